This is an optimization exercise on Yosys and OpenROAD, whose aim is small area, a short achievable clock period and few clock cycles per item, not a production implementation. Where RTL was checked, it was by simulation tests only, not by an equivalence proof against the original. The runs stand in the order in which they began. Some may have run side by side, so a run need not build on the results above it, and the first need not be the original design. Some runs may be left out. An edit can pass the tests and still lose a function that they never use. No functional check of the RTL was part of runs 2 and 4. Power figures rest on the tool's default switching activity, not on a simulated workload.

==> flow/design.v <==
module RC6dynamicRotFun(
    input   wire    [4:0]   inRotValue,
    input   wire    [31:0]  inData,
    output  reg     [31:0]  outData
    );
    always @(*) begin
        case (inRotValue)
            5'd0:  outData = inData;
            5'd1:  outData = {inData[30:0], inData[31]};
            5'd2:  outData = {inData[29:0], inData[31:30]};
            5'd3:  outData = {inData[28:0], inData[31:29]};
            5'd4:  outData = {inData[27:0], inData[31:28]};
            5'd5:  outData = {inData[26:0], inData[31:27]};
            5'd6:  outData = {inData[25:0], inData[31:26]};
            5'd7:  outData = {inData[24:0], inData[31:25]};
            5'd8:  outData = {inData[23:0], inData[31:24]};
            5'd9:  outData = {inData[22:0], inData[31:23]};
            5'd10: outData = {inData[21:0], inData[31:22]};
            5'd11: outData = {inData[20:0], inData[31:21]};
            5'd12: outData = {inData[19:0], inData[31:20]};
            5'd13: outData = {inData[18:0], inData[31:19]};
            5'd14: outData = {inData[17:0], inData[31:18]};
            5'd15: outData = {inData[16:0], inData[31:17]};
            5'd16: outData = {inData[15:0], inData[31:16]};
            5'd17: outData = {inData[14:0], inData[31:15]};
            5'd18: outData = {inData[13:0], inData[31:14]};
            5'd19: outData = {inData[12:0], inData[31:13]};
            5'd20: outData = {inData[11:0], inData[31:12]};
            5'd21: outData = {inData[10:0], inData[31:11]};
            5'd22: outData = {inData[9:0],  inData[31:10]};
            5'd23: outData = {inData[8:0],  inData[31:9]};
            5'd24: outData = {inData[7:0],  inData[31:8]};
            5'd25: outData = {inData[6:0],  inData[31:7]};
            5'd26: outData = {inData[5:0],  inData[31:6]};
            5'd27: outData = {inData[4:0],  inData[31:5]};
            5'd28: outData = {inData[3:0],  inData[31:4]};
            5'd29: outData = {inData[2:0],  inData[31:3]};
            5'd30: outData = {inData[1:0],  inData[31:2]};
            5'd31: outData = {inData[0],    inData[31:1]};
        endcase
    end
endmodule
module RC6keyExpansion(
    input   wire    [31:0]  inLregValue,
    input   wire    [31:0]  inSregValue,
    input   wire    [31:0]  inAdata,
    input   wire    [31:0]  inBdata,
    output  wire    [31:0]  outAdata,
    output  wire    [31:0]  outBdata
    );
wire    [4:0]   RotationValue;
wire    [31:0]  temp1;
wire    [31:0]  temp2;
assign temp1 = inSregValue + inAdata + inBdata;
assign outAdata = {temp1[28:0], temp1[31:29]};
assign RotationValue = outAdata + inBdata;
assign temp2 = inLregValue + outAdata + inBdata;
RC6dynamicRotFun _RC6dynamicRotFun1(.inRotValue(RotationValue), .inData(temp2), .outData(outBdata));
endmodule
module RC6keyReg(
	input		wire			 	inClk,
	input		wire			 	inReset,
	input 	wire			 	inExtWr,
	input 	wire			 	inIntWr,
	input		wire				inKeyRd,
	input		wire				inStart,	 
	input 	wire 	[255:0] 	inExtKey,
	input		wire	[31:0]	inSvalue,
	input		wire	[31:0]	inLvalue,
	output	wire	[31:0]	outKey0,
	output	wire	[31:0]	outKey1,
	output	wire	[31:0]	outKey2,
	output	wire	[31:0]	outKey3,
	output	wire	[63:0]	outSubKeys,
	output 	wire 	[31:0] 	outLregValue,
	output	wire	[31:0]	outSregValue,
	output	wire	[31:0]	outAdata,
	output	wire	[31:0]	outBdata
	);
reg 	[255:0] 	regLarray;	 
reg	[1407:0]	regSarray;	 
reg	[31:0]	regAdata;	 
reg	[31:0]	regBdata;	 
always @(posedge(inClk)) begin	 
	if(inReset == 1'b1 || inStart == 1'b1) begin
		regSarray <= 1408'h4B32C376ACFB49BD0EC3D004708C564BD254DC92341D62D995E5E920F7AE6F675976F5AEBB3F7BF51D08023C7ED08883E0990ECA42619511A42A1B5805F2A19F67BB27E6C983AE2D2B4C34748D14BABBEEDD410250A5C749B26E4D901436D3D775FF5A1ED7C7E065399066AC9B58ECF3FD21733A5EE9F981C0B27FC8227B060F84438C56E60C129D47D498E4A99D1F2B0B65A5726D2E2BB9CEF6B20030BF38479287BE8EF45044D55618CB1CB7E15163;
		regLarray <= 256'b0;
		regAdata <= 32'b0;
		regBdata <= 32'b0;	
	end
	if(inExtWr == 1'b1) begin  
				regLarray[7:0]     <= inExtKey[255:248];
            regLarray[15:8]    <= inExtKey[247:240];
            regLarray[23:16]   <= inExtKey[239:232];
            regLarray[31:24]   <= inExtKey[231:224];
            regLarray[39:32]   <= inExtKey[223:216];
            regLarray[47:40]   <= inExtKey[215:208];
            regLarray[55:48]   <= inExtKey[207:200];
            regLarray[63:56]   <= inExtKey[199:192];
            regLarray[71:64]   <= inExtKey[191:184];
            regLarray[79:72]   <= inExtKey[183:176];
            regLarray[87:80]   <= inExtKey[175:168];
            regLarray[95:88]   <= inExtKey[167:160];
            regLarray[103:96]  <= inExtKey[159:152];
            regLarray[111:104] <= inExtKey[151:144];
            regLarray[119:112] <= inExtKey[143:136];
            regLarray[127:120] <= inExtKey[135:128];
            regLarray[135:128] <= inExtKey[127:120];
            regLarray[143:136] <= inExtKey[119:112];
            regLarray[151:144] <= inExtKey[111:104];
            regLarray[159:152] <= inExtKey[103:96];
            regLarray[167:160] <= inExtKey[95:88];
            regLarray[175:168] <= inExtKey[87:80];
            regLarray[183:176] <= inExtKey[79:72];
            regLarray[191:184] <= inExtKey[71:64];
            regLarray[199:192] <= inExtKey[63:56];
            regLarray[207:200] <= inExtKey[55:48];
            regLarray[215:208] <= inExtKey[47:40];
            regLarray[223:216] <= inExtKey[39:32];
            regLarray[231:224] <= inExtKey[31:24];
            regLarray[239:232] <= inExtKey[23:16];
            regLarray[247:240] <= inExtKey[15:8];
            regLarray[255:248] <= inExtKey[7:0];
	end
	if(inIntWr == 1'b1) begin
		regSarray <= {inSvalue, regSarray[1407:32]};	 
		regLarray <= {inLvalue,regLarray[255:32]};  
		regAdata <= inSvalue;
		regBdata <= inLvalue;
	end
	if(inKeyRd == 1'b1) begin  
		regSarray <= {64'b0, regSarray[1407:64]};
	end
end
assign outKey0 = regSarray[31:0];		
assign outKey1 = regSarray[63:32];
assign outKey2 = regSarray[159:128];
assign outKey3 = regSarray[191:160];
assign outSubKeys = regSarray[127:64];
assign outLregValue = regLarray[31:0];
assign outSregValue = regSarray[31:0];
assign outAdata = regAdata;
assign outBdata = regBdata;
endmodule
module RC6control(
	input 	wire 			inClk,
	input 	wire 			inReset,
	input 	wire 			inKeyWr,
	input		wire 			inDataWr,
	output	wire			outKeyExtWr,
	output	wire			outKeyIntWr,
	output	wire			outDataExtWr,
	output	wire			outDataIntWr,
	output	wire			outMode1,
	output	wire			outMode2,
	output	wire			outBusy,
	output	wire			outStart
	);
reg	[8:0]	regCounter;
always @(posedge(inClk)) begin
	if (inReset == 1'b1 || regCounter == 8'd152) begin
		regCounter <= 9'b0;
	end else
	if ((inKeyWr == 1'b1 && inDataWr == 1'b1) || regCounter != 9'b0) begin
		regCounter <= regCounter + 9'd1;
	end
end
assign outKeyExtWr 		= (regCounter == 9'b0) ? inKeyWr : 1'b0;
assign outKeyIntWr 		= (regCounter == 9'b0 || regCounter > 9'd132) ? 1'b0 : 1'b1;
assign outDataIntWr 		= (regCounter > 9'd132) ? 1'b1 : 1'b0;
assign outDataExtWr 		= (regCounter == 9'b0) ? inDataWr : 1'b0;
assign outMode1	 		= (regCounter == 9'd133) ? 1'b1 : 1'b0;
assign outMode2	 		= (regCounter == 9'd152) ? 1'b1 : 1'b0;
assign outBusy  			= (regCounter == 9'b0) ? 1'b0 : 1'b1;
assign outStart			= (regCounter == 9'b0 && inKeyWr == 1'b1 && inDataWr == 1'b1 && inReset == 1'b0) ? 1'b1 : 1'b0;
endmodule
module RC6dataReg(
	input		wire				inClk,
	input		wire				inReset,
	input		wire				inExtWr,
	input		wire				inIntWr,
	input		wire	[127:0]	inExtData,
	input		wire	[127:0]	inIntData,
	output	wire	[127:0]	outData
	);
reg	[127:0]	regData;
always @(posedge(inClk)) begin
	if(inReset == 1'b1) begin
		regData <= 128'b0;
	end
	if(inExtWr == 1'b1) begin
		regData <= inExtData;
	end
	if(inIntWr == 1'b1) begin
		regData <= inIntData;
	end
end
assign outData = regData;
endmodule
module RC6round(
    input  wire           inMode1,	 
    input  wire           inMode2,	 
    input  wire  [31:0]   inKey0,	 
    input  wire  [31:0]   inKey1,	 
    input  wire  [31:0]   inKey2,	 
    input  wire  [31:0]   inKey3,	 
    input  wire  [127:0]  inData,	 
    input  wire  [63:0]   inSubKeys, 
    output wire  [127:0]  outData	 
    );
wire [31:0] Adata;	 
wire [31:0] Bdata;
wire [31:0] Cdata;
wire [31:0] Ddata;
wire [31:0] B_final;
wire [31:0] D_final;
wire [31:0] tVariable;
wire [31:0] uVariable;
wire [4:0] t_shift;
wire [4:0] u_shift;
wire [63:0] temp0_full;
wire [63:0] temp1_full;
wire [31:0] temp0;
wire [31:0] temp1;
wire [31:0] temp3;
wire [31:0] temp4;
wire [31:0] temp5;
wire [31:0] temp6;
assign Bdata = (inMode1) ? (inData[95:64] + inKey0) : inData[95:64];
assign Ddata = (inMode1) ? (inData[31:0] + inKey1)  : inData[31:0];
assign temp0_full = Bdata * ({Bdata[30:0], 1'b0} + 1);  
assign temp0 = temp0_full[31:0];  
assign tVariable = {temp0[26:0],temp0[31:27]};
assign temp1_full = Ddata * ({Ddata[30:0], 1'b0} + 1);  
assign temp1 = temp1_full[31:0];  
assign uVariable = {temp1[26:0],temp1[31:27]};
assign t_shift = tVariable[4:0];
assign u_shift = uVariable[4:0];
assign temp3 = inData[127:96] ^ tVariable;
RC6dynamicRotFun _RC6dynamicRotFun2(.inRotValue(u_shift), .inData(temp3), .outData(temp4));
assign temp5 = inData[63:32] ^ uVariable;
RC6dynamicRotFun _RC6dynamicRotFun3(.inRotValue(t_shift), .inData(temp5), .outData(temp6));
assign Adata = (temp4 + inSubKeys[31:0]);
assign Cdata = (temp6 + inSubKeys[63:32]);
assign B_final = (Bdata + inKey2);
assign D_final = (Ddata + inKey3);
assign outData = (inMode2 == 1'b1) ? {B_final, Cdata, D_final, Adata} : {Bdata, Cdata, Ddata, Adata};
endmodule
module RC6dataOutReg(
	input		wire				inClk,
	input		wire				inRd,
	input		wire				inReset,
	input		wire	[127:0]	inData,
	output	wire	[127:0]	outData
	);
reg	[127:0]	regData;
always @(posedge(inClk)) begin	 
	if(inReset == 1'b1) begin
		regData <= 128'b0;
	end
	if(inRd == 1'b1) begin			 
		regData[127:120] <= inData[103:96]; 	 
		regData[119:112] <= inData[111:104]; 	 
		regData[111:104] <= inData[119:112]; 	 
		regData[103:96]  <= inData[127:120]; 	 
		regData[95:88]   <= inData[71:64]; 		 
		regData[87:80]   <= inData[79:72]; 		 
		regData[79:72]   <= inData[87:80]; 		 
		regData[71:64]   <= inData[95:88]; 		 
		regData[63:56]   <= inData[39:32]; 		 
		regData[55:48]   <= inData[47:40]; 		 
		regData[47:40]   <= inData[55:48]; 		 
		regData[39:32]   <= inData[63:56]; 		 
		regData[31:24]   <= inData[7:0]; 		 
		regData[23:16]   <= inData[15:8]; 		 
		regData[15:8]    <= inData[23:16]; 		 
		regData[7:0]     <= inData[31:24]; 		 
	end
end
assign outData = regData;			 
endmodule
module RC6encryption(
	input		wire			  	inClk,
	input		wire				inReset,
	input		wire				inKeyWr,
	input		wire				inDataWr,
	input 	wire 	[127:0] 	inData,
	input		wire	[255:0] 	inKey,
	output 	wire 	[127:0] 	outData,
	output	wire				outBusy
	);
wire	wireOutControl_outKeyExtWr;
wire	wireOutControl_outKeyIntWr;
wire	wireOutControl_outDataExtWr;
wire	wireOutControl_outDataIntWr;
wire	wireOutControl_outMode1;
wire	wireOutControl_outMode2;
wire	wireOutControl_outStart;
wire	[63:0]	wireOutKeyReg_outSubKeys;
wire	[31:0]	wireOutKeyReg_outKey0;
wire	[31:0]	wireOutKeyReg_outKey1;
wire	[31:0]	wireOutKeyReg_outKey2;
wire	[31:0]	wireOutKeyReg_outKey3;
wire	[31:0]	wireOutKeyReg_outLvalue;
wire	[31:0]	wireOutKeyReg_outSvalue;
wire	[31:0]	wireOutKeyReg_outAdata;
wire	[31:0]	wireOutKeyReg_outBdata;
wire	[31:0]	wireOutKeyExpansion_outSvalue;
wire	[31:0]	wireOutKeyExpansion_outLvalue;
wire	[127:0]	wireOutRC6round_outData;
wire	[127:0]	wireOutDataReg_outData;
RC6keyReg _RC6keyReg(
	.inClk(inClk),
	.inReset(inReset),
	.inExtWr(wireOutControl_outKeyExtWr),
	.inIntWr(wireOutControl_outKeyIntWr),
	.inKeyRd(wireOutControl_outDataIntWr),
	.inStart(wireOutControl_outStart),
	.inExtKey(inKey),
	.inSvalue(wireOutKeyExpansion_outSvalue),
	.inLvalue(wireOutKeyExpansion_outLvalue),
	.outKey0(wireOutKeyReg_outKey0),
	.outKey1(wireOutKeyReg_outKey1),
	.outKey2(wireOutKeyReg_outKey2),
	.outKey3(wireOutKeyReg_outKey3),
	.outSubKeys(wireOutKeyReg_outSubKeys),
	.outLregValue(wireOutKeyReg_outLvalue),
	.outSregValue(wireOutKeyReg_outSvalue),
	.outAdata(wireOutKeyReg_outAdata),
	.outBdata(wireOutKeyReg_outBdata)
	);
RC6keyExpansion _RC6keyExpansion(
	.inLregValue(wireOutKeyReg_outLvalue),
	.inSregValue(wireOutKeyReg_outSvalue),
	.inAdata(wireOutKeyReg_outAdata),
	.inBdata(wireOutKeyReg_outBdata),
	.outAdata(wireOutKeyExpansion_outSvalue),
	.outBdata(wireOutKeyExpansion_outLvalue)
	);
RC6control _RC6control(
	.inClk(inClk),
	.inReset(inReset),
	.inKeyWr(inKeyWr),
	.inDataWr(inDataWr),
	.outKeyExtWr(wireOutControl_outKeyExtWr),
	.outKeyIntWr(wireOutControl_outKeyIntWr),
	.outDataExtWr(wireOutControl_outDataExtWr),
	.outDataIntWr(wireOutControl_outDataIntWr),
	.outMode1(wireOutControl_outMode1),
	.outMode2(wireOutControl_outMode2),
	.outBusy(outBusy),
	.outStart(wireOutControl_outStart)
	);
RC6dataReg _RC6dataReg(
	.inClk(inClk),
	.inReset(inReset),
	.inExtWr(wireOutControl_outDataExtWr),
	.inIntWr(wireOutControl_outDataIntWr),
	.inExtData(inData),
	.inIntData(wireOutRC6round_outData),
	.outData(wireOutDataReg_outData)
	);
RC6round _RC6round(	
	.inMode1(wireOutControl_outMode1),
	.inMode2(wireOutControl_outMode2),
	.inKey0(wireOutKeyReg_outKey0),
	.inKey1(wireOutKeyReg_outKey1),
	.inKey2(wireOutKeyReg_outKey2),
	.inKey3(wireOutKeyReg_outKey3),
	.inData(wireOutDataReg_outData),
	.inSubKeys(wireOutKeyReg_outSubKeys),
	.outData(wireOutRC6round_outData)
	);
RC6dataOutReg _RC6dataOutReg(
	.inClk(inClk),
	.inRd(wireOutControl_outMode2),
	.inReset(inReset),
	.inData(wireOutRC6round_outData),
	.outData(outData)
	);
endmodule
==> flow/run.sh <==
#!/bin/bash
# synth_recipe.tcl (not shown) runs the flow's synth.tcl, then flattens the netlist and writes it again
# the make line also repeats each setting of config.mk as NAME=value (left out here)
make -C /OpenROAD-flow-scripts/flow DESIGN_CONFIG=/design/flow/config.mk WORK_HOME=/design/flow/orfs CLKGATE_MAP_FILE= SYNTH_SCRIPT=/design/flow/synth_recipe.tcl finish
==> flow/config.mk <==
export PLATFORM = sky130hd
export DESIGN_NAME = RC6encryption
export DESIGN_NICKNAME = RC6encryption
export VERILOG_FILES = /design/flow/design.v
export SDC_FILE = /design/flow/constraint.sdc
export NUM_CORES = 4
export LEC_CHECK = 0
export CAP_MARGIN = 20
export CORE_MARGIN = 2
export CORE_UTILIZATION = 40
export SLEW_MARGIN = 20
==> flow/constraint.sdc <==
create_clock -name core_clock -period 20.0 [get_ports {inClk}]
set_input_delay 4.0000 -clock core_clock [delete_from_list [all_inputs] [get_ports {inClk}]]
set_output_delay 4.0000 -clock core_clock [all_outputs]
set_load 0.01 [all_outputs]
==> results of run 1 <==
sequential cells by signal (all words and copies together) (netlist names):
| register | count |
|---|---|
| _RC6keyReg.regBdata | 32 |
| _RC6dataReg.regData | 128 |
| _RC6dataOutReg.regData | 128 |
| _RC6keyReg.regSarray | 1408 |
| _RC6control.regCounter | 9 |
| _RC6keyReg.regAdata | 32 |
| _RC6keyReg.regLarray | 256 |
synth_stat cells (43+ instances only):
library cell	count
inv_1	981
nor3_1	163
o22ai_1	685
nand4_1	64
a221oi_1	151
a21o_1	143
nor2_1	794
a22oi_1	136
a221o_1	44
clkbuf_1	1053
a2111oi_0	46
nand3_1	803
xor2_1	159
dfxtp_1	73
ha_1	515
mux2i_1	62
o2111ai_1	47
edfxtp_1	1920
nand2b_1	49
and3_1	44
a211oi_1	64
o21ai_0	1063
a22o_1	251
o211ai_1	56
fa_1	809
o21bai_1	56
xnor2_1	303
o221ai_1	126
a21oi_1	415
and2_1	43
nand2_1	3378
o21a_1	46
nor4_1	118
layout by cell type, fill, tap and decap left out, drive strengths merged, types with 33 or more instances in the layout:
cell | netlist | final
clkinv | 14 | 110
o211ai | 56 | 56
or4 | 40 | 40
edfxtp | 1920 | 1920
nor4 | 118 | 118
a31oi | 40 | 40
nand3 | 806 | 806
a221o | 44 | 44
buf | 94 | 532
a221oi | 151 | 151
o22ai | 685 | 685
a211oi | 64 | 64
fa | 809 | 809
xnor2 | 303 | 303
clkdlybuf4s50 | 0 | 516
nand4 | 64 | 64
nor3 | 165 | 165
dfxtp | 73 | 73
o21ai | 1077 | 1077
ha | 515 | 515
o221ai | 126 | 126
nand2b | 49 | 49
o21bai | 56 | 56
a21o | 143 | 143
a22o | 251 | 251
o2111ai | 47 | 47
and2 | 45 | 45
nor2 | 794 | 794
nand2 | 3384 | 3384
a21oi | 415 | 415
or3 | 33 | 33
a2111oi | 46 | 46
clkbuf | 1053 | 289
o21a | 46 | 46
and3 | 44 | 44
a22oi | 136 | 136
inv | 983 | 991
xor2 | 159 | 159
mux2i | 62 | 62
path summary, 6_finish.rpt:
path | depth (start not counted) | startpoint | end | slack (ns)
worst max-delay path | 56 | _RC6keyReg.regSarray[0] | _RC6dataReg.regData[30] | 1.58
worst min-delay path | 2 | _RC6keyReg.regSarray[991] | _RC6keyReg.regSarray[927] | 0.45
worst max register to register | 56 | _RC6keyReg.regSarray[0] | _RC6dataReg.regData[30] | 1.58
worst min register to register | 2 | _RC6keyReg.regSarray[991] | _RC6keyReg.regSarray[927] | 0.45
layer usage:
metal	up-vias	routed length (um)
met2	7306	259000
met1	61500	240000
met3	2044	61600
li1	54600	-
met5	-	357
met4	30	47300
layout make-up:
class                           count  area, sq um  area share [%]
Antenna cell                       25         62.6          0.0387
Clock buffer                      289         5940            3.68
Clock inverter                    125         1180           0.731
Inverter                          997         3750            2.32
Multi-Input combinational cell  11100        76300            47.2
Sequential cell                  1993        59100            36.6
Tap cell                         4751         5940            3.68
Timing Repair Buffer             1048         9270            5.74
stage by stage:
| stage | area (sq um) | setup TNS [ns] | std cells | setup WS [ns] |
|---|---|---|---|---|
| 2_1_floorplan | 142000 | -7582.58 | 15300 | -5.64 |
| 3_3_place_gp | 154000 | 0 | 19900 | 2.27 |
| 3_5_place_dp | 154000 | 0 | 19900 | 1.99 |
| 4_1_cts | 161000 | 0 | 20300 | 1.83 |
| 5_1_grt | 162000 | 0 | 20300 | 0.553 |
| 6_report | 162000 | 0 | 20300 | 1.58 |
worst reg2reg max path, delay by kind of cell (launching register included):
family                   cells  cell delay, ns
AO/OA/AOI/OAI               29            7.83
adder cells (fa/ha/maj)     12            5.19
AND/OR/NAND/NOR              6            2.14
buffers and inverters        6            1.51
XOR/XNOR                     3            1.01
flip-flops                   1            0.42
logic make-up (layout without fill, tap and decap cells):
kind of cell,after synthesis,in the layout
buf+inv,2144,2459
other cells,0,25
flops,1993,1993
compound gates,3629,3629
xor+xnor,466,466
simple gates,5626,5626
fa+ha+maj,1324,1324
mux,73,73
==> reports/metrics.csv, run 1 <==
stage,metric,value,unit
outcome,status,timing/DRC/antenna clean,
worst_setup_path,most frequent cell on the critical path,fa_1,
synthesis,Synth Register Bits,1993,
synthesis,synthesized area per cell,9.33,sq um
worst_setup_path,Critical Path Start Type,register,
clocking,Clock Sinks,1993,
routing,Final ANT Viol Nets,0,
worst_setup_path,CP max stage cell,a21oi_1,
grt,initial antenna violation count,55,
synthesis,Post-synth EDFFs,1920,
clocking,CTS tree,yes,
timing,Rel. slew slack,10.9,%
clocking,Root Driver,clkbuf_16,
synthesis,Synth Flop Type,edfxtp_1,
clocking,post-CTS setup buffers,0,
timing,RSZ-0062 raised after global routing,no,
grt,GR met3 Demand/Resource,8.11,%
place,I/O Buffers,516,
grt,Most Crowded Layer GR,met2,
timing,final worst-path cycle share,92.1,%
timing,Min Hold Slack,0.451,ns
worst_setup_path,CP max FO,39,
place,dpl hpwl,425,mm
place,GP Congestion,1.03,
die,Die Wd,601,um
die,Die Height,601,um
clocking,worst skew pair latency,0.98,ns
worst_setup_path,Worst Path Required,20.60,ns
grt,gr ovfl total,0,
routing,DRT iter0 DRCs,17600,
clocking,clock-pin slew on the worst setup and hold paths,0.06,ns
timing,Worst Tran Pin Value,1.32,ns
synthesis,Synth cell types,93,
die,Site Rows,219,
die,Initial Utilization,40.1,%
grt,first-pass GRT wire length,876,mm
timing,Fin. Hold Viols,0,
routing,routed wire length,608,mm
clocking,CTS Buffer Depth,4,
synthesis,dominant cells by area after synthesis,"edfxtp_1 40%, fa_1 11%, nand2_1 8.9%",
timing,fin crit period,18.42,ns
die,Core ar.,355000,sq um
routing,TritonRoute pass-1 iters,13,
grt,met1 Usage GRT,43.1,%
synthesis,"Seq/Total Area, Yosys",41.5,%
synthesis,Post-Synth XOR/XNOR Area,2.90,%
clocking,post-cts hold buffer count,0,
layout,Layout area overhead,13.4,%
layout,post-layout util,45.5,%
grt,met2 Use GR,48.3,%
synthesis,synth warn,5,
min_path,Worst Hold Class,register to register,
synthesis,Mapped Area,142000,sq um
synthesis,post-synthesis mux area share,0.523,%
worst_setup_path,crit-path max cell delay,0.74,ns
worst_setup_path,Top Family by Delay on Critical Path,compound AO/OA/AOI/OAI gates,
timing,FMAX,54.3,MHz
layout,fillers,34300,
clocking,Num CTS Buffers,224,
synthesis,Synth Area in Adders,15.9,%
flow_run,max-cap violations,0,
synthesis,combinational family with the most area after synthesis,compound AO/OA/AOI/OAI gates,
layout,fraction of layout cells with a size suffix above 1,6.94,%
die,num ports,517,
synthesis,Synth top area share,40.5,%
clocking,CTS resizes,0,
layout,fin nets,17100,
clocking,H-tree Lvls,4,
timing,Layout Skew,0.130,ns
worst_setup_path,Critical Path AT,19.03,ns
timing,Setup Viol. Count Final,0,
die,die area,361000,sq um
worst_setup_path,crit end category,register,
routing,via count,125000,
worst_setup_path,CP Class,register to register,
worst_setup_path,WP buf/inv,6,
grt,largest net degree at the start of global routing,216,
synthesis,simple logic cell fraction of the synthesized area,16.7,%
grt,Overall Global Routing Usage,32.8,%
synthesis,compound-cell area share of the yosys netlist,16.8,%
timing,max-slew violations,0,
synthesis,Gate Count Post-Synth,15300,
routing,# DRC,0,
synthesis,"FFs w/ async S/R, synth",0,%
routing,via/cell ratio,6.16,
synthesis,top cell type by total area after synthesis,edfxtp_1,
grt,number of global-route vias before repair,122000,
routing,DR WL/cell,29.9,um
Testbench counts, summed over its fixed seeds: cycles 48,960, items 320.
Power of run 1 is not shown: default switching activity piles up to over one toggle a cycle in this logic, so the estimate is an artifact.
==> run 2: changes to the inputs <==
==> flow/design.v (replaced) <==
module RC6round(
    input  wire [31:0] inData,
    output wire [31:0] outData
    );
wire [31:0] rows [0:15];
wire [31:0] diag;
genvar i, k;
generate
    for (k = 0; k < 32; k = k + 1) begin : g_diag
        if (k % 2 == 1) begin : g_odd
            assign diag[k] = inData[(k - 1) / 2];
        end else begin : g_even
            assign diag[k] = 1'b0;
        end
    end
    for (i = 0; i < 15; i = i + 1) begin : g_rows
        for (k = 0; k < 32; k = k + 1) begin : g_bits
            if (k >= 2 * i + 3) begin : g_pp
                assign rows[i][k] = inData[i] & inData[k - i - 2];
            end else begin : g_zero
                assign rows[i][k] = 1'b0;
            end
        end
    end
endgenerate
assign rows[15] = 32'd0;
wire [31:0] sum = inData + diag + rows[0] + rows[1] + rows[2] + rows[3] + rows[4] + rows[5] + rows[6]
                + rows[7] + rows[8] + rows[9] + rows[10] + rows[11] + rows[12] + rows[13] + rows[14];
assign outData = {sum[26:0], sum[31:27]};
endmodule
module RC6encryption(
	input		wire			  	inClk,
	input		wire				inReset,
	input		wire				inKeyWr,
	input		wire				inDataWr,
	input 	wire 	[127:0] 	inData,
	input		wire	[255:0] 	inKey,
	output 	wire 	[127:0] 	outData,
	output	wire				outBusy
	);
localparam [31:0] P32 = 32'hB7E15163;
localparam [31:0] Q32 = 32'h9E3779B9;
function [31:0] bswap(input [31:0] x);
	bswap = {x[7:0], x[15:8], x[23:16], x[31:24]};
endfunction
function [31:0] rotl(input [31:0] x, input [4:0] n);
	reg [31:0] y;
	begin
		y = n[0] ? {x[30:0], x[31]}    : x;
		y = n[1] ? {y[29:0], y[31:30]} : y;
		y = n[2] ? {y[27:0], y[31:28]} : y;
		y = n[3] ? {y[23:0], y[31:24]} : y;
		y = n[4] ? {y[15:0], y[31:16]} : y;
		rotl = y;
	end
endfunction
reg			busy;
reg	[7:0]	cnt;
always @(posedge inClk) begin
	if (inReset)
		busy <= 1'b0;
	else if (!busy)
		busy <= inKeyWr & inDataWr;
	else if (cnt == 8'd132)
		busy <= 1'b0;
	cnt <= (busy && !inReset) ? cnt + 8'd1 : 8'd0;
end
wire	start	= inKeyWr & inDataWr & ~busy & ~inReset;
wire	first	= (cnt == 8'd0);
wire	pass1	= (cnt < 8'd44);
wire	stepX	= (cnt >= 8'd91) && (cnt <= 8'd129) && cnt[0];
wire	stepY	= (cnt >= 8'd90) && !cnt[0];
wire	pre		= (cnt == 8'd90);
assign outBusy = busy;
reg	[31:0]	sr [0:43];	 
reg	[31:0]	lr [0:7];	 
reg	[31:0]	pc;			 
wire	[31:0]	Ap = sr[43];
wire	[31:0]	Bp = first ? 32'd0 : lr[7];
wire	[31:0]	Sin = pass1 ? pc : sr[0];
wire	[31:0]	s1 = Sin + Ap + Bp;
wire	[31:0]	An = {s1[28:0], s1[31:29]};
wire	[31:0]	s2 = lr[0] + An + Bp;
wire	[4:0]		rk = An[4:0] + Bp[4:0];
wire	[31:0]	Bn = rotl(s2, rk);
integer n;
always @(posedge inClk) begin
	for (n = 0; n < 43; n = n + 1)
		sr[n] <= sr[n + 1];
	sr[43] <= busy ? An : 32'd0;
	for (n = 0; n < 7; n = n + 1)
		lr[n] <= busy ? lr[n + 1] : bswap(inKey[255 - 32 * n -: 32]);
	lr[7] <= busy ? Bn : bswap(inKey[31:0]);
	pc <= busy ? pc + Q32 : P32;
end
reg	[31:0]	d0, d1, d2, d3;	 
reg	[31:0]	T, U;
wire	[31:0]	ft, fu;
RC6round _fB(.inData(d1), .outData(ft));
RC6round _fD(.inData(d3), .outData(fu));
wire	[31:0]	K0 = pre ? sr[43] : sr[42];
wire	[31:0]	K2 = pre ? sr[42] : sr[43];
wire	[31:0]	a0 = rotl(d0 ^ T, U[4:0]) + K0;
wire	[31:0]	a2 = rotl(d2 ^ U, T[4:0]) + K2;
always @(posedge inClk) begin
	T <= stepX ? ft : 32'd0;
	U <= stepX ? fu : 32'd0;
	if (start) begin
		d0 <= inData[31:0];
		d1 <= inData[127:96];
		d2 <= inData[95:64];
		d3 <= inData[63:32];
	end else if (stepY) begin
		d0 <= d1;
		d1 <= a2;
		d2 <= d3;
		d3 <= a0;
	end
end
assign outData = {bswap(d3), bswap(d0), bswap(d1), bswap(d2)};
endmodule
==> reports/metrics.csv, run 2 <==
stage,metric,value,unit,change
clocking,CTS resizes,0,,unchanged
synthesis,synthesized area per cell,11.4,sq um,+22%
min_path,hold_sp,sr[16][31],,
routing,DRT iter0 DRCs,3278,,-81%
routing,TritonRoute pass-1 iters,7,,-6
grt,gr ovfl total,0,,unchanged
clocking,Root Driver,clkbuf_16,,
min_path,Worst Hold Class,register to register,,
place,I/O Buffers,516,,unchanged
routing,# DRC,0,,unchanged
synthesis,Post-synth top cells,"1,769 x dfxtp_1, 690 x nand2_1, 640 x inv_1",,
die,Core ar.,190000,sq um,-46%
worst_setup_path,CP max FO,36,,-7.7%
routing,via/cell ratio,4.90,,-21%
synthesis,combinational family with the most area after synthesis,adder cells,,
grt,GR met3 Demand/Resource,3.24,%,-4.9 points
layout,most frequent cells in the layout,"1,768 x dfxtp_1, 689 x nand2_1, 639 x inv_1",,
grt,number of global-route vias before repair,49200,,-60%
outcome,status,timing/DRC/antenna clean,,
min_path,Hold EP,sr[15][31],,
layout,fillers,17200,,-50%
die,Die Wd,442,um,-26%
layout,"most common cell after layout, fill and taps aside",dfxtp_1,,
synthesis,"FFs w/ async S/R, synth",0,%,unchanged
clocking,post-cts hold buffer count,0,,unchanged
worst_setup_path,crit end category,register,,
die,Die Height,442,um,-26%
synthesis,simple logic cell fraction of the synthesized area,8.94,%,-7.7 points
timing,max-slew violations,0,,unchanged
synthesis,Synth Register Bits,1897,,-4.8%
routing,routed wire length,204,mm,-66%
grt,met2 Use GR,34.2,%,-14 points
place,GP Congestion,0.928,,-10%
worst_setup_path,CP Class,register to register,,
layout,area of the multi-input gates,34100,sq um,-55%
synthesis,synth warn,4,,-1
pwr,maximum vdd drop,0.112,mV,
layout,post-layout util,47.9,%,+2.4 points
grt,Overall Global Routing Usage,20.7,%,-12 points
clocking,clock-pin slew on the worst setup and hold paths,0.06,ns,about the same
layout,max reg flops,1408,,unchanged
worst_setup_path,crit-path max cell delay,0.55,ns,-0.19 ns
timing,Setup Viol. Count Final,0,,unchanged
die,die area,195000,sq um,-46%
place,pre-CTS WS,9.70,ns,+7.71 ns
die,num ports,517,,unchanged
clocking,CTS tree,yes,,
synthesis,Synth Flop Type,dfxtp_1,,
layout,Register Area,39300,sq um,-34%
synthesis,Post-Synth XOR/XNOR Area,3.48,%,+0.58 points
layout,fraction of layout cells with a size suffix above 1,10.2,%,+3.3 points
clocking,Clock Sinks,1897,,-4.8%
synthesis,top cell type by total area after synthesis,dfxtp_1,,
grt,initial antenna violation count,11,,-80%
routing,Final ANT Viol Nets,0,,unchanged
grt,Most Crowded Layer GR,met2,,
synthesis,dominant cells by area after synthesis,"dfxtp_1 46%, fa_1 12%, ha_1 5.6%",,
place,dpl hpwl,153,mm,-64%
min_path,Hold Path Depth,0,,-2
timing,RSZ-0062 raised after global routing,no,,
worst_setup_path,Reg2Reg Depth,36,,-36%
flow_run,max-cap violations,0,,unchanged
worst_setup_path,Critical Path Start Type,register,,
routing,DR WL/cell,20.5,um,-31%
timing,FMAX,95.3,MHz,+76%
layout,Finished Layout Cells,9922,,-51%
clocking,post-CTS setup buffers,0,,unchanged
timing,final worst-path cycle share,52.5,%,-40 points
worst_setup_path,Worst Path Required,20.68,ns,+0.08 ns
synthesis,Synth cell types,85,,-8.6%
worst_setup_path,Worst R2R Start,cnt[2],,
synthesis,"Seq/Total Area, Yosys",51.2,%,+9.7 points
layout,Layout area overhead,18.8,%,
pwr,Leak,39.4,nW,
worst_setup_path,CP max stage cell,o41ai_1,,
synthesis,Post-synth EDFFs,128,,-93%
timing,Min Hold Slack,0.281,ns,-0.171 ns
grt,first-pass GRT wire length,306,mm,-65%
synthesis,Mapped Area,76700,sq um,-46%
worst_setup_path,reg-to-reg endpoint,lr[7][28],,
timing,Layout Skew,0.0612,ns,-0.0687 ns
clocking,CTS Buffer Depth,3,,-1
worst_setup_path,Critical Path AT,11.18,ns,-7.85 ns
grt,met1 Usage GRT,27.3,%,-16 points
clocking,Num CTS Buffers,181,,-19%
timing,Fin. Hold Viols,0,,unchanged
routing,via count,48600,,-61%
clocking,worst skew pair latency,0.83,ns,-0.15 ns
timing,fin crit period,10.50,ns,-7.93 ns
synthesis,compound-cell area share of the yosys netlist,6.85,%,-9.9 points
layout,largest reg by FF count,sr,,
place,placed cells,9576,,-52%
layout,fin nets,8426,,-51%
synthesis,Gate Count Post-Synth,6729,,-56%
grt,largest net degree at the start of global routing,93,,-57%
timing,Setup WS post-layout,9.50,ns,+7.93 ns
layout,top flop regs,"sr x1408, lr x256",,
clocking,H-tree Lvls,4,,unchanged
pwr,PD cells,153,nW/um^2,
worst_setup_path,Reg2Reg Setup Slack,9.50,ns,+7.93 ns
timing,Setup TNS Final,0,ns,unchanged
synthesis,post-synthesis mux area share,7.91,%,+7.4 points
timing,Worst Tran Pin Value,1.08,ns,-0.243 ns
die,Site Rows,160,,-27%
die,Initial Utilization,40.3,%,+0.17 points
timing,Rel. slew slack,28.0,%,+17 points
synthesis,Synth Area in Adders,17.2,%,+1.3 points
synthesis,"count leader, synth",dfxtp_1,,
synthesis,Synth top area share,46.2,%,+5.7 points
run 2: cell types whose count changed in the layout (fill, tap and decap cells not counted), sizes merged, moves of 455 or more:
cell,delta
o22ai,-676
nor2,-455
o21ai,-885
buf,-456
nand3,-757
dfxtp,+1696
edfxtp,-1792
nand2,-2694
run 2: worst max-delay path by stage:
| stage | from | endpoint | slack (ns) | cells after the start |
|---|---|---|---|---|
| 2_1_floorplan | cnt[6] | d0[0] | 9.33 | 4 |
| 3_3_place_gp | cnt[2] | lr[7][28] | 9.83 | 36 |
| 3_5_place_dp | cnt[2] | lr[7][28] | 9.70 | 36 |
| 4_1_cts | cnt[2] | lr[7][28] | 9.67 | 36 |
| 5_1_grt | cnt[2] | lr[7][28] | 8.80 | 36 |
| 6_report | cnt[2] | lr[7][28] | 9.50 | 36 |
run 2: kinds of logic (layout without fill, tap and decap cells):
kind of cell,count (synthesis),count (layout)
mux,491,491
simple gates,1521,1521
other cells,0,6
buf+inv,901,1577
flops,1897,1897
compound gates,826,826
xor+xnor,305,305
fa+ha+maj,788,788
run 2: report_power, final:
part           switching (W)  leakage (nW)  total [W]  internal [W]
logic                0.00339          20.6    0.00574       0.00235
clock network        0.00149          3.10    0.00354       0.00205
registers           0.000248          15.7    0.00462       0.00437
run 2: area by class of cell:
cell class / count / area share, %
Sequential cell: 1897 / 43.1
Antenna cell: 6 / 0.0165
Multi-Input combinational cell: 3931 / 37.4
Clock buffer: 248 / 5.58
Timing Repair Buffer: 592 / 6.34
Tap cell: 2511 / 3.45
Inverter: 647 / 2.67
Clock inverter: 90 / 1.46
run 2: routing by layer:
layer | part of all wire, % | vias to the layer above | wire length (um)
met2 | 47 | 1299 | 96300
li1 | - | 23100 | -
met5 | 0 | - | 0
met4 | 3.8 | 0 | 7740
met1 | 44 | 23900 | 89800
met3 | 5.0 | 321 | 10100
run 2: per-stage QoR:
step | instance area [sq um] | total power [W]
after floorplan | 76700 | 0.00871
after global placement | 84600 | 0.0103
after detailed placement | 84600 | 0.0104
after CTS | 91000 | 0.0140
after global routing | 91100 | 0.0149
final | 91100 | 0.0139
run 2: worst max-delay path: cells and delay by family, from the launching register on:
| kind | cells | cell delay (ns) |
|---|---|---|
| flip-flops | 1 | 0.50 |
| adder cells (fa/ha/maj) | 6 | 1.89 |
| AO/OA/AOI/OAI | 16 | 4.68 |
| AND/OR/NAND/NOR | 7 | 1.12 |
| buffers and inverters | 4 | 1.04 |
| multiplexers | 1 | 0.41 |
| XOR/XNOR | 2 | 0.64 |
==> run 3: changes to the inputs <==
==> flow/design.v (replaced) <==
module RC6dynamicRotFun(
    input   wire    [4:0]   inRotValue,
    input   wire    [31:0]  inData,
    output  wire    [31:0]  outData
    );
wire [31:0] r0 = inRotValue[0] ? {inData[30:0], inData[31]} : inData;
wire [31:0] r1 = inRotValue[1] ? {r0[29:0], r0[31:30]} : r0;
wire [31:0] r2 = inRotValue[2] ? {r1[27:0], r1[31:28]} : r1;
wire [31:0] r3 = inRotValue[3] ? {r2[23:0], r2[31:24]} : r2;
assign outData = inRotValue[4] ? {r3[15:0], r3[31:16]} : r3;
endmodule
module RC6keyExpansion #(parameter W = 32) (
    input   wire    [W-1:0]  inA,
    input   wire    [W-1:0]  inB,
    output  wire    [W-1:0]  outSum0,
    output  wire    [W-1:0]  outSum1
    );
wire [W-1:0] p = inA ^ inB;
wire [W-1:0] g0 = inA & inB;
wire [W-1:0] p0 = p;
wire [W-1:0] g1, p1, g2, p2, g3, p3, g4, p4, g5, p5;
genvar i;
generate
    for (i = 0; i < W; i = i + 1) begin : g_ks
        if (i >= 1) begin : g_l1
            assign g1[i] = g0[i] | (p0[i] & g0[i-1]);
            assign p1[i] = p0[i] & p0[i-1];
        end else begin : g_l1n
            assign g1[i] = g0[i];
            assign p1[i] = p0[i];
        end
        if (i >= 2) begin : g_l2
            assign g2[i] = g1[i] | (p1[i] & g1[i-2]);
            assign p2[i] = p1[i] & p1[i-2];
        end else begin : g_l2n
            assign g2[i] = g1[i];
            assign p2[i] = p1[i];
        end
        if (i >= 4) begin : g_l3
            assign g3[i] = g2[i] | (p2[i] & g2[i-4]);
            assign p3[i] = p2[i] & p2[i-4];
        end else begin : g_l3n
            assign g3[i] = g2[i];
            assign p3[i] = p2[i];
        end
        if (i >= 8) begin : g_l4
            assign g4[i] = g3[i] | (p3[i] & g3[i-8]);
            assign p4[i] = p3[i] & p3[i-8];
        end else begin : g_l4n
            assign g4[i] = g3[i];
            assign p4[i] = p3[i];
        end
        if (i >= 16) begin : g_l5
            assign g5[i] = g4[i] | (p4[i] & g4[i-16]);
            assign p5[i] = p4[i] & p4[i-16];
        end else begin : g_l5n
            assign g5[i] = g4[i];
            assign p5[i] = p4[i];
        end
    end
endgenerate
assign outSum0 = p ^ {g5[W-2:0], 1'b0};
assign outSum1 = p ^ {g5[W-2:0] | p5[W-2:0], 1'b1};
endmodule
module RC6keyReg #(parameter W = 29) (
    input   wire    [W-1:0]  inA,
    input   wire    [W-1:0]  inB,
    output  wire             outCarry
    );
wire [W-1:0] g0 = inA & inB;
wire [W-1:0] p0 = inA ^ inB;
wire [W-1:0] g1, p1, g2, p2, g3, p3, g4, p4, g5;
genvar i;
generate
    for (i = 0; i < W; i = i + 1) begin : g_ks
        if (i >= 1) begin : g_l1
            assign g1[i] = g0[i] | (p0[i] & g0[i-1]);
            assign p1[i] = p0[i] & p0[i-1];
        end else begin : g_l1n
            assign g1[i] = g0[i];
            assign p1[i] = p0[i];
        end
        if (i >= 2) begin : g_l2
            assign g2[i] = g1[i] | (p1[i] & g1[i-2]);
            assign p2[i] = p1[i] & p1[i-2];
        end else begin : g_l2n
            assign g2[i] = g1[i];
            assign p2[i] = p1[i];
        end
        if (i >= 4) begin : g_l3
            assign g3[i] = g2[i] | (p2[i] & g2[i-4]);
            assign p3[i] = p2[i] & p2[i-4];
        end else begin : g_l3n
            assign g3[i] = g2[i];
            assign p3[i] = p2[i];
        end
        if (i >= 8) begin : g_l4
            assign g4[i] = g3[i] | (p3[i] & g3[i-8]);
            assign p4[i] = p3[i] & p3[i-8];
        end else begin : g_l4n
            assign g4[i] = g3[i];
            assign p4[i] = p3[i];
        end
        if (i >= 16) begin : g_l5
            assign g5[i] = g4[i] | (p4[i] & g4[i-16]);
        end else begin : g_l5n
            assign g5[i] = g4[i];
        end
    end
endgenerate
assign outCarry = g5[W-1];
endmodule
module RC6control #(parameter W = 1) (
    input   wire            inSel,
    input   wire    [W-1:0] inData0,
    input   wire    [W-1:0] inData1,
    output  wire    [W-1:0] outData
    );
assign outData = inSel ? inData1 : inData0;
endmodule
module RC6round(
    input  wire [31:0] inData,
    output wire [31:0] outData
    );
wire [31:0] rows [0:15];
wire [31:0] diag;
genvar i, k;
generate
    for (k = 0; k < 32; k = k + 1) begin : g_diag
        if (k % 2 == 1) begin : g_odd
            assign diag[k] = inData[(k - 1) / 2];
        end else begin : g_even
            assign diag[k] = 1'b0;
        end
    end
    for (i = 0; i < 15; i = i + 1) begin : g_rows
        for (k = 0; k < 32; k = k + 1) begin : g_bits
            if (k >= 2 * i + 3) begin : g_pp
                assign rows[i][k] = inData[i] & inData[k - i - 2];
            end else begin : g_zero
                assign rows[i][k] = 1'b0;
            end
        end
    end
endgenerate
assign rows[15] = 32'd0;
wire [31:0] sum = inData + diag + rows[0] + rows[1] + rows[2] + rows[3] + rows[4] + rows[5] + rows[6]
                + rows[7] + rows[8] + rows[9] + rows[10] + rows[11] + rows[12] + rows[13] + rows[14];
assign outData = {sum[26:0], sum[31:27]};
endmodule
module RC6encryption(
	input		wire			  	inClk,
	input		wire				inReset,
	input		wire				inKeyWr,
	input		wire				inDataWr,
	input 	wire 	[127:0] 	inData,
	input		wire	[255:0] 	inKey,
	output 	wire 	[127:0] 	outData,
	output	wire				outBusy
	);
localparam [31:0] P32 = 32'hB7E15163;
localparam [31:0] Q32 = 32'h9E3779B9;
function [31:0] bswap(input [31:0] x);
	bswap = {x[7:0], x[15:8], x[23:16], x[31:24]};
endfunction
function [31:0] rotl3(input [31:0] x);
	rotl3 = {x[28:0], x[31:29]};
endfunction
reg			busy;
reg	[7:0]	cnt;
reg			pass1n;		 
reg			loadD;		 
reg			stepY;		 
reg			pre;		 
reg			post;		 
reg			noTU;		 
wire		last = (cnt == 8'd131);
wire	[7:0]	cntn = cnt + 8'd1;
wire		run = busy && !inReset && !last;	 
always @(posedge inClk) begin
	if (inReset)
		busy <= 1'b0;
	else if (!busy)
		busy <= inKeyWr & inDataWr;
	else if (last)
		busy <= 1'b0;
	cnt		<= run ? cntn : 8'd0;
	pass1n	<= run ? (cntn < 8'd43) : 1'b1;
	loadD	<= run && (cntn == 8'd1);
	stepY	<= run && (((cntn >= 8'd90) && !cntn[0]) || (cntn == 8'd131));
	pre		<= run && (cntn == 8'd90);
	post	<= run && (cntn == 8'd131);
	noTU	<= run && ((cntn == 8'd90) || (cntn == 8'd131));
end
assign outBusy = busy;
reg	[31:0]	sr [0:42];	 
reg	[31:0]	lr [0:7];	 
reg	[31:0]	pc;			 
reg	[31:0]	SA;			 
reg	[31:0]	Br;			 
wire	[31:0]	x = SA;
wire	[31:0]	y = Br;
wire	[31:0]	L = lr[0];
wire	[28:0]	lo = x[28:0] + y[28:0];
wire			c29;
RC6keyReg #(.W(29)) _c29(.inA(x[28:0]), .inB(y[28:0]), .outCarry(c29));
wire	[2:0]		hi0 = x[31:29] + y[31:29];
wire	[2:0]		hi1 = hi0 + 3'd1;
wire	[3:0]		w = {1'b0, L[2:0]} + {1'b0, y[2:0]};
wire	[3:0]		wl0 = {1'b0, w[2:0]} + {1'b0, hi0};
wire	[3:0]		wl1 = {1'b0, w[2:0]} + {1'b0, hi1};
wire	[3:0]		wl;
RC6control #(.W(4)) _mwl(.inSel(c29), .inData0(wl0), .inData1(wl1), .outData(wl));
wire	[28:0]	b1 = L[31:3], b2 = y[31:3], b3 = x[28:0], b4 = y[28:0];
wire	[28:0]	bh = b1 ^ b2 ^ b3;
wire	[28:0]	bk = {((b1[27:0] & b2[27:0]) | (b1[27:0] & b3[27:0]) | (b2[27:0] & b3[27:0])), w[3]};
wire	[28:0]	bu = bh ^ bk ^ b4;
wire	[28:0]	bv = {((bh[27:0] & bk[27:0]) | (bh[27:0] & b4[27:0]) | (bk[27:0] & b4[27:0])), 1'b0};
wire	[28:0]	bs0, bs1;
RC6keyExpansion #(.W(29)) _addB(.inA(bu), .inB(bv), .outSum0(bs0), .outSum1(bs1));
wire	[28:0]	bs;
RC6control #(.W(29)) _mbs(.inSel(wl[3]), .inData0(bs0), .inData1(bs1), .outData(bs));
wire	[31:0]	s2 = {bs, wl[2:0]};
wire	[4:0]		rk0 = {lo[1:0], hi0} + y[4:0];
wire	[4:0]		rk1 = {lo[1:0], hi1} + y[4:0];
wire	[4:0]		rk;
RC6control #(.W(5)) _mrk(.inSel(c29), .inData0(rk0), .inData1(rk1), .outData(rk));
wire	[31:0]	Bn;
RC6dynamicRotFun _rotB(.inRotValue(rk), .inData(s2), .outData(Bn));
wire	[31:0]	Snext = pass1n ? pc : sr[0];
wire	[3:0]		ql0 = {1'b0, Snext[2:0]} + {1'b0, hi0};
wire	[3:0]		ql1 = {1'b0, Snext[2:0]} + {1'b0, hi1};
wire	[3:0]		ql;
RC6control #(.W(4)) _mql(.inSel(c29), .inData0(ql0), .inData1(ql1), .outData(ql));
wire	[28:0]	q1 = Snext[31:3], q2 = x[28:0], q3 = y[28:0];
wire	[28:0]	qh = q1 ^ q2 ^ q3;
wire	[28:0]	qk = {((q1[27:0] & q2[27:0]) | (q1[27:0] & q3[27:0]) | (q2[27:0] & q3[27:0])), 1'b0};
wire	[28:0]	qs0, qs1;
RC6keyExpansion #(.W(29)) _addA(.inA(qh), .inB(qk), .outSum0(qs0), .outSum1(qs1));
wire	[28:0]	qs;
RC6control #(.W(29)) _mqs(.inSel(ql[3]), .inData0(qs0), .inData1(qs1), .outData(qs));
wire	[31:0]	SAn = {qs, ql[2:0]};
wire	[31:0]	An = {lo[28:0], c29 ? hi1 : hi0};
integer n;
always @(posedge inClk) begin
	for (n = 0; n < 42; n = n + 1)
		sr[n] <= sr[n + 1];
	sr[42] <= busy ? An : inData[127:96];
	if (!busy) begin
		sr[41] <= inData[95:64];
		sr[40] <= inData[63:32];
		sr[39] <= inData[31:0];
	end
	for (n = 0; n < 7; n = n + 1)
		lr[n] <= busy ? lr[n + 1] : bswap(inKey[255 - 32 * n -: 32]);
	lr[7] <= busy ? Bn : bswap(inKey[31:0]);
	pc <= busy ? pc + Q32 : P32 + Q32;
	SA <= busy ? SAn : P32;
	Br <= busy ? Bn : 32'd0;
end
reg	[31:0]	d0, d1, d2, d3;	 
reg	[31:0]	d1s, d3s;			 
reg	[31:0]	T, U;
wire	[31:0]	ft, fu;
RC6round _fB(.inData(d1s), .outData(ft));
RC6round _fD(.inData(d3s), .outData(fu));
wire	[31:0]	Te = noTU ? 32'd0 : T;
wire	[31:0]	Ue = noTU ? 32'd0 : U;
wire	[31:0]	K0 = noTU ? sr[42] : sr[41];
wire	[31:0]	K2 = pre ? sr[41] : (post ? An : sr[42]);
wire	[31:0]	r0, r2;
RC6dynamicRotFun _rot0(.inRotValue(Ue[4:0]), .inData(d0 ^ Te), .outData(r0));
RC6dynamicRotFun _rot2(.inRotValue(Te[4:0]), .inData(d2 ^ Ue), .outData(r2));
wire	[31:0]	a0 = r0 + K0;
wire	[31:0]	a2 = r2 + K2;
always @(posedge inClk) begin
	T <= ft;
	U <= fu;
	d1s <= a2;
	d3s <= a0;
	if (loadD) begin
		d0 <= sr[38];
		d1 <= sr[41];
		d2 <= sr[40];
		d3 <= sr[39];
	end else if (stepY) begin
		d0 <= d1;
		d1 <= a2;
		d2 <= d3;
		d3 <= a0;
	end
end
assign outData = {bswap(d3), bswap(d0), bswap(d1), bswap(d2)};
endmodule
==> flow/flow/run.sh (new file) <==
#!/bin/bash
set -euo pipefail
bash standard.sh SETUP_SLACK_MARGIN=14 finish > standard.log 2>&1
==> flow/standard.sh (new file) <==
#!/bin/bash
# synth_recipe.tcl (not shown) runs the flow's synth.tcl, then flattens the netlist and writes it again
# the make line also repeats each setting of config.mk as NAME=value (left out here)
make -C /OpenROAD-flow-scripts/flow DESIGN_CONFIG=/design/flow/config.mk WORK_HOME=/design/flow/orfs CLKGATE_MAP_FILE= SYNTH_SCRIPT=/design/flow/synth_recipe.tcl "${@:-finish}"
--- a/flow/config.mk
+++ b/flow/config.mk
@@ -5,7 +5,8 @@
 export SDC_FILE = /design/flow/constraint.sdc
 export NUM_CORES = 4
 export LEC_CHECK = 0
-export CAP_MARGIN = 20
+export CAP_MARGIN = 30
 export CORE_MARGIN = 2
 export CORE_UTILIZATION = 40
-export SLEW_MARGIN = 20
+export SLEW_MARGIN = 30
+export SYNTH_HIERARCHICAL = 1
removed: flow/run.sh
==> reports/metrics.csv, run 3 <==
stage,metric,value,unit,change
layout,largest reg by FF count,sr,,
min_path,Worst Hold Class,register to register,,
clocking,Clock Sinks,1999,,+5.4%
worst_setup_path,Worst Path Required,16.00,ns,-4.68 ns
routing,DRT iter0 DRCs,4030,,+23%
layout,"most common cell after layout, fill and taps aside",dfxtp_1,,
synthesis,synthesized area per cell,12.4,sq um,+9.0%
place,dpl hpwl,203,mm,+33%
synthesis,Post-synth EDFFs,128,,unchanged
clocking,CTS Buffer Depth,3,,unchanged
layout,fin nets,8811,,+4.6%
synthesis,top cell type by total area after synthesis,dfxtp_1,,
timing,max-slew violations,0,,unchanged
timing,Rel. slew slack,24.4,%,-3.5 points
place,GP Congestion,0.943,,+1.6%
grt,gr ovfl total,0,,unchanged
worst_setup_path,Critical Path AT,1.95,ns,-9.23 ns
synthesis,Mapped Area,86300,sq um,+13%
worst_setup_path,crit-path max cell delay,0.59,ns,+0.04 ns
grt,largest net degree at the start of global routing,90,,-3.2%
flow_run,max-cap violations,0,,unchanged
timing,fin crit period,5.95,ns,-4.55 ns
layout,fraction of layout cells with a size suffix above 1,19.7,%,+9.5 points
routing,# DRC,0,,unchanged
die,Site Rows,170,,+6.3%
layout,post-layout util,47.7,%,-0.19 points
synthesis,Synth Flop Type,dfxtp_1,,
die,Core ar.,215000,sq um,+13%
worst_setup_path,CP Class,register to output pin,,
place,I/O Buffers,516,,unchanged
timing,final worst-path cycle share,29.8,%,-23 points
routing,routed wire length,261,mm,+28%
layout,most frequent cells in the layout,"1,829 x dfxtp_1, 682 x mux2_2, 551 x nand2_1",,
routing,Final ANT Viol Nets,0,,unchanged
clocking,Num CTS Buffers,197,,+8.8%
die,Die Wd,469,um,+6.1%
worst_setup_path,crit-path cells,clkdlybuf4s50_1,,
timing,Setup TNS Final,0,ns,unchanged
timing,Setup Viol. Count Final,0,,unchanged
synthesis,Post-synth top cells,"1,871 x dfxtp_1, 686 x mux2_2, 551 x nand2_1",,
clocking,worst skew pair latency,0.90,ns,+0.07 ns
synthesis,Synth cell types,95,,+12%
routing,via count,53900,,+11%
synthesis,"Seq/Total Area, Yosys",47.8,%,-3.4 points
die,Initial Utilization,40.2,%,-0.050 points
grt,Overall Global Routing Usage,23.5,%,+2.8 points
synthesis,dominant cells by area after synthesis,"dfxtp_1 43%, fa_1 11%, mux2_2 8.9%",,
clocking,CTS tree,yes,,
timing,Fin. Hold Viols,0,,unchanged
worst_setup_path,Top Family by Delay on Critical Path,buffers and inverters,,
synthesis,Synth Register Bits,1999,,+5.4%
worst_setup_path,WP buf/inv,1,,-3
clocking,clock-pin slew on the worst setup and hold paths,0.06,ns,about the same
timing,RSZ-0062 raised after global routing,no,,
grt,number of global-route vias before repair,54900,,+11%
routing,via/cell ratio,5.11,,+4.4%
synthesis,Synth top area share,43.4,%,-2.8 points
worst_setup_path,Critical Path Start Type,register,,
synthesis,Gate Count Post-Synth,6951,,+3.3%
clocking,Root Driver,clkbuf_16,,
timing,Worst Tran Pin Value,1.13,ns,+0.0450 ns
layout,Finished Layout Cells,10500,,+6.3%
timing,Layout Skew,0.0848,ns,+0.0236 ns
die,Die Height,469,um,+6.1%
synthesis,"count leader, synth",dfxtp_1,,
timing,Min Hold Slack,0.276,ns,-0.00406 ns
grt,first-pass GRT wire length,375,mm,+22%
routing,TritonRoute pass-1 iters,6,,-1
clocking,H-tree Lvls,4,,unchanged
die,num ports,517,,unchanged
timing,FMAX,168,MHz,+76%
grt,initial antenna violation count,33,,+22
layout,fillers,19000,,+11%
synthesis,synth warn,10,,+6
layout,top flop regs,"sr x1376, lr x256",,
die,die area,220000,sq um,+12%
layout,Layout area overhead,18.5,%,
clocking,post-cts hold buffer count,0,,unchanged
place,placed cells,10100,,+5.3%
worst_setup_path,CP max FO,2,,-94%
worst_setup_path,CP max stage cell,clkdlybuf4s50_1,,
routing,DR WL/cell,24.7,um,+20%
worst_setup_path,crit end category,output pin,,
outcome,status,timing/DRC/antenna clean,,
synthesis,"FFs w/ async S/R, synth",0,%,unchanged
layout,max reg flops,1376,,-2.3%
-- run 3: changes by cell type after synthesis, sizes merged, moves of 116 or more --
cell	delta
mux2	+423
nor2	-190
inv	-151
nand2	-137
mux4	+130
mux2i	-116
-- run 3: layer usage --
| metal | vias up | global-route usage, % | wire, um |
|---|---|---|---|
| met4 | 8 | 10.6 | 13300 |
| li1 | 24600 | - | - |
| met5 | - | 0.0649 | 45 |
| met2 | 2010 | 39.0 | 123000 |
| met1 | 26800 | 29.7 | 107000 |
| met3 | 462 | 4.41 | 17200 |
-- run 3: worst paths after layout --
kind	startpoint	endpoint	slack (ns)	cells after the start
min reg2reg	sr[27][1]	sr[26][1]	0.28	0
max reg2reg	d3s[19]	U[4]	14.16	19
max	d1[15]	outData[55]	14.05	1
min	sr[27][1]	sr[26][1]	0.28	0
-- run 3: Yosys stat by module (local to each module, per instance), excerpt --
module | copies in the design | cells inside | cell area [sq um]
RC6round | 2 | 906 | 8070
RC6encryption | 1 | 3976 | 58100
RC6dynamicRotFun | 3 | 116 | 1950
-- run 3: kinds of logic after synthesis --
kind of cell / count (synthesis) / share of synthesized area, %
adder cells (fa/ha/maj): 895 / 17.1
XOR/XNOR: 392 / 3.98
other: 1 / 0.00434
AO/OA/AOI/OAI: 731 / 5.77
flip-flops: 1999 / 47.8
multiplexers: 928 / 14.7
AND/OR/NAND/NOR: 1228 / 6.85
buffers and inverters: 777 / 3.77
-- run 3: final cells by class --
type,count,area [sq um],area share [%]
well taps,2838,3550,3.47
multi-input cells,4181,42000,41.1
inverters,495,1860,1.82
diodes,8,20.0,0.0196
clock inverters,102,1430,1.40
flip-flops and latches,1999,41400,40.4
repair buffers,654,6420,6.28
clock buffers,269,5630,5.51
-- run 3: timing repair --
| item | CTS | global route |
|---|---|---|
| endpoints found under the setup margin | 92 | 30 |
| setup buffers | 71 | 12 |
| cloned | 3 | 1 |
| pin swaps | 2 | 0 |
| endpoints found under the hold margin | 0 | 0 |
| gates resized for setup | 37 | 60 |
-- run 3: per-stage QoR --
| stage | setup slack [ns] | cell area [sq um] |
|---|---|---|
| after detailed placement | 13.60 | 94200 |
| final | 14.05 | 102000 |
| after floorplan | 14.51 | 86300 |
| after global placement | 13.60 | 94100 |
| after global routing | 13.98 | 102000 |
| after CTS | 13.93 | 102000 |
Testbench counts for the RTL of run 3, summed over its fixed seeds: cycles 42,560, items 320.
Power of run 3 is left out: the tool's default activity adds up to more than one toggle a clock period on the data nets, which glitch-free logic cannot reach.
==> run 4: changes to the inputs <==
--- a/flow/design.v
+++ b/flow/design.v
@@ -174,6 +174,7 @@
 reg			pre;		 
 reg			post;		 
 reg			noTU;		 
+reg			zS;			 
 wire		last = (cnt == 8'd131);
 wire	[7:0]	cntn = cnt + 8'd1;
 wire		run = busy && !inReset && !last;	 
@@ -191,6 +192,7 @@
 	pre		<= run && (cntn == 8'd90);
 	post	<= run && (cntn == 8'd131);
 	noTU	<= run && ((cntn == 8'd90) || (cntn == 8'd131));
+	zS		<= run && ((cntn == 8'd88) || (cntn == 8'd129));
 end
 assign outBusy = busy;
 reg	[31:0]	sr [0:42];	 
@@ -264,20 +266,18 @@
 wire	[31:0]	ft, fu;
 RC6round _fB(.inData(d1s), .outData(ft));
 RC6round _fD(.inData(d3s), .outData(fu));
-wire	[31:0]	Te = noTU ? 32'd0 : T;
-wire	[31:0]	Ue = noTU ? 32'd0 : U;
 wire	[31:0]	K0 = noTU ? sr[42] : sr[41];
 wire	[31:0]	K2 = pre ? sr[41] : (post ? An : sr[42]);
 wire	[31:0]	r0, r2;
-RC6dynamicRotFun _rot0(.inRotValue(Ue[4:0]), .inData(d0 ^ Te), .outData(r0));
-RC6dynamicRotFun _rot2(.inRotValue(Te[4:0]), .inData(d2 ^ Ue), .outData(r2));
+RC6dynamicRotFun _rot0(.inRotValue(U[4:0]), .inData(d0 ^ T), .outData(r0));
+RC6dynamicRotFun _rot2(.inRotValue(T[4:0]), .inData(d2 ^ U), .outData(r2));
 wire	[31:0]	a0 = r0 + K0;
 wire	[31:0]	a2 = r2 + K2;
 always @(posedge inClk) begin
 	T <= ft;
 	U <= fu;
-	d1s <= a2;
-	d3s <= a0;
+	d1s <= zS ? 32'd0 : a2;
+	d3s <= zS ? 32'd0 : a0;
 	if (loadD) begin
 		d0 <= sr[38];
 		d1 <= sr[41];
==> flow/flow/run.sh (replaced) <==
#!/bin/bash
set -euo pipefail
bash standard.sh SETUP_SLACK_MARGIN=15 finish > standard.log 2>&1
==> reports/metrics.csv, run 4 <==
stage,metric,value,unit,change
routing,DR WL/cell,24.7,um,about the same
layout,"most common cell after layout, fill and taps aside",dfxtp_1,,
synthesis,"FFs w/ async S/R, synth",0,%,unchanged
die,Initial Utilization,40.2,%,about the same
grt,gr ovfl total,0,,unchanged
synthesis,"Seq/Total Area, Yosys",47.9,%,+0.050 points
die,num ports,517,,unchanged
synthesis,dominant cells by area after synthesis,"dfxtp_1 43%, fa_1 11%, mux2_2 8.6%",,
outcome,status,timing/DRC/antenna clean,,
worst_setup_path,crit end category,output pin,,
die,Die Wd,468,um,about the same
layout,max reg flops,1376,,unchanged
clocking,Clock Sinks,2000,,+0.050%
clocking,worst skew pair latency,0.86,ns,-0.04 ns
clocking,CTS tree,yes,,
worst_setup_path,Reg2Reg Depth,20,,+1
timing,final worst-path cycle share,28.0,%,-1.7 points
routing,via/cell ratio,5.16,,+1.0%
min_path,Worst Hold Class,register to register,,
synthesis,Gate Count Post-Synth,7005,,+0.78%
routing,routed wire length,270,mm,+3.5%
timing,RSZ-0062 raised after global routing,yes,,
layout,most frequent cells in the layout,"1,748 x dfxtp_1, 590 x mux2_2, 524 x nand2_1",,
worst_setup_path,CP max stage cell,edfxtp_1,,
place,GP Congestion,0.953,,+0.99%
die,Core ar.,214000,sq um,about the same
synthesis,Post-synth top cells,"1,872 x dfxtp_1, 661 x mux2_2, 543 x nand2_1",,
synthesis,synth warn,10,,unchanged
layout,fin nets,9173,,+4.1%
routing,# DRC,0,,unchanged
flow_run,max-cap violations,0,,unchanged
timing,Setup Viol. Count Final,0,,unchanged
grt,Overall Global Routing Usage,23.9,%,+0.46 points
worst_setup_path,crit-path max cell delay,0.55,ns,-0.04 ns
routing,via count,56300,,+4.5%
min_path,Hold EP,sr[14][8],,
grt,initial antenna violation count,24,,-27%
timing,max-slew violations,0,,unchanged
grt,number of global-route vias before repair,56800,,+3.5%
synthesis,Post-synth EDFFs,128,,unchanged
place,dpl hpwl,201,mm,-0.79%
synthesis,"count leader, synth",dfxtp_1,,
synthesis,Mapped Area,86300,sq um,about the same
min_path,Hold Path Depth,0,,unchanged
worst_setup_path,WP buf/inv,1,,unchanged
clocking,Num CTS Buffers,198,,+0.51%
clocking,Root Driver,clkbuf_16,,
synthesis,Synth cell types,101,,+6.3%
routing,DRT iter0 DRCs,4347,,+7.9%
worst_setup_path,Critical Path AT,1.60,ns,-0.35 ns
worst_setup_path,Worst Path Required,16.00,ns,about the same
worst_setup_path,Worst R2R Start,d1s[3],,
worst_setup_path,Reg2Reg Setup Slack,14.55,ns,+0.39 ns
routing,TritonRoute pass-1 iters,5,,-1
synthesis,Synth Register Bits,2000,,+0.050%
timing,FMAX,178,MHz,+6.2%
clocking,H-tree Lvls,4,,unchanged
synthesis,Synth Flop Type,dfxtp_1,,
worst_setup_path,Critical Path Start Type,register,,
layout,largest reg by FF count,sr,,
worst_setup_path,reg-to-reg endpoint,T[0],,
grt,largest net degree at the start of global routing,151,,+68%
layout,fraction of layout cells with a size suffix above 1,30.2,%,+10 points
min_path,hold_sp,sr[15][8],,
timing,fin crit period,5.60,ns,-0.348 ns
synthesis,synthesized area per cell,12.3,sq um,-0.83%
worst_setup_path,CP max FO,2,,unchanged
timing,Layout Skew,0.0619,ns,-0.0229 ns
timing,Rel. slew slack,29.1,%,+4.7 points
die,die area,219000,sq um,about the same
timing,Worst Tran Pin Value,1.06,ns,-0.0620 ns
clocking,post-cts hold buffer count,0,,unchanged
layout,top flop regs,"sr x1376, lr x256",,
synthesis,top cell type by total area after synthesis,dfxtp_1,,
timing,Setup TNS Final,0,ns,unchanged
worst_setup_path,CP Class,register to output pin,,
routing,Final ANT Viol Nets,0,,unchanged
layout,Layout area overhead,25.5,%,
grt,first-pass GRT wire length,382,mm,+1.8%
clocking,CTS Buffer Depth,3,,unchanged
place,I/O Buffers,516,,unchanged
timing,Fin. Hold Viols,0,,unchanged
die,Die Height,468,um,about the same
worst_setup_path,crit-path cells,buf_2,,
clocking,clock-pin slew on the worst setup and hold paths,0.07,ns,about the same
worst_setup_path,Top Family by Delay on Critical Path,flip-flops,,
synthesis,Synth top area share,43.4,%,+0.048 points
die,Site Rows,170,,unchanged
==> run 4: worst max path at each step <==
stage | from | end | cells past startpoint
after floorplan | d3s[3] | U[0] | 20
after global placement | Br[1] | d1[20] | 22
after detailed placement | Br[1] | d1[20] | 22
after CTS | d2[23] | outData[15] | 1
after global routing | d1[12] | outData[52] | 1
final | d1[12] | outData[52] | 1
==> run 4: area by class of cell <==
type                       count  area, sq um
multi-input combinational   4219        45200
tap                         2838         3550
inverter                     501         1900
timing repair buffer         971         8980
fill                       18700       106000
clock inverter                88         1240
clock buffer                 280         5680
antenna                       14         35.0
sequential                  2000        41700
==> run 4: logic make-up after synthesis <==
family / synth area share (%)
simple gates: 6.84
fa+ha+maj: 17.1
xor+xnor: 3.94
flops: 47.9
mux: 14.4
other cells: 0.00435
compound gates: 6.08
buf+inv: 3.81
==> run 4: what timing repair did <==
item                       in CTS  in global routing
setup endpoints to repair     321                282
pin swaps                     140                196
setup buffers                 286                141
resized for setup            1088                406
gates cloned                    5                  0
==> run 4: per-stage QoR <==
| stage | hold slack [ns] | worst slack, ns | std cells | cell area (sq um) | utilization, % |
|---|---|---|---|---|---|
| 2_1_floorplan | 0.310 | 14.92 | 7008 | 87000 | - |
| 3_3_place_gp | 0.310 | 13.76 | 10100 | 94200 | 43.9 |
| 3_5_place_dp | 0.312 | 13.77 | 10100 | 94200 | 44.0 |
| 4_1_cts | 0.282 | 14.33 | 10800 | 105000 | 49.1 |
| 5_1_grt | 0.283 | 14.35 | 10900 | 108000 | 50.5 |
| 6_report | 0.286 | 14.40 | 10900 | 108000 | 50.5 |
==> run 4: Yosys stat by module (local to each module, per instance), excerpt <==
| module | flip-flops and latches | times used | cells inside | area [sq um] |
|---|---|---|---|---|
| RC6encryption | 2000 | 1 | 4046 | 58200 |
| RC6dynamicRotFun | 0 | 3 | 116 | 1950 |
| RC6round | 0 | 2 | 898 | 7990 |
==> run 4: metal layers <==
layer  part of all wire (%)  wire length (um)  global-route usage (%)  up-vias
met2                     47            128000                    39.6     2138
met3                    7.7             20900                    5.77      529
li1                       -                 -                       -    25500
met5                  0.023                61                       0        -
met4                    5.3             14400                    11.5       10
met1                     39            106000                    29.4    28100
Power of run 4 is left out for the same reason.
==> run 5: changes to the inputs <==
--- a/flow/design.v
+++ b/flow/design.v
@@ -122,30 +122,415 @@
     input  wire [31:0] inData,
     output wire [31:0] outData
     );
-wire [31:0] rows [0:15];
-wire [31:0] diag;
-genvar i, k;
-generate
-    for (k = 0; k < 32; k = k + 1) begin : g_diag
-        if (k % 2 == 1) begin : g_odd
-            assign diag[k] = inData[(k - 1) / 2];
-        end else begin : g_even
-            assign diag[k] = 1'b0;
-        end
-    end
-    for (i = 0; i < 15; i = i + 1) begin : g_rows
-        for (k = 0; k < 32; k = k + 1) begin : g_bits
-            if (k >= 2 * i + 3) begin : g_pp
-                assign rows[i][k] = inData[i] & inData[k - i - 2];
-            end else begin : g_zero
-                assign rows[i][k] = 1'b0;
-            end
-        end
-    end
-endgenerate
-assign rows[15] = 32'd0;
-wire [31:0] sum = inData + diag + rows[0] + rows[1] + rows[2] + rows[3] + rows[4] + rows[5] + rows[6]
-                + rows[7] + rows[8] + rows[9] + rows[10] + rows[11] + rows[12] + rows[13] + rows[14];
+wire w1 = (inData[11] & inData[12]) ^ (inData[0] & inData[24]);
+wire w2 = (inData[11] & inData[12]) & (inData[0] & inData[24]);
+wire w3 = (inData[13] & ~inData[12]) ^ (inData[0] & inData[25]) ^ (inData[1] & inData[24]);
+wire w4 = ((inData[13] & ~inData[12]) & (inData[0] & inData[25])) | ((inData[13] & ~inData[12]) & (inData[1] & inData[24])) | ((inData[0] & inData[25]) & (inData[1] & inData[24]));
+wire w5 = (inData[12] & inData[13]) ^ (inData[0] & inData[26]) ^ (inData[1] & inData[25]);
+wire w6 = ((inData[12] & inData[13]) & (inData[0] & inData[26])) | ((inData[12] & inData[13]) & (inData[1] & inData[25])) | ((inData[0] & inData[26]) & (inData[1] & inData[25]));
+wire w7 = (inData[2] & inData[24]) ^ (inData[3] & inData[23]);
+wire w8 = (inData[2] & inData[24]) & (inData[3] & inData[23]);
+wire w9 = (inData[14] & ~inData[13]) ^ (inData[0] & inData[27]) ^ (inData[1] & inData[26]);
+wire w10 = ((inData[14] & ~inData[13]) & (inData[0] & inData[27])) | ((inData[14] & ~inData[13]) & (inData[1] & inData[26])) | ((inData[0] & inData[27]) & (inData[1] & inData[26]));
+wire w11 = (inData[2] & inData[25]) ^ (inData[3] & inData[24]) ^ (inData[4] & inData[23]);
+wire w12 = ((inData[2] & inData[25]) & (inData[3] & inData[24])) | ((inData[2] & inData[25]) & (inData[4] & inData[23])) | ((inData[3] & inData[24]) & (inData[4] & inData[23]));
+wire w13 = (inData[13] & inData[14]) ^ (inData[0] & inData[28]) ^ (inData[1] & inData[27]);
+wire w14 = ((inData[13] & inData[14]) & (inData[0] & inData[28])) | ((inData[13] & inData[14]) & (inData[1] & inData[27])) | ((inData[0] & inData[28]) & (inData[1] & inData[27]));
+wire w15 = (inData[2] & inData[26]) ^ (inData[3] & inData[25]) ^ (inData[4] & inData[24]);
+wire w16 = ((inData[2] & inData[26]) & (inData[3] & inData[25])) | ((inData[2] & inData[26]) & (inData[4] & inData[24])) | ((inData[3] & inData[25]) & (inData[4] & inData[24]));
+wire w17 = (inData[5] & inData[23]) ^ (inData[6] & inData[22]);
+wire w18 = (inData[5] & inData[23]) & (inData[6] & inData[22]);
+wire w19 = (inData[15] & ~inData[14]) ^ (inData[0] & inData[29]) ^ (inData[1] & inData[28]);
+wire w21 = (inData[2] & inData[27]) ^ (inData[3] & inData[26]) ^ (inData[4] & inData[25]);
+wire w23 = (inData[5] & inData[24]) ^ (inData[6] & inData[23]) ^ (inData[7] & inData[22]);
+wire w25 = (inData[7] & inData[8]) ^ (inData[0] & inData[16]);
+wire w26 = (inData[7] & inData[8]) & (inData[0] & inData[16]);
+wire w27 = (inData[9] & ~inData[8]) ^ (inData[0] & inData[17]) ^ (inData[1] & inData[16]);
+wire w28 = ((inData[9] & ~inData[8]) & (inData[0] & inData[17])) | ((inData[9] & ~inData[8]) & (inData[1] & inData[16])) | ((inData[0] & inData[17]) & (inData[1] & inData[16]));
+wire w29 = (inData[8] & inData[9]) ^ (inData[0] & inData[18]) ^ (inData[1] & inData[17]);
+wire w30 = ((inData[8] & inData[9]) & (inData[0] & inData[18])) | ((inData[8] & inData[9]) & (inData[1] & inData[17])) | ((inData[0] & inData[18]) & (inData[1] & inData[17]));
+wire w31 = (inData[2] & inData[16]) ^ (inData[3] & inData[15]);
+wire w32 = (inData[2] & inData[16]) & (inData[3] & inData[15]);
+wire w33 = (inData[10] & ~inData[9]) ^ (inData[0] & inData[19]) ^ (inData[1] & inData[18]);
+wire w34 = ((inData[10] & ~inData[9]) & (inData[0] & inData[19])) | ((inData[10] & ~inData[9]) & (inData[1] & inData[18])) | ((inData[0] & inData[19]) & (inData[1] & inData[18]));
+wire w35 = (inData[2] & inData[17]) ^ (inData[3] & inData[16]) ^ (inData[4] & inData[15]);
+wire w36 = ((inData[2] & inData[17]) & (inData[3] & inData[16])) | ((inData[2] & inData[17]) & (inData[4] & inData[15])) | ((inData[3] & inData[16]) & (inData[4] & inData[15]));
+wire w37 = (inData[9] & inData[10]) ^ (inData[0] & inData[20]) ^ (inData[1] & inData[19]);
+wire w38 = ((inData[9] & inData[10]) & (inData[0] & inData[20])) | ((inData[9] & inData[10]) & (inData[1] & inData[19])) | ((inData[0] & inData[20]) & (inData[1] & inData[19]));
+wire w39 = (inData[2] & inData[18]) ^ (inData[3] & inData[17]) ^ (inData[4] & inData[16]);
+wire w40 = ((inData[2] & inData[18]) & (inData[3] & inData[17])) | ((inData[2] & inData[18]) & (inData[4] & inData[16])) | ((inData[3] & inData[17]) & (inData[4] & inData[16]));
+wire w41 = (inData[5] & inData[15]) ^ (inData[6] & inData[14]);
+wire w42 = (inData[5] & inData[15]) & (inData[6] & inData[14]);
+wire w43 = (inData[11] & ~inData[10]) ^ (inData[0] & inData[21]) ^ (inData[1] & inData[20]);
+wire w44 = ((inData[11] & ~inData[10]) & (inData[0] & inData[21])) | ((inData[11] & ~inData[10]) & (inData[1] & inData[20])) | ((inData[0] & inData[21]) & (inData[1] & inData[20]));
+wire w45 = (inData[2] & inData[19]) ^ (inData[3] & inData[18]) ^ (inData[4] & inData[17]);
+wire w46 = ((inData[2] & inData[19]) & (inData[3] & inData[18])) | ((inData[2] & inData[19]) & (inData[4] & inData[17])) | ((inData[3] & inData[18]) & (inData[4] & inData[17]));
+wire w47 = (inData[5] & inData[16]) ^ (inData[6] & inData[15]) ^ (inData[7] & inData[14]);
+wire w48 = ((inData[5] & inData[16]) & (inData[6] & inData[15])) | ((inData[5] & inData[16]) & (inData[7] & inData[14])) | ((inData[6] & inData[15]) & (inData[7] & inData[14]));
+wire w49 = (inData[10] & inData[11]) ^ (inData[0] & inData[22]) ^ (inData[1] & inData[21]);
+wire w50 = ((inData[10] & inData[11]) & (inData[0] & inData[22])) | ((inData[10] & inData[11]) & (inData[1] & inData[21])) | ((inData[0] & inData[22]) & (inData[1] & inData[21]));
+wire w51 = (inData[2] & inData[20]) ^ (inData[3] & inData[19]) ^ (inData[4] & inData[18]);
+wire w52 = ((inData[2] & inData[20]) & (inData[3] & inData[19])) | ((inData[2] & inData[20]) & (inData[4] & inData[18])) | ((inData[3] & inData[19]) & (inData[4] & inData[18]));
+wire w53 = (inData[5] & inData[17]) ^ (inData[6] & inData[16]) ^ (inData[7] & inData[15]);
+wire w54 = ((inData[5] & inData[17]) & (inData[6] & inData[16])) | ((inData[5] & inData[17]) & (inData[7] & inData[15])) | ((inData[6] & inData[16]) & (inData[7] & inData[15]));
+wire w55 = (inData[8] & inData[14]) ^ (inData[9] & inData[13]);
+wire w56 = (inData[8] & inData[14]) & (inData[9] & inData[13]);
+wire w57 = (inData[12] & ~inData[11]) ^ (inData[0] & inData[23]) ^ (inData[1] & inData[22]);
+wire w58 = ((inData[12] & ~inData[11]) & (inData[0] & inData[23])) | ((inData[12] & ~inData[11]) & (inData[1] & inData[22])) | ((inData[0] & inData[23]) & (inData[1] & inData[22]));
+wire w59 = (inData[2] & inData[21]) ^ (inData[3] & inData[20]) ^ (inData[4] & inData[19]);
+wire w60 = ((inData[2] & inData[21]) & (inData[3] & inData[20])) | ((inData[2] & inData[21]) & (inData[4] & inData[19])) | ((inData[3] & inData[20]) & (inData[4] & inData[19]));
+wire w61 = (inData[5] & inData[18]) ^ (inData[6] & inData[17]) ^ (inData[7] & inData[16]);
+wire w62 = ((inData[5] & inData[18]) & (inData[6] & inData[17])) | ((inData[5] & inData[18]) & (inData[7] & inData[16])) | ((inData[6] & inData[17]) & (inData[7] & inData[16]));
+wire w63 = (inData[8] & inData[15]) ^ (inData[9] & inData[14]) ^ (inData[10] & inData[13]);
+wire w64 = ((inData[8] & inData[15]) & (inData[9] & inData[14])) | ((inData[8] & inData[15]) & (inData[10] & inData[13])) | ((inData[9] & inData[14]) & (inData[10] & inData[13]));
+wire w65 = (inData[1] & inData[23]) ^ (inData[2] & inData[22]) ^ (inData[3] & inData[21]);
+wire w66 = ((inData[1] & inData[23]) & (inData[2] & inData[22])) | ((inData[1] & inData[23]) & (inData[3] & inData[21])) | ((inData[2] & inData[22]) & (inData[3] & inData[21]));
+wire w67 = (inData[4] & inData[20]) ^ (inData[5] & inData[19]) ^ (inData[6] & inData[18]);
+wire w68 = ((inData[4] & inData[20]) & (inData[5] & inData[19])) | ((inData[4] & inData[20]) & (inData[6] & inData[18])) | ((inData[5] & inData[19]) & (inData[6] & inData[18]));
+wire w69 = (inData[7] & inData[17]) ^ (inData[8] & inData[16]) ^ (inData[9] & inData[15]);
+wire w70 = ((inData[7] & inData[17]) & (inData[8] & inData[16])) | ((inData[7] & inData[17]) & (inData[9] & inData[15])) | ((inData[8] & inData[16]) & (inData[9] & inData[15]));
+wire w71 = (inData[10] & inData[14]) ^ (inData[11] & inData[13]) ^ inData[26];
+wire w72 = ((inData[10] & inData[14]) & (inData[11] & inData[13])) | ((inData[10] & inData[14]) & inData[26]) | ((inData[11] & inData[13]) & inData[26]);
+wire w73 = (inData[2] & inData[23]) ^ (inData[3] & inData[22]) ^ (inData[4] & inData[21]);
+wire w74 = ((inData[2] & inData[23]) & (inData[3] & inData[22])) | ((inData[2] & inData[23]) & (inData[4] & inData[21])) | ((inData[3] & inData[22]) & (inData[4] & inData[21]));
+wire w75 = (inData[5] & inData[20]) ^ (inData[6] & inData[19]) ^ (inData[7] & inData[18]);
+wire w76 = ((inData[5] & inData[20]) & (inData[6] & inData[19])) | ((inData[5] & inData[20]) & (inData[7] & inData[18])) | ((inData[6] & inData[19]) & (inData[7] & inData[18]));
+wire w77 = (inData[8] & inData[17]) ^ (inData[9] & inData[16]) ^ (inData[10] & inData[15]);
+wire w78 = ((inData[8] & inData[17]) & (inData[9] & inData[16])) | ((inData[8] & inData[17]) & (inData[10] & inData[15])) | ((inData[9] & inData[16]) & (inData[10] & inData[15]));
+wire w79 = (inData[11] & inData[14]) ^ inData[27] ^ w3;
+wire w80 = ((inData[11] & inData[14]) & inData[27]) | ((inData[11] & inData[14]) & w3) | (inData[27] & w3);
+wire w81 = (inData[4] & inData[22]) ^ (inData[5] & inData[21]) ^ (inData[6] & inData[20]);
+wire w82 = ((inData[4] & inData[22]) & (inData[5] & inData[21])) | ((inData[4] & inData[22]) & (inData[6] & inData[20])) | ((inData[5] & inData[21]) & (inData[6] & inData[20]));
+wire w83 = (inData[7] & inData[19]) ^ (inData[8] & inData[18]) ^ (inData[9] & inData[17]);
+wire w84 = ((inData[7] & inData[19]) & (inData[8] & inData[18])) | ((inData[7] & inData[19]) & (inData[9] & inData[17])) | ((inData[8] & inData[18]) & (inData[9] & inData[17]));
+wire w85 = (inData[10] & inData[16]) ^ (inData[11] & inData[15]) ^ (inData[12] & inData[14]);
+wire w86 = ((inData[10] & inData[16]) & (inData[11] & inData[15])) | ((inData[10] & inData[16]) & (inData[12] & inData[14])) | ((inData[11] & inData[15]) & (inData[12] & inData[14]));
+wire w87 = inData[28] ^ w5 ^ w7;
+wire w88 = (inData[28] & w5) | (inData[28] & w7) | (w5 & w7);
+wire w89 = (inData[5] & inData[22]) ^ (inData[6] & inData[21]) ^ (inData[7] & inData[20]);
+wire w90 = ((inData[5] & inData[22]) & (inData[6] & inData[21])) | ((inData[5] & inData[22]) & (inData[7] & inData[20])) | ((inData[6] & inData[21]) & (inData[7] & inData[20]));
+wire w91 = (inData[8] & inData[19]) ^ (inData[9] & inData[18]) ^ (inData[10] & inData[17]);
+wire w92 = ((inData[8] & inData[19]) & (inData[9] & inData[18])) | ((inData[8] & inData[19]) & (inData[10] & inData[17])) | ((inData[9] & inData[18]) & (inData[10] & inData[17]));
+wire w93 = (inData[11] & inData[16]) ^ (inData[12] & inData[15]) ^ inData[29];
+wire w94 = ((inData[11] & inData[16]) & (inData[12] & inData[15])) | ((inData[11] & inData[16]) & inData[29]) | ((inData[12] & inData[15]) & inData[29]);
+wire w95 = w9 ^ w11 ^ w6;
+wire w96 = (w9 & w11) | (w9 & w6) | (w11 & w6);
+wire w97 = (inData[7] & inData[21]) ^ (inData[8] & inData[20]) ^ (inData[9] & inData[19]);
+wire w98 = ((inData[7] & inData[21]) & (inData[8] & inData[20])) | ((inData[7] & inData[21]) & (inData[9] & inData[19])) | ((inData[8] & inData[20]) & (inData[9] & inData[19]));
+wire w99 = (inData[10] & inData[18]) ^ (inData[11] & inData[17]) ^ (inData[12] & inData[16]);
+wire w100 = ((inData[10] & inData[18]) & (inData[11] & inData[17])) | ((inData[10] & inData[18]) & (inData[12] & inData[16])) | ((inData[11] & inData[17]) & (inData[12] & inData[16]));
+wire w101 = (inData[13] & inData[15]) ^ inData[30] ^ w13;
+wire w102 = ((inData[13] & inData[15]) & inData[30]) | ((inData[13] & inData[15]) & w13) | (inData[30] & w13);
+wire w103 = w15 ^ w17 ^ w10;
+wire w104 = (w15 & w17) | (w15 & w10) | (w17 & w10);
+wire w105 = (inData[8] & inData[21]) ^ (inData[9] & inData[20]) ^ (inData[10] & inData[19]);
+wire w107 = (inData[11] & inData[18]) ^ (inData[12] & inData[17]) ^ (inData[13] & inData[16]);
+wire w109 = inData[31] ^ w19 ^ w21;
+wire w111 = w23 ^ w14 ^ w16;
+wire w113 = (inData[4] & inData[5]) ^ (inData[0] & inData[10]);
+wire w114 = (inData[4] & inData[5]) & (inData[0] & inData[10]);
+wire w115 = (inData[6] & ~inData[5]) ^ (inData[0] & inData[11]) ^ (inData[1] & inData[10]);
+wire w116 = ((inData[6] & ~inData[5]) & (inData[0] & inData[11])) | ((inData[6] & ~inData[5]) & (inData[1] & inData[10])) | ((inData[0] & inData[11]) & (inData[1] & inData[10]));
+wire w117 = (inData[5] & inData[6]) ^ (inData[0] & inData[12]) ^ (inData[1] & inData[11]);
+wire w118 = ((inData[5] & inData[6]) & (inData[0] & inData[12])) | ((inData[5] & inData[6]) & (inData[1] & inData[11])) | ((inData[0] & inData[12]) & (inData[1] & inData[11]));
+wire w119 = (inData[2] & inData[10]) ^ (inData[3] & inData[9]);
+wire w120 = (inData[2] & inData[10]) & (inData[3] & inData[9]);
+wire w121 = (inData[7] & ~inData[6]) ^ (inData[0] & inData[13]) ^ (inData[1] & inData[12]);
+wire w122 = ((inData[7] & ~inData[6]) & (inData[0] & inData[13])) | ((inData[7] & ~inData[6]) & (inData[1] & inData[12])) | ((inData[0] & inData[13]) & (inData[1] & inData[12]));
+wire w123 = (inData[2] & inData[11]) ^ (inData[3] & inData[10]) ^ (inData[4] & inData[9]);
+wire w124 = ((inData[2] & inData[11]) & (inData[3] & inData[10])) | ((inData[2] & inData[11]) & (inData[4] & inData[9])) | ((inData[3] & inData[10]) & (inData[4] & inData[9]));
+wire w125 = (inData[6] & inData[7]) ^ (inData[0] & inData[14]) ^ (inData[1] & inData[13]);
+wire w126 = ((inData[6] & inData[7]) & (inData[0] & inData[14])) | ((inData[6] & inData[7]) & (inData[1] & inData[13])) | ((inData[0] & inData[14]) & (inData[1] & inData[13]));
+wire w127 = (inData[2] & inData[12]) ^ (inData[3] & inData[11]) ^ (inData[4] & inData[10]);
+wire w128 = ((inData[2] & inData[12]) & (inData[3] & inData[11])) | ((inData[2] & inData[12]) & (inData[4] & inData[10])) | ((inData[3] & inData[11]) & (inData[4] & inData[10]));
+wire w129 = (inData[5] & inData[9]) ^ (inData[6] & inData[8]);
+wire w130 = (inData[5] & inData[9]) & (inData[6] & inData[8]);
+wire w131 = (inData[8] & ~inData[7]) ^ (inData[0] & inData[15]) ^ (inData[1] & inData[14]);
+wire w132 = ((inData[8] & ~inData[7]) & (inData[0] & inData[15])) | ((inData[8] & ~inData[7]) & (inData[1] & inData[14])) | ((inData[0] & inData[15]) & (inData[1] & inData[14]));
+wire w133 = (inData[2] & inData[13]) ^ (inData[3] & inData[12]) ^ (inData[4] & inData[11]);
+wire w134 = ((inData[2] & inData[13]) & (inData[3] & inData[12])) | ((inData[2] & inData[13]) & (inData[4] & inData[11])) | ((inData[3] & inData[12]) & (inData[4] & inData[11]));
+wire w135 = (inData[5] & inData[10]) ^ (inData[6] & inData[9]) ^ inData[17];
+wire w136 = ((inData[5] & inData[10]) & (inData[6] & inData[9])) | ((inData[5] & inData[10]) & inData[17]) | ((inData[6] & inData[9]) & inData[17]);
+wire w137 = (inData[1] & inData[15]) ^ (inData[2] & inData[14]) ^ (inData[3] & inData[13]);
+wire w138 = ((inData[1] & inData[15]) & (inData[2] & inData[14])) | ((inData[1] & inData[15]) & (inData[3] & inData[13])) | ((inData[2] & inData[14]) & (inData[3] & inData[13]));
+wire w139 = (inData[4] & inData[12]) ^ (inData[5] & inData[11]) ^ (inData[6] & inData[10]);
+wire w140 = ((inData[4] & inData[12]) & (inData[5] & inData[11])) | ((inData[4] & inData[12]) & (inData[6] & inData[10])) | ((inData[5] & inData[11]) & (inData[6] & inData[10]));
+wire w141 = (inData[7] & inData[9]) ^ inData[18] ^ w25;
+wire w142 = ((inData[7] & inData[9]) & inData[18]) | ((inData[7] & inData[9]) & w25) | (inData[18] & w25);
+wire w143 = (inData[2] & inData[15]) ^ (inData[3] & inData[14]) ^ (inData[4] & inData[13]);
+wire w144 = ((inData[2] & inData[15]) & (inData[3] & inData[14])) | ((inData[2] & inData[15]) & (inData[4] & inData[13])) | ((inData[3] & inData[14]) & (inData[4] & inData[13]));
+wire w145 = (inData[5] & inData[12]) ^ (inData[6] & inData[11]) ^ (inData[7] & inData[10]);
+wire w146 = ((inData[5] & inData[12]) & (inData[6] & inData[11])) | ((inData[5] & inData[12]) & (inData[7] & inData[10])) | ((inData[6] & inData[11]) & (inData[7] & inData[10]));
+wire w147 = inData[19] ^ w27 ^ w26;
+wire w148 = (inData[19] & w27) | (inData[19] & w26) | (w27 & w26);
+wire w149 = (inData[4] & inData[14]) ^ (inData[5] & inData[13]) ^ (inData[6] & inData[12]);
+wire w150 = ((inData[4] & inData[14]) & (inData[5] & inData[13])) | ((inData[4] & inData[14]) & (inData[6] & inData[12])) | ((inData[5] & inData[13]) & (inData[6] & inData[12]));
+wire w151 = (inData[7] & inData[11]) ^ (inData[8] & inData[10]) ^ inData[20];
+wire w152 = ((inData[7] & inData[11]) & (inData[8] & inData[10])) | ((inData[7] & inData[11]) & inData[20]) | ((inData[8] & inData[10]) & inData[20]);
+wire w153 = w29 ^ w31 ^ w28;
+wire w154 = (w29 & w31) | (w29 & w28) | (w31 & w28);
+wire w155 = (inData[5] & inData[14]) ^ (inData[6] & inData[13]) ^ (inData[7] & inData[12]);
+wire w156 = ((inData[5] & inData[14]) & (inData[6] & inData[13])) | ((inData[5] & inData[14]) & (inData[7] & inData[12])) | ((inData[6] & inData[13]) & (inData[7] & inData[12]));
+wire w157 = (inData[8] & inData[11]) ^ inData[21] ^ w33;
+wire w158 = ((inData[8] & inData[11]) & inData[21]) | ((inData[8] & inData[11]) & w33) | (inData[21] & w33);
+wire w159 = w35 ^ w30 ^ w32;
+wire w160 = (w35 & w30) | (w35 & w32) | (w30 & w32);
+wire w161 = (inData[7] & inData[13]) ^ (inData[8] & inData[12]) ^ (inData[9] & inData[11]);
+wire w162 = ((inData[7] & inData[13]) & (inData[8] & inData[12])) | ((inData[7] & inData[13]) & (inData[9] & inData[11])) | ((inData[8] & inData[12]) & (inData[9] & inData[11]));
+wire w163 = inData[22] ^ w37 ^ w39;
+wire w164 = (inData[22] & w37) | (inData[22] & w39) | (w37 & w39);
+wire w165 = w41 ^ w34 ^ w36;
+wire w166 = (w41 & w34) | (w41 & w36) | (w34 & w36);
+wire w167 = (inData[8] & inData[13]) ^ (inData[9] & inData[12]) ^ inData[23];
+wire w168 = ((inData[8] & inData[13]) & (inData[9] & inData[12])) | ((inData[8] & inData[13]) & inData[23]) | ((inData[9] & inData[12]) & inData[23]);
+wire w169 = w43 ^ w45 ^ w47;
+wire w170 = (w43 & w45) | (w43 & w47) | (w45 & w47);
+wire w171 = w38 ^ w40 ^ w42;
+wire w172 = (w38 & w40) | (w38 & w42) | (w40 & w42);
+wire w173 = (inData[10] & inData[12]) ^ inData[24] ^ w49;
+wire w174 = ((inData[10] & inData[12]) & inData[24]) | ((inData[10] & inData[12]) & w49) | (inData[24] & w49);
+wire w175 = w51 ^ w53 ^ w55;
+wire w176 = (w51 & w53) | (w51 & w55) | (w53 & w55);
+wire w177 = w44 ^ w46 ^ w48;
+wire w178 = (w44 & w46) | (w44 & w48) | (w46 & w48);
+wire w179 = inData[25] ^ w57 ^ w59;
+wire w180 = (inData[25] & w57) | (inData[25] & w59) | (w57 & w59);
+wire w181 = w61 ^ w63 ^ w50;
+wire w182 = (w61 & w63) | (w61 & w50) | (w63 & w50);
+wire w183 = w52 ^ w54 ^ w56;
+wire w184 = (w52 & w54) | (w52 & w56) | (w54 & w56);
+wire w185 = w1 ^ w65 ^ w67;
+wire w186 = (w1 & w65) | (w1 & w67) | (w65 & w67);
+wire w187 = w69 ^ w71 ^ w58;
+wire w188 = (w69 & w71) | (w69 & w58) | (w71 & w58);
+wire w189 = w60 ^ w62 ^ w64;
+wire w190 = (w60 & w62) | (w60 & w64) | (w62 & w64);
+wire w191 = w2 ^ w73 ^ w75;
+wire w192 = (w2 & w73) | (w2 & w75) | (w73 & w75);
+wire w193 = w77 ^ w79 ^ w66;
+wire w194 = (w77 & w79) | (w77 & w66) | (w79 & w66);
+wire w195 = w68 ^ w70 ^ w72;
+wire w196 = (w68 & w70) | (w68 & w72) | (w70 & w72);
+wire w197 = w4 ^ w81 ^ w83;
+wire w198 = (w4 & w81) | (w4 & w83) | (w81 & w83);
+wire w199 = w85 ^ w87 ^ w74;
+wire w200 = (w85 & w87) | (w85 & w74) | (w87 & w74);
+wire w201 = w76 ^ w78 ^ w80;
+wire w202 = (w76 & w78) | (w76 & w80) | (w78 & w80);
+wire w203 = w8 ^ w89 ^ w91;
+wire w204 = (w8 & w89) | (w8 & w91) | (w89 & w91);
+wire w205 = w93 ^ w95 ^ w82;
+wire w206 = (w93 & w95) | (w93 & w82) | (w95 & w82);
+wire w207 = w84 ^ w86 ^ w88;
+wire w208 = (w84 & w86) | (w84 & w88) | (w86 & w88);
+wire w209 = w12 ^ w97 ^ w99;
+wire w210 = (w12 & w97) | (w12 & w99) | (w97 & w99);
+wire w211 = w101 ^ w103 ^ w90;
+wire w212 = (w101 & w103) | (w101 & w90) | (w103 & w90);
+wire w213 = w92 ^ w94 ^ w96;
+wire w214 = (w92 & w94) | (w92 & w96) | (w94 & w96);
+wire w215 = w18 ^ w105 ^ w107;
+wire w217 = w109 ^ w111 ^ w98;
+wire w219 = w100 ^ w102 ^ w104;
+wire w221 = (inData[2] & inData[3]) ^ (inData[0] & inData[6]);
+wire w222 = (inData[2] & inData[3]) & (inData[0] & inData[6]);
+wire w223 = (inData[4] & ~inData[3]) ^ (inData[0] & inData[7]) ^ (inData[1] & inData[6]);
+wire w224 = ((inData[4] & ~inData[3]) & (inData[0] & inData[7])) | ((inData[4] & ~inData[3]) & (inData[1] & inData[6])) | ((inData[0] & inData[7]) & (inData[1] & inData[6]));
+wire w225 = (inData[3] & inData[4]) ^ (inData[0] & inData[8]) ^ (inData[1] & inData[7]);
+wire w226 = ((inData[3] & inData[4]) & (inData[0] & inData[8])) | ((inData[3] & inData[4]) & (inData[1] & inData[7])) | ((inData[0] & inData[8]) & (inData[1] & inData[7]));
+wire w227 = (inData[2] & inData[6]) ^ (inData[3] & inData[5]);
+wire w228 = (inData[2] & inData[6]) & (inData[3] & inData[5]);
+wire w229 = (inData[5] & ~inData[4]) ^ (inData[0] & inData[9]) ^ (inData[1] & inData[8]);
+wire w230 = ((inData[5] & ~inData[4]) & (inData[0] & inData[9])) | ((inData[5] & ~inData[4]) & (inData[1] & inData[8])) | ((inData[0] & inData[9]) & (inData[1] & inData[8]));
+wire w231 = (inData[2] & inData[7]) ^ (inData[3] & inData[6]) ^ inData[11];
+wire w232 = ((inData[2] & inData[7]) & (inData[3] & inData[6])) | ((inData[2] & inData[7]) & inData[11]) | ((inData[3] & inData[6]) & inData[11]);
+wire w233 = (inData[1] & inData[9]) ^ (inData[2] & inData[8]) ^ (inData[3] & inData[7]);
+wire w234 = ((inData[1] & inData[9]) & (inData[2] & inData[8])) | ((inData[1] & inData[9]) & (inData[3] & inData[7])) | ((inData[2] & inData[8]) & (inData[3] & inData[7]));
+wire w235 = (inData[4] & inData[6]) ^ inData[12] ^ w113;
+wire w236 = ((inData[4] & inData[6]) & inData[12]) | ((inData[4] & inData[6]) & w113) | (inData[12] & w113);
+wire w237 = (inData[2] & inData[9]) ^ (inData[3] & inData[8]) ^ (inData[4] & inData[7]);
+wire w238 = ((inData[2] & inData[9]) & (inData[3] & inData[8])) | ((inData[2] & inData[9]) & (inData[4] & inData[7])) | ((inData[3] & inData[8]) & (inData[4] & inData[7]));
+wire w239 = inData[13] ^ w115 ^ w114;
+wire w240 = (inData[13] & w115) | (inData[13] & w114) | (w115 & w114);
+wire w241 = (inData[4] & inData[8]) ^ (inData[5] & inData[7]) ^ inData[14];
+wire w242 = ((inData[4] & inData[8]) & (inData[5] & inData[7])) | ((inData[4] & inData[8]) & inData[14]) | ((inData[5] & inData[7]) & inData[14]);
+wire w243 = w117 ^ w119 ^ w116;
+wire w244 = (w117 & w119) | (w117 & w116) | (w119 & w116);
+wire w245 = (inData[5] & inData[8]) ^ inData[15] ^ w121;
+wire w246 = ((inData[5] & inData[8]) & inData[15]) | ((inData[5] & inData[8]) & w121) | (inData[15] & w121);
+wire w247 = w123 ^ w118 ^ w120;
+wire w248 = (w123 & w118) | (w123 & w120) | (w118 & w120);
+wire w249 = inData[16] ^ w125 ^ w127;
+wire w250 = (inData[16] & w125) | (inData[16] & w127) | (w125 & w127);
+wire w251 = w129 ^ w122 ^ w124;
+wire w252 = (w129 & w122) | (w129 & w124) | (w122 & w124);
+wire w253 = w131 ^ w133 ^ w135;
+wire w254 = (w131 & w133) | (w131 & w135) | (w133 & w135);
+wire w255 = w126 ^ w128 ^ w130;
+wire w256 = (w126 & w128) | (w126 & w130) | (w128 & w130);
+wire w257 = w137 ^ w139 ^ w141;
+wire w258 = (w137 & w139) | (w137 & w141) | (w139 & w141);
+wire w259 = w132 ^ w134 ^ w136;
+wire w260 = (w132 & w134) | (w132 & w136) | (w134 & w136);
+wire w261 = w143 ^ w145 ^ w147;
+wire w262 = (w143 & w145) | (w143 & w147) | (w145 & w147);
+wire w263 = w138 ^ w140 ^ w142;
+wire w264 = (w138 & w140) | (w138 & w142) | (w140 & w142);
+wire w265 = w149 ^ w151 ^ w153;
+wire w266 = (w149 & w151) | (w149 & w153) | (w151 & w153);
+wire w267 = w144 ^ w146 ^ w148;
+wire w268 = (w144 & w146) | (w144 & w148) | (w146 & w148);
+wire w269 = w155 ^ w157 ^ w159;
+wire w270 = (w155 & w157) | (w155 & w159) | (w157 & w159);
+wire w271 = w150 ^ w152 ^ w154;
+wire w272 = (w150 & w152) | (w150 & w154) | (w152 & w154);
+wire w273 = w161 ^ w163 ^ w165;
+wire w274 = (w161 & w163) | (w161 & w165) | (w163 & w165);
+wire w275 = w156 ^ w158 ^ w160;
+wire w276 = (w156 & w158) | (w156 & w160) | (w158 & w160);
+wire w277 = w167 ^ w169 ^ w171;
+wire w278 = (w167 & w169) | (w167 & w171) | (w169 & w171);
+wire w279 = w162 ^ w164 ^ w166;
+wire w280 = (w162 & w164) | (w162 & w166) | (w164 & w166);
+wire w281 = w173 ^ w175 ^ w177;
+wire w282 = (w173 & w175) | (w173 & w177) | (w175 & w177);
+wire w283 = w168 ^ w170 ^ w172;
+wire w284 = (w168 & w170) | (w168 & w172) | (w170 & w172);
+wire w285 = w179 ^ w181 ^ w183;
+wire w286 = (w179 & w181) | (w179 & w183) | (w181 & w183);
+wire w287 = w174 ^ w176 ^ w178;
+wire w288 = (w174 & w176) | (w174 & w178) | (w176 & w178);
+wire w289 = w185 ^ w187 ^ w189;
+wire w290 = (w185 & w187) | (w185 & w189) | (w187 & w189);
+wire w291 = w180 ^ w182 ^ w184;
+wire w292 = (w180 & w182) | (w180 & w184) | (w182 & w184);
+wire w293 = w191 ^ w193 ^ w195;
+wire w294 = (w191 & w193) | (w191 & w195) | (w193 & w195);
+wire w295 = w186 ^ w188 ^ w190;
+wire w296 = (w186 & w188) | (w186 & w190) | (w188 & w190);
+wire w297 = w197 ^ w199 ^ w201;
+wire w298 = (w197 & w199) | (w197 & w201) | (w199 & w201);
+wire w299 = w192 ^ w194 ^ w196;
+wire w300 = (w192 & w194) | (w192 & w196) | (w194 & w196);
+wire w301 = w203 ^ w205 ^ w207;
+wire w302 = (w203 & w205) | (w203 & w207) | (w205 & w207);
+wire w303 = w198 ^ w200 ^ w202;
+wire w304 = (w198 & w200) | (w198 & w202) | (w200 & w202);
+wire w305 = w209 ^ w211 ^ w213;
+wire w306 = (w209 & w211) | (w209 & w213) | (w211 & w213);
+wire w307 = w204 ^ w206 ^ w208;
+wire w308 = (w204 & w206) | (w204 & w208) | (w206 & w208);
+wire w309 = w215 ^ w217 ^ w219;
+wire w311 = w210 ^ w212 ^ w214;
+wire w313 = (inData[1] & inData[2]) ^ (inData[0] & inData[4]);
+wire w314 = (inData[1] & inData[2]) & (inData[0] & inData[4]);
+wire w315 = (inData[3] & ~inData[2]) ^ (inData[0] & inData[5]) ^ (inData[1] & inData[4]);
+wire w316 = ((inData[3] & ~inData[2]) & (inData[0] & inData[5])) | ((inData[3] & ~inData[2]) & (inData[1] & inData[4])) | ((inData[0] & inData[5]) & (inData[1] & inData[4]));
+wire w317 = (inData[1] & inData[5]) ^ (inData[2] & inData[4]) ^ inData[8];
+wire w318 = ((inData[1] & inData[5]) & (inData[2] & inData[4])) | ((inData[1] & inData[5]) & inData[8]) | ((inData[2] & inData[4]) & inData[8]);
+wire w319 = (inData[2] & inData[5]) ^ inData[9] ^ w223;
+wire w320 = ((inData[2] & inData[5]) & inData[9]) | ((inData[2] & inData[5]) & w223) | (inData[9] & w223);
+wire w321 = inData[10] ^ w225 ^ w227;
+wire w322 = (inData[10] & w225) | (inData[10] & w227) | (w225 & w227);
+wire w323 = w229 ^ w231 ^ w226;
+wire w324 = (w229 & w231) | (w229 & w226) | (w231 & w226);
+wire w325 = w233 ^ w235 ^ w230;
+wire w326 = (w233 & w235) | (w233 & w230) | (w235 & w230);
+wire w327 = w237 ^ w239 ^ w234;
+wire w328 = (w237 & w239) | (w237 & w234) | (w239 & w234);
+wire w329 = w241 ^ w243 ^ w238;
+wire w330 = (w241 & w243) | (w241 & w238) | (w243 & w238);
+wire w331 = w245 ^ w247 ^ w242;
+wire w332 = (w245 & w247) | (w245 & w242) | (w247 & w242);
+wire w333 = w249 ^ w251 ^ w246;
+wire w334 = (w249 & w251) | (w249 & w246) | (w251 & w246);
+wire w335 = w253 ^ w255 ^ w250;
+wire w336 = (w253 & w255) | (w253 & w250) | (w255 & w250);
+wire w337 = w257 ^ w259 ^ w254;
+wire w338 = (w257 & w259) | (w257 & w254) | (w259 & w254);
+wire w339 = w261 ^ w263 ^ w258;
+wire w340 = (w261 & w263) | (w261 & w258) | (w263 & w258);
+wire w341 = w265 ^ w267 ^ w262;
+wire w342 = (w265 & w267) | (w265 & w262) | (w267 & w262);
+wire w343 = w269 ^ w271 ^ w266;
+wire w344 = (w269 & w271) | (w269 & w266) | (w271 & w266);
+wire w345 = w273 ^ w275 ^ w270;
+wire w346 = (w273 & w275) | (w273 & w270) | (w275 & w270);
+wire w347 = w277 ^ w279 ^ w274;
+wire w348 = (w277 & w279) | (w277 & w274) | (w279 & w274);
+wire w349 = w281 ^ w283 ^ w278;
+wire w350 = (w281 & w283) | (w281 & w278) | (w283 & w278);
+wire w351 = w285 ^ w287 ^ w282;
+wire w352 = (w285 & w287) | (w285 & w282) | (w287 & w282);
+wire w353 = w289 ^ w291 ^ w286;
+wire w354 = (w289 & w291) | (w289 & w286) | (w291 & w286);
+wire w355 = w293 ^ w295 ^ w290;
+wire w356 = (w293 & w295) | (w293 & w290) | (w295 & w290);
+wire w357 = w297 ^ w299 ^ w294;
+wire w358 = (w297 & w299) | (w297 & w294) | (w299 & w294);
+wire w359 = w301 ^ w303 ^ w298;
+wire w360 = (w301 & w303) | (w301 & w298) | (w303 & w298);
+wire w361 = w305 ^ w307 ^ w302;
+wire w362 = (w305 & w307) | (w305 & w302) | (w307 & w302);
+wire w363 = w309 ^ w311 ^ w306;
+wire w365 = (inData[0] & inData[1]) ^ (inData[0] & inData[2]);
+wire w366 = (inData[0] & inData[1]) & (inData[0] & inData[2]);
+wire w367 = (inData[2] & ~inData[1]) ^ (inData[0] & inData[3]) ^ inData[5];
+wire w368 = ((inData[2] & ~inData[1]) & (inData[0] & inData[3])) | ((inData[2] & ~inData[1]) & inData[5]) | ((inData[0] & inData[3]) & inData[5]);
+wire w369 = (inData[1] & inData[3]) ^ inData[6] ^ w313;
+wire w370 = ((inData[1] & inData[3]) & inData[6]) | ((inData[1] & inData[3]) & w313) | (inData[6] & w313);
+wire w371 = inData[7] ^ w315 ^ w314;
+wire w372 = (inData[7] & w315) | (inData[7] & w314) | (w315 & w314);
+wire w373 = w221 ^ w317 ^ w316;
+wire w374 = (w221 & w317) | (w221 & w316) | (w317 & w316);
+wire w375 = w222 ^ w319 ^ w318;
+wire w376 = (w222 & w319) | (w222 & w318) | (w319 & w318);
+wire w377 = w224 ^ w321 ^ w320;
+wire w378 = (w224 & w321) | (w224 & w320) | (w321 & w320);
+wire w379 = w228 ^ w323 ^ w322;
+wire w380 = (w228 & w323) | (w228 & w322) | (w323 & w322);
+wire w381 = w232 ^ w325 ^ w324;
+wire w382 = (w232 & w325) | (w232 & w324) | (w325 & w324);
+wire w383 = w236 ^ w327 ^ w326;
+wire w384 = (w236 & w327) | (w236 & w326) | (w327 & w326);
+wire w385 = w240 ^ w329 ^ w328;
+wire w386 = (w240 & w329) | (w240 & w328) | (w329 & w328);
+wire w387 = w244 ^ w331 ^ w330;
+wire w388 = (w244 & w331) | (w244 & w330) | (w331 & w330);
+wire w389 = w248 ^ w333 ^ w332;
+wire w390 = (w248 & w333) | (w248 & w332) | (w333 & w332);
+wire w391 = w252 ^ w335 ^ w334;
+wire w392 = (w252 & w335) | (w252 & w334) | (w335 & w334);
+wire w393 = w256 ^ w337 ^ w336;
+wire w394 = (w256 & w337) | (w256 & w336) | (w337 & w336);
+wire w395 = w260 ^ w339 ^ w338;
+wire w396 = (w260 & w339) | (w260 & w338) | (w339 & w338);
+wire w397 = w264 ^ w341 ^ w340;
+wire w398 = (w264 & w341) | (w264 & w340) | (w341 & w340);
+wire w399 = w268 ^ w343 ^ w342;
+wire w400 = (w268 & w343) | (w268 & w342) | (w343 & w342);
+wire w401 = w272 ^ w345 ^ w344;
+wire w402 = (w272 & w345) | (w272 & w344) | (w345 & w344);
+wire w403 = w276 ^ w347 ^ w346;
+wire w404 = (w276 & w347) | (w276 & w346) | (w347 & w346);
+wire w405 = w280 ^ w349 ^ w348;
+wire w406 = (w280 & w349) | (w280 & w348) | (w349 & w348);
+wire w407 = w284 ^ w351 ^ w350;
+wire w408 = (w284 & w351) | (w284 & w350) | (w351 & w350);
+wire w409 = w288 ^ w353 ^ w352;
+wire w410 = (w288 & w353) | (w288 & w352) | (w353 & w352);
+wire w411 = w292 ^ w355 ^ w354;
+wire w412 = (w292 & w355) | (w292 & w354) | (w355 & w354);
+wire w413 = w296 ^ w357 ^ w356;
+wire w414 = (w296 & w357) | (w296 & w356) | (w357 & w356);
+wire w415 = w300 ^ w359 ^ w358;
+wire w416 = (w300 & w359) | (w300 & w358) | (w359 & w358);
+wire w417 = w304 ^ w361 ^ w360;
+wire w418 = (w304 & w361) | (w304 & w360) | (w361 & w360);
+wire w419 = w308 ^ w363 ^ w362;
+wire [31:0] ra = {w419 , w417 , w415 , w413 , w411 , w409 , w407 , w405 , w403 , w401 , w399 , w397 , w395 , w393 , w391 , w389 , w387 , w385 , w383 , w381 , w379 , w377 , w375 , w373 , w371 , w369 , w367 , inData[4] , (inData[1] & ~inData[0]) , inData[2] , inData[0] , inData[0]};
+wire [31:0] rb = {w418 , w416 , w414 , w412 , w410 , w408 , w406 , w404 , w402 , w400 , w398 , w396 , w394 , w392 , w390 , w388 , w386 , w384 , w382 , w380 , w378 , w376 , w374 , w372 , w370 , w368 , w366 , w365 , inData[3] , 1'b0 , inData[1] , 1'b0};
+wire [31:0] sum = ra + rb;
 assign outData = {sum[26:0], sum[31:27]};
 endmodule
 module RC6encryption(
@@ -195,6 +580,7 @@
 	zS		<= run && ((cntn == 8'd88) || (cntn == 8'd129));
 end
 assign outBusy = busy;
+reg	[31:0]	d0, d1, d2, d3;	 
 reg	[31:0]	sr [0:42];	 
 reg	[31:0]	lr [0:7];	 
 reg	[31:0]	pc;			 
@@ -229,7 +615,7 @@
 RC6control #(.W(5)) _mrk(.inSel(c29), .inData0(rk0), .inData1(rk1), .outData(rk));
 wire	[31:0]	Bn;
 RC6dynamicRotFun _rotB(.inRotValue(rk), .inData(s2), .outData(Bn));
-wire	[31:0]	Snext = pass1n ? pc : sr[0];
+wire	[31:0]	Snext = pass1n ? pc : (post ? d2 : sr[0]);
 wire	[3:0]		ql0 = {1'b0, Snext[2:0]} + {1'b0, hi0};
 wire	[3:0]		ql1 = {1'b0, Snext[2:0]} + {1'b0, hi1};
 wire	[3:0]		ql;
@@ -260,14 +646,13 @@
 	SA <= busy ? SAn : P32;
 	Br <= busy ? Bn : 32'd0;
 end
-reg	[31:0]	d0, d1, d2, d3;	 
 reg	[31:0]	d1s, d3s;			 
 reg	[31:0]	T, U;
 wire	[31:0]	ft, fu;
 RC6round _fB(.inData(d1s), .outData(ft));
 RC6round _fD(.inData(d3s), .outData(fu));
 wire	[31:0]	K0 = noTU ? sr[42] : sr[41];
-wire	[31:0]	K2 = pre ? sr[41] : (post ? An : sr[42]);
+wire	[31:0]	K2 = pre ? sr[41] : sr[42];
 wire	[31:0]	r0, r2;
 RC6dynamicRotFun _rot0(.inRotValue(U[4:0]), .inData(d0 ^ T), .outData(r0));
 RC6dynamicRotFun _rot2(.inRotValue(T[4:0]), .inData(d2 ^ U), .outData(r2));
@@ -285,7 +670,7 @@
 		d3 <= sr[39];
 	end else if (stepY) begin
 		d0 <= d1;
-		d1 <= a2;
+		d1 <= post ? SAn : a2;
 		d2 <= d3;
 		d3 <= a0;
 	end
==> flow/flow/run.sh (replaced) <==
#!/bin/bash
# The standard ORFS layout (standard.sh: unchanged synthesis and steps)
# with two knobs the settings list does not offer:
#  - the port buffers that every input and output gets are buf_2 cells.
set -euo pipefail
bash standard.sh SETUP_SLACK_MARGIN=15 "BUFFER_PORTS_ARGS=-buffer_cell sky130_fd_sc_hd__buf_2" finish > standard.log 2>&1
--- a/flow/config.mk
+++ b/flow/config.mk
@@ -8,5 +8,7 @@
 export CAP_MARGIN = 30
 export CORE_MARGIN = 2
 export CORE_UTILIZATION = 40
+export CTS_CLUSTER_DIAMETER = 60
+export CTS_CLUSTER_SIZE = 25
 export SLEW_MARGIN = 30
 export SYNTH_HIERARCHICAL = 1
==> reports/metrics.csv, run 5 <==
stage,metric,value,unit,change
outcome,status,timing/DRC/antenna clean,,
synthesis,Synth Flop Type,dfxtp_1,,
die,Die Height,468,um,about the same
layout,top flop regs,"sr x1376, lr x256",,
layout,area of the multi-input gates,44000,sq um,-2.6%
synthesis,Post-synth EDFFs,128,,unchanged
grt,largest net degree at the start of global routing,166,,+9.9%
synthesis,Synth Register Bits,2000,,unchanged
die,die area,219000,sq um,-0.10%
timing,Setup Viol. Count Final,0,,unchanged
layout,fillers,19300,,+3.1%
timing,final worst-path cycle share,28.2,%,+0.16 points
routing,Final ANT Viol Nets,0,,unchanged
layout,"Design Area, Final",103000,sq um,-4.6%
worst_setup_path,crit end category,output pin,,
timing,Layout Skew,0.0809,ns,+0.0190 ns
routing,routed wire length,307,mm,+14%
clocking,CTS Buffer Depth,3,,unchanged
worst_setup_path,CP max stage cell,edfxtp_1,,
routing,DRT iter0 DRCs,5297,,+22%
synthesis,"count leader, synth",dfxtp_1,,
synthesis,synthesized area per cell,12.1,sq um,-2.1%
layout,fraction of layout cells with a size suffix above 1,32.1,%,+2.0 points
timing,Rel. slew slack,14.8,%,-14 points
synthesis,"FFs w/ async S/R, synth",0,%,unchanged
layout,Register Area,41600,sq um,-0.13%
timing,Worst Tran Pin Value,1.28,ns,+0.215 ns
routing,DR WL/cell,28.3,um,+15%
routing,via/cell ratio,5.37,,+4.0%
timing,RSZ-0062 raised after global routing,yes,,
routing,TritonRoute pass-1 iters,5,,unchanged
worst_setup_path,Critical Path AT,1.64,ns,+0.04 ns
clocking,worst skew pair latency,0.87,ns,about the same
die,Initial Utilization,40.2,%,-0.041 points
timing,Setup TNS Final,0,ns,unchanged
min_path,Worst Hold Class,register to register,,
synthesis,synth warn,9,,-1
worst_setup_path,Worst Path Required,16.00,ns,about the same
clocking,Root Driver,clkbuf_16,,
routing,via count,58200,,+3.3%
synthesis,Post-synth top cells,"1,872 x dfxtp_1, 620 x mux2_2, 513 x nand2_1",,
place,I/O Buffers,516,,unchanged
die,Die Wd,468,um,about the same
timing,fin crit period,5.64,ns,+0.0328 ns
synthesis,Synth cell types,104,,+3.0%
worst_setup_path,CP max FO,2,,unchanged
layout,Layout area overhead,19.8,%,
grt,initial antenna violation count,47,,+96%
layout,max reg flops,1376,,unchanged
synthesis,Mapped Area,86200,sq um,-0.10%
die,num ports,517,,unchanged
synthesis,Gate Count Post-Synth,7147,,+2.0%
timing,FMAX,177,MHz,-0.58%
synthesis,dominant cells by area after synthesis,"dfxtp_1 43%, fa_1 11%, mux2_2 8.1%",,
worst_setup_path,crit-path max cell delay,0.56,ns,about the same
grt,gr ovfl total,0,,unchanged
clocking,Clock Sinks,2000,,unchanged
worst_setup_path,crit-path cells,buf_2,,
die,Core ar.,214000,sq um,unchanged
worst_setup_path,WP buf/inv,1,,unchanged
grt,first-pass GRT wire length,427,mm,+12%
flow_run,max-cap violations,0,,unchanged
layout,"most common cell after layout, fill and taps aside",dfxtp_1,,
die,Site Rows,170,,unchanged
clocking,clock-pin slew on the worst setup and hold paths,0.09,ns,+0.02 ns
clocking,Num CTS Buffers,149,,-25%
clocking,CTS tree,yes,,
synthesis,Synth top area share,43.5,%,+0.045 points
grt,Overall Global Routing Usage,27.4,%,+3.5 points
synthesis,"Seq/Total Area, Yosys",47.9,%,+0.049 points
worst_setup_path,CP Class,register to output pin,,
worst_setup_path,Top Family by Delay on Critical Path,flip-flops,,
worst_setup_path,Critical Path Start Type,register,,
grt,number of global-route vias before repair,57100,,+0.56%
place,DP Area,91300,sq um,-3.2%
routing,# DRC,0,,unchanged
place,GP Congestion,0.998,,+4.7%
place,dpl hpwl,233,mm,+16%
clocking,H-tree Lvls,4,,unchanged
synthesis,top cell type by total area after synthesis,dfxtp_1,,
timing,max-slew violations,0,,unchanged
layout,most frequent cells in the layout,"1,750 x dfxtp_1, 578 x mux2_2, 499 x nand2_1",,
timing,Fin. Hold Viols,0,,unchanged
layout,fin nets,9021,,-1.7%
layout,largest reg by FF count,sr,,
## run 5: cell types whose count changed after synthesis, sizes merged, moves of 42 or more
cell / delta
a21o: +44
ha: -125
mux2: -42
a21oi: +43
inv: -44
and2: +68
## run 5: logic make-up after synthesis
family,count (synthesis),share of synthesized area (%)
fa+ha+maj,757,15.0
mux,884,14.1
other cells,1,0.00435
simple gates,1360,7.67
compound gates,955,7.32
xor+xnor,397,4.03
buf+inv,793,3.91
flops,2000,47.9
## run 5: modules after synthesis (local to each module, per instance), excerpt
| module | flops+latches | cells inside | area (sq um) |
|---|---|---|---|
| RC6round | 0 | 909 | 7670 |
| RC6dynamicRotFun | 0 | 116 | 1950 |
| RC6encryption | 2000 | 4166 | 58800 |
## run 5: final cells by class
| type | instances | area share [%] |
|---|---|---|
| inverter | 458 | 1.72 |
| clock inverter | 103 | 1.56 |
| sequential | 2000 | 40.3 |
| clock buffer | 157 | 3.69 |
| timing repair buffer | 910 | 6.64 |
| antenna | 7 | 0.0170 |
| tap | 2838 | 3.44 |
| multi-input combinational | 4357 | 42.6 |
## run 5: worst paths after layout
check	slack, ns	depth (start not counted)	startpoint	end
max	14.36	1	d0[2]	outData[90]
min	0.31	0	sr[3][21]	sr[2][21]
max reg2reg	14.81	17	Br[1]	lr[7][26]
min reg2reg	0.31	0	sr[3][21]	sr[2][21]
## run 5: repair_timing
item,4_1_cts,5_1_grt
endpoints found under the setup margin,288,260
resized for setup,696,229
pin swaps,146,122
cloned,8,3
hold buffers,0,0
setup buffers,235,85
## run 5: routing by layer
metal,vias up,GRT usage [%],share of wire (%)
met2,2413,40.7,43
met4,14,12.1,5.0
li1,25700,-,-
met1,29500,38.7,44
met3,511,5.41,7.9
met5,-,0,0.028
## run 5: through the flow
step | setup slack (ns) | cells | hold WS (ns) | util, %
finish | 14.36 | 10800 | 0.305 | 48.2
global route | 14.31 | 10800 | 0.305 | 48.2
CTS | 14.31 | 10700 | 0.300 | 47.3
detailed placement | 14.04 | 10200 | 0.312 | 42.6
global placement | 14.08 | 10200 | 0.309 | 42.6
floorplan | 15.00 | 7150 | 0.310 | -
Testbench counts for the RTL of run 5, summed over its fixed seeds: cycles 42,560, items 320.
Power of run 5 is left out for the same reason.
==> run 6: changes to the inputs <==
--- a/flow/config.mk
+++ b/flow/config.mk
@@ -8,7 +8,5 @@
 export CAP_MARGIN = 30
 export CORE_MARGIN = 2
 export CORE_UTILIZATION = 40
-export CTS_CLUSTER_DIAMETER = 60
-export CTS_CLUSTER_SIZE = 25
 export SLEW_MARGIN = 30
 export SYNTH_HIERARCHICAL = 1
==> reports/metrics.csv, run 6 <==
stage,metric,value,unit,change
outcome,status,timing/DRC/antenna clean,,
clocking,CTS tree,yes,,
grt,gr ovfl total,0,,unchanged
place,I/O Buffers,516,,unchanged
layout,post-layout util,49.2,%,+1.1 points
timing,Setup WS post-layout,14.34,ns,-0.0276 ns
synthesis,Synth Flop Type,dfxtp_1,,
grt,number of global-route vias before repair,57700,,+0.94%
timing,fin crit period,5.66,ns,+0.0276 ns
synthesis,top cell type by total area after synthesis,dfxtp_1,,
synthesis,Gate Count Post-Synth,7147,,unchanged
die,num ports,517,,unchanged
synthesis,Post-Synth XOR/XNOR Area,4.03,%,unchanged
worst_setup_path,Top Family by Delay on Critical Path,flip-flops,,
clocking,worst skew pair latency,0.91,ns,+0.04 ns
routing,# DRC,0,,unchanged
layout,most frequent cells in the layout,"1,754 x dfxtp_1, 573 x mux2_2, 495 x nand2_1",,
worst_setup_path,worst setup path start,d1[12],,
grt,first-pass GRT wire length,431,mm,+0.98%
min_path,hold_sp,sr[6][13],,
timing,Layout Skew,0.0987,ns,+0.0178 ns
synthesis,dominant cells by area after synthesis,"dfxtp_1 43%, fa_1 11%, mux2_2 8.1%",,
synthesis,Synth cell types,104,,unchanged
routing,DR WL/cell,28.3,um,-0.24%
place,pre-CTS WS,14.04,ns,unchanged
layout,fin nets,9078,,+0.63%
routing,met3 WL,23.6,mm,-2.1%
timing,final worst-path cycle share,28.3,%,+0.14 points
synthesis,Synth top area share,43.5,%,unchanged
layout,max reg flops,1376,,unchanged
worst_setup_path,crit end category,output pin,,
synthesis,post-synthesis mux area share,14.1,%,unchanged
layout,fraction of layout cells with a size suffix above 1,33.1,%,+0.95 points
layout,top flop regs,"sr x1376, lr x256",,
worst_setup_path,CP Class,register to output pin,,
clocking,Root Driver,clkbuf_16,,
layout,Layout area overhead,22.5,%,
synthesis,simple logic cell fraction of the synthesized area,7.67,%,unchanged
routing,via/cell ratio,5.35,,-0.29%
timing,RSZ-0062 raised after global routing,yes,,
worst_setup_path,Reg2Reg Setup Slack,14.72,ns,-0.09 ns
grt,Overall Global Routing Usage,27.7,%,+0.27 points
synthesis,"FFs w/ async S/R, synth",0,%,unchanged
synthesis,"count leader, synth",dfxtp_1,,
synthesis,Post-synth EDFFs,128,,unchanged
place,dpl hpwl,233,mm,unchanged
timing,Fin. Hold Viols,0,,unchanged
layout,fillers,19000,,-1.3%
worst_setup_path,Critical Path Start Type,register,,
clocking,CTS Buffer Depth,3,,unchanged
timing,FMAX,177,MHz,-0.49%
clocking,Num CTS Buffers,200,,+34%
worst_setup_path,CP max stage cell,edfxtp_1,,
clocking,H-tree Lvls,4,,unchanged
synthesis,synthesized area per cell,12.1,sq um,unchanged
clocking,post-cts hold buffer count,0,,unchanged
flow_run,max-cap violations,0,,unchanged
worst_setup_path,CP max FO,2,,unchanged
timing,Rel. slew slack,19.4,%,+4.6 points
worst_setup_path,crit-path max cell delay,0.56,ns,about the same
timing,Setup TNS Final,0,ns,unchanged
routing,met1 WL,137,mm,+1.9%
synthesis,Mapped Area,86200,sq um,unchanged
routing,TritonRoute pass-1 iters,6,,+1
worst_setup_path,WP buf/inv,1,,unchanged
synthesis,"Seq/Total Area, Yosys",47.9,%,unchanged
clocking,clock-pin slew on the worst setup and hold paths,0.07,ns,-0.02 ns
min_path,Worst Hold Class,register to register,,
synthesis,Post-synth top cells,"1,872 x dfxtp_1, 620 x mux2_2, 513 x nand2_1",,
layout,"most common cell after layout, fill and taps aside",dfxtp_1,,
routing,Final ANT Viol Nets,0,,unchanged
synthesis,combinational family with the most area after synthesis,adder cells,,
worst_setup_path,crit-path cells,buf_2,,
die,Die Wd,468,um,unchanged
timing,max-slew violations,0,,unchanged
routing,DR WL met2,134,mm,+1.3%
worst_setup_path,Critical Path AT,1.66,ns,+0.02 ns
routing,via count,58700,,+0.91%
routing,routed wire length,310,mm,+0.96%
timing,Min Hold Slack,0.236,ns,-0.0693 ns
worst_setup_path,Worst R2R Start,d3s[1],,
timing,Setup Viol. Count Final,0,,unchanged
timing,Worst Tran Pin Value,1.21,ns,-0.0687 ns
clocking,Clock Sinks,2000,,unchanged
synthesis,Synth Area in Adders,15.0,%,unchanged
die,Initial Utilization,40.2,%,unchanged
routing,max layer used,met5,,
synthesis,synth warn,9,,unchanged
grt,initial antenna violation count,46,,-2.1%
synthesis,Synth Register Bits,2000,,unchanged
die,Core ar.,214000,sq um,unchanged
synthesis,compound-cell area share of the yosys netlist,7.32,%,unchanged
die,die area,219000,sq um,unchanged
grt,largest net degree at the start of global routing,166,,unchanged
routing,DRT iter0 DRCs,5492,,+3.7%
place,GP Congestion,0.998,,unchanged
die,Die Height,468,um,unchanged
die,Site Rows,170,,unchanged
worst_setup_path,Worst Path Required,16.00,ns,about the same
layout,largest reg by FF count,sr,,
run 6: metal layers:
layer	global-route usage, %	vias up
met5	0	-
met4	11.6	10
met3	5.47	496
met2	41.1	2508
met1	39.3	29800
li1	-	25900
run 6: layout make-up:
cell class / instances / area, sq um / area share (%)
antenna: 16 / 40.0 / 0.0379
clock buffer: 266 / 5700 / 5.40
clock inverter: 109 / 1460 / 1.38
inverter: 458 / 1770 / 1.68
multi-input combinational: 4360 / 44300 / 42.0
sequential: 2000 / 41600 / 39.5
tap: 2838 / 3550 / 3.36
timing repair buffer: 913 / 7050 / 6.68
run 6: worst paths after layout:
| check | endpoint | depth (start not counted) |
|---|---|---|
| max reg2reg | U[4] | 19 |
| max | outData[52] | 1 |
| min | sr[5][13] | 0 |
| min reg2reg | sr[5][13] | 0 |
run 6: metrics by stage:
stage	area [sq um]	cells
after detailed placement	91300	10200
after floorplan	86300	7150
final	106000	11000
after CTS	103000	10800
after global routing	106000	10900
after global placement	91200	10200
run 6: kinds of logic (layout without fill, tap and decap cells):
kind of cell	count (synthesis)	in the layout
flops	2000	2000
simple gates	1360	1360
compound gates	955	955
mux	884	887
buf+inv	793	1746
fa+ha+maj	757	757
xor+xnor	397	397
other cells	1	20
run 6: per-module statistics from Yosys, one instance, submodules excluded, a selection:
module            cells  flip-flops and latches  cell area, sq um  times used
RC6dynamicRotFun    116                       0              1950           3
RC6encryption      4166                    2000             58800           1
RC6round            909                       0              7670           2
run 6: timing repair:
action,CTS,global route
setup buffers,211,110
pin swaps,146,145
cloned,13,3
gates resized for setup,708,278
setup endpoints to repair,290,260
Power of run 6 is left out for the same reason.
==> run 7: changes to the inputs <==
--- a/flow/config.mk
+++ b/flow/config.mk
@@ -7,6 +7,8 @@
 export LEC_CHECK = 0
 export CAP_MARGIN = 30
 export CORE_MARGIN = 2
-export CORE_UTILIZATION = 40
+export CORE_UTILIZATION = 55
+export CTS_CLUSTER_DIAMETER = 60
+export CTS_CLUSTER_SIZE = 25
 export SLEW_MARGIN = 30
 export SYNTH_HIERARCHICAL = 1
==> reports/metrics.csv, run 7 <==
stage,metric,value,unit,change
outcome,status,timing/DRC/antenna clean,,
synthesis,top cell type by total area after synthesis,dfxtp_1,,
die,Site Rows,145,,-15%
layout,Register Area,41600,sq um,about the same
layout,top flop regs,"sr x1376, lr x256",,
synthesis,"Seq/Total Area, Yosys",47.9,%,unchanged
layout,Layout area overhead,17.8,%,
worst_setup_path,WP buf/inv,1,,unchanged
die,Initial Utilization,55.3,%,+15 points
clocking,Root Driver,clkbuf_16,,
clocking,H-tree Lvls,4,,unchanged
place,GP Congestion,1.01,,+1.0%
synthesis,Synth top area share,43.5,%,unchanged
routing,# DRC,0,,unchanged
layout,"most common cell after layout, fill and taps aside",dfxtp_1,,
routing,via count,58000,,-1.2%
layout,fillers,11900,,-37%
layout,max reg flops,1376,,unchanged
timing,final worst-path cycle share,28.0,%,-0.36 points
synthesis,Synth Flop Type,dfxtp_1,,
clocking,clock-pin slew on the worst setup and hold paths,0.09,ns,+0.02 ns
routing,Final ANT Viol Nets,0,,unchanged
layout,largest reg by FF count,sr,,
timing,Rel. slew slack,24.1,%,+4.7 points
timing,FMAX,179,MHz,+1.3%
synthesis,synthesized area per cell,12.1,sq um,unchanged
worst_setup_path,CP Class,register to output pin,,
layout,fraction of layout cells with a size suffix above 1,31.6,%,-1.5 points
synthesis,Gate Count Post-Synth,7147,,unchanged
worst_setup_path,Top Family by Delay on Critical Path,flip-flops,,
timing,Setup TNS Final,0,ns,unchanged
min_path,Worst Hold Class,register to register,,
worst_setup_path,Critical Path AT,1.59,ns,-0.07 ns
synthesis,Synth cell types,104,,unchanged
worst_setup_path,crit-path max cell delay,0.56,ns,about the same
timing,fin crit period,5.59,ns,-0.0722 ns
synthesis,Post-synth EDFFs,128,,unchanged
worst_setup_path,crit end category,output pin,,
synthesis,"count leader, synth",dfxtp_1,,
grt,first-pass GRT wire length,398,mm,-7.6%
grt,largest net degree at the start of global routing,162,,-2.4%
grt,Overall Global Routing Usage,35.0,%,+7.2 points
layout,area of the multi-input gates,44000,sq um,-0.78%
worst_setup_path,CP max stage cell,edfxtp_1,,
worst_setup_path,Worst Path Required,16.00,ns,about the same
grt,number of global-route vias before repair,56100,,-2.8%
die,Die Height,400,um,-15%
timing,Worst Tran Pin Value,1.14,ns,-0.0705 ns
timing,RSZ-0062 raised after global routing,yes,,
clocking,CTS tree,yes,,
routing,via/cell ratio,5.79,,+8.2%
layout,most frequent cells in the layout,"1,747 x dfxtp_1, 582 x mux2_2, 496 x nand2_1",,
routing,DR WL/cell,28.5,um,+0.95%
synthesis,synth warn,9,,unchanged
clocking,worst skew pair latency,0.84,ns,-0.07 ns
layout,fin nets,8997,,-0.89%
die,num ports,517,,unchanged
clocking,CTS Buffer Depth,3,,unchanged
routing,DRT iter0 DRCs,5593,,+1.8%
die,die area,160000,sq um,-27%
synthesis,dominant cells by area after synthesis,"dfxtp_1 43%, fa_1 11%, mux2_2 8.1%",,
clocking,Num CTS Buffers,132,,-34%
place,dpl hpwl,214,mm,-8.5%
timing,max-slew violations,0,,unchanged
clocking,Clock Sinks,2000,,unchanged
routing,routed wire length,286,mm,-7.8%
synthesis,Post-synth top cells,"1,872 x dfxtp_1, 620 x mux2_2, 513 x nand2_1",,
routing,TritonRoute pass-1 iters,6,,unchanged
die,Die Wd,400,um,-15%
flow_run,max-cap violations,0,,unchanged
worst_setup_path,CP max FO,2,,unchanged
worst_setup_path,crit-path cells,buf_2,,
timing,Fin. Hold Viols,0,,unchanged
worst_setup_path,Critical Path Start Type,register,,
synthesis,"FFs w/ async S/R, synth",0,%,unchanged
synthesis,Mapped Area,86200,sq um,unchanged
synthesis,Synth Register Bits,2000,,unchanged
grt,gr ovfl total,0,,unchanged
timing,Layout Skew,0.0961,ns,-0.00256 ns
grt,initial antenna violation count,34,,-26%
timing,Setup Viol. Count Final,0,,unchanged
place,I/O Buffers,516,,unchanged
die,Core ar.,156000,sq um,-27%
run 7: final cells by class:
type	count	area share, %
Antenna cell	24	0.0591
Timing Repair Buffer	903	6.78
Clock inverter	65	1.15
Multi-Input combinational cell	4357	43.3
Sequential cell	2000	41.0
Tap cell	2058	2.54
Clock buffer	145	3.40
Inverter	458	1.73
run 7: repair_timing:
action | in CTS | in global routing
resized for setup | 558 | 329
pin swaps | 92 | 152
gates cloned | 10 | 3
hold buffers | 0 | 0
endpoints found under the setup margin | 279 | 254
endpoints found under the hold margin | 0 | 0
buffers inserted | 188 | 134
run 7: final timing paths:
check	startpoint	end	slack (ns)	cells past startpoint
worst min-delay path	sr[1][1]	sr[0][1]	0.31	0
worst max register to register	d3s[10]	U[1]	14.86	16
worst min register to register	sr[1][1]	sr[0][1]	0.31	0
worst max-delay path	d2[8]	outData[16]	14.41	1
run 7: per-module statistics from Yosys (local to each module, per instance), excerpt:
module | copies in the design | flip-flops and latches | cells inside | cell area, sq um
RC6encryption | 1 | 2000 | 4166 | 58800
RC6round | 2 | 0 | 909 | 7670
RC6dynamicRotFun | 3 | 0 | 116 | 1950
run 7: per-stage QoR:
step	instances	utilization [%]	setup slack, ns	area [sq um]	hold slack, ns
global route	9989	65.1	14.38	101000	0.296
detailed placement	9440	57.9	14.14	90200	0.312
CTS	9848	63.4	14.38	98800	0.297
global placement	9440	57.9	14.10	90200	0.310
floorplan	7150	-	15.00	86300	0.310
finish	10000	65.2	14.41	102000	0.306
run 7: logic make-up after synthesis:
logic type	count (synthesis)	synth area share (%)
buffers and inverters	793	3.91
and+or+nand+nor	1360	7.67
adders and majority gates	757	15.0
AOI/OAI and AO/OA	955	7.32
xor gates and xnor gates	397	4.03
DFF	2000	47.9
muxes	884	14.1
other	1	0.00435
run 7: routing by layer:
metal	routed length [um]	up-vias	track usage, %
met2	120000	2841	50.0
li1	-	25600	-
met1	124000	29000	49.8
met3	31300	506	11.5
met4	10700	20	11.7
met5	128	-	0
Power of run 7 is left out for the same reason.
==> run 8: changes to the inputs <==
==> flow/flow/run.sh (replaced) <==
#!/bin/bash
# The standard ORFS layout (standard.sh: unchanged synthesis and steps)
# with two knobs the settings list does not offer:
#  - the port buffers that every input and output gets are buf_2 cells.
set -euo pipefail
bash standard.sh SETUP_SLACK_MARGIN=14.2 "BUFFER_PORTS_ARGS=-buffer_cell sky130_fd_sc_hd__buf_2" finish > standard.log 2>&1
==> reports/metrics.csv, run 8 <==
stage,metric,value,unit,change
place,dpl hpwl,213,mm,-0.20%
clocking,post-cts hold buffer count,0,,unchanged
synthesis,simple logic cell fraction of the synthesized area,7.67,%,unchanged
outcome,status,timing/DRC/antenna clean,,
clocking,worst skew pair latency,0.83,ns,about the same
layout,Finished Layout Cells,9676,,-3.3%
grt,gr ovfl total,0,,unchanged
routing,routed wire length,271,mm,-5.1%
synthesis,dominant cells by area after synthesis,"dfxtp_1 43%, fa_1 11%, mux2_2 8.1%",,
worst_setup_path,Top Family by Delay on Critical Path,multiplexers,,
routing,# DRC,0,,unchanged
clocking,Clock Sinks,2000,,unchanged
synthesis,top cell type by total area after synthesis,dfxtp_1,,
worst_setup_path,Worst R2R Start,Br[1],,
synthesis,Synth Flop Type,dfxtp_1,,
min_path,Worst Hold Class,register to register,,
timing,Fin. Hold Viols,0,,unchanged
worst_setup_path,Worst Path Required,20.70,ns,+4.70 ns
worst_setup_path,Reg2Reg Depth,18,,+2
clocking,Root Driver,clkbuf_16,,
synthesis,"count leader, synth",dfxtp_1,,
clocking,H-tree Lvls,4,,unchanged
routing,Final ANT Viol Nets,0,,unchanged
synthesis,Synth top area share,43.5,%,unchanged
timing,Setup TNS Final,0,ns,unchanged
timing,FMAX,174,MHz,-2.7%
clocking,clock-pin slew on the worst setup and hold paths,0.09,ns,about the same
routing,DR WL/cell,28.0,um,-1.8%
grt,number of global-route vias before repair,54600,,-2.5%
place,placed cells,9444,,+0.042%
worst_setup_path,most frequent cell on the critical path,a21o_1,,
worst_setup_path,reg-to-reg endpoint,lr[7][27],,
worst_setup_path,WP buf/inv,1,,unchanged
synthesis,Post-Synth XOR/XNOR Area,4.03,%,unchanged
place,GP Congestion,1.00,,-0.69%
worst_setup_path,crit-path cells,ha_1 > a21o_1 > a21o_1 > fa_1 > inv_1 > ha_1 > nand4_1 > o211a_1 > o21ai_1 > a21oi_2 > o21ai_0 > xor2_1 > mux2_4 > mux4_2 > mux4_2 > mux2_2 > and2_1 > a21o_1,,
die,num ports,517,,unchanged
clocking,CTS Buffer Depth,3,,unchanged
synthesis,Synth Register Bits,2000,,unchanged
flow_run,max-cap violations,0,,unchanged
synthesis,Synth cell types,104,,unchanged
timing,Layout Skew,0.0523,ns,-0.0438 ns
timing,Rel. slew slack,19.6,%,-4.5 points
die,die area,160000,sq um,unchanged
grt,largest net degree at the start of global routing,172,,+6.2%
synthesis,combinational family with the most area after synthesis,adder cells,,
layout,most frequent cells in the layout,"1,833 x dfxtp_1, 616 x mux2_2, 516 x buf_2",,
timing,max-slew violations,0,,unchanged
worst_setup_path,crit-path max cell delay,0.57,ns,about the same
synthesis,post-synthesis mux area share,14.1,%,unchanged
layout,top flop regs,"sr x1376, lr x256",,
min_path,hold_sp,sr[7][6],,
layout,"most common cell after layout, fill and taps aside",dfxtp_1,,
timing,RSZ-0062 raised after global routing,yes,,
die,Initial Utilization,55.3,%,unchanged
worst_setup_path,Critical Path Start Type,register,,
worst_setup_path,Reg2Reg Setup Slack,14.25,ns,-0.61 ns
layout,Layout area overhead,10.2,%,
die,Die Height,400,um,unchanged
synthesis,"Seq/Total Area, Yosys",47.9,%,unchanged
worst_setup_path,Critical Path AT,6.45,ns,+4.86 ns
synthesis,"FFs w/ async S/R, synth",0,%,unchanged
die,Core ar.,156000,sq um,unchanged
synthesis,synth warn,9,,unchanged
synthesis,Post-synth EDFFs,128,,unchanged
layout,area of the multi-input gates,41600,sq um,-5.5%
grt,first-pass GRT wire length,387,mm,-3.0%
grt,Overall Global Routing Usage,33.8,%,-1.2 points
timing,Setup Viol. Count Final,0,,unchanged
synthesis,compound-cell area share of the yosys netlist,7.32,%,unchanged
min_path,Hold EP,sr[6][6],,
routing,DRT iter0 DRCs,5723,,+2.3%
worst_setup_path,crit end category,register,,
timing,Worst Tran Pin Value,1.19,ns,+0.0544 ns
synthesis,Synth Area in Adders,15.0,%,unchanged
die,Die Wd,400,um,unchanged
layout,max reg flops,1376,,unchanged
synthesis,synthesized area per cell,12.1,sq um,unchanged
layout,fraction of layout cells with a size suffix above 1,22.9,%,-8.7 points
layout,largest reg by FF count,sr,,
clocking,CTS tree,yes,,
synthesis,Gate Count Post-Synth,7147,,unchanged
timing,final worst-path cycle share,28.7,%,+0.79 points
place,I/O Buffers,516,,unchanged
timing,fin crit period,5.75,ns,+0.158 ns
routing,via/cell ratio,5.79,,about the same
clocking,Num CTS Buffers,132,,unchanged
worst_setup_path,CP max stage cell,fa_1,,
grt,initial antenna violation count,41,,+21%
layout,fin nets,8669,,-3.6%
routing,TritonRoute pass-1 iters,8,,+2
routing,via count,56000,,-3.4%
layout,fillers,12500,,+4.6%
worst_setup_path,CP max FO,10,,+8
min_path,Hold Path Depth,0,,unchanged
die,Site Rows,145,,unchanged
layout,Register Area,41400,sq um,-0.63%
synthesis,Mapped Area,86200,sq um,unchanged
worst_setup_path,CP Class,register to register,,
synthesis,Post-synth top cells,"1,872 x dfxtp_1, 620 x mux2_2, 513 x nand2_1",,
==> run 8: cell counts after synthesis <==
Identical to the previous run, type by type.
==> run 8: worst reg2reg max path: stages (launching register included) <==
cell,delay [ns]
dfxtp_2,0.53
ha_1,0.30
a21o_1,0.18
a21o_1,0.22
fa_1,0.57
inv_1,0.07
ha_1,0.37
nand4_1,0.22
o211a_1,0.18
o21ai_1,0.33
a21oi_2,0.22
o21ai_0,0.26
xor2_1,0.16
mux2_4,0.32
mux4_2,0.53
mux4_2,0.50
mux2_2,0.27
and2_1,0.25
a21o_1,0.18
==> run 8: layout make-up <==
class | instances | area share, %
Antenna cell | 13 | 0.0343
Clock buffer | 141 | 3.55
Clock inverter | 74 | 1.26
Inverter | 458 | 1.82
Multi-Input combinational cell | 4357 | 43.8
Sequential cell | 2000 | 43.6
Tap cell | 2058 | 2.71
Timing Repair Buffer | 575 | 3.26
==> run 8: cell families (layout without fill, tap and decap cells) <==
family                   Yosys count  after routing
XOR/XNOR                         397            397
other                              1             17
buffers and inverters            793           1248
AO/OA/AOI/OAI                    955            955
AND/OR/NAND/NOR                 1360           1360
adder cells (fa/ha/maj)          757            757
multiplexers                     884            884
flip-flops                      2000           2000
==> run 8: metrics by stage <==
step                      hold WS (ns)  cell area (sq um)  util [%]  setup WS, ns
after floorplan                  0.310              86200         -         14.76
after global placement           0.310              90200      57.8         14.10
after detailed placement         0.312              90200      57.9         13.98
after CTS                        0.313              94800      60.8         14.22
after global routing             0.311              94900      60.9         14.18
final                            0.312              94900      60.9         14.25
==> run 8: worst max-delay path by stage <==
| stage | startpoint | to | slack (ns) | cells after the start |
|---|---|---|---|---|
| CTS | d2[21] | outData[13] | 14.22 | 1 |
| finish | Br[1] | lr[7][27] | 14.25 | 18 |
| global placement | Br[1] | lr[7][4] | 14.10 | 13 |
| global route | d3s[15] | U[1] | 14.18 | 15 |
| floorplan | d1s[1] | T[0] | 14.76 | 17 |
| detailed placement | Br[1] | lr[7][27] | 13.98 | 13 |
==> run 8: per-module statistics from Yosys, one instance, submodules excluded, a selection <==
| module | copies in the design | flip-flops and latches | cells |
|---|---|---|---|
| RC6round | 2 | 0 | 909 |
| RC6encryption | 1 | 2000 | 4166 |
| RC6dynamicRotFun | 3 | 0 | 116 |
==> run 8: what timing repair did <==
action                     in CTS  in global routing
setup endpoints to repair      61                 53
buffers inserted                3                  1
resized for setup              10                 35
pin swaps                       0                  1
==> run 8: metal layers <==
layer | global-route usage [%] | share of wire [%] | wire (um) | up-vias
li1 | - | - | - | 25000
met3 | 9.37 | 10 | 28000 | 423
met4 | 10.5 | 3.4 | 9350 | 14
met5 | 0 | 0.030 | 82 | -
met1 | 50.0 | 45 | 121000 | 28000
met2 | 47.7 | 41 | 112000 | 2600
Power of run 8 is left out for the same reason.
==> run 9: changes to the inputs <==
==> flow/flow/run.sh (replaced) <==
#!/bin/bash
# The standard ORFS layout (standard.sh: unchanged synthesis and steps)
# with two knobs the settings list does not offer:
#  - the port buffers that every input and output gets are buf_2 cells.
set -euo pipefail
bash standard.sh SETUP_SLACK_MARGIN=14.45 "BUFFER_PORTS_ARGS=-buffer_cell sky130_fd_sc_hd__buf_2" finish > standard.log 2>&1
==> reports/metrics.csv, run 9 <==
stage,metric,value,unit,change
clocking,CTS tree,yes,,
timing,final worst-path cycle share,28.1,%,-0.64 points
grt,first-pass GRT wire length,390,mm,+0.85%
timing,FMAX,178,MHz,+2.3%
routing,DR WL/cell,28.1,um,+0.48%
synthesis,synth warn,9,,unchanged
synthesis,top cell type by total area after synthesis,dfxtp_1,,
worst_setup_path,CP Class,register to output pin,,
routing,via count,56600,,+1.0%
outcome,status,timing/DRC/antenna clean,,
timing,RSZ-0062 raised after global routing,yes,,
synthesis,Post-synth EDFFs,128,,unchanged
worst_setup_path,crit-path cells,buf_2,,
layout,fraction of layout cells with a size suffix above 1,24.5,%,+1.6 points
worst_setup_path,Worst Path Required,16.00,ns,-4.70 ns
worst_setup_path,crit end category,output pin,,
worst_setup_path,Reg2Reg Setup Slack,14.45,ns,+0.20 ns
worst_setup_path,crit-path max cell delay,0.60,ns,+0.03 ns
grt,initial antenna violation count,34,,-17%
routing,# DRC,0,,unchanged
place,GP Congestion,1.00,,unchanged
layout,most frequent cells in the layout,"1,799 x dfxtp_1, 616 x mux2_2, 513 x nand2_1",,
die,Core ar.,156000,sq um,unchanged
synthesis,synthesized area per cell,12.1,sq um,unchanged
synthesis,Gate Count Post-Synth,7147,,unchanged
synthesis,"count leader, synth",dfxtp_1,,
clocking,worst skew pair latency,0.82,ns,about the same
timing,fin crit period,5.62,ns,-0.128 ns
routing,DR WL met2,114,mm,+1.0%
worst_setup_path,WP buf/inv,1,,unchanged
die,num ports,517,,unchanged
synthesis,dominant cells by area after synthesis,"dfxtp_1 43%, fa_1 11%, mux2_2 8.1%",,
min_path,hold_sp,sr[7][6],,
min_path,Hold Path Depth,0,,unchanged
worst_setup_path,Critical Path Start Type,register,,
clocking,H-tree Lvls,4,,unchanged
synthesis,Synth Register Bits,2000,,unchanged
clocking,Clock Sinks,2000,,unchanged
worst_setup_path,Top Family by Delay on Critical Path,flip-flops,,
worst_setup_path,reg-to-reg endpoint,d1[20],,
clocking,CTS Buffer Depth,3,,unchanged
worst_setup_path,Reg2Reg Depth,14,,-4
worst_setup_path,CP max FO,2,,-8
timing,Layout Skew,0.0537,ns,+0.00142 ns
layout,"Design Area, Final",95900,sq um,+1.0%
layout,Layout area overhead,11.3,%,
synthesis,Post-synth top cells,"1,872 x dfxtp_1, 620 x mux2_2, 513 x nand2_1",,
routing,Final ANT Viol Nets,0,,unchanged
worst_setup_path,CP max stage cell,edfxtp_1,,
synthesis,Synth cell types,104,,unchanged
grt,number of global-route vias before repair,54900,,+0.49%
clocking,Root Driver,clkbuf_16,,
routing,via/cell ratio,5.81,,+0.28%
layout,post-layout util,61.6,%,+0.63 points
routing,routed wire length,274,mm,+1.2%
synthesis,Synth top area share,43.5,%,unchanged
grt,gr ovfl total,0,,unchanged
worst_setup_path,Critical Path AT,1.62,ns,-4.83 ns
timing,Setup Viol. Count Final,0,,unchanged
layout,top flop regs,"sr x1376, lr x256",,
synthesis,Synth Flop Type,dfxtp_1,,
die,Die Wd,400,um,unchanged
layout,"most common cell after layout, fill and taps aside",dfxtp_1,,
die,die area,160000,sq um,unchanged
worst_setup_path,Worst R2R Start,d2[14],,
timing,Worst Tran Pin Value,1.08,ns,-0.113 ns
clocking,Num CTS Buffers,132,,unchanged
synthesis,Mapped Area,86200,sq um,unchanged
min_path,Hold EP,sr[6][6],,
die,Site Rows,145,,unchanged
place,I/O Buffers,516,,unchanged
min_path,Worst Hold Class,register to register,,
layout,fin nets,8733,,+0.74%
routing,TritonRoute pass-1 iters,6,,-2
grt,Overall Global Routing Usage,34.1,%,+0.33 points
die,Initial Utilization,55.3,%,unchanged
synthesis,"Seq/Total Area, Yosys",47.9,%,unchanged
die,Die Height,400,um,unchanged
layout,max reg flops,1376,,unchanged
flow_run,max-cap violations,0,,unchanged
timing,max-slew violations,0,,unchanged
timing,Setup TNS Final,0,ns,unchanged
timing,Rel. slew slack,27.5,%,+7.9 points
layout,largest reg by FF count,sr,,
routing,max layer used,met5,,
routing,DRT iter0 DRCs,5753,,+0.52%
clocking,clock-pin slew on the worst setup and hold paths,0.09,ns,about the same
timing,Fin. Hold Viols,0,,unchanged
place,DP Area,90200,sq um,unchanged
routing,met3 WL,29.3,mm,+4.6%
place,dpl hpwl,213,mm,unchanged
synthesis,"FFs w/ async S/R, synth",0,%,unchanged
grt,largest net degree at the start of global routing,172,,unchanged
routing,met1 WL,121,mm,-0.18%
## run 9: cell counts after synthesis
Identical to the previous run, type by type.
## run 9: worst max path at each step
| stage | start | endpoint | slack [ns] | depth (start not counted) |
|---|---|---|---|---|
| floorplan | d1s[1] | T[0] | 14.76 | 17 |
| global placement | Br[1] | lr[7][4] | 14.10 | 13 |
| detailed placement | Br[1] | lr[7][27] | 13.98 | 13 |
| CTS | d1[17] | outData[41] | 14.39 | 1 |
| global route | d3s[4] | U[4] | 14.39 | 18 |
| finish | d1[17] | outData[41] | 14.38 | 1 |
## run 9: logic make-up after synthesis
logic type	count (synthesis)	synth area share (%)
and+or+nand+nor	1360	7.67
AOI/OAI and AO/OA	955	7.32
xor gates and xnor gates	397	4.03
buffers and inverters	793	3.91
DFF	2000	47.9
other	1	0.00435
muxes	884	14.1
adders and majority gates	757	15.0
## run 9: stage by stage
step | setup slack [ns] | cells | hold slack, ns
floorplan | 14.76 | 7150 | 0.310
global placement | 14.10 | 9444 | 0.310
detailed placement | 13.98 | 9444 | 0.312
CTS | 14.39 | 9720 | 0.313
global route | 14.39 | 9732 | 0.311
finish | 14.38 | 9746 | 0.310
## run 9: Yosys stat by module (local to each module, per instance), excerpt
module / copies in the design / area (sq um) / cells
RC6round: 2 / 7670 / 909
RC6dynamicRotFun: 3 / 1950 / 116
RC6encryption: 1 / 58800 / 4166
## run 9: area by class of cell
type	instances	area (sq um)
repair buffers	639	3770
diodes	19	47.5
flip-flops and latches	2000	41500
clock inverters	74	1200
fillers	12400	59900
clock buffers	141	3370
inverters	458	1730
well taps	2058	2570
multi-input cells	4357	41800
## run 9: routing by layer
| metal | vias up | global-route usage [%] |
|---|---|---|
| li1 | 25100 | - |
| met1 | 28400 | 50.0 |
| met2 | 2663 | 48.0 |
| met3 | 428 | 9.89 |
| met4 | 16 | 11.4 |
| met5 | - | 0 |
## run 9: repair_timing
| action | 4_1_cts | 5_1_grt |
|---|---|---|
| gates cloned | 0 | 0 |
| hold buffers | 0 | 0 |
| endpoints found under the setup margin | 127 | 114 |
| gates resized for setup | 81 | 111 |
| buffers inserted | 61 | 7 |
| pin swaps | 1 | 5 |
Power of run 9 is left out for the same reason.
==> run 10: changes to the inputs <==
--- a/flow/design.v
+++ b/flow/design.v
@@ -554,7 +554,6 @@
 reg			busy;
 reg	[7:0]	cnt;
 reg			pass1n;		 
-reg			loadD;		 
 reg			stepY;		 
 reg			pre;		 
 reg			post;		 
@@ -563,6 +562,7 @@
 wire		last = (cnt == 8'd131);
 wire	[7:0]	cntn = cnt + 8'd1;
 wire		run = busy && !inReset && !last;	 
+wire		start = !busy && inKeyWr && inDataWr && !inReset;
 always @(posedge inClk) begin
 	if (inReset)
 		busy <= 1'b0;
@@ -572,7 +572,6 @@
 		busy <= 1'b0;
 	cnt		<= run ? cntn : 8'd0;
 	pass1n	<= run ? (cntn < 8'd43) : 1'b1;
-	loadD	<= run && (cntn == 8'd1);
 	stepY	<= run && (((cntn >= 8'd90) && !cntn[0]) || (cntn == 8'd131));
 	pre		<= run && (cntn == 8'd90);
 	post	<= run && (cntn == 8'd131);
@@ -633,12 +632,7 @@
 always @(posedge inClk) begin
 	for (n = 0; n < 42; n = n + 1)
 		sr[n] <= sr[n + 1];
-	sr[42] <= busy ? An : inData[127:96];
-	if (!busy) begin
-		sr[41] <= inData[95:64];
-		sr[40] <= inData[63:32];
-		sr[39] <= inData[31:0];
-	end
+	sr[42] <= An;
 	for (n = 0; n < 7; n = n + 1)
 		lr[n] <= busy ? lr[n + 1] : bswap(inKey[255 - 32 * n -: 32]);
 	lr[7] <= busy ? Bn : bswap(inKey[31:0]);
@@ -663,11 +657,11 @@
 	U <= fu;
 	d1s <= zS ? 32'd0 : a2;
 	d3s <= zS ? 32'd0 : a0;
-	if (loadD) begin
-		d0 <= sr[38];
-		d1 <= sr[41];
-		d2 <= sr[40];
-		d3 <= sr[39];
+	if (start) begin
+		d0 <= inData[31:0];
+		d1 <= inData[127:96];
+		d2 <= inData[95:64];
+		d3 <= inData[63:32];
 	end else if (stepY) begin
 		d0 <= d1;
 		d1 <= post ? SAn : a2;
==> reports/metrics.csv, run 10 <==
stage,metric,value,unit,change
outcome,status,timing/DRC/antenna clean,,
synthesis,Mapped Area,84200,sq um,-2.3%
die,Core ar.,152000,sq um,-2.5%
timing,final worst-path cycle share,27.8,%,-0.28 points
worst_setup_path,Reg2Reg Depth,16,,+2
worst_setup_path,crit-path max cell delay,0.55,ns,-0.05 ns
layout,max reg flops,1376,,unchanged
timing,Layout Skew,0.114,ns,+0.0602 ns
layout,Layout area overhead,11.2,%,about the same
grt,Overall Global Routing Usage,28.6,%,-5.5 points
die,Initial Utilization,55.4,%,+0.12 points
synthesis,top cell type by total area after synthesis,dfxtp_1,,
worst_setup_path,CP max stage cell,edfxtp_1,,
routing,DRT iter0 DRCs,4069,,-29%
timing,RSZ-0062 raised after global routing,yes,,
clocking,clock-pin slew on the worst setup and hold paths,0.09,ns,about the same
timing,Fin. Hold Viols,0,,unchanged
synthesis,"count leader, synth",dfxtp_1,,
routing,TritonRoute pass-1 iters,5,,-1
timing,Setup TNS Final,0,ns,unchanged
grt,number of global-route vias before repair,52800,,-3.9%
worst_setup_path,CP max FO,2,,unchanged
worst_setup_path,Top Family by Delay on Critical Path,flip-flops,,
grt,initial antenna violation count,17,,-50%
place,GP Congestion,0.956,,-4.5%
timing,max-slew violations,0,,unchanged
grt,gr ovfl total,0,,unchanged
routing,# DRC,0,,unchanged
layout,"most common cell after layout, fill and taps aside",dfxtp_1,,
die,Site Rows,143,,-1.4%
worst_setup_path,Critical Path AT,1.56,ns,-0.06 ns
layout,largest reg by FF count,sr,,
clocking,CTS tree,yes,,
routing,routed wire length,225,mm,-18%
synthesis,synthesized area per cell,12.0,sq um,-0.62%
clocking,post-cts hold buffer count,0,,unchanged
clocking,H-tree Lvls,3,,-1
die,Die Height,395,um,-1.2%
synthesis,Post-synth EDFFs,128,,unchanged
synthesis,synth warn,9,,unchanged
die,num ports,517,,unchanged
worst_setup_path,WP depth,1,,unchanged
clocking,Clock Sinks,1999,,-0.050%
worst_setup_path,Reg2Reg Setup Slack,14.54,ns,+0.09 ns
clocking,CTS Buffer Depth,3,,unchanged
min_path,Worst Hold Class,register to register,,
synthesis,Post-synth top cells,"1,871 x dfxtp_1, 659 x nand2_1, 469 x mux2_2",,
worst_setup_path,Critical Path Start Type,register,,
routing,via/cell ratio,5.53,,-4.7%
grt,first-pass GRT wire length,335,mm,-14%
layout,fillers,12300,,-0.18%
layout,fraction of layout cells with a size suffix above 1,22.4,%,-2.1 points
synthesis,Synth cell types,104,,unchanged
layout,fin nets,8628,,-1.2%
timing,Setup Viol. Count Final,0,,unchanged
worst_setup_path,crit end category,output pin,,
synthesis,Synth Flop Type,dfxtp_1,,
clocking,Root Driver,clkbuf_16,,
place,dpl hpwl,171,mm,-20%
clocking,worst skew pair latency,0.82,ns,about the same
die,die area,156000,sq um,-2.3%
synthesis,Synth Register Bits,1999,,-0.050%
worst_setup_path,reg-to-reg endpoint,d1[24],,
die,Die Wd,395,um,-1.2%
routing,via count,53000,,-6.3%
timing,Rel. slew slack,35.0,%,+7.5 points
worst_setup_path,Critical Path End,outData[94],,
worst_setup_path,Worst R2R Start,d2[2],,
worst_setup_path,crit-path cells,buf_2,,
synthesis,"FFs w/ async S/R, synth",0,%,unchanged
synthesis,Gate Count Post-Synth,7025,,-1.7%
worst_setup_path,CP Class,register to output pin,,
worst_setup_path,Worst Path Required,16.00,ns,about the same
synthesis,"Seq/Total Area, Yosys",49.1,%,+1.1 points
synthesis,dominant cells by area after synthesis,"dfxtp_1 44%, fa_1 11%, mux2_2 6.3%",,
timing,FMAX,180,MHz,+1.0%
routing,DR WL/cell,23.5,um,-17%
routing,Final ANT Viol Nets,0,,unchanged
layout,most frequent cells in the layout,"1,815 x dfxtp_1, 659 x nand2_1, 515 x buf_2",,
grt,largest net degree at the start of global routing,100,,-42%
synthesis,Synth top area share,44.5,%,+1.0 points
place,I/O Buffers,516,,unchanged
flow_run,max-cap violations,0,,unchanged
worst_setup_path,worst setup path start,d0[6],,
timing,fin crit period,5.56,ns,-0.0560 ns
clocking,Num CTS Buffers,120,,-9.1%
worst_setup_path,WP buf/inv,1,,unchanged
timing,Worst Tran Pin Value,0.976,ns,-0.105 ns
layout,top flop regs,"sr x1376, lr x256",,
[run 10: metal layers]
layer  global-route usage [%]  vias to the layer above  wire [um]
met5                        0                        -         69
met4                     9.60                       10       9070
met3                     4.87                      384      16100
met2                     45.9                     2001     103000
met1                     39.3                    26200      96500
li1                         -                    24400          -
[run 10: timing repair]
item	4_1_cts	5_1_grt
resized for setup	45	113
setup buffers	57	19
gates cloned	1	3
pin swaps	1	5
setup endpoints to repair	207	107
[run 10: cells by family after synthesis]
| group | Yosys count | synth area share [%] |
|---|---|---|
| and+or+nand+nor | 1494 | 8.40 |
| AOI/OAI and AO/OA | 883 | 6.85 |
| muxes | 723 | 12.3 |
| other | 1 | 0.00445 |
| adders and majority gates | 757 | 15.4 |
| DFF | 1999 | 49.1 |
| buffers and inverters | 757 | 3.75 |
| xor gates and xnor gates | 411 | 4.28 |
[run 10: metrics by stage]
step                      util [%]  setup slack (ns)  area (sq um)  instances  hold slack, ns
after floorplan                  -             14.33         84200       7028           0.310
after global placement        58.1             13.43         88300       9311           0.310
after detailed placement      58.1             13.42         88300       9311           0.312
after CTS                     61.2             14.39         93000       9558           0.228
after global routing          61.6             14.33         93600       9581           0.243
final                         61.6             14.44         93600       9583           0.243
[run 10: area by class of cell]
cell class	count	area, sq um	share of cell area [%]
clock inverters	61	1040	1.11
clock buffers	128	3080	3.29
flip-flops and latches	1999	41400	44.2
well taps	2030	2540	2.71
multi-input cells	4273	40000	42.7
inverters	446	1690	1.81
diodes	3	7.51	0.00802
repair buffers	643	3830	4.09
[run 10: how the worst min path moves through the flow]
stage | start | to | slack (ns) | depth (start not counted)
after floorplan | sr[1][0] | sr[0][0] | 0.31 | 0
after global placement | sr[1][9] | sr[0][9] | 0.31 | 0
after detailed placement | sr[1][2] | sr[0][2] | 0.31 | 0
after CTS | sr[37][15] | sr[36][15] | 0.23 | 0
after global routing | sr[37][15] | sr[36][15] | 0.24 | 0
final | sr[40][19] | sr[39][19] | 0.24 | 0
[run 10: modules after synthesis (local to each module, per instance), a selection]
module / area, sq um / cells inside
RC6dynamicRotFun: 1950 / 116
RC6encryption: 57100 / 4114
RC6round: 7500 / 874
Testbench counts for the RTL of run 10, summed over its fixed seeds: cycles 42,560, items 320.
Power of run 10 is left out for the same reason.
==> run 11: changes to the inputs <==
==> flow/config.mk (replaced) <==
export PLATFORM = sky130hd
export DESIGN_NAME = RC6encryption
export DESIGN_NICKNAME = RC6encryption
export VERILOG_FILES = /design/flow/design.v
export SDC_FILE = /design/flow/constraint.sdc
export NUM_CORES = 4
export LEC_CHECK = 0
export CAP_MARGIN = 25
export CORE_MARGIN = 2
export CORE_UTILIZATION = 55
export CTS_CLUSTER_DIAMETER = 65
export CTS_CLUSTER_SIZE = 30
export SLEW_MARGIN = 25
export SYNTH_HIERARCHICAL = 1
==> reports/metrics.csv, run 11 <==
stage,metric,value,unit,change
grt,Overall Global Routing Usage,28.6,%,about the same
worst_setup_path,crit end category,output pin,,
layout,fin nets,8616,,-0.14%
routing,Final ANT Viol Nets,0,,unchanged
layout,Layout area overhead,11.0,%,
routing,via/cell ratio,5.52,,-0.15%
grt,number of global-route vias before repair,52600,,-0.37%
grt,first-pass GRT wire length,335,mm,+0.16%
worst_setup_path,CP Class,register to output pin,,
worst_setup_path,Top Family by Delay on Critical Path,flip-flops,,
place,dpl hpwl,171,mm,about the same
timing,final worst-path cycle share,27.7,%,-0.16 points
synthesis,Synth top area share,44.5,%,unchanged
die,Site Rows,143,,unchanged
timing,Setup TNS Final,0,ns,unchanged
worst_setup_path,WP buf/inv,1,,unchanged
grt,initial antenna violation count,16,,-1
timing,Setup Viol. Count Final,0,,unchanged
synthesis,top cell type by total area after synthesis,dfxtp_1,,
clocking,worst skew pair latency,0.80,ns,-0.02 ns
worst_setup_path,Critical Path AT,1.53,ns,-0.03 ns
die,Die Height,395,um,unchanged
layout,fraction of layout cells with a size suffix above 1,22.3,%,-0.094 points
min_path,Worst Hold Class,register to register,,
die,Initial Utilization,55.4,%,unchanged
place,I/O Buffers,516,,unchanged
synthesis,Synth Flop Type,dfxtp_1,,
timing,Layout Skew,0.109,ns,-0.00506 ns
synthesis,"count leader, synth",dfxtp_1,,
timing,Rel. slew slack,33.0,%,-2.0 points
synthesis,combinational family with the most area after synthesis,adder cells,,
clocking,Clock Sinks,1999,,unchanged
timing,FMAX,181,MHz,+0.58%
synthesis,Synth Register Bits,1999,,unchanged
synthesis,Mapped Area,84200,sq um,unchanged
die,Core ar.,152000,sq um,unchanged
clocking,post-cts hold buffer count,0,,unchanged
timing,max-slew violations,0,,unchanged
worst_setup_path,CP max FO,2,,unchanged
timing,fin crit period,5.53,ns,-0.0322 ns
layout,fillers,12300,,-0.0081%
synthesis,simple logic cell fraction of the synthesized area,8.40,%,unchanged
synthesis,"Seq/Total Area, Yosys",49.1,%,unchanged
clocking,clock-pin slew on the worst setup and hold paths,0.10,ns,about the same
clocking,H-tree Lvls,3,,unchanged
layout,"most common cell after layout, fill and taps aside",dfxtp_1,,
timing,Fin. Hold Viols,0,,unchanged
worst_setup_path,Worst Path Required,16.00,ns,about the same
synthesis,synthesized area per cell,12.0,sq um,unchanged
routing,TritonRoute pass-1 iters,5,,unchanged
synthesis,Synth cell types,104,,unchanged
layout,area of the multi-input gates,40000,sq um,about the same
synthesis,Post-synth EDFFs,128,,unchanged
routing,DRT iter0 DRCs,4382,,+7.7%
synthesis,post-synthesis mux area share,12.3,%,unchanged
layout,most frequent cells in the layout,"1,813 x dfxtp_1, 659 x nand2_1, 513 x buf_2",,
synthesis,compound-cell area share of the yosys netlist,6.85,%,unchanged
layout,post-layout util,61.5,%,-0.10 points
clocking,CTS Buffer Depth,3,,unchanged
synthesis,Post-Synth XOR/XNOR Area,4.28,%,unchanged
layout,top flop regs,"sr x1376, lr x256",,
synthesis,Synth Area in Adders,15.4,%,unchanged
clocking,CTS tree,yes,,
flow_run,max-cap violations,0,,unchanged
synthesis,"FFs w/ async S/R, synth",0,%,unchanged
layout,max reg flops,1376,,unchanged
worst_setup_path,crit-path max cell delay,0.56,ns,about the same
clocking,Root Driver,clkbuf_16,,
grt,largest net degree at the start of global routing,100,,unchanged
synthesis,Gate Count Post-Synth,7025,,unchanged
timing,Worst Tran Pin Value,1.01,ns,+0.0300 ns
grt,gr ovfl total,0,,unchanged
worst_setup_path,crit-path cells,buf_6,,
layout,Register Area,41400,sq um,about the same
routing,routed wire length,226,mm,+0.34%
routing,# DRC,0,,unchanged
routing,DR WL/cell,23.6,um,+0.50%
layout,largest reg by FF count,sr,,
clocking,Num CTS Buffers,108,,-10%
place,GP Congestion,0.956,,unchanged
synthesis,synth warn,9,,unchanged
routing,via count,52800,,-0.30%
synthesis,Post-synth top cells,"1,871 x dfxtp_1, 659 x nand2_1, 469 x mux2_2",,
die,Die Wd,395,um,unchanged
timing,Min Hold Slack,0.305,ns,+0.0613 ns
die,die area,156000,sq um,unchanged
worst_setup_path,Critical Path Start Type,register,,
worst_setup_path,CP max stage cell,edfxtp_1,,
die,num ports,517,,unchanged
timing,RSZ-0062 raised after global routing,yes,,
synthesis,dominant cells by area after synthesis,"dfxtp_1 44%, fa_1 11%, mux2_2 6.3%",,
outcome,status,timing/DRC/antenna clean,,
## run 11: cell count changes in the layout (fill, tap and decap cells not counted), moves of 4 or more
cell	previous run	this run
inv_8	3	7
clkbuf_16	124	111
dfxtp_4	13	17
ha_1	286	282
clkinv_16	10	17
inv_6	9	3
## run 11: kinds of logic (layout without fill, tap and decap cells)
logic type / Yosys count / after routing
adder cells (fa/ha/maj): 757 / 757
AO/OA/AOI/OAI: 883 / 883
multiplexers: 723 / 723
flip-flops: 1999 / 1999
other: 1 / 5
XOR/XNOR: 411 / 411
buffers and inverters: 757 / 1265
AND/OR/NAND/NOR: 1494 / 1495
## run 11: worst paths after layout
kind         startpoint          end  slack, ns  cells past startpoint
min reg2reg   sr[9][12]    sr[8][12]       0.30                      0
max reg2reg      d2[16]       d1[24]      14.53                     16
max               d0[6]  outData[94]      14.47                      1
min           sr[9][12]    sr[8][12]       0.30                      0
## run 11: what timing repair did
action / CTS / global route
setup buffers: 62 / 14
gates cloned: 1 / 3
setup endpoints to repair: 213 / 160
pin swaps: 1 / 9
resized for setup: 52 / 117
## run 11: cell type report
type                       count  share of cell area (%)
tap                         2030                    2.72
clock buffer                 112                    2.94
multi-input combinational   4273                    42.8
clock inverter                64                    1.31
inverter                     446                    1.81
sequential                  1999                    44.3
timing repair buffer         643                    4.11
antenna                        1                 0.00268
## run 11: per-module statistics from Yosys (local to each module, per instance), a selection
| module | copies in the design | cell area, sq um | cells | flops+latches |
|---|---|---|---|---|
| RC6dynamicRotFun | 3 | 1950 | 116 | 0 |
| RC6encryption | 1 | 57100 | 4114 | 1999 |
| RC6round | 2 | 7500 | 874 | 0 |
## run 11: per-layer routing
metal  GRT usage (%)  wire (um)  up-vias
met5               0         44        -
met4            9.87       8610       10
met3            4.44      16200      350
met2            45.7     103000     2052
met1            39.7      97300    26100
li1                -          -    24400
## run 11: through the flow
step / cell area [sq um] / instances / setup WS, ns
5_1_grt: 93500 / 9567 / 14.39
6_report: 93500 / 9568 / 14.47
4_1_cts: 92900 / 9550 / 14.35
3_5_place_dp: 88300 / 9311 / 13.41
3_3_place_gp: 88300 / 9311 / 13.43
2_1_floorplan: 84200 / 7028 / 14.33
Power of run 11 is left out for the same reason.
==> run 12: changes to the inputs <==
==> flow/config.mk (replaced) <==
export PLATFORM = sky130hd
export DESIGN_NAME = RC6encryption
export DESIGN_NICKNAME = RC6encryption
export VERILOG_FILES = /design/flow/design.v
export SDC_FILE = /design/flow/constraint.sdc
export NUM_CORES = 4
export LEC_CHECK = 0
export CAP_MARGIN = 30
export CORE_MARGIN = 2
export CORE_UTILIZATION = 55
export CTS_CLUSTER_DIAMETER = 60
export CTS_CLUSTER_SIZE = 25
export SLEW_MARGIN = 30
export SYNTH_HIERARCHICAL = 1
export TNS_END_PERCENT = 30
==> reports/metrics.csv, run 12 <==
stage,metric,value,unit,change
grt,first-pass GRT wire length,334,mm,-0.30%
clocking,worst skew pair latency,0.82,ns,+0.02 ns
grt,Overall Global Routing Usage,28.5,%,-0.056 points
synthesis,dominant cells by area after synthesis,"dfxtp_1 44%, fa_1 11%, mux2_2 6.3%",,
worst_setup_path,crit-path max cell delay,0.64,ns,+0.08 ns
die,Core ar.,152000,sq um,unchanged
routing,# DRC,0,,unchanged
routing,Final ANT Viol Nets,0,,unchanged
worst_setup_path,CP max FO,3,,+1
die,Die Height,395,um,unchanged
die,Site Rows,143,,unchanged
worst_setup_path,Critical Path AT,1.69,ns,+0.16 ns
flow_run,max-cap violations,0,,unchanged
synthesis,Synth Flop Type,dfxtp_1,,
layout,most frequent cells in the layout,"1,816 x dfxtp_1, 659 x nand2_1, 516 x buf_2",,
grt,largest net degree at the start of global routing,100,,unchanged
timing,RSZ-0062 raised after global routing,yes,,
grt,number of global-route vias before repair,52500,,-0.051%
place,pre-CTS WS,13.42,ns,+0.00860 ns
layout,fin nets,8588,,-0.32%
routing,DR WL/cell,23.5,um,-0.14%
clocking,H-tree Lvls,3,,unchanged
die,Initial Utilization,55.4,%,unchanged
synthesis,"FFs w/ async S/R, synth",0,%,unchanged
timing,Setup TNS Final,0,ns,unchanged
layout,"most common cell after layout, fill and taps aside",dfxtp_1,,
synthesis,"count leader, synth",dfxtp_1,,
place,GP Congestion,0.956,,unchanged
clocking,clock-pin slew on the worst setup and hold paths,0.09,ns,about the same
place,I/O Buffers,516,,unchanged
timing,Setup Viol. Count Final,0,,unchanged
place,DP Area,88300,sq um,about the same
worst_setup_path,Top Family by Delay on Critical Path,flip-flops,,
timing,Rel. slew slack,34.7,%,+1.8 points
synthesis,Synth Register Bits,1999,,unchanged
worst_setup_path,crit end category,output pin,,
timing,max-slew violations,0,,unchanged
routing,routed wire length,225,mm,-0.39%
grt,initial antenna violation count,18,,+2
clocking,CTS Buffer Depth,3,,unchanged
worst_setup_path,Worst Path Required,16.00,ns,about the same
worst_setup_path,crit-path cells,buf_2,,
synthesis,synthesized area per cell,12.0,sq um,unchanged
layout,"Design Area, Final",93300,sq um,-0.19%
synthesis,Synth cell types,104,,unchanged
routing,via/cell ratio,5.54,,+0.24%
die,Die Wd,395,um,unchanged
layout,max reg flops,1376,,unchanged
place,dpl hpwl,171,mm,about the same
layout,Layout area overhead,10.8,%,
synthesis,Post-synth top cells,"1,871 x dfxtp_1, 659 x nand2_1, 469 x mux2_2",,
synthesis,Synth top area share,44.5,%,unchanged
timing,Setup WS post-layout,14.31,ns,-0.154 ns
clocking,Root Driver,clkbuf_16,,
timing,Fin. Hold Viols,0,,unchanged
synthesis,Post-synth EDFFs,128,,unchanged
routing,DRT iter0 DRCs,4058,,-7.4%
routing,TritonRoute pass-1 iters,6,,+1
worst_setup_path,Critical Path Start Type,register,,
timing,fin crit period,5.69,ns,+0.154 ns
timing,FMAX,176,MHz,-2.7%
die,die area,156000,sq um,unchanged
clocking,Clock Sinks,1999,,unchanged
timing,Layout Skew,0.115,ns,+0.00655 ns
clocking,post-cts hold buffer count,0,,unchanged
layout,fraction of layout cells with a size suffix above 1,21.9,%,-0.43 points
outcome,status,timing/DRC/antenna clean,,
grt,gr ovfl total,0,,unchanged
layout,largest reg by FF count,sr,,
clocking,CTS tree,yes,,
min_path,Worst Hold Class,register to register,,
routing,via count,52800,,-0.0095%
layout,top flop regs,"sr x1376, lr x256",,
synthesis,top cell type by total area after synthesis,dfxtp_1,,
worst_setup_path,CP Class,register to output pin,,
worst_setup_path,CP max stage cell,edfxtp_1,,
synthesis,synth warn,9,,unchanged
timing,Worst Tran Pin Value,0.979,ns,-0.0266 ns
clocking,Num CTS Buffers,120,,+11%
die,num ports,517,,unchanged
synthesis,Mapped Area,84200,sq um,unchanged
timing,final worst-path cycle share,28.4,%,+0.77 points
worst_setup_path,WP buf/inv,1,,unchanged
synthesis,"Seq/Total Area, Yosys",49.1,%,unchanged
synthesis,Gate Count Post-Synth,7025,,unchanged
[run 12: cell counts after synthesis]
No cell type changed its count.
[run 12: worst paths after layout]
check / from / endpoint / slack [ns] / cells past startpoint
worst max register to register: d3s[0] / U[29] / 14.52 / 16
worst min register to register: sr[40][19] / sr[39][19] / 0.24 / 0
worst min-delay path: sr[40][19] / sr[39][19] / 0.24 / 0
worst max-delay path: d2[7] / outData[31] / 14.31 / 1
[run 12: cell families (layout without fill, tap and decap cells)]
kind of cell    count (synthesis)  count (layout)  synth area share (%)
buf+inv                       757            1238                  3.75
fa+ha+maj                     757             757                  15.4
xor+xnor                      411             411                  4.28
flops                        1999            1999                  49.1
mux                           723             723                  12.3
other cells                     1               8               0.00445
simple gates                 1494            1495                  8.40
compound gates                883             883                  6.85
[run 12: cell type report]
type	count	area [sq um]
inverters	446	1690
clock buffers	128	3080
fillers	12400	58600
well taps	2030	2540
clock inverters	61	1040
repair buffers	603	3530
multi-input cells	4273	40000
diodes	4	10.0
flip-flops and latches	1999	41400
[run 12: routing by layer]
layer	vias to the layer above	share of wire, %	GRT usage (%)
li1	24300	-	-
met1	26200	43	39.3
met2	1970	46	45.9
met3	364	7.1	4.93
met4	12	3.8	9.20
met5	-	0.035	0
[run 12: what timing repair did]
item	4_1_cts	5_1_grt
gates resized for setup	38	113
cloned	1	3
endpoints found under the setup margin	207	128
pin swaps	1	4
buffers inserted	16	20
[run 12: through the flow]
| step | hold WS [ns] | instances | util [%] |
|---|---|---|---|
| 2_1_floorplan | 0.310 | 7028 | - |
| 3_3_place_gp | 0.310 | 9311 | 58.1 |
| 3_5_place_dp | 0.312 | 9311 | 58.1 |
| 4_1_cts | 0.228 | 9517 | 61.0 |
| 5_1_grt | 0.243 | 9541 | 61.4 |
| 6_report | 0.244 | 9544 | 61.4 |
[run 12: per-module statistics from Yosys (local to each module, per instance), excerpt]
module | area [sq um] | flip-flops and latches
RC6dynamicRotFun | 1950 | 0
RC6encryption | 57100 | 1999
RC6round | 7500 | 0
Power of run 12 is left out for the same reason.
==> run 13: changes to the inputs <==
--- a/flow/config.mk
+++ b/flow/config.mk
@@ -7,9 +7,8 @@
 export LEC_CHECK = 0
 export CAP_MARGIN = 30
 export CORE_MARGIN = 2
-export CORE_UTILIZATION = 55
+export CORE_UTILIZATION = 62
 export CTS_CLUSTER_DIAMETER = 60
 export CTS_CLUSTER_SIZE = 25
 export SLEW_MARGIN = 30
 export SYNTH_HIERARCHICAL = 1
-export TNS_END_PERCENT = 30
==> reports/metrics.csv, run 13 <==
stage,metric,value,unit,change
layout,Layout area overhead,11.1,%,
synthesis,synthesized area per cell,12.0,sq um,unchanged
timing,Setup WS post-layout,14.42,ns,+0.107 ns
layout,largest reg by FF count,sr,,
synthesis,Post-synth top cells,"1,871 x dfxtp_1, 659 x nand2_1, 469 x mux2_2",,
grt,gr ovfl total,0,,unchanged
routing,# DRC,0,,unchanged
layout,most frequent cells in the layout,"1,815 x dfxtp_1, 659 x nand2_1, 515 x buf_2",,
timing,Fin. Hold Viols,0,,unchanged
synthesis,Mapped Area,84200,sq um,unchanged
routing,DR WL/cell,24.0,um,+2.0%
min_path,Worst Hold Class,register to register,,
layout,fin nets,8622,,+0.40%
clocking,clock-pin slew on the worst setup and hold paths,0.09,ns,about the same
layout,"most common cell after layout, fill and taps aside",dfxtp_1,,
timing,final worst-path cycle share,27.9,%,-0.53 points
clocking,Num CTS Buffers,119,,-0.83%
synthesis,"Seq/Total Area, Yosys",49.1,%,unchanged
clocking,CTS Buffer Depth,3,,unchanged
timing,Worst Tran Pin Value,1.03,ns,+0.0525 ns
timing,Layout Skew,0.0826,ns,-0.0328 ns
die,Die Height,372,um,-5.8%
worst_setup_path,crit end category,output pin,,
clocking,worst skew pair latency,0.80,ns,-0.02 ns
flow_run,max-cap violations,0,,unchanged
layout,post-layout util,69.2,%,+7.8 points
routing,TritonRoute pass-1 iters,6,,unchanged
worst_setup_path,Reg2Reg Depth,16,,unchanged
min_path,hold_sp,sr[22][15],,
timing,Rel. slew slack,31.2,%,-3.5 points
timing,Min Hold Slack,0.273,ns,+0.0291 ns
synthesis,Synth cell types,104,,unchanged
timing,Setup Viol. Count Final,0,,unchanged
min_path,Hold EP,sr[21][15],,
clocking,H-tree Lvls,3,,unchanged
clocking,CTS tree,yes,,
layout,max reg flops,1376,,unchanged
min_path,Hold Path Depth,0,,unchanged
timing,max-slew violations,0,,unchanged
die,Core ar.,135000,sq um,-11%
synthesis,dominant cells by area after synthesis,"dfxtp_1 44%, fa_1 11%, mux2_2 6.3%",,
timing,RSZ-0062 raised after global routing,yes,,
clocking,Root Driver,clkbuf_16,,
synthesis,Synth Register Bits,1999,,unchanged
timing,fin crit period,5.58,ns,-0.107 ns
synthesis,"FFs w/ async S/R, synth",0,%,unchanged
worst_setup_path,Critical Path AT,1.58,ns,-0.11 ns
worst_setup_path,Critical Path Start Type,register,,
grt,largest net degree at the start of global routing,181,,+81%
routing,via/cell ratio,5.73,,+3.5%
place,I/O Buffers,516,,unchanged
clocking,post-cts hold buffer count,0,,unchanged
synthesis,Post-synth EDFFs,128,,unchanged
synthesis,Synth Flop Type,dfxtp_1,,
die,Initial Utilization,62.3,%,+6.9 points
outcome,status,timing/DRC/antenna clean,,
grt,number of global-route vias before repair,52400,,-0.21%
worst_setup_path,CP Class,register to output pin,,
timing,Setup TNS Final,0,ns,unchanged
place,pre-CTS WS,13.45,ns,+0.0284 ns
worst_setup_path,CP max FO,2,,-1
clocking,Clock Sinks,1999,,unchanged
routing,via count,53500,,+1.3%
routing,routed wire length,224,mm,-0.21%
place,dpl hpwl,166,mm,-2.8%
die,Site Rows,135,,-5.6%
synthesis,top cell type by total area after synthesis,dfxtp_1,,
layout,fraction of layout cells with a size suffix above 1,22.3,%,+0.47 points
layout,top flop regs,"sr x1376, lr x256",,
timing,FMAX,179,MHz,+1.9%
die,Die Wd,372,um,-5.8%
die,die area,139000,sq um,-11%
place,GP Congestion,0.972,,+1.7%
worst_setup_path,reg-to-reg endpoint,d1[24],,
die,num ports,517,,unchanged
routing,Final ANT Viol Nets,0,,unchanged
routing,DRT iter0 DRCs,4424,,+9.0%
grt,Overall Global Routing Usage,31.7,%,+3.2 points
grt,initial antenna violation count,20,,+2
synthesis,"count leader, synth",dfxtp_1,,
grt,first-pass GRT wire length,327,mm,-2.1%
worst_setup_path,Reg2Reg Setup Slack,14.52,ns,about the same
synthesis,Synth top area share,44.5,%,unchanged
synthesis,synth warn,9,,unchanged
synthesis,Gate Count Post-Synth,7025,,unchanged
worst_setup_path,Worst Path Required,16.00,ns,about the same
worst_setup_path,Worst R2R Start,d2[21],,
## run 13: cell counts after synthesis
Identical to the previous run, type by type.
## run 13: metal layers
metal	vias to the layer above	part of all wire (%)	track usage [%]
met1	26300	41	42.3
met3	440	8.7	6.63
met4	18	4.2	11.5
met2	2362	46	51.3
met5	-	0.051	0
li1	24400	-	-
## run 13: cell type report
| class | count | area, sq um |
|---|---|---|
| multi-input combinational | 4272 | 40000 |
| antenna | 11 | 27.5 |
| sequential | 1999 | 41400 |
| timing repair buffer | 639 | 3960 |
| fill | 9752 | 41600 |
| tap | 1781 | 2230 |
| clock buffer | 127 | 3040 |
| inverter | 446 | 1690 |
| clock inverter | 62 | 1140 |
## run 13: cell families after synthesis
| kind of cell | share of synthesized area [%] |
|---|---|
| buffers and inverters | 3.75 |
| XOR/XNOR | 4.28 |
| flip-flops | 49.1 |
| multiplexers | 12.3 |
| other | 0.00445 |
| adder cells (fa/ha/maj) | 15.4 |
| AND/OR/NAND/NOR | 8.40 |
| AO/OA/AOI/OAI | 6.85 |
## run 13: timing repair
action,in CTS,in global routing
endpoints found under the setup margin,212,112
cloned,0,4
hold endpoints to repair,0,0
pin swaps,1,5
setup buffers,47,24
gates resized for setup,51,106
## run 13: modules after synthesis, one instance, submodules excluded, excerpt
| module | times used | flip-flops and latches | cells | cell area [sq um] |
|---|---|---|---|---|
| RC6round | 2 | 0 | 874 | 7500 |
| RC6encryption | 1 | 1999 | 4114 | 57100 |
| RC6dynamicRotFun | 3 | 0 | 116 | 1950 |
## run 13: worst max path at each step
stage	startpoint	slack, ns	to	depth (start not counted)
finish	d2[31]	14.42	outData[7]	2
global route	T[0]	14.38	d3[31]	14
CTS	busy	14.19	outBusy	1
detailed placement	inDataWr	13.45	d1[28]	7
global placement	inDataWr	13.48	d1[28]	7
floorplan	inReset	14.33	d0[0]	3
## run 13: worst max-delay path, cell delays in order (launching register included)
cell	delay, ns
edfxtp_1	0.51
buf_4	0.21
buf_6	0.13
## run 13: through the flow
step           instances  instance area [sq um]
3_5_place_dp        9061                  88000
6_report            9337                  93500
4_1_cts             9297                  92700
5_1_grt             9326                  93500
2_1_floorplan       7028                  84200
3_3_place_gp        9059                  87900
Power of run 13 is left out for the same reason.
==> run 14: changes to the inputs <==
--- a/flow/config.mk
+++ b/flow/config.mk
@@ -7,7 +7,7 @@
 export LEC_CHECK = 0
 export CAP_MARGIN = 30
 export CORE_MARGIN = 2
-export CORE_UTILIZATION = 62
+export CORE_UTILIZATION = 50
 export CTS_CLUSTER_DIAMETER = 60
 export CTS_CLUSTER_SIZE = 25
 export SLEW_MARGIN = 30
==> reports/metrics.csv, run 14 <==
stage,metric,value,unit,change
timing,Layout Skew,0.0521,ns,-0.0305 ns
routing,TritonRoute pass-1 iters,6,,unchanged
layout,area of the multi-input gates,40000,sq um,-0.11%
timing,Setup Viol. Count Final,0,,unchanged
worst_setup_path,CP max stage cell,edfxtp_1,,
die,Site Rows,150,,+11%
layout,Register Area,41400,sq um,about the same
synthesis,synth warn,9,,unchanged
timing,fin crit period,5.56,ns,-0.0213 ns
grt,first-pass GRT wire length,343,mm,+5.0%
flow_run,max-cap violations,0,,unchanged
layout,most frequent cells in the layout,"1,821 x dfxtp_1, 659 x nand2_1, 515 x buf_2",,
synthesis,"Seq/Total Area, Yosys",49.1,%,unchanged
worst_setup_path,crit-path cells,buf_2,,
layout,fillers,14200,,+45%
layout,largest reg by FF count,sr,,
routing,routed wire length,234,mm,+4.3%
clocking,Root Driver,clkbuf_16,,
layout,max reg flops,1376,,unchanged
clocking,CTS tree,yes,,
synthesis,top cell type by total area after synthesis,dfxtp_1,,
synthesis,dominant cells by area after synthesis,"dfxtp_1 44%, fa_1 11%, mux2_2 6.3%",,
die,Die Height,414,um,+11%
clocking,CTS Buffer Depth,3,,unchanged
synthesis,simple logic cell fraction of the synthesized area,8.40,%,unchanged
layout,"most common cell after layout, fill and taps aside",dfxtp_1,,
synthesis,synthesized area per cell,12.0,sq um,unchanged
synthesis,"FFs w/ async S/R, synth",0,%,unchanged
worst_setup_path,crit-path max cell delay,0.55,ns,+0.04 ns
layout,fraction of layout cells with a size suffix above 1,22.6,%,+0.28 points
synthesis,Synth Area in Adders,15.4,%,unchanged
worst_setup_path,Critical Path Start Type,register,,
timing,Worst Tran Pin Value,0.990,ns,-0.0415 ns
clocking,worst skew pair latency,0.83,ns,+0.03 ns
layout,Layout area overhead,12.2,%,
clocking,clock-pin slew on the worst setup and hold paths,0.09,ns,about the same
clocking,Clock Sinks,1999,,unchanged
worst_setup_path,CP max FO,2,,unchanged
timing,final worst-path cycle share,27.8,%,-0.11 points
synthesis,Post-synth EDFFs,128,,unchanged
timing,Fin. Hold Viols,0,,unchanged
timing,Min Hold Slack,0.305,ns,+0.0318 ns
synthesis,post-synthesis mux area share,12.3,%,unchanged
synthesis,"count leader, synth",dfxtp_1,,
worst_setup_path,Top Family by Delay on Critical Path,flip-flops,,
routing,DR WL/cell,23.8,um,-0.73%
clocking,H-tree Lvls,4,,+1
die,Core ar.,167000,sq um,+24%
place,dpl hpwl,178,mm,+6.9%
die,die area,172000,sq um,+24%
grt,largest net degree at the start of global routing,207,,+14%
timing,max-slew violations,0,,unchanged
layout,fin nets,8660,,+0.44%
place,I/O Buffers,516,,unchanged
synthesis,Mapped Area,84200,sq um,unchanged
routing,# DRC,0,,unchanged
grt,Overall Global Routing Usage,26.9,%,-4.8 points
outcome,status,timing/DRC/antenna clean,,
die,Die Wd,414,um,+11%
timing,Setup TNS Final,0,ns,unchanged
timing,Rel. slew slack,34.0,%,+2.8 points
synthesis,Synth cell types,104,,unchanged
synthesis,Gate Count Post-Synth,7025,,unchanged
synthesis,Post-Synth XOR/XNOR Area,4.28,%,unchanged
synthesis,compound-cell area share of the yosys netlist,6.85,%,unchanged
grt,gr ovfl total,0,,unchanged
worst_setup_path,Critical Path AT,1.56,ns,-0.02 ns
layout,top flop regs,"sr x1376, lr x256",,
grt,initial antenna violation count,22,,+10%
grt,number of global-route vias before repair,52800,,+0.80%
clocking,Num CTS Buffers,133,,+12%
worst_setup_path,CP Class,register to output pin,,
routing,via count,53200,,-0.60%
routing,Final ANT Viol Nets,0,,unchanged
worst_setup_path,WP buf/inv,1,,-1
synthesis,Synth top area share,44.5,%,unchanged
clocking,post-cts hold buffer count,0,,unchanged
timing,RSZ-0062 raised after global routing,yes,,
timing,FMAX,180,MHz,+0.38%
worst_setup_path,crit end category,output pin,,
synthesis,combinational family with the most area after synthesis,adder cells,,
synthesis,Synth Flop Type,dfxtp_1,,
routing,DRT iter0 DRCs,4046,,-8.5%
place,GP Congestion,0.920,,-5.3%
die,Initial Utilization,50.3,%,-12 points
synthesis,Synth Register Bits,1999,,unchanged
min_path,Worst Hold Class,register to register,,
synthesis,Post-synth top cells,"1,871 x dfxtp_1, 659 x nand2_1, 469 x mux2_2",,
die,num ports,517,,unchanged
worst_setup_path,Worst Path Required,16.00,ns,about the same
routing,via/cell ratio,5.42,,-5.4%
-- run 14: cell counts after synthesis --
No cell type changed its count.
-- run 14: what timing repair did --
item	4_1_cts	5_1_grt
resized for setup	32	109
buffers inserted	69	19
endpoints found under the setup margin	231	182
pin swaps	1	6
gates cloned	1	5
-- run 14: cells by family (layout without fill, tap and decap cells) --
| group | count (synthesis) | count (layout) |
|---|---|---|
| DFF | 1999 | 1999 |
| buffers and inverters | 757 | 1323 |
| and+or+nand+nor | 1494 | 1496 |
| adders and majority gates | 757 | 757 |
| muxes | 723 | 723 |
| other | 1 | 12 |
| xor gates and xnor gates | 411 | 411 |
| AOI/OAI and AO/OA | 883 | 883 |
-- run 14: stage by stage --
| stage | cell area [sq um] | setup WS, ns | utilization (%) | instances |
|---|---|---|---|---|
| 6_report | 94400 | 14.44 | 56.5 | 9808 |
| 5_1_grt | 94400 | 14.42 | 56.5 | 9803 |
| 4_1_cts | 93700 | 14.40 | 56.1 | 9775 |
| 3_5_place_dp | 88600 | 13.34 | 53.0 | 9489 |
| 3_3_place_gp | 88500 | 13.20 | 52.9 | 9487 |
| 2_1_floorplan | 84200 | 14.33 | - | 7028 |
-- run 14: final cells by class --
cell class	instances	share of cell area, %
clock buffers	145	3.63
well taps	2204	2.92
diodes	8	0.0212
clock inverters	71	1.13
flip-flops and latches	1999	43.8
repair buffers	661	4.34
inverters	446	1.79
multi-input cells	4274	42.3
-- run 14: modules after synthesis (local to each module, per instance), a selection --
module / cell area (sq um) / flip-flops and latches
RC6encryption: 57100 / 1999
RC6dynamicRotFun: 1950 / 0
RC6round: 7500 / 0
-- run 14: worst paths after layout --
path                            startpoint           to  slack [ns]  cells after the start
worst min-delay path             sr[11][1]    sr[10][1]        0.31                      0
worst max register to register        post       d1[27]       14.55                     13
worst min register to register   sr[11][1]    sr[10][1]        0.31                      0
worst max-delay path                d1[30]  outData[38]       14.44                      1
-- run 14: routing by layer --
layer	vias to the layer above	global-route usage [%]	wire length, um
li1	24500	-	-
met1	26200	36.3	101000
met2	2007	43.1	108000
met3	400	4.79	15400
met4	24	10.4	9940
met5	-	0	149
Power of run 14 is left out for the same reason.
==> run 15: changes to the inputs <==
==> flow/config.mk (replaced) <==
export PLATFORM = sky130hd
export DESIGN_NAME = RC6encryption
export DESIGN_NICKNAME = RC6encryption
export VERILOG_FILES = /design/flow/design.v
export SDC_FILE = /design/flow/constraint.sdc
export NUM_CORES = 4
export LEC_CHECK = 0
export CAP_MARGIN = 20
export CORE_MARGIN = 2
export CORE_UTILIZATION = 55
export CTS_CLUSTER_DIAMETER = 60
export CTS_CLUSTER_SIZE = 25
export SLEW_MARGIN = 20
export SYNTH_HIERARCHICAL = 1
==> reports/metrics.csv, run 15 <==
stage,metric,value,unit,change
timing,Setup TNS Final,0,ns,unchanged
synthesis,Post-Synth XOR/XNOR Area,4.28,%,unchanged
grt,gr ovfl total,0,,unchanged
clocking,worst skew pair latency,0.82,ns,about the same
timing,Layout Skew,0.0618,ns,+0.00966 ns
place,I/O Buffers,516,,unchanged
layout,Finished Layout Cells,9591,,-2.2%
flow_run,max-cap violations,0,,unchanged
synthesis,compound-cell area share of the yosys netlist,6.85,%,unchanged
layout,top flop regs,"sr x1376, lr x256",,
die,Die Height,395,um,-4.6%
min_path,Hold Path Depth,0,,unchanged
layout,fillers,12300,,-14%
min_path,Worst Hold Class,register to register,,
timing,Rel. slew slack,32.8,%,-1.2 points
synthesis,post-synthesis mux area share,12.3,%,unchanged
place,GP Congestion,0.956,,+3.8%
die,Die Wd,395,um,-4.6%
die,die area,156000,sq um,-9.0%
clocking,CTS tree,yes,,
routing,DRT iter0 DRCs,4332,,+7.1%
worst_setup_path,Worst Path Required,16.00,ns,about the same
die,Core ar.,152000,sq um,-9.2%
die,num ports,517,,unchanged
worst_setup_path,CP Class,register to output pin,,
worst_setup_path,WP buf/inv,1,,unchanged
synthesis,Synth cell types,104,,unchanged
worst_setup_path,CP max stage cell,edfxtp_1,,
clocking,clock-pin slew on the worst setup and hold paths,0.09,ns,about the same
synthesis,"FFs w/ async S/R, synth",0,%,unchanged
synthesis,Synth Area in Adders,15.4,%,unchanged
routing,Final ANT Viol Nets,0,,unchanged
clocking,Num CTS Buffers,130,,-2.3%
layout,most frequent cells in the layout,"1,813 x dfxtp_1, 659 x nand2_1, 511 x buf_2",,
synthesis,Post-synth top cells,"1,871 x dfxtp_1, 659 x nand2_1, 469 x mux2_2",,
grt,number of global-route vias before repair,52600,,-0.44%
synthesis,Synth Register Bits,1999,,unchanged
clocking,Root Driver,clkbuf_16,,
clocking,post-cts hold buffer count,0,,unchanged
die,Initial Utilization,55.4,%,+5.1 points
synthesis,Synth top area share,44.5,%,unchanged
worst_setup_path,WP depth,1,,unchanged
synthesis,combinational family with the most area after synthesis,adder cells,,
routing,DR WL/cell,23.5,um,-1.4%
routing,routed wire length,225,mm,-3.6%
layout,Layout area overhead,11.7,%,
synthesis,"count leader, synth",dfxtp_1,,
layout,post-layout util,61.9,%,+5.4 points
clocking,Clock Sinks,1999,,unchanged
grt,largest net degree at the start of global routing,100,,-52%
synthesis,synth warn,9,,unchanged
synthesis,simple logic cell fraction of the synthesized area,8.40,%,unchanged
worst_setup_path,Top Family by Delay on Critical Path,flip-flops,,
synthesis,Gate Count Post-Synth,7025,,unchanged
grt,first-pass GRT wire length,333,mm,-2.9%
synthesis,Post-synth EDFFs,128,,unchanged
worst_setup_path,crit-path cells,buf_2,,
timing,RSZ-0062 raised after global routing,yes,,
routing,TritonRoute pass-1 iters,6,,unchanged
timing,Worst Tran Pin Value,1.01,ns,+0.0180 ns
timing,Setup Viol. Count Final,0,,unchanged
layout,area of the multi-input gates,40000,sq um,about the same
synthesis,Mapped Area,84200,sq um,unchanged
layout,fraction of layout cells with a size suffix above 1,22.4,%,-0.17 points
timing,Fin. Hold Viols,0,,unchanged
routing,# DRC,0,,unchanged
synthesis,top cell type by total area after synthesis,dfxtp_1,,
outcome,status,timing/DRC/antenna clean,,
layout,max reg flops,1376,,unchanged
synthesis,Synth Flop Type,dfxtp_1,,
layout,"most common cell after layout, fill and taps aside",dfxtp_1,,
layout,fin nets,8628,,-0.37%
synthesis,synthesized area per cell,12.0,sq um,unchanged
clocking,H-tree Lvls,4,,unchanged
routing,via count,53000,,-0.30%
grt,Overall Global Routing Usage,28.5,%,+1.6 points
worst_setup_path,crit end category,output pin,,
timing,max-slew violations,0,,unchanged
worst_setup_path,Reg2Reg Depth,16,,+3
clocking,CTS Buffer Depth,3,,unchanged
routing,via/cell ratio,5.53,,+2.0%
die,Site Rows,143,,-4.7%
layout,Register Area,41400,sq um,about the same
place,placed cells,9311,,-1.9%
synthesis,dominant cells by area after synthesis,"dfxtp_1 44%, fa_1 11%, mux2_2 6.3%",,
layout,largest reg by FF count,sr,,
worst_setup_path,Critical Path Start Type,register,,
worst_setup_path,Critical Path AT,1.57,ns,about the same
worst_setup_path,Worst R2R Start,d2[3],,
place,dpl hpwl,171,mm,-3.8%
grt,initial antenna violation count,6,,-73%
timing,final worst-path cycle share,27.8,%,+0.043 points
worst_setup_path,CP max FO,2,,unchanged
timing,FMAX,180,MHz,-0.15%
synthesis,"Seq/Total Area, Yosys",49.1,%,unchanged
min_path,hold_sp,sr[37][18],,
timing,fin crit period,5.57,ns,+0.00850 ns
worst_setup_path,crit-path max cell delay,0.56,ns,about the same
timing,Min Hold Slack,0.311,ns,+0.00569 ns
worst_setup_path,worst setup path start,d0[6],,
## run 15: final cells by class
cell class                 count  share of cell area, %
antenna                        1                0.00266
sequential                  1999                   44.0
clock buffer                 137                   3.53
tap                         2030                   2.70
multi-input combinational   4272                   42.5
clock inverter                72                   1.37
inverter                     446                   1.80
timing repair buffer         634                   4.03
## run 15: worst paths after layout
path / end / slack [ns]
setup reg to reg: d1[24] / 14.52
hold / removal: sr[36][18] / 0.31
setup / recovery: outData[94] / 14.43
hold reg to reg: sr[36][18] / 0.31
## run 15: routing by layer
layer | vias to the layer above | GRT usage, % | routed length (um)
met5 | - | 0 | 27
met4 | 4 | 11.0 | 9810
met3 | 387 | 4.93 | 15700
met2 | 2017 | 45.0 | 102000
met1 | 26200 | 39.3 | 97400
li1 | 24400 | - | -
## run 15: kinds of logic (layout without fill, tap and decap cells)
| group | Yosys count | count (layout) |
|---|---|---|
| buf+inv | 757 | 1289 |
| fa+ha+maj | 757 | 757 |
| other cells | 1 | 5 |
| compound gates | 883 | 883 |
| mux | 723 | 723 |
| flops | 1999 | 1999 |
| simple gates | 1494 | 1494 |
| xor+xnor | 411 | 411 |
## run 15: stage by stage
step / instance area, sq um / setup WS, ns
floorplan: 84200 / 14.33
global placement: 88300 / 13.43
detailed placement: 88300 / 13.43
CTS: 93400 / 14.39
global route: 94000 / 14.38
finish: 94100 / 14.43
## run 15: Yosys stat by module (local to each module, per instance), a selection
module            times used  flops+latches
RC6dynamicRotFun           3              0
RC6encryption              1           1999
RC6round                   2              0
## run 15: repair_timing
item,CTS,global route
setup buffers,49,17
pin swaps,1,9
setup endpoints to repair,210,112
resized for setup,56,112
cloned,0,4
Power of run 15 is left out for the same reason.
==> run 16: changes to the inputs <==
==> flow/flow/run.sh (replaced) <==
#!/bin/bash
# The standard ORFS layout (standard.sh: unchanged synthesis and steps)
# with two knobs the settings list does not offer:
#  - the port buffers that every input and output gets are buf_2 cells.
set -euo pipefail
bash standard.sh SETUP_SLACK_MARGIN=14.6 "BUFFER_PORTS_ARGS=-buffer_cell sky130_fd_sc_hd__buf_2" finish > standard.log 2>&1
--- a/flow/config.mk
+++ b/flow/config.mk
@@ -5,10 +5,10 @@
 export SDC_FILE = /design/flow/constraint.sdc
 export NUM_CORES = 4
 export LEC_CHECK = 0
-export CAP_MARGIN = 20
+export CAP_MARGIN = 30
 export CORE_MARGIN = 2
 export CORE_UTILIZATION = 55
 export CTS_CLUSTER_DIAMETER = 60
 export CTS_CLUSTER_SIZE = 25
-export SLEW_MARGIN = 20
+export SLEW_MARGIN = 30
 export SYNTH_HIERARCHICAL = 1
==> reports/metrics.csv, run 16 <==
stage,metric,value,unit,change
routing,# DRC,0,,unchanged
grt,largest net degree at the start of global routing,95,,-5.0%
place,I/O Buffers,516,,unchanged
timing,Setup TNS Final,0,ns,unchanged
clocking,post-cts hold buffer count,0,,unchanged
clocking,Clock Sinks,1999,,unchanged
routing,routed wire length,228,mm,+1.4%
timing,FMAX,180,MHz,+0.37%
outcome,status,timing/DRC/antenna clean,,
synthesis,dominant cells by area after synthesis,"dfxtp_1 44%, fa_1 11%, mux2_2 6.3%",,
routing,DRT iter0 DRCs,4237,,-2.2%
timing,Fin. Hold Viols,0,,unchanged
worst_setup_path,CP max stage cell,edfxtp_1,,
timing,Worst Tran Pin Value,0.923,ns,-0.0846 ns
worst_setup_path,crit-path max cell delay,0.54,ns,-0.02 ns
synthesis,synthesized area per cell,12.0,sq um,unchanged
grt,first-pass GRT wire length,339,mm,+1.6%
worst_setup_path,Reg2Reg Setup Slack,14.65,ns,+0.13 ns
worst_setup_path,Worst Path Required,16.00,ns,about the same
synthesis,"count leader, synth",dfxtp_1,,
clocking,CTS Buffer Depth,3,,unchanged
worst_setup_path,crit end category,output pin,,
die,Die Wd,395,um,unchanged
timing,Rel. slew slack,36.7,%,+3.9 points
synthesis,Synth top area share,44.5,%,unchanged
synthesis,Synth Register Bits,1999,,unchanged
die,Initial Utilization,55.4,%,unchanged
min_path,hold_sp,sr[28][0],,
layout,Register Area,41500,sq um,+0.11%
place,dpl hpwl,172,mm,+0.69%
clocking,CTS tree,yes,,
layout,fin nets,8754,,+1.5%
synthesis,top cell type by total area after synthesis,dfxtp_1,,
die,die area,156000,sq um,unchanged
grt,gr ovfl total,0,,unchanged
grt,initial antenna violation count,18,,+12
clocking,Root Driver,clkbuf_16,,
flow_run,max-cap violations,0,,unchanged
synthesis,Synth cell types,104,,unchanged
timing,final worst-path cycle share,27.7,%,-0.10 points
layout,fraction of layout cells with a size suffix above 1,24.7,%,+2.3 points
layout,largest reg by FF count,sr,,
timing,Layout Skew,0.0453,ns,-0.0165 ns
worst_setup_path,crit-path cells,buf_2,,
worst_setup_path,WP buf/inv,1,,unchanged
synthesis,Gate Count Post-Synth,7025,,unchanged
synthesis,Post-synth top cells,"1,871 x dfxtp_1, 659 x nand2_1, 469 x mux2_2",,
worst_setup_path,CP max FO,2,,unchanged
clocking,worst skew pair latency,0.81,ns,about the same
worst_setup_path,CP Class,register to output pin,,
place,GP Congestion,0.948,,-0.74%
layout,area of the multi-input gates,40400,sq um,+0.91%
worst_setup_path,Reg2Reg Depth,15,,-1
timing,fin crit period,5.55,ns,-0.0203 ns
die,Site Rows,143,,unchanged
clocking,clock-pin slew on the worst setup and hold paths,0.08,ns,about the same
worst_setup_path,reg-to-reg endpoint,lr[7][24],,
worst_setup_path,Critical Path Start Type,register,,
clocking,Num CTS Buffers,134,,+3.1%
timing,Setup Viol. Count Final,0,,unchanged
worst_setup_path,Top Family by Delay on Critical Path,flip-flops,,
synthesis,"FFs w/ async S/R, synth",0,%,unchanged
synthesis,synth warn,9,,unchanged
layout,fillers,12000,,-2.1%
min_path,Worst Hold Class,register to register,,
layout,top flop regs,"sr x1376, lr x256",,
die,num ports,517,,unchanged
routing,DR WL/cell,23.5,um,about the same
timing,max-slew violations,0,,unchanged
synthesis,Mapped Area,84200,sq um,unchanged
worst_setup_path,Critical Path AT,1.55,ns,-0.02 ns
layout,"most common cell after layout, fill and taps aside",dfxtp_1,,
routing,Final ANT Viol Nets,0,,unchanged
synthesis,Post-synth EDFFs,128,,unchanged
die,Die Height,395,um,unchanged
routing,via count,53600,,+1.1%
layout,Layout area overhead,13.8,%,
layout,most frequent cells in the layout,"1,791 x dfxtp_1, 658 x nand2_1, 493 x buf_2",,
synthesis,"Seq/Total Area, Yosys",49.1,%,unchanged
die,Core ar.,152000,sq um,unchanged
routing,TritonRoute pass-1 iters,6,,unchanged
timing,RSZ-0062 raised after global routing,yes,,
min_path,Hold EP,sr[27][0],,
min_path,Hold Path Depth,0,,unchanged
place,DP Area,88300,sq um,about the same
clocking,H-tree Lvls,4,,unchanged
worst_setup_path,Worst R2R Start,lr[0][6],,
routing,via/cell ratio,5.51,,-0.29%
grt,Overall Global Routing Usage,29.1,%,+0.56 points
synthesis,Synth Flop Type,dfxtp_1,,
grt,number of global-route vias before repair,53600,,+1.8%
layout,max reg flops,1376,,unchanged
layout,"Design Area, Final",95800,sq um,+1.9%
run 16: per-module statistics from Yosys, one instance, submodules excluded, excerpt:
| module | cells | times used |
|---|---|---|
| RC6round | 874 | 2 |
| RC6dynamicRotFun | 116 | 3 |
| RC6encryption | 4114 | 1 |
run 16: kinds of logic (layout without fill, tap and decap cells):
kind of cell               Yosys count  after routing  share of synthesized area [%]
adders and majority gates          757            757                           15.4
AOI/OAI and AO/OA                  883            883                           6.85
buffers and inverters              757           1420                           3.75
and+or+nand+nor                   1494           1495                           8.40
xor gates and xnor gates           411            411                           4.28
muxes                              723            723                           12.3
other                                1             11                        0.00445
DFF                               1999           1999                           49.1
run 16: metal layers:
layer | GRT usage [%] | wire (um) | vias up
li1 | - | - | 24700
met1 | 39.1 | 97100 | 26400
met4 | 11.8 | 9820 | 14
met3 | 5.99 | 16900 | 411
met2 | 46.0 | 105000 | 2092
met5 | 0 | 95 | -
run 16: cell type report:
class,count,share of cell area [%]
flip-flops and latches,1999,43.3
multi-input cells,4273,42.1
repair buffers,755,5.29
clock buffers,148,3.64
well taps,2030,2.65
inverters,446,1.77
clock inverters,71,1.24
diodes,7,0.0183
run 16: through the flow:
stage | setup WS, ns | instances | hold WS (ns) | utilization (%)
after CTS | 14.39 | 9653 | 0.315 | 62.2
after global routing | 14.40 | 9724 | 0.312 | 63.1
after global placement | 13.24 | 9314 | 0.309 | 58.1
final | 14.45 | 9729 | 0.316 | 63.1
after floorplan | 14.33 | 7028 | 0.310 | -
after detailed placement | 13.23 | 9314 | 0.312 | 58.1
run 16: how the worst max path moves through the flow:
| stage | start | to | cells after the start | slack, ns |
|---|---|---|---|---|
| floorplan | inReset | d0[0] | 3 | 14.33 |
| global placement | inReset | d3[15] | 5 | 13.24 |
| detailed placement | inReset | d3[15] | 5 | 13.23 |
| CTS | busy | outBusy | 1 | 14.39 |
| global route | d2[10] | outData[18] | 1 | 14.40 |
| finish | d1[1] | outData[57] | 1 | 14.45 |
run 16: repair_timing:
action | CTS | global route
gates cloned | 4 | 2
endpoints found under the setup margin | 320 | 278
pin swaps | 5 | 22
buffers inserted | 116 | 67
resized for setup | 139 | 179
Power of run 16 is left out for the same reason.
==> run 17: changes to the inputs <==
==> flow/run.sh (new file) <==
#!/bin/bash
# synth_recipe.tcl (not shown) runs the flow's synth.tcl, then flattens the netlist and writes it again
# the make line also repeats each setting of config.mk as NAME=value (left out here)
make -C /OpenROAD-flow-scripts/flow DESIGN_CONFIG=/design/flow/config.mk WORK_HOME=/design/flow/orfs CLKGATE_MAP_FILE= SYNTH_SCRIPT=/design/flow/synth_recipe.tcl finish
removed: flow/flow/run.sh
removed: flow/standard.sh
==> reports/metrics.csv, run 17 <==
stage,metric,value,unit,change
timing,Setup Viol. Count Final,0,,unchanged
min_path,Hold EP,sr[38][16],,
layout,fraction of layout cells with a size suffix above 1,13.6,%,-11 points
die,Die Wd,395,um,unchanged
layout,max reg flops,1376,,unchanged
synthesis,Post-synth EDFFs,128,,unchanged
synthesis,"FFs w/ async S/R, synth",0,%,unchanged
place,I/O Buffers,516,,unchanged
worst_setup_path,Reg2Reg Depth,14,,-1
layout,largest reg by FF count,sr,,
die,die area,156000,sq um,unchanged
worst_setup_path,Critical Path Start Type,input port,,
layout,top flop regs,"sr x1376, lr x256",,
clocking,worst skew pair latency,0.81,ns,about the same
synthesis,Post-synth top cells,"1,871 x dfxtp_1, 659 x nand2_1, 469 x mux2_2",,
grt,first-pass GRT wire length,330,mm,-2.5%
layout,fin nets,8553,,-2.3%
grt,number of global-route vias before repair,52200,,-2.6%
synthesis,Mapped Area,84200,sq um,unchanged
place,GP Congestion,0.948,,about the same
routing,routed wire length,221,mm,-3.1%
routing,Final ANT Viol Nets,0,,unchanged
routing,DR WL/cell,23.3,um,-0.93%
routing,# DRC,0,,unchanged
worst_setup_path,crit end category,register,,
synthesis,Synth Flop Type,dfxtp_1,,
worst_setup_path,Worst Path Required,20.41,ns,+4.41 ns
timing,Layout Skew,0.0829,ns,+0.0376 ns
routing,DRT iter0 DRCs,3940,,-7.0%
grt,largest net degree at the start of global routing,191,,+100%
layout,area of the multi-input gates,39800,sq um,-1.4%
grt,gr ovfl total,0,,unchanged
clocking,Root Driver,clkbuf_16,,
routing,via/cell ratio,5.50,,-0.24%
synthesis,"Seq/Total Area, Yosys",49.1,%,unchanged
worst_setup_path,Worst R2R Start,T[0],,
synthesis,Synth Register Bits,1999,,unchanged
timing,Fin. Hold Viols,0,,unchanged
worst_setup_path,Reg2Reg Setup Slack,13.95,ns,-0.70 ns
layout,fillers,11900,,-0.92%
worst_setup_path,reg-to-reg endpoint,d3[29],,
die,Core ar.,152000,sq um,unchanged
synthesis,Synth top area share,44.5,%,unchanged
timing,Worst Tran Pin Value,1.13,ns,+0.209 ns
clocking,Clock Sinks,1999,,unchanged
die,num ports,517,,unchanged
clocking,post-CTS setup buffers,0,,-100%
min_path,Worst Hold Class,register to register,,
worst_setup_path,CP Class,input port to register,,
place,dpl hpwl,170,mm,-1.1%
worst_setup_path,crit-path max cell delay,0.80,ns,+0.26 ns
clocking,clock-pin slew on the worst setup and hold paths,0.09,ns,about the same
timing,RSZ-0062 raised after global routing,no,,
timing,max-slew violations,0,,unchanged
timing,Rel. slew slack,24.5,%,-12 points
worst_setup_path,CP max FO,66,,+64
clocking,Num CTS Buffers,121,,-9.7%
synthesis,synthesized area per cell,12.0,sq um,unchanged
routing,TritonRoute pass-1 iters,6,,unchanged
routing,via count,52400,,-2.4%
grt,initial antenna violation count,10,,-8
timing,FMAX,148,MHz,-18%
min_path,hold_sp,sr[39][16],,
grt,Overall Global Routing Usage,28.2,%,-0.92 points
clocking,CTS tree,yes,,
flow_run,max-cap violations,0,,unchanged
die,Die Height,395,um,unchanged
layout,most frequent cells in the layout,"1,859 x dfxtp_1, 659 x nand2_1, 516 x clkdlybuf4s50_1",,
die,Initial Utilization,55.4,%,unchanged
outcome,status,timing/DRC/antenna clean,,
synthesis,"count leader, synth",dfxtp_1,,
timing,final worst-path cycle share,33.8,%,+6.0 points
die,Site Rows,143,,unchanged
synthesis,Synth cell types,104,,unchanged
worst_setup_path,crit-path cells,clkdlybuf4s50_1 > nand4bb_4 > nand2b_4 > buf_16 > buf_4,,
synthesis,synth warn,9,,unchanged
timing,fin crit period,6.75,ns,+1.21 ns
synthesis,dominant cells by area after synthesis,"dfxtp_1 44%, fa_1 11%, mux2_2 6.3%",,
worst_setup_path,CP max stage cell,nand4bb_4,,
timing,Setup TNS Final,0,ns,unchanged
layout,Layout area overhead,13.1,%,
layout,"most common cell after layout, fill and taps aside",dfxtp_1,,
min_path,Hold Path Depth,0,,unchanged
clocking,CTS resizes,0,,-100%
clocking,CTS Buffer Depth,3,,unchanged
synthesis,Gate Count Post-Synth,7025,,unchanged
clocking,H-tree Lvls,3,,-1
layout,Register Area,41300,sq um,-0.33%
clocking,post-cts hold buffer count,0,,unchanged
synthesis,top cell type by total area after synthesis,dfxtp_1,,
worst_setup_path,Critical Path AT,7.16,ns,+5.61 ns
==> run 17: cell families after synthesis <==
group | Yosys count | share of synthesized area, %
DFF | 1999 | 49.1
buffers and inverters | 757 | 3.75
muxes | 723 | 12.3
AOI/OAI and AO/OA | 883 | 6.85
other | 1 | 0.00445
xor gates and xnor gates | 411 | 4.28
and+or+nand+nor | 1494 | 8.40
adders and majority gates | 757 | 15.4
==> run 17: worst max-delay path by stage <==
stage          slack (ns)  depth (start not counted)     from  endpoint
2_1_floorplan       12.09                          3  inReset     d0[0]
3_3_place_gp        12.25                          4  inReset    d2[23]
3_5_place_dp        12.19                          4  inReset    d2[26]
4_1_cts             13.04                          4  inReset    d1[25]
5_1_grt             13.12                          5  inReset    d1[25]
6_report            13.25                          5  inReset     d3[4]
==> run 17: final cells by class <==
type | count | share of cell area (%)
tap | 2030 | 2.67
clock inverter | 65 | 1.15
inverter | 446 | 1.76
timing repair buffer | 568 | 5.90
sequential | 1999 | 43.4
clock buffer | 132 | 3.31
multi-input combinational | 4272 | 41.8
antenna | 6 | 0.0158
==> run 17: Yosys stat by module, one instance, submodules excluded, excerpt <==
module / flops+latches / cell area (sq um)
RC6encryption: 1999 / 57100
RC6dynamicRotFun: 0 / 1950
RC6round: 0 / 7500
==> run 17: worst max-delay path: cells and delay by family <==
| family | cells | cell delay, ns |
|---|---|---|
| AND/OR/NAND/NOR | 2 | 1.43 |
| buffers and inverters | 3 | 1.56 |
==> run 17: stage by stage <==
step | worst slack [ns] | utilization (%) | instance area (sq um) | instances | hold WS, ns
6_report | 13.25 | 62.7 | 95200 | 9518 | 0.308
5_1_grt | 13.12 | 62.7 | 95200 | 9512 | 0.288
4_1_cts | 13.04 | 62.6 | 95200 | 9511 | 0.290
3_5_place_dp | 12.19 | 59.8 | 90900 | 9314 | 0.312
3_3_place_gp | 12.25 | 59.8 | 90900 | 9312 | 0.310
2_1_floorplan | 12.09 | - | 84200 | 7028 | 0.310
==> run 17: routing by layer <==
layer  share of wire, %  GRT usage [%]  vias to the layer above
met5              0.022              0                        -
met4                3.7           10.2                        8
met3                8.0           6.31                      347
met2                 46           45.0                     2002
met1                 42           37.7                    25700
li1                   -              -                    24300
Power of run 17 is left out for the same reason.
==> run 18: changes to the inputs <==
==> flow/flow/run.sh (new file) <==
#!/bin/bash
# The standard ORFS layout (standard.sh: unchanged synthesis and steps)
# with two knobs the settings list does not offer:
#  - the port buffers that every input and output gets are buf_2 cells.
set -euo pipefail
bash standard.sh SETUP_SLACK_MARGIN=14.45 "BUFFER_PORTS_ARGS=-buffer_cell sky130_fd_sc_hd__buf_2" finish > standard.log 2>&1
==> flow/standard.sh (new file) <==
#!/bin/bash
# synth_recipe.tcl (not shown) runs the flow's synth.tcl, then flattens the netlist and writes it again
# the make line also repeats each setting of config.mk as NAME=value (left out here)
make -C /OpenROAD-flow-scripts/flow DESIGN_CONFIG=/design/flow/config.mk WORK_HOME=/design/flow/orfs CLKGATE_MAP_FILE= SYNTH_SCRIPT=/design/flow/synth_recipe.tcl "${@:-finish}"
--- a/flow/config.mk
+++ b/flow/config.mk
@@ -10,5 +10,6 @@
 export CORE_UTILIZATION = 55
 export CTS_CLUSTER_DIAMETER = 60
 export CTS_CLUSTER_SIZE = 25
+export GPL_ROUTABILITY_DRIVEN = 0
 export SLEW_MARGIN = 30
 export SYNTH_HIERARCHICAL = 1
removed: flow/run.sh
==> reports/metrics.csv, run 18 <==
stage,metric,value,unit,change
outcome,status,timing/DRC/antenna clean,,
die,Core ar.,152000,sq um,unchanged
die,num ports,517,,unchanged
worst_setup_path,WP buf/inv,1,,-2
worst_setup_path,CP max FO,2,,-97%
worst_setup_path,crit-path cells,buf_2,,
worst_setup_path,Critical Path Start Type,register,,
worst_setup_path,reg-to-reg endpoint,lr[7][8],,
routing,DR WL/cell,23.1,um,-0.73%
worst_setup_path,Worst R2R Start,Br[29],,
routing,TritonRoute pass-1 iters,6,,unchanged
synthesis,synthesized area per cell,12.0,sq um,unchanged
worst_setup_path,CP max stage cell,edfxtp_1,,
timing,Setup TNS Final,0,ns,unchanged
routing,via/cell ratio,5.53,,+0.51%
layout,"most common cell after layout, fill and taps aside",dfxtp_1,,
place,pre-CTS WS,13.35,ns,+1.16 ns
grt,gr ovfl total,0,,unchanged
synthesis,"Seq/Total Area, Yosys",49.1,%,unchanged
flow_run,max-cap violations,0,,unchanged
routing,Final ANT Viol Nets,0,,unchanged
die,Initial Utilization,55.4,%,unchanged
layout,Layout area overhead,11.5,%,
synthesis,Post-synth EDFFs,128,,unchanged
synthesis,Gate Count Post-Synth,7025,,unchanged
routing,DRT iter0 DRCs,4559,,+16%
routing,# DRC,0,,unchanged
synthesis,"count leader, synth",dfxtp_1,,
layout,top flop regs,"sr x1376, lr x256",,
place,placed cells,9309,,-0.054%
clocking,CTS tree,yes,,
clocking,Num CTS Buffers,121,,unchanged
worst_setup_path,Worst Path Required,16.00,ns,-4.41 ns
synthesis,Synth Flop Type,dfxtp_1,,
clocking,CTS Buffer Depth,3,,unchanged
worst_setup_path,Reg2Reg Setup Slack,14.58,ns,+0.63 ns
place,dpl hpwl,167,mm,-1.8%
layout,fraction of layout cells with a size suffix above 1,22.3,%,+8.7 points
synthesis,Synth cell types,104,,unchanged
layout,most frequent cells in the layout,"1,814 x dfxtp_1, 659 x nand2_1, 511 x buf_2",,
layout,post-layout util,61.8,%,-0.88 points
worst_setup_path,WP depth,1,,-4
worst_setup_path,Reg2Reg Depth,14,,unchanged
timing,Fin. Hold Viols,0,,unchanged
grt,number of global-route vias before repair,52100,,-0.16%
worst_setup_path,Critical Path AT,1.52,ns,-5.64 ns
worst_setup_path,crit-path max cell delay,0.53,ns,-0.27 ns
die,Site Rows,143,,unchanged
min_path,Worst Hold Class,register to register,,
place,I/O Buffers,516,,unchanged
routing,routed wire length,221,mm,about the same
synthesis,synth warn,9,,unchanged
timing,Rel. slew slack,35.9,%,+11 points
clocking,Root Driver,clkbuf_16,,
synthesis,top cell type by total area after synthesis,dfxtp_1,,
layout,fin nets,8614,,+0.71%
synthesis,Synth top area share,44.5,%,unchanged
timing,max-slew violations,0,,unchanged
worst_setup_path,worst setup path start,d1[4],,
clocking,clock-pin slew on the worst setup and hold paths,0.09,ns,about the same
synthesis,dominant cells by area after synthesis,"dfxtp_1 44%, fa_1 11%, mux2_2 6.3%",,
die,die area,156000,sq um,unchanged
synthesis,Post-synth top cells,"1,871 x dfxtp_1, 659 x nand2_1, 469 x mux2_2",,
layout,Finished Layout Cells,9580,,+0.65%
timing,Setup Viol. Count Final,0,,unchanged
clocking,worst skew pair latency,0.82,ns,about the same
layout,max reg flops,1376,,unchanged
worst_setup_path,Top Family by Delay on Critical Path,flip-flops,,
timing,Layout Skew,0.0960,ns,+0.0131 ns
grt,Overall Global Routing Usage,27.9,%,-0.27 points
grt,largest net degree at the start of global routing,187,,-2.1%
clocking,H-tree Lvls,3,,unchanged
worst_setup_path,Critical Path End,outData[60],,
timing,fin crit period,5.52,ns,-1.23 ns
worst_setup_path,CP Class,register to output pin,,
timing,RSZ-0062 raised after global routing,no,,
synthesis,Synth Register Bits,1999,,unchanged
grt,initial antenna violation count,14,,+4
timing,FMAX,181,MHz,+22%
timing,Worst Tran Pin Value,0.962,ns,-0.170 ns
worst_setup_path,crit end category,output pin,,
clocking,Clock Sinks,1999,,unchanged
synthesis,"FFs w/ async S/R, synth",0,%,unchanged
grt,first-pass GRT wire length,328,mm,-0.56%
synthesis,Mapped Area,84200,sq um,unchanged
timing,Setup WS post-layout,14.48,ns,+1.23 ns
die,Die Height,395,um,unchanged
layout,fillers,12300,,+3.1%
layout,largest reg by FF count,sr,,
timing,final worst-path cycle share,27.6,%,-6.1 points
routing,via count,53000,,+1.2%
die,Die Wd,395,um,unchanged
==> run 18: logic make-up after synthesis <==
logic type	share of synthesized area (%)
compound gates	6.85
xor+xnor	4.28
fa+ha+maj	15.4
buf+inv	3.75
flops	49.1
mux	12.3
other cells	0.00445
simple gates	8.40
==> run 18: area by class of cell <==
class	instances	area (sq um)	area share (%)
flip-flops and latches	1999	41400	44.1
multi-input cells	4272	40000	42.6
repair buffers	629	3890	4.14
clock buffers	129	3080	3.28
well taps	2030	2540	2.71
inverters	446	1690	1.80
clock inverters	72	1260	1.34
diodes	3	7.51	0.00800
==> run 18: modules after synthesis, one instance, submodules excluded, excerpt <==
| module | flip-flops and latches | copies in the design | cell area, sq um | cells |
|---|---|---|---|---|
| RC6encryption | 1999 | 1 | 57100 | 4114 |
| RC6dynamicRotFun | 0 | 3 | 1950 | 116 |
| RC6round | 0 | 2 | 7500 | 874 |
==> run 18: how the worst min path moves through the flow <==
| stage | startpoint | endpoint | slack (ns) | cells after the start |
|---|---|---|---|---|
| 6_report | sr[35][6] | sr[34][6] | 0.28 | 0 |
| 5_1_grt | sr[35][6] | sr[34][6] | 0.27 | 0 |
| 4_1_cts | sr[14][10] | sr[13][10] | 0.26 | 0 |
| 2_1_floorplan | sr[1][0] | sr[0][0] | 0.31 | 0 |
| 3_5_place_dp | sr[13][18] | sr[12][18] | 0.31 | 0 |
| 3_3_place_gp | sr[22][3] | sr[21][3] | 0.31 | 0 |
==> run 18: layer usage <==
metal	part of all wire (%)	vias up	wire (um)	global-route usage, %
met5	0.050	-	111	0
met4	3.7	18	8180	9.46
met3	7.6	357	16800	4.93
met2	46	2160	101000	44.4
met1	43	26000	95400	38.6
li1	-	24400	-	-
==> run 18: per-stage QoR <==
stage	area, sq um	hold WS, ns
2_1_floorplan	84200	0.310
3_3_place_gp	88200	0.310
3_5_place_dp	88300	0.312
4_1_cts	93200	0.259
5_1_grt	93900	0.265
6_report	93900	0.276
==> run 18: timing repair <==
item / 4_1_cts / 5_1_grt
hold buffers: 0 / 0
buffers inserted: 48 / 13
setup endpoints to repair: 220 / 111
gates resized for setup: 44 / 114
pin swaps: 1 / 5
cloned: 0 / 4
Power of run 18 is left out for the same reason.
==> run 19: changes to the inputs <==
==> flow/flow/run.sh (replaced) <==
#!/bin/bash
# The standard ORFS layout (standard.sh: unchanged synthesis and steps)
# with two knobs the settings list does not offer:
#  - the port buffers that every input and output gets are buf_1 cells.
set -euo pipefail
bash standard.sh SETUP_SLACK_MARGIN=14.45 "BUFFER_PORTS_ARGS=-buffer_cell sky130_fd_sc_hd__buf_1" finish > standard.log 2>&1
==> reports/metrics.csv, run 19 <==
stage,metric,value,unit,change
place,dpl hpwl,166,mm,-0.48%
routing,TritonRoute pass-1 iters,5,,-1
layout,max reg flops,1376,,unchanged
grt,gr ovfl total,0,,unchanged
min_path,Hold EP,sr[21][7],,
synthesis,Synth Register Bits,1999,,unchanged
routing,routed wire length,223,mm,+0.71%
synthesis,dominant cells by area after synthesis,"dfxtp_1 44%, fa_1 11%, mux2_2 6.3%",,
worst_setup_path,reg-to-reg endpoint,lr[7][24],,
timing,fin crit period,5.60,ns,+0.0759 ns
die,Die Height,395,um,unchanged
synthesis,top cell type by total area after synthesis,dfxtp_1,,
layout,top flop regs,"sr x1376, lr x256",,
timing,max-slew violations,0,,unchanged
synthesis,synth warn,9,,unchanged
timing,Rel. slew slack,39.2,%,+3.3 points
die,Initial Utilization,55.4,%,unchanged
timing,Setup WS post-layout,14.40,ns,-0.0759 ns
grt,Overall Global Routing Usage,28.0,%,+0.10 points
synthesis,synthesized area per cell,12.0,sq um,unchanged
die,Core ar.,152000,sq um,unchanged
die,Site Rows,143,,unchanged
layout,fraction of layout cells with a size suffix above 1,15.8,%,-6.5 points
grt,initial antenna violation count,6,,-8
clocking,Clock Sinks,1999,,unchanged
layout,fin nets,8633,,+0.22%
layout,most frequent cells in the layout,"1,820 x dfxtp_1, 659 x nand2_1, 504 x buf_1",,
routing,DR WL/cell,23.2,um,+0.60%
layout,"most common cell after layout, fill and taps aside",dfxtp_1,,
worst_setup_path,CP Class,register to output pin,,
synthesis,Mapped Area,84200,sq um,unchanged
clocking,worst skew pair latency,0.79,ns,-0.03 ns
synthesis,"count leader, synth",dfxtp_1,,
routing,via count,53000,,+0.12%
worst_setup_path,Reg2Reg Depth,14,,unchanged
clocking,CTS Buffer Depth,3,,unchanged
timing,Setup TNS Final,0,ns,unchanged
layout,fillers,12400,,+1.6%
routing,# DRC,0,,unchanged
grt,first-pass GRT wire length,328,mm,about the same
timing,Fin. Hold Viols,0,,unchanged
worst_setup_path,crit end category,output pin,,
routing,Final ANT Viol Nets,0,,unchanged
worst_setup_path,Critical Path AT,1.60,ns,+0.08 ns
die,num ports,517,,unchanged
timing,final worst-path cycle share,28.0,%,+0.38 points
synthesis,Post-synth EDFFs,128,,unchanged
clocking,Root Driver,clkbuf_16,,
min_path,Worst Hold Class,register to register,,
worst_setup_path,Critical Path Start Type,register,,
timing,Setup Viol. Count Final,0,,unchanged
min_path,hold_sp,sr[22][7],,
worst_setup_path,Reg2Reg Setup Slack,14.59,ns,about the same
synthesis,"Seq/Total Area, Yosys",49.1,%,unchanged
clocking,CTS tree,yes,,
die,die area,156000,sq um,unchanged
synthesis,"FFs w/ async S/R, synth",0,%,unchanged
layout,post-layout util,61.4,%,-0.43 points
min_path,Hold Path Depth,0,,unchanged
synthesis,Synth Flop Type,dfxtp_1,,
synthesis,Synth top area share,44.5,%,unchanged
synthesis,Gate Count Post-Synth,7025,,unchanged
clocking,H-tree Lvls,3,,unchanged
layout,Layout area overhead,10.7,%,
grt,largest net degree at the start of global routing,86,,-54%
worst_setup_path,CP max FO,2,,unchanged
timing,FMAX,179,MHz,-1.4%
clocking,post-cts hold buffer count,0,,unchanged
worst_setup_path,Worst Path Required,16.00,ns,about the same
die,Die Wd,395,um,unchanged
routing,via/cell ratio,5.53,,about the same
place,pre-CTS WS,12.57,ns,-0.788 ns
place,I/O Buffers,516,,unchanged
layout,largest reg by FF count,sr,,
timing,Layout Skew,0.0594,ns,-0.0366 ns
routing,DRT iter0 DRCs,4226,,-7.3%
clocking,Num CTS Buffers,120,,-0.83%
outcome,status,timing/DRC/antenna clean,,
timing,Worst Tran Pin Value,0.906,ns,-0.0563 ns
flow_run,max-cap violations,0,,unchanged
synthesis,Synth cell types,104,,unchanged
grt,number of global-route vias before repair,51900,,-0.35%
clocking,clock-pin slew on the worst setup and hold paths,0.09,ns,about the same
timing,RSZ-0062 raised after global routing,yes,,
worst_setup_path,Worst R2R Start,Br[17],,
synthesis,Post-synth top cells,"1,871 x dfxtp_1, 659 x nand2_1, 469 x mux2_2",,
## run 19: modules after synthesis, one instance, submodules excluded, a selection
module | cells inside | flops+latches | times used | area [sq um]
RC6encryption | 4114 | 1999 | 1 | 57100
RC6round | 874 | 0 | 2 | 7500
RC6dynamicRotFun | 116 | 0 | 3 | 1950
## run 19: logic make-up (layout without fill, tap and decap cells)
| group | Yosys count | in the layout | share of synthesized area (%) |
|---|---|---|---|
| AOI/OAI and AO/OA | 883 | 883 | 6.85 |
| adders and majority gates | 757 | 757 | 15.4 |
| other | 1 | 9 | 0.00445 |
| and+or+nand+nor | 1494 | 1496 | 8.40 |
| buffers and inverters | 757 | 1283 | 3.75 |
| DFF | 1999 | 1999 | 49.1 |
| muxes | 723 | 723 | 12.3 |
| xor gates and xnor gates | 411 | 411 | 4.28 |
## run 19: critical path, cell delays in order (launching register included)
cell      delay, ns
edfxtp_1       0.49
buf_4          0.20
buf_6          0.13
## run 19: stage by stage
stage          instances  hold WS (ns)  area, sq um
2_1_floorplan       7028         0.310        84200
4_1_cts             9566         0.284        92500
3_5_place_dp        9314         0.312        87600
6_report            9591         0.293        93200
5_1_grt             9586         0.292        93200
3_3_place_gp        9314         0.309        87600
## run 19: timing repair
item	in CTS	in global routing
gates resized for setup	65	128
gates cloned	2	5
pin swaps	2	6
endpoints found under the setup margin	289	110
setup buffers	60	15
## run 19: worst max path at each step
stage	startpoint	endpoint	slack, ns
after global placement	inReset	d2[25]	12.64
after CTS	inReset	d1[11]	14.39
after detailed placement	inReset	d2[25]	12.57
after floorplan	inReset	d0[0]	14.33
final	d2[2]	outData[26]	14.40
after global routing	d2[2]	d1[25]	14.36
## run 19: cell type report
| class | instances | area (sq um) | share of cell area, % |
|---|---|---|---|
| flip-flops and latches | 1999 | 41400 | 44.4 |
| multi-input cells | 4274 | 40100 | 43.0 |
| repair buffers | 647 | 3370 | 3.61 |
| clock buffers | 126 | 3050 | 3.27 |
| well taps | 2030 | 2540 | 2.72 |
| inverters | 446 | 1690 | 1.81 |
| clock inverters | 64 | 1050 | 1.13 |
| diodes | 5 | 12.5 | 0.0134 |
## run 19: per-layer routing
layer	global-route usage [%]	share of wire [%]	vias up
met2	44.2	45	2143
met1	38.4	43	26100
met3	5.32	7.8	353
met4	10.5	4.3	0
met5	0	0	-
li1	-	-	24400
Power of run 19 is left out for the same reason.

## separate check: timing with driven ports
No port has a modelled driver above. Below, the same layouts with a new extraction and two added sets of constraints.
Step 1 sets driving cells, clkbuf_16 on the clock port and buf_2 on the other inputs (assumed; they add their load-dependent delay and slew).
Step 2 also shifts input and output timing later by t, the mid clock arrival at the registers, as if the neighbouring blocks saw the same clock.
Slacks: ideal / step 1 / step 2; pairs: ideal / step 1.
| run | shift t [ns] | setup slack, ns | hold slack, ns | latest minus earliest clock arrival (ns) | slew at the worst register clock pin (ns) |
|---|---|---|---|---|---|
| run 1 | 1.018 | 1.578 / 1.578 / 1.578 | 0.451 / 0.451 / 0.451 | 0.133 / 0.133 | 0.07 / 0.07 |
| run 2 | 0.891 | 9.504 / 9.504 / 9.504 | 0.281 / 0.281 / 0.281 | 0.066 / 0.066 | 0.07 / 0.07 |
| run 3 | 0.941 | 14.050 / 13.963 / 13.899 | 0.276 / 0.276 / 0.276 | 0.088 / 0.088 | 0.07 / 0.07 |
| run 4 | 0.910 | 14.397 / 14.315 / 14.403 | 0.286 / 0.286 / 0.286 | 0.073 / 0.072 | 0.07 / 0.07 |
| run 5 | 0.920 | 14.365 / 14.275 / 14.747 | 0.305 / 0.305 / 0.305 | 0.088 / 0.088 | 0.10 / 0.10 |
| run 6 | 0.949 | 14.337 / 14.248 / 14.716 | 0.236 / 0.236 / 0.236 | 0.099 / 0.100 | 0.07 / 0.07 |
| run 7 | 0.882 | 14.409 / 14.323 / 14.464 | 0.306 / 0.306 / 0.306 | 0.096 / 0.096 | 0.10 / 0.10 |
| run 8 | 0.896 | 14.252 / 14.159 / 14.252 | 0.312 / 0.312 / 0.312 | 0.060 / 0.060 | 0.10 / 0.10 |
| run 9 | 0.887 | 14.380 / 14.290 / 14.453 | 0.310 / 0.310 / 0.310 | 0.062 / 0.062 | 0.10 / 0.10 |
| run 10 | 0.844 | 14.436 / 14.353 / 13.742 | 0.243 / 0.243 / 0.243 | 0.130 / 0.131 | 0.10 / 0.10 |
| run 11 | 0.833 | 14.468 / 14.385 / 13.812 | 0.305 / 0.305 / 0.305 | 0.114 / 0.113 | 0.11 / 0.11 |
| run 12 | 0.840 | 14.314 / 14.232 / 13.739 | 0.244 / 0.244 / 0.244 | 0.132 / 0.132 | 0.10 / 0.10 |
| run 13 | 0.844 | 14.421 / 14.336 / 13.774 | 0.273 / 0.273 / 0.273 | 0.086 / 0.086 | 0.10 / 0.10 |
| run 14 | 0.879 | 14.442 / 14.361 / 13.769 | 0.305 / 0.305 / 0.305 | 0.058 / 0.058 | 0.10 / 0.10 |
| run 15 | 0.867 | 14.434 / 14.353 / 13.726 | 0.311 / 0.311 / 0.311 | 0.062 / 0.061 | 0.10 / 0.10 |
| run 16 | 0.875 | 14.454 / 14.367 / 13.890 | 0.316 / 0.316 / 0.316 | 0.055 / 0.055 | 0.10 / 0.10 |
| run 17 | 0.858 | 13.249 / 13.301 / 12.444 | 0.308 / 0.308 / 0.308 | 0.093 / 0.093 | 0.10 / 0.10 |
| run 18 | 0.861 | 14.477 / 14.390 / 13.840 | 0.276 / 0.276 / 0.276 | 0.105 / 0.105 | 0.10 / 0.10 |
| run 19 | 0.851 | 14.401 / 14.316 / 13.882 | 0.293 / 0.293 / 0.293 | 0.062 / 0.063 | 0.09 / 0.09 |
After both steps setup and hold are still met in every run listed. For run 17, which loses most, drivers alone change the setup slack by +0.052 ns; drivers and shift together by -0.805 ns.
